Source: an optimization exercise on an open RTL-to-GDS flow (aim: small area, a short achievable clock period and few clock cycles). Production flows keep margins and buffers that such runs may drop.
Where RTL was checked, it was by simulation tests only, not by an equivalence proof against the original.
The runs stand in the order in which they began. Some may have run side by side, so a run need not build on the results above it, and the first need not be the original design.
The series may have gaps, and a smaller design here may also do less where the tests do not look.
The RTL of runs 1, 4, 5, 8 to 13, 16, 19, 20, 24, 28 and 29 was laid out without a check of its function.
Power and IR drop assume default switching activity.

**design/flow/run.sh**
```bash
#!/bin/bash
# synth_recipe.tcl (not shown) runs the flow's synth.tcl, then flattens the netlist and writes it again
# the make line also repeats each setting of config.mk as NAME=value (left out here)
make -C /OpenROAD-flow-scripts/flow DESIGN_CONFIG=/design/flow/config.mk WORK_HOME=/design/flow/orfs CLKGATE_MAP_FILE= SYNTH_SCRIPT=/design/flow/synth_recipe.tcl finish
```
**design/flow/config.mk**
```make
export PLATFORM = sky130hd
export DESIGN_NAME = cpu
export DESIGN_NICKNAME = cpu
export VERILOG_FILES = /design/flow/design.v
export SDC_FILE = /design/flow/constraint.sdc
export NUM_CORES = 4
export LEC_CHECK = 0
export CAP_MARGIN = 20
export CORE_MARGIN = 2
export CORE_UTILIZATION = 40
export SLEW_MARGIN = 20
```
**design/flow/constraint.sdc**
```tcl
create_clock -name core_clock -period 10.0 [get_ports {clk}]
set_input_delay 2.0000 -clock core_clock [delete_from_list [all_inputs] [get_ports {clk}]]
set_output_delay 2.0000 -clock core_clock [all_outputs]
set_load 0.01 [all_outputs]
```
**design/flow/design.v**
```verilog
module shifter(in, shift, out);
  input [15:0] in;
  input [1:0] shift;
  output reg [15:0] out;
  always @(*) begin
    case(shift)
      2'b00: out = in;   
      2'b01: out = in << 1;   
      2'b10: out = in >> 1;   
      2'b11: out = {in[15], in[15:1]};   
      default: out = {16{1'bx}};    
    endcase
  end
endmodule
module ALU(ain, bin, alu_op, out, status);
  input [15:0] ain, bin;
  input [1:0] alu_op;
  output [15:0] out;
  output [2:0] status;
  ALU_result result(ain, bin, alu_op, out);  
  ALU_status result_status(ain, bin, out, status);  
endmodule
module ALU_result(ain, bin, alu_op, out);
  input [15:0] ain, bin;
  input [1:0] alu_op;
  output reg [15:0] out;
  always @(*) begin
    case(alu_op)
      2'b00: out = ain + bin;   
      2'b01: out = ain - bin;   
      2'b10: out = ain & bin;   
      2'b11: out = ~bin;        
      default: out = {16{1'bx}};   
    endcase
  end
endmodule
module ALU_status(ain, bin, alu_result, status);
  input [15:0] ain, bin, alu_result;
  output [2:0] status;
  assign status = {ain[15] & bin[15] & ~alu_result[15],   
                   alu_result[15],         
                   alu_result == 16'b0};   
endmodule
module Load_enabled_register(clk, load, in, out);
  parameter width = 16;  
  input clk, load;
  input [width-1:0] in;
  output [width-1:0] out; 
  reg [width-1:0] out;  
  wire[width-1:0] next_out = load ? in : out;
  always @(posedge clk) begin
    out <= next_out;   
  end
endmodule
module Decoder(in, out);
  parameter in_width = 3;
  parameter out_width = 8;
  input [in_width-1:0] in;
  output [out_width-1:0] out;
  wire [out_width-1:0] out = 1 << in; 
endmodule
module MUX_2in_binary(in1, in0, select, out);
  parameter width = 16;   
  input [width-1:0] in1, in0;
  input select;
  output reg [width-1:0] out;
  always @(*) begin
    case(select)
      1'b0: out = in0;
      1'b1: out = in1;
      default: out = {width{1'bx}};   
    endcase
  end
endmodule
module MUX_4in_binary(in3, in2, in1, in0, select, out);
  parameter width = 16;   
  input [width-1:0] in3, in2, in1, in0;
  input [1:0] select;
  output reg [width-1:0] out;
  always @(*) begin
    case(select)
      2'b00: out = in0;
      2'b01: out = in1;
      2'b10: out = in2;
      2'b11: out = in3;
      default: out = {width{1'bx}};   
    endcase
  end
endmodule
module MUX_8in(in7, in6, in5, in4, in3, in2, in1, in0, select, out);
  parameter width = 16;  
  input [width-1:0] in7, in6, in5, in4, in3, in2, in1, in0;
  input [7:0] select;
  output reg [width-1:0] out;
  always @(*) begin
    case(select)
      8'b00000001: out = in0;
      8'b00000010: out = in1;
      8'b00000100: out = in2;
      8'b00001000: out = in3;
      8'b00010000: out = in4;
      8'b00100000: out = in5;
      8'b01000000: out = in6;
      8'b10000000: out = in7;
      default: out = {width{1'bx}};  
    endcase
  end
endmodule
module Register_file(clk, data_in, write, writenum, readnum, data_out);
  input clk, write;   
  input [2:0] writenum, readnum;   
  input [15:0] data_in;  
  output [15:0] data_out;  
  wire [7:0] decoded_writenum;
  Decoder #(3, 8) decoder_write(writenum, decoded_writenum);
  wire [15:0] R0, R1, R2, R3, R4, R5, R6, R7; 
  Load_enabled_register #(16) R0_reg(clk, write & decoded_writenum[0], data_in, R0);
  Load_enabled_register #(16) R1_reg(clk, write & decoded_writenum[1], data_in, R1);
  Load_enabled_register #(16) R2_reg(clk, write & decoded_writenum[2], data_in, R2);
  Load_enabled_register #(16) R3_reg(clk, write & decoded_writenum[3], data_in, R3);
  Load_enabled_register #(16) R4_reg(clk, write & decoded_writenum[4], data_in, R4);
  Load_enabled_register #(16) R5_reg(clk, write & decoded_writenum[5], data_in, R5);
  Load_enabled_register #(16) R6_reg(clk, write & decoded_writenum[6], data_in, R6);
  Load_enabled_register #(16) R7_reg(clk, write & decoded_writenum[7], data_in, R7);
  wire [7:0] decoded_readnum;
  Decoder #(3, 8) decoder_read(readnum, decoded_readnum);
  MUX_8in #(16) output_multiplexer(R7, R6, R5, R4, R3, R2, R1, R0, decoded_readnum, data_out);
endmodule
module datapath(clk,  
                readnum, vsel, loada, loadb,   
                shift, asel, bsel, ALUop, loadc, loads, sximm5,  
                writenum, write, sximm8, mdata, PC,  
                status, datapath_out  
              );
   input clk, write, asel, bsel, loada, loadb, loadc, loads;
   input [2:0] readnum, writenum;
   input [1:0] ALUop, shift, vsel;
   input [15:0] mdata, sximm8, sximm5;
   input [7:0] PC;
   output [2:0] status;
   output [15:0] datapath_out;  
   wire [15:0] reg_data_in;   
   wire [15:0] reg_data_out;
   Register_file REGFILE(clk, reg_data_in, write, writenum, readnum, reg_data_out);
   wire [15:0] pipeline_reg_A_out, pipeline_reg_B_out;
   Load_enabled_register #(16) pipeline_reg_A(clk, loada, reg_data_out, pipeline_reg_A_out);
   Load_enabled_register #(16) pipeline_reg_B(clk, loadb, reg_data_out, pipeline_reg_B_out);
   wire [15:0] pipeline_reg_B_out_shifted;
   shifter shift_reg_B(pipeline_reg_B_out, shift, pipeline_reg_B_out_shifted);
   wire [15:0] source_operand_A_out, source_operand_B_out;
   MUX_2in_binary source_operand_A(16'b0, pipeline_reg_A_out, asel, source_operand_A_out);
   MUX_2in_binary source_operand_B(sximm5, pipeline_reg_B_out_shifted, bsel, source_operand_B_out);
   wire [15:0] alu_out;
   wire[2:0] alu_status;
   ALU alu_block(source_operand_A_out, source_operand_B_out, ALUop, alu_out, alu_status);
   Load_enabled_register #(3) status_register(clk, loads, alu_status, status);
   Load_enabled_register #(16) pipeline_reg_C(clk, loadc, alu_out, datapath_out);
   MUX_4in_binary writeback_mux(mdata, sximm8, {8'b0, PC}, datapath_out, vsel, reg_data_in);
endmodule
module vDFF(clk,D,Q);
  parameter n=1;
  input clk;
  input [n-1:0] D;
  output [n-1:0] Q;
  reg [n-1:0] Q;
  always @(posedge clk)
    Q <= D;
endmodule
module cpu(clk,reset,s,load,in,out,N,V,Z,w);
  input clk, reset, s, load;
  input [15:0] in;
  output [15:0] out;
  output N, V, Z, w;
  wire [15:0] inst_reg_out;
  Load_enabled_register #(16) instruction_register(clk, load, in, inst_reg_out);
  wire [2:0] nsel, opcode, readnum, writenum;
  wire [1:0] op, ALUop, shift;
  wire [15:0] sximm5, sximm8;
  Inst_dec instruction_decoder(inst_reg_out, nsel, opcode, op, ALUop, sximm5, sximm8, shift, readnum, writenum);
  wire [1:0] vsel;
  wire loada, loadb, asel, bsel, loadc, loads, write; 
  Controller datapath_controller(clk, s, reset, opcode, op, w, loada, loadb, loadc, loads, asel, bsel, vsel, nsel, write);
  datapath DP(.clk(clk),  
                .readnum(readnum), .vsel(vsel), .loada(loada), .loadb(loadb),   
                .shift(shift), .asel(asel), .bsel(bsel), .ALUop(ALUop), .loadc(loadc), .loads(loads), .sximm5(sximm5),  
                .writenum(writenum), .write(write), .sximm8(sximm8), .mdata(16'b0), .PC(8'b0),  
                .status({V, N, Z}), .datapath_out(out)  
              );
endmodule
module Inst_dec(inst_reg, nsel, opcode, op, ALUop, sximm5, sximm8, shift, readnum, writenum);
  input [15:0] inst_reg;
  input [2:0] nsel;
  output [2:0] opcode, readnum, writenum;
  output [1:0] op, ALUop, shift;
  output [15:0] sximm5, sximm8;
  assign opcode = inst_reg[15:13];
  assign op = inst_reg[12:11];
  assign ALUop = op;  
  assign sximm5 = { {11{inst_reg[4]}}, inst_reg[4:0] };   
  assign sximm8 = { {8{inst_reg[7]}}, inst_reg[7:0] };    
  assign shift = inst_reg[4:3];
  assign readnum = (nsel == 3'b001) ? inst_reg[10:8]   
                 : (nsel == 3'b010) ? inst_reg[7:5]    
                 : (nsel == 3'b100) ? inst_reg[2:0]    
                 : 3'bxxx;
  assign writenum = readnum;
endmodule
module Controller(clk, s, reset, opcode, op, w, loada, loadb, loadc, loads, asel, bsel, vsel, nsel, write);
  input clk, s, reset;
  input [2:0] opcode;
  input [1:0] op;
  output w, loada, loadb, loadc, loads, asel, bsel, write;
  output [2:0] nsel;
  output [1:0] vsel;
  wire [2:0] present_state, next_state;
  wire [2:0] next_state_reset = reset ? 3'b000 : next_state;
  reg [15:0] next;
  vDFF #(3) clk_state(clk, next_state_reset, present_state);
  always @(*) begin
    casex({s, opcode, op, present_state})
      {6'b0xxxxx, 3'b000}: next = {3'b000, 13'b1000000000000};   
      {6'b1xxxxx, 3'b000}: next = {3'b001, 13'b1000000000000};  
      {6'bx11010, 3'b001}: next = {3'b101, 13'b0};  
      {6'bx10101, 3'b001}, {6'bx101x0, 3'b001}: next = {3'b010, 13'b0};  
      {6'bx11000, 3'b001}, {6'bx10111, 3'b001}: next = {3'b011, 13'b0};  
      {6'bxxxxxx, 3'b010}: next = {3'b011, 13'b0100000000010};  
      {6'bxxxxxx, 3'b011}: next = {3'b100, 13'b0010000001000};  
      {6'bx11000, 3'b100}: next = {3'b101, 13'b0001010000000};  
      {6'bx10111, 3'b100}, {6'bx101x0, 3'b100}: next = {3'b101, 13'b0001000000000};  
      {6'bx10101, 3'b100}: next = {3'b000, 13'b0000100000000};  
      {6'bx11010, 3'b101}: next = {3'b000, 13'b0000000100011};  
      {6'bxxxxxx, 3'b101}: next = {3'b000, 13'b0000000000101};  
      default: next = {16{1'bx}};
   endcase
  end
  assign {next_state, w, loada, loadb, loadc, loads, asel, bsel, vsel, nsel, write} = next;
endmodule
```
==> impl_metrics.yaml, run 1 <==
layout:
  multiInputGateArea_um2: 3820
  area_growth_syn_to_layout_pct: 12.8
  ff_latch_area_um2: 5920
  nFillCells: 2206
  drive_gt1_share_pct: 11.6
  diodes: 0
  fin_cells: 1163
  final_nets: 862
floorplan:
  initial_core_util_pct: 40.9
  die-area_um2: 26200
  die_w_um: 162
  row_count: 57
  pin_count: 40
  core_um2: 24400
  die_h_um: 162
logic_synthesis:
  yosysWarnings: 9
  synth_area_um2: 9980
  synthTopCellsByArea: "edfxtp_1, nand2_1, mux4_2, mux2i_1, a21oi_1"
  synthArstFlopShare_pct: 0
  ys_seq_area_share_pct: 59.2
  yosys_register_bits: 198
  synth_area_leader_cell: "edfxtp_1"
  yosys_most_used_dff: "edfxtp_1"
  syn_inst: 794
  synth_enable_flop_cells: 195
  syn_area_per_cell_um2: 12.6
  yosysTopAreaCellShare_pct: 58.6
  netlist-cell-type-count: 89
hold_path:
  holdCritStartpoint: "DP.REGFILE.R0_reg.out[11]"
  hold_depth: 1
  hp-class: "reg2reg"
  holdPathEnd: "DP.pipeline_reg_B.out[11]"
placement:
  dp_cells: 1131
  gp_congestion: 0.784
  dp_hpwl_um: 15500
  portBuffers: 39
flow_run:
  cap_violations: 0
setup_path:
  cp_num_buf_inv: 2
  slowest_delay_ns: 0.83
  cp_max_fo: 29
  critPathTopFamily: "compound AO/OA/AOI/OAI gates"
  slowest_stage: "o21a_1"
  end_kind: "register"
  crit_type: "in2reg"
  critical_path_required_ns: 10.11
  path_cells: "clkdlybuf4s50_1 > o221a_2 > o2111ai_1 > nor4_2 > mux2i_1 > o21a_1 > o21ai_0 > nor3_2 > buf_4"
  rr_worst_depth: 15
  r2r-start: "instruction_register.out[3]"
  cp-startpoint: "s"
  reg2reg_slack_ns: 4.71
  arrival_ns: 5.73
  rr_endpoint: "DP.status_register.out[0]"
  critPathLaunchType: "input port"
detailed_routing:
  drc_errors: 0
  routedWlPerCell_um: 19.1
  ant_nets: 0
  vias: 6489
  first_iter_violations: 497
  drt_wl_total_um: 22200
  viasPerCell: 5.58
  dr.pass1.iters: 5
power_and_ir_drop:
  internal_power_mw: 1.40
  seq_power_share_pct: 49.4
  p_sw_mw: 0.530
  combPwrFrac_pct: 17.7
  p_leak_nw: 3.95
  swShare_pct: 27.4
  pwr-share-clk_pct: 33.0
  cellPowerDensity_nw_per_um2: 172
  max-vdd-ir-drop_v: 0.000124
grt:
  grt_pass1_vias: 6283
  met1_usage_pct: 24.7
  grt_usage_pct: 17.6
  grt.met3_usage_pct: 2.63
  antenna_found_initial: 0
  grt_overflow: 0
  use_met2_pct: 28.1
  grt.busiest_layer: "met2"
  grt_pass1_wl_um: 35400
  grt_max_degree: 46
cts:
  cts_tree: "built"
  hold_buffers: 0
  h-tree-depth: 4
  clk_pin_slew_worst_paths_ns: 0.07
  clk_latency_ns: 0.43
  cts_setup_buffers: 0
  cts_buffer_depth: 2
  cts_resized: 0
  clkSinkCount: 198
  cts_buffers: 17
  cts-root-buf: "clkbuf_16"
timing:
  setup_violations: 0
  drv_slew: 0
  relSlewSlack_pct: 28.5
  rsz0062_at_grt: "no"
  hold_viol: 0
  max_freq_mhz: 178
  tns_ns: 0
  tightest_slew_ns: 1.07
  fin_crit_sh_pct: 56.1
  fin_crit_ns: 5.61
  clock_skew_ns: 0.0127
status:
  outcome: "complete, no violations"
## layout by cell type, fill, tap and decap left out, drive strengths merged, types with 5 or more instances in the layout
cell / instances
nor2b: 6
xnor2: 9
nand2b: 11
and2: 18
nor2: 52
buf: 18
inv: 20
nand3: 17
a21o: 14
nor3b: 7
mux4: 16
nand2: 106
edfxtp: 195
or3: 5
clkbuf: 17
nor3: 17
a22oi: 7
a31oi: 9
o21a: 8
ha: 15
mux2i: 34
a21oi: 39
clkdlybuf4s50: 39
o31ai: 5
xor2: 11
clkinv: 8
o21ai: 36
and3: 6
## routing by layer
layer  share of wire (%)  vias up
li1                    -     3096
met4                 1.8        0
met5                   0        -
met1                  47     3213
met3                 3.9       28
met2                  47      152
## final cells by class
| type | count | share of cell area [%] |
|---|---|---|
| sequential | 198 | 52.5 |
| multi-input combinational | 539 | 33.9 |
| timing repair buffer | 57 | 4.67 |
| clock buffer | 17 | 3.78 |
| tap | 324 | 3.60 |
| clock inverter | 15 | 1.06 |
| inverter | 13 | 0.433 |
## synthesized netlist by cell type (5+ instances only)
cell,n
nor3b_1,7
mux4_2,16
o21a_1,8
nand2b_1,11
ha_1,15
a21o_1,14
o21ai_0,27
nand2_1,105
a21oi_1,39
a31oi_1,9
and3_1,6
o21ai_1,8
nor3_1,16
inv_1,12
a22oi_1,7
buf_2,13
nand3_1,17
clkbuf_1,20
nor2b_1,6
edfxtp_1,195
mux2i_1,34
xnor2_1,9
xor2_1,11
and2_1,17
buf_1,5
nor2_1,52
## cells by family (layout without fill, tap and decap cells)
logic type	count (synthesis)	in the layout	share of synthesized area (%)
buf+inv	57	102	2.64
fa+ha+maj	17	17	2.18
compound gates	173	173	12.2
flops	198	198	59.2
xor+xnor	25	25	2.89
mux	54	54	7.47
simple gates	270	270	13.4
## metrics by stage
| stage | power [mW] | hold slack (ns) | cell area [um2] | setup WS [ns] | util, % |
|---|---|---|---|---|---|
| after detailed placement | 1.31 | 0.618 | 10700 | 4.05 | 43.9 |
| after floorplan | 1.22 | 0.543 | 9980 | 4.60 | - |
| after global placement | 1.31 | 0.593 | 10700 | 4.14 | 43.9 |
| after global routing | 2.01 | 0.658 | 11300 | 4.05 | 46.2 |
| after CTS | 1.94 | 0.641 | 11300 | 4.50 | 46.2 |
| final | 1.93 | 0.649 | 11300 | 4.39 | 46.2 |
## worst max path at each step
| stage | to | cells past startpoint |
|---|---|---|
| 2_1_floorplan | DP.REGFILE.R1_reg.out[0] | 9 |
| 3_3_place_gp | DP.REGFILE.R2_reg.out[10] | 9 |
| 3_5_place_dp | DP.REGFILE.R2_reg.out[9] | 9 |
| 4_1_cts | DP.REGFILE.R2_reg.out[13] | 9 |
| 5_1_grt | DP.REGFILE.R2_reg.out[13] | 9 |
| 6_report | DP.REGFILE.R2_reg.out[13] | 9 |
## power by group through the flow
stage               clock network, mW  logic [mW]  registers, mW
global placement                    0       0.336          0.972
finish                          0.636       0.341          0.954
detailed placement                  0       0.338          0.972
CTS                             0.645       0.341          0.954
floorplan                           0       0.256          0.966
global route                    0.678       0.379          0.956
==> run 2, diff against run 1 <==
==> design/flow/design.v (replaced) <==
module cpu(clk,reset,s,load,in,out,N,V,Z,w);
  input clk, reset, s, load;
  input [15:0] in;
  output [15:0] out;
  output N, V, Z, w;
  reg [13:0] ir;
  always @(posedge clk)
    if (load) ir <= {in[14], in[12:0]};
  wire [13:0] e = load ? {in[14], in[12:0]} : ir;
  wire       movg = e[13];           
  wire [1:0] op   = e[12:11];
  wire       movi = movg &  op[1];   
  wire       movr = movg & ~op[1];   
  wire       cmp  = ~movg & (op == 2'b01);
  wire [2:0] rn = e[10:8];
  wire [2:0] rd = e[7:5];
  wire [1:0] sh = e[4:3];
  wire [2:0] rm = e[2:0];
  wire [7:0] im8 = e[7:0];
  wire go = s & ~reset;
  reg [15:0] r0, r1, r2, r3, r4, r5, r6, r7;
  reg [15:0] a, bm;
  always @(*) begin
    case (rn)
      3'd0: a = r0; 3'd1: a = r1; 3'd2: a = r2; 3'd3: a = r3;
      3'd4: a = r4; 3'd5: a = r5; 3'd6: a = r6; default: a = r7;
    endcase
    case (rm)
      3'd0: bm = r0; 3'd1: bm = r1; 3'd2: bm = r2; 3'd3: bm = r3;
      3'd4: bm = r4; 3'd5: bm = r5; 3'd6: bm = r6; default: bm = r7;
    endcase
  end
  reg [15:0] b;
  always @(*)
    case (sh)
      2'b00: b = bm;
      2'b01: b = {bm[14:0], 1'b0};
      2'b10: b = {1'b0, bm[15:1]};
      default: b = {bm[15], bm[15:1]};
    endcase
  wire [15:0] sum  = a + b;
  wire [15:0] diff = a - b;
  reg  [15:0] res;
  always @(*)
    if (movg) res = b;
    else case (op)
      2'b00:   res = sum;
      2'b10:   res = a & b;
      default: res = ~b;
    endcase
  wire [15:0] wdata = movi ? {{8{im8[7]}}, im8} : res;
  wire [2:0]  wnum  = movi ? rn : rd;
  wire        wen   = go & ~cmp;
  always @(posedge clk) begin
    if (wen && wnum == 3'd0) r0 <= wdata;
    if (wen && wnum == 3'd1) r1 <= wdata;
    if (wen && wnum == 3'd2) r2 <= wdata;
    if (wen && wnum == 3'd3) r3 <= wdata;
    if (wen && wnum == 3'd4) r4 <= wdata;
    if (wen && wnum == 3'd5) r5 <= wdata;
    if (wen && wnum == 3'd6) r6 <= wdata;
    if (wen && wnum == 3'd7) r7 <= wdata;
  end
  reg [15:0] c;
  reg [2:0]  nvz;
  always @(posedge clk) begin
    if (go && !cmp && !movi) c <= res;
    if (go && cmp) nvz <= {diff[15], a[15] & b[15] & ~diff[15], a == b};
  end
  assign out = c;
  assign {N, V, Z} = nvz;
  assign w = 1'b1;
endmodule
==> run 2 against run 1 <==
  * Worst hold slack worse by 0.14 ns
  * Worst setup slack worse by 2.3 ns
  * Clock power is 2% higher
  * Wire length up 30%
  * Cell area is 1.8% lower
  * Critical path depth increased by 8
  * Combinational power grew 130%
  * Core utilization is 0.30 points lower
  * Highest routed layer unchanged
  * Register-to-register slack got worse by 0.82 ns
  * Synthesized cell count grew 22%
  * First-iteration DRC count rose by 45%
==> impl_metrics.yaml, run 2 <==
timing:
  max_freq_mhz: 127
  fin_crit_ns: 7.88
  hold_viol: 0
  setup_violations: 0
  drv_slew: 0
  clock_skew_ns: 0.0182
  layout_setup_ws_ns: 2.12
  tns_ns: 0
  relSlewSlack_pct: 28.1
  tightest_slew_ns: 1.08
  fin_crit_sh_pct: 78.8
  rsz0062_at_grt: "no"
cts:
  h-tree-depth: 4
  cts-root-buf: "clkbuf_16"
  cts_tree: "built"
  cts_resized: 0
  cts_setup_buffers: 0
  cts_buffers: 17
  clk_latency_ns: 0.43
  clkSinkCount: 161
  cts_buffer_depth: 2
  clk_pin_slew_worst_paths_ns: 0.07
  hold_buffers: 0
floorplan:
  core_um2: 24100
  initial_core_util_pct: 40.4
  row_count: 57
  die-area_um2: 25600
  pin_count: 40
  die_w_um: 160
  die_h_um: 160
logic_synthesis:
  syn_inst: 970
  synthMostInstantiatedCell: "nand2_1"
  yosys_most_used_dff: "edfxtp_1"
  synthTopCellsByCount: "nand2_1, edfxtp_1, nor2_1"
  yosys_register_bits: 161
  synth_area_leader_cell: "edfxtp_1"
  synth_area_um2: 9730
  syn_area_per_cell_um2: 10.0
  synthArstFlopShare_pct: 0
  netlist-cell-type-count: 81
  yosysWarnings: 1
  synthTopCellsByArea: "edfxtp_1, nand2_1, ha_1, a21oi_1, mux2i_1"
  yosysTopAreaCellShare_pct: 45.4
  ys_seq_area_share_pct: 48.2
  synth_enable_flop_cells: 147
flow_run:
  cap_violations: 0
placement:
  portBuffers: 36
  dpl_worst_slack_ns: 1.76
  dpl_cell_area_um2: 10500
  gp_congestion: 0.896
  dp_hpwl_um: 18900
status:
  outcome: "complete, no violations"
layout:
  diodes: 0
  nFillCells: 2324
  drive_gt1_share_pct: 11.9
  fin_util_pct: 45.9
  area_growth_syn_to_layout_pct: 13.6
  final_common_cell: "nand2_1"
  design_area_um2: 11100
  final_nets: 1045
  layout_common_cells: "nand2_1, edfxtp_1, a21oi_1, nor2_1, nand3_1"
setup_path:
  crit_type: "in2reg"
  slowest_delay_ns: 0.70
  path_cells: "clkdlybuf4s50_1 > mux2i_4 > inv_2 > nand3_2 > o221ai_1 > o22ai_1 > nor2_2 > inv_1 > ha_1 > nor2b_1 > o31a_1 > o221a_2 > o31ai_1 > a21oi_1 > xnor2_1 > a211o_1 > o21ai_0"
  critPathLaunchType: "input port"
  arrival_ns: 7.98
  critical_path_required_ns: 10.10
  end_kind: "register"
  cp_max_fo: 36
  slowest_stage: "o21ai_0"
power_and_ir_drop:
  cellPowerDensity_nw_per_um2: 203
  max-vdd-ir-drop_v: 0.000108
  finalPower_mw: 2.25
  swShare_pct: 35.6
  internal_power_mw: 1.45
  pwr-share-clk_pct: 28.9
  p_sw_mw: 0.801
  p_leak_nw: 3.96
  combPwrFrac_pct: 34.1
  seq_power_share_pct: 36.9
detailed_routing:
  drt_wl_total_um: 29000
  routedWlPerCell_um: 21.8
  first_iter_violations: 719
  dr.pass1.iters: 5
  vias: 7877
  viasPerCell: 5.93
  ant_nets: 0
  drc_errors: 0
grt:
  antenna_found_initial: 0
  grt_usage_pct: 22.7
  grt_pass1_wl_um: 44000
  grt_overflow: 0
  grt_max_degree: 45
  grt_pass1_vias: 7348
hold_path:
  hp-class: "reg2reg"
## run 2: cell families after synthesis
group,count (synthesis),synth area share [%]
and+or+nand+nor,345,15.2
other,1,0.0385
AOI/OAI and AO/OA,274,20.0
adders and majority gates,32,4.19
xor gates and xnor gates,11,0.990
buffers and inverters,94,4.37
DFF,161,48.2
muxes,52,7.01
## run 2: worst max-delay path: cells and delay by family
family,cells,cell delay [ns]
muxes,1,0.10
buffers and inverters,3,1.16
and+or+nand+nor,3,1.05
AOI/OAI and AO/OA,8,3.11
adders and majority gates,1,0.35
xor gates and xnor gates,1,0.17
## run 2: cell type report
type | count | area (um2) | share of cell area (%)
multi-input combinational | 715 | 4690 | 42.4
inverter | 36 | 135 | 1.22
clock buffer | 18 | 439 | 3.97
timing repair buffer | 62 | 551 | 4.98
clock inverter | 13 | 139 | 1.26
sequential | 161 | 4690 | 42.5
tap | 324 | 405 | 3.67
## run 2: through the flow
stage          cells  hold WS [ns]
2_1_floorplan    970         0.455
3_3_place_gp    1298         0.495
3_5_place_dp    1298         0.504
4_1_cts         1329         0.523
5_1_grt         1329         0.542
6_report        1329         0.514
## run 2: worst paths after layout
path | startpoint | to | slack, ns | cells after the start
hold reg to reg | ir[5] | ir[5] | 0.51 | 2
setup reg to reg | ir[2] | r6[14] | 3.89 | 16
setup / recovery | in[2] | r6[14] | 2.12 | 17
hold / removal | ir[5] | ir[5] | 0.51 | 2
## run 2: per-layer routing
metal | share of wire, % | track usage (%) | up-vias
met1 | 43 | 31.6 | 3822
met2 | 47 | 36.5 | 346
met3 | 8.7 | 4.23 | 36
met5 | 0 | 0 | -
met4 | 1.9 | 5.98 | 0
li1 | - | - | 3673
## run 2: power groups by stage
stage               Sequential [mW]  Clock, mW  Combinational [mW]
detailed placement            0.845          0               0.751
finish                        0.830      0.650               0.768
global route                  0.833      0.687               0.836
floorplan                     0.844          0               0.540
global placement              0.844          0               0.746
CTS                           0.830      0.658               0.755
Testbench counts for the RTL of run 2, summed over its fixed seeds: cycles 16,000.
==> run 3, diff against run 2 <==
--- a/design/flow/config.mk
+++ b/design/flow/config.mk
@@ -8,4 +8,6 @@
 export CAP_MARGIN = 20
 export CORE_MARGIN = 2
 export CORE_UTILIZATION = 40
+export SETUP_SLACK_MARGIN = 5
 export SLEW_MARGIN = 20
+export TNS_END_PERCENT = 100
==> run 3 against run 2 <==
  * Clock-buffer cell count is 1 lower
  * Global-route usage is 3.4 points higher
  * First-iteration DRC count increased by 26%
  * Register-to-register slack gained 1.9 ns
  * Via count up 11%
  * Synthesized cell count did not move
  * Clock power is 0.9% higher
  * Flip-flop and latch count unchanged
  * Critical path depth up 3
  * Critical path type unchanged
  * Largest power group is now combinational cells
==> impl_metrics.yaml, run 3 <==
status:
  outcome: "complete, no violations"
logic_synthesis:
  syn_inst: 970
  synth_area_leader_cell: "edfxtp_1"
  synth_area_um2: 9730
  yosysTopAreaCellShare_pct: 45.4
  netlist-cell-type-count: 81
  ys_seq_area_share_pct: 48.2
  synthMostInstantiatedCell: "nand2_1"
  syn_area_per_cell_um2: 10.0
  synthArstFlopShare_pct: 0
  yosys_most_used_dff: "edfxtp_1"
  synth_enable_flop_cells: 147
  yosys_register_bits: 161
  yosysWarnings: 1
  synthTopCellsByCount: "nand2_1, edfxtp_1, nor2_1"
  synthTopCellsByArea: "edfxtp_1, nand2_1, ha_1, a21oi_1, mux2i_1"
timing:
  clock_skew_ns: 0.0125
  fin_crit_ns: 5.57
  relSlewSlack_pct: 47.8
  drv_slew: 0
  fin_crit_sh_pct: 55.7
  setup_violations: 0
  hold_viol: 0
  timing.hold.ws_ns: 0.514
  rsz0062_at_grt: "yes"
  tns_ns: 0
  max_freq_mhz: 180
  tightest_slew_ns: 0.784
cts:
  clk_pin_slew_worst_paths_ns: 0.07
  clk_latency_ns: 0.44
  cts_tree: "built"
  hold_buffers: 0
  h-tree-depth: 4
  clkSinkCount: 161
  cts_buffer_depth: 2
  cts-root-buf: "clkbuf_16"
  cts_buffers: 17
grt:
  grt_overflow: 0
  met1_usage_pct: 35.1
  grt_pass1_vias: 8319
  grt.met3_usage_pct: 3.77
  use_met2_pct: 42.7
  antenna_found_initial: 0
  grt.busiest_layer: "met2"
  grt_usage_pct: 26.1
  grt_max_degree: 38
  grt_pass1_wl_um: 50600
power_and_ir_drop:
  p_leak_nw: 4.87
  max-vdd-ir-drop_v: 0.000125
  cellPowerDensity_nw_per_um2: 199
placement:
  portBuffers: 36
  dp_hpwl_um: 19100
  dpl_cell_area_um2: 10700
  gp_congestion: 0.865
floorplan:
  core_um2: 24100
  initial_core_util_pct: 40.4
  pin_count: 40
  die-area_um2: 25600
  die_w_um: 160
  row_count: 57
  die_h_um: 160
detailed_routing:
  drt_wl_total_um: 33300
  vias: 8709
  routedWlPerCell_um: 23.2
  drc_errors: 0
  first_iter_violations: 908
  dr.pass1.iters: 7
  viasPerCell: 6.05
  ant_nets: 0
layout:
  area_growth_syn_to_layout_pct: 36.2
  diodes: 0
  nFillCells: 2055
  final_nets: 1154
  layout_common_cells: "nand2_1, edfxtp_1, buf_4, nor2_1, a21oi_1"
  drive_gt1_share_pct: 30.8
  design_area_um2: 13200
  fin_util_pct: 55.0
  final_common_cell: "nand2_1"
setup_path:
  arrival_ns: 5.80
  crit_type: "in2reg"
  cp_max_fo: 8
  critPathLaunchType: "input port"
  critical_path_required_ns: 10.23
  end_kind: "register"
flow_run:
  cap_violations: 0
hold_path:
  hp-class: "reg2reg"
[run 3: cells by family after synthesis]
family,synth area share (%)
AO/OA/AOI/OAI,20.0
XOR/XNOR,0.990
adder cells (fa/ha/maj),4.19
buffers and inverters,4.37
flip-flops,48.2
multiplexers,7.01
other,0.0385
AND/OR/NAND/NOR,15.2
[run 3: cell type report]
| class | count | area (um2) | area share, % |
|---|---|---|---|
| Timing Repair Buffer | 170 | 1860 | 14.0 |
| Sequential cell | 161 | 4690 | 35.4 |
| Inverter | 36 | 186 | 1.41 |
| Tap cell | 324 | 405 | 3.06 |
| Clock buffer | 17 | 425 | 3.21 |
| Timing Repair inverter | 1 | 8.76 | 0.0661 |
| Multi-Input combinational cell | 715 | 5510 | 41.6 |
| Clock inverter | 15 | 164 | 1.24 |
[run 3: per-layer routing]
layer / part of all wire [%] / vias up
met5: 0 / -
met3: 9.0 / 83
li1: - / 3902
met2: 47 / 485
met1: 41 / 4239
met4: 3.7 / 0
[run 3: metrics by stage]
step | std cells | setup WS [ns] | total power [mW]
detailed placement | 1300 | 2.42 | 1.66
global route | 1439 | 4.27 | 2.74
global placement | 1300 | 2.46 | 1.65
CTS | 1428 | 4.48 | 2.57
floorplan | 970 | 4.33 | 1.44
finish | 1439 | 4.43 | 2.64
[run 3: where the power goes]
part | leakage, nW | internal [mW] | switching (mW)
sequential | 1.46 | 0.817 | 0.0130
combinational | 3.13 | 0.503 | 0.647
clock | 0.285 | 0.337 | 0.319
total | 4.87 | 1.66 | 0.979
[run 3: worst paths after layout]
kind / start / end / slack, ns / cells after the start
setup / recovery: load / r7[10] / 4.43 / 20
hold / removal: ir[6] / ir[6] / 0.51 / 1
setup reg to reg: ir[1] / r7[10] / 5.76 / 18
hold reg to reg: ir[6] / ir[6] / 0.51 / 1
[run 3: repair_timing]
| item | in CTS | in global routing |
|---|---|---|
| setup buffers | 84 | 11 |
| gates resized for setup | 175 | 21 |
| pin swaps | 66 | 18 |
| cloned | 12 | 0 |
| endpoints found under the setup margin | 147 | 167 |
[run 3: worst max-delay path, cell delays in order]
cell	delay (ns)
buf_16	0.11
buf_12	0.11
mux2i_4	0.25
buf_12	0.17
mux4_2	0.50
nor2_1	0.12
a211o_1	0.25
nor2_2	0.08
nor2_4	0.15
inv_2	0.06
ha_4	0.21
nor2b_4	0.13
o31a_1	0.30
o221a_4	0.24
o31ai_4	0.25
buf_6	0.15
nand4b_1	0.15
o311ai_4	0.15
o21ai_2	0.12
o2bb2ai_4	0.29
==> run 4, diff against run 3 <==
==> design/flow/design.v (replaced) <==
module shifter(in, shift, out);
  input [15:0] in;
  input [1:0] shift;
  output reg [15:0] out;
  always @(*)
    case (shift)
      2'b00: out = in;
      2'b01: out = {in[14:0], 1'b0};
      2'b10: out = {1'b0, in[15:1]};
      default: out = {in[15], in[15:1]};
    endcase
endmodule
module cpu(clk,reset,s,load,in,out,N,V,Z,w);
  input clk, reset, s, load;
  input [15:0] in;
  output [15:0] out;
  output N, V, Z, w;
  reg [13:0] ir;
  always @(posedge clk)
    if (load) ir <= {in[14], in[12:0]};
  wire [13:0] e = load ? {in[14], in[12:0]} : ir;
  wire       movg = e[13];           
  wire [1:0] op   = e[12:11];        
  wire       movi = movg &  op[1];   
  wire       cmp  = ~movg & ~op[1] & op[0];
  wire [2:0] rn = e[10:8];
  wire [2:0] rd = e[7:5];
  wire [1:0] sh = e[4:3];
  wire [2:0] rm = e[2:0];
  wire [7:0] im8 = e[7:0];
  wire go = s & ~reset;
  reg [15:0] r0, r1, r2, r3, r4, r5, r6, r7;
  wire [127:0] rf = {r7, r6, r5, r4, r3, r2, r1, r0};
  wire [7:0] sa = movg ? 8'd0 : (8'd1 << rn);
  wire [7:0] sb = 8'd1 << rm;
  wire [15:0] a, bm;
  rdport pa(rf, sa, a);
  rdport pb(rf, sb, bm);
  wire [15:0] b;
  shifter u_sh(bm, sh, b);
  wire        sub = ~op[1] & op[0];
  wire [15:0] sum = a + (b ^ {16{sub}}) + {15'd0, sub};
  reg  [15:0] res;
  always @(*)
    case (op)
      2'b10:   res = a & b;
      2'b11:   res = ~b;
      default: res = sum;
    endcase
  wire [15:0] wdata = movi ? {{8{im8[7]}}, im8} : res;
  wire [2:0]  wnum  = movi ? rn : rd;
  wire [7:0]  wsel  = (go & ~cmp) ? (8'd1 << wnum) : 8'd0;
  always @(posedge clk) begin
    if (wsel[0]) r0 <= wdata;
    if (wsel[1]) r1 <= wdata;
    if (wsel[2]) r2 <= wdata;
    if (wsel[3]) r3 <= wdata;
    if (wsel[4]) r4 <= wdata;
    if (wsel[5]) r5 <= wdata;
    if (wsel[6]) r6 <= wdata;
    if (wsel[7]) r7 <= wdata;
  end
  reg [15:0] c;
  reg [2:0]  nvz;
  always @(posedge clk) begin
    if (go && !cmp && !movi) c <= res;
    if (go && cmp) nvz <= {sum[15], a[15] & b[15] & ~sum[15], sum == 16'd0};
  end
  assign out = c;
  assign {N, V, Z} = nvz;
  assign w = 1'b1;
endmodule
module rdport(rf, sel, q);
  input [127:0] rf;
  input [7:0] sel;
  output reg [15:0] q;
  integer k;
  always @(*) begin
    q = 16'd0;
    for (k = 0; k < 8; k = k + 1) q = q | ({16{sel[k]}} & rf[k*16 +: 16]);
  end
endmodule
==> run 4 against run 3 <==
  * Clock skew is 0.0018 ns higher
  * Worst hold slack better by 0.0068 ns
  * Largest cell class unchanged
  * Largest power group unchanged
  * Cell count decreased by 14%
  * Power rose by 0.84%
  * Non-clock buffer count shrank 17
  * Critical path depth fell by 3
  * Clock power about the same
  * Sequential share of layout area grew 2.7 points
  * Register-to-register slack worse by 0.13 ns
==> impl_metrics.yaml, run 4 <==
placement:
  dp_hpwl_um: 18300
  portBuffers: 36
  dp_cells: 1110
  gp_congestion: 0.880
logic_synthesis:
  synth_area_leader_cell: "edfxtp_1"
  synthTopCellsByCount: "edfxtp_1, mux2i_1, nand2_1"
  ys_seq_area_share_pct: 51.3
  yosysWarnings: 3
  synth_area_um2: 9160
  yosys_register_bits: 161
  synthTopCellsByArea: "edfxtp_1, mux2i_1, nand2_1, dfxtp_1, a22oi_1"
  synth_enable_flop_cells: 147
  yosysTopAreaCellShare_pct: 48.2
  synthArstFlopShare_pct: 0
  synthMostInstantiatedCell: "edfxtp_1"
  yosys_most_used_dff: "edfxtp_1"
  syn_area_per_cell_um2: 11.3
  syn_inst: 808
  netlist-cell-type-count: 73
grt:
  met1_usage_pct: 33.3
  use_met2_pct: 42.9
  grt_usage_pct: 25.9
  grt.busiest_layer: "met2"
  grt_pass1_vias: 7364
  grt_pass1_wl_um: 45900
  grt.met3_usage_pct: 4.29
  grt_overflow: 0
  antenna_found_initial: 0
  grt_max_degree: 27
power_and_ir_drop:
  cellPowerDensity_nw_per_um2: 216
  finalPower_mw: 2.66
  p_leak_nw: 4.59
  max-vdd-ir-drop_v: 0.000118
cts:
  clk_pin_slew_worst_paths_ns: 0.07
  cts_buffers: 17
  cts-root-buf: "clkbuf_16"
  clk_latency_ns: 0.44
  cts_buffer_depth: 2
  h-tree-depth: 4
  hold_buffers: 0
  clkSinkCount: 161
  cts_tree: "built"
floorplan:
  row_count: 55
  initial_core_util_pct: 40.6
  die_w_um: 155
  die-area_um2: 24100
  core_um2: 22600
  pin_count: 40
  die_h_um: 155
status:
  outcome: "complete, no violations"
setup_path:
  crit_type: "in2reg"
  cp_max_fo: 5
  critPathLaunchType: "input port"
  cp-startpoint: "in[10]"
  end_kind: "register"
  reg2reg_slack_ns: 5.63
  endpoint: "nvz[0]"
  slowest_stage: "or3b_4"
  slowest_delay_ns: 0.48
  path_depth: 17
  r2r-start: "ir[2]"
  rr_endpoint: "nvz[0]"
  arrival_ns: 6.06
  critical_path_required_ns: 10.25
  rr_worst_depth: 20
  critPathTopFamily: "compound AO/OA/AOI/OAI gates"
  cp_num_buf_inv: 2
  path_cells: "clkdlybuf4s50_1 > or3b_4 > and2_2 > o221ai_1 > a22oi_2 > mux2_4 > fa_2 > nor2b_2 > o31a_1 > o211ai_1 > buf_4 > a21oi_2 > nor2_2 > xor2_2 > o2111ai_2 > a211oi_2 > nor4bb_4"
timing:
  rsz0062_at_grt: "yes"
  clock_skew_ns: 0.0143
  tns_ns: 0
  drv_slew: 0
  fin_crit_sh_pct: 58.1
  tightest_slew_ns: 0.920
  relSlewSlack_pct: 38.0
  setup_violations: 0
  hold_viol: 0
  fin_crit_ns: 5.81
  max_freq_mhz: 172
  timing.hold.ws_ns: 0.521
detailed_routing:
  routedWlPerCell_um: 25.1
  drc_errors: 0
  dr.pass1.iters: 6
  viasPerCell: 6.11
  ant_nets: 0
  first_iter_violations: 775
  drt_wl_total_um: 31000
  vias: 7559
hold_path:
  hp-class: "reg2reg"
layout:
  diodes: 0
  fin_cells: 1237
  area_growth_syn_to_layout_pct: 34.4
  layout_common_cells: "edfxtp_1, buf_4, mux2i_1, nand2_1, nor2_1"
  final_common_cell: "edfxtp_1"
  drive_gt1_share_pct: 33.1
  nFillCells: 1841
  final_nets: 974
flow_run:
  cap_violations: 0
-- run 4: cell types whose count changed in the layout (fill, tap and decap cells not counted), sizes merged, moves of 17 or more --
cell,change
nand2,-74
nor2,-31
mux2i,+60
nand3,-20
ha,-17
inv,-18
a21oi,-44
a22oi,+22
-- run 4: routing by layer --
metal,up-vias,part of all wire (%)
met3,72,7.6
met4,0,4.0
met2,381,48
met5,-,0
li1,3383,-
met1,3723,40
-- run 4: final cells by class --
cell class                      count  area (um2)  share of cell area, %
Timing Repair Buffer              153        1600                   13.0
Multi-Input combinational cell    586        4910                   39.9
Sequential cell                   161        4690                   38.1
Clock buffer                       18         429                   3.49
Timing Repair inverter              5        53.8                  0.437
Tap cell                          285         357                   2.90
Inverter                           15         114                  0.925
Clock inverter                     14         153                   1.24
-- run 4: per-stage QoR --
step                      setup slack (ns)  util, %  cell area [um2]
after floorplan                       4.11        -             9300
after global placement                1.85     44.3            10000
after detailed placement              1.77     44.3            10000
after CTS                             4.24     53.1            12000
after global routing                  3.99     54.5            12300
final                                 4.19     54.5            12300
-- run 4: what timing repair did --
action                                  4_1_cts  5_1_grt
gates cloned                                 13        0
pin swaps                                    46       19
gates resized for setup                     147       50
endpoints found under the setup margin      294      136
setup buffers                                68       14
-- run 4: power by group --
part           switching [mW]  internal (mW)  total, mW
Sequential             0.0140          0.848      0.862
Clock                   0.288          0.371      0.659
Combinational           0.637          0.500       1.14
Total                   0.939           1.72       2.66
-- run 4: cells by family after synthesis --
logic type,count (synthesis),share of synthesized area (%)
AOI/OAI and AO/OA,204,15.8
xor gates and xnor gates,26,2.57
adders and majority gates,15,2.13
buffers and inverters,61,2.86
DFF,161,51.3
muxes,115,13.8
other,1,0.0410
and+or+nand+nor,225,11.5
-- run 4: how the worst min path moves through the flow --
stage,from,endpoint,slack (ns),depth (start not counted)
2_1_floorplan,ir[5],ir[5],0.47,1
3_3_place_gp,ir[7],ir[7],0.50,1
3_5_place_dp,ir[7],ir[7],0.51,1
4_1_cts,ir[7],ir[7],0.52,1
5_1_grt,ir[7],ir[7],0.54,1
6_report,ir[7],ir[7],0.52,1
==> run 5, diff against run 4 <==
==> design/flow/design.v (replaced) <==
module cpu(clk,reset,s,load,in,out,N,V,Z,w);
  input clk, reset, s, load;
  input [15:0] in;
  output [15:0] out;
  output N, V, Z, w;
  reg [13:0] ir;
  always @(posedge clk)
    if (load) ir <= {in[14], in[12:0]};
  wire [13:0] e = load ? {in[14], in[12:0]} : ir;
  wire       movg = e[13];           
  wire [1:0] op   = e[12:11];        
  wire       movi = movg &  op[1];   
  wire       cmp  = ~movg & ~op[1] &  op[0];
  wire       andi = ~movg &  op[1] & ~op[0];
  wire       inv  = ~movg &  op[0];            
  wire       usea = ~movg & ~(op[1] & op[0]);  
  wire [2:0] rn = e[10:8];
  wire [1:0] sh = e[4:3];
  wire [2:0] rm = e[2:0];
  wire go = s & ~reset;
  reg pend;
  reg [15:0] r0, r1, r2, r3, r4, r5, r6, r7;
  wire [15:0] sum;
  wire        wmovi = ir[13] & ir[12];
  wire [15:0] wdata = wmovi ? {{8{ir[7]}}, ir[7:0]} : sum;
  wire [2:0]  wnum  = wmovi ? ir[10:8] : ir[7:5];
  wire [7:0]  wsel  = pend ? (8'd1 << wnum) : 8'd0;
  always @(posedge clk) begin
    pend <= go & ~cmp;
    if (wsel[0]) r0 <= wdata;
    if (wsel[1]) r1 <= wdata;
    if (wsel[2]) r2 <= wdata;
    if (wsel[3]) r3 <= wdata;
    if (wsel[4]) r4 <= wdata;
    if (wsel[5]) r5 <= wdata;
    if (wsel[6]) r6 <= wdata;
    if (wsel[7]) r7 <= wdata;
  end
  wire [127:0] rf = {r7, r6, r5, r4, r3, r2, r1, r0};
  wire fwa = pend & (wnum == rn);
  wire fwb = pend & (wnum == rm);
  wire [7:0] sa = (usea & ~fwa) ? (8'd1 << rn) : 8'd0;
  wire [7:0] sb = fwb ? 8'd0 : (8'd1 << rm);
  wire [15:0] a, bm;
  rdport pa(rf, wdata, sa, usea & fwa, a);
  rdport pb(rf, wdata, sb, fwb, bm);
  reg [15:0] b;
  always @(*)
    case (sh)
      2'b00: b = bm;
      2'b01: b = {bm[14:0], 1'b0};
      2'b10: b = {1'b0, bm[15:1]};
      default: b = {bm[15], bm[15:1]};
    endcase
  wire [15:0] bi = inv ? ~b : b;
  reg [15:0] p, g;
  reg cin, vpre;
  reg cw, cf;    
  always @(posedge clk)
    if (go && !movi) begin
      p    <= andi ? (a & bi) : (a ^ bi);
      g    <= andi ? 16'd0 : (a & bi);
      cin  <= cmp;
      vpre <= a[15] & b[15];
      cw   <= ~cmp;
      cf   <= cmp;
    end
  wire [15:0] cy;    
  adder_carries ac(p, g, cin, cy);
  assign sum = p ^ cy;
  wire [2:0] nvz = {sum[15], vpre & ~sum[15], &p};
  reg [15:0] c;
  reg [2:0]  st;
  always @(posedge clk) begin
    if (cw) c <= sum;
    if (cf) st <= nvz;
  end
  assign out = cw ? sum : c;
  assign {N, V, Z} = cf ? nvz : st;
  assign w = 1'b1;
endmodule
module rdport(rf, fw, sel, fsel, q);
  input [127:0] rf;
  input [15:0] fw;
  input [7:0] sel;
  input fsel;
  output reg [15:0] q;
  integer k;
  always @(*) begin
    q = {16{fsel}} & fw;
    for (k = 0; k < 8; k = k + 1) q = q | ({16{sel[k]}} & rf[k*16 +: 16]);
  end
endmodule
module adder_carries(p, g, cin, cy);
  input [15:0] p, g;
  input cin;
  output [15:0] cy;
  wire [15:0] g0 = {g[15:1], g[0] | (p[0] & cin)};
  wire [15:0] g1, p1, g2, p2, g3, p3, g4;
  wire [15:0] p0 = p;
  genvar i;
  generate
    for (i = 0; i < 16; i = i + 1) begin : ks
      if (i >= 1) begin : l1
        assign g1[i] = g0[i] | (p0[i] & g0[i-1]);
        assign p1[i] = p0[i] & p0[i-1];
      end else begin : l1b
        assign g1[i] = g0[i];
        assign p1[i] = p0[i];
      end
      if (i >= 2) begin : l2
        assign g2[i] = g1[i] | (p1[i] & g1[i-2]);
        assign p2[i] = p1[i] & p1[i-2];
      end else begin : l2b
        assign g2[i] = g1[i];
        assign p2[i] = p1[i];
      end
      if (i >= 4) begin : l3
        assign g3[i] = g2[i] | (p2[i] & g2[i-4]);
        assign p3[i] = p2[i] & p2[i-4];
      end else begin : l3b
        assign g3[i] = g2[i];
        assign p3[i] = p2[i];
      end
      if (i >= 8) begin : l4
        assign g4[i] = g3[i] | (p3[i] & g3[i-8]);
      end else begin : l4b
        assign g4[i] = g3[i];
      end
    end
  endgenerate
  assign cy = {g4[14:0], cin};
endmodule
==> run 5 against run 4 <==
  * Non-clock buffer count grew 9
  * Power shrank 8.4%
  * Critical path type unchanged
  * Synthesized cell count grew 16%
  * Sequential power grew 19%
  * Clock-buffer cell count shrank 1
  * First-iteration DRC count grew 69%
  * Largest power group is now sequential cells
  * Critical path depth shrank 1
  * Register-to-register slack gained 0.02 ns
  * Maximum frequency grew 8.1%
==> impl_metrics.yaml, run 5 <==
status:
  outcome: "complete, no violations"
layout:
  area_growth_syn_to_layout_pct: 28.3
  final_common_cell: "edfxtp_1"
  nFillCells: 2155
  final_nets: 1114
  drive_gt1_share_pct: 28.0
  layout_common_cells: "edfxtp_1, nand2_1, buf_4, nand3_1, a21oi_1"
  diodes: 0
setup_path:
  crit_type: "in2reg"
  cp-startpoint: "load"
  critical_path_required_ns: 10.20
  reg2reg_slack_ns: 5.65
  end_kind: "register"
  arrival_ns: 5.59
  rr_endpoint: "p[10]"
  rr_worst_depth: 16
  critPathLaunchType: "input port"
  r2r-start: "cf"
  cp_max_fo: 8
cts:
  clk_latency_ns: 0.45
  cts_buffer_depth: 2
  cts-root-buf: "clkbuf_16"
  clkSinkCount: 196
  cts_buffers: 17
  cts_tree: "built"
  h-tree-depth: 4
  clk_pin_slew_worst_paths_ns: 0.08
timing:
  clock_skew_ns: 0.0130
  tns_ns: 0
  rsz0062_at_grt: "yes"
  drv_slew: 0
  fin_crit_sh_pct: 53.8
  tightest_slew_ns: 1.11
  relSlewSlack_pct: 25.5
  layout_setup_ws_ns: 4.62
  max_freq_mhz: 186
  fin_crit_ns: 5.38
  setup_violations: 0
  hold_viol: 0
placement:
  gp_congestion: 0.943
  dp_hpwl_um: 23100
  portBuffers: 36
  dpl_worst_slack_ns: 2.89
logic_synthesis:
  synth_enable_flop_cells: 165
  synthMostInstantiatedCell: "edfxtp_1"
  yosysTopAreaCellShare_pct: 47.7
  yosys_register_bits: 196
  synthTopCellsByArea: "edfxtp_1, dfxtp_1, nand2_1, mux2_2, a22oi_1"
  ys_seq_area_share_pct: 53.7
  yosysWarnings: 2
  synth_area_um2: 10400
  syn_area_per_cell_um2: 11.0
  yosys_most_used_dff: "edfxtp_1"
  synthTopCellsByCount: "edfxtp_1, nand2_1, nand3_1"
  synthArstFlopShare_pct: 0
  netlist-cell-type-count: 74
  synth_area_leader_cell: "edfxtp_1"
  syn_inst: 941
floorplan:
  initial_core_util_pct: 41.0
  pin_count: 40
  die_h_um: 165
  core_um2: 25300
  row_count: 58
  die_w_um: 165
  die-area_um2: 27300
detailed_routing:
  viasPerCell: 6.38
  dr.pass1.iters: 6
  vias: 9053
  drt_wl_total_um: 36100
  ant_nets: 0
  drc_errors: 0
  routedWlPerCell_um: 25.4
  first_iter_violations: 1313
grt:
  grt_max_degree: 35
  antenna_found_initial: 0
  grt_usage_pct: 26.5
  grt_pass1_vias: 8655
  grt_overflow: 0
  grt_pass1_wl_um: 52300
hold_path:
  hp-class: "reg2reg"
  holdPathEnd: "c[14]"
  hold_depth: 2
  holdCritStartpoint: "c[14]"
power_and_ir_drop:
  finalPower_mw: 2.43
  max-vdd-ir-drop_v: 0.000123
  p_leak_nw: 4.87
  cellPowerDensity_nw_per_um2: 183
flow_run:
  cap_violations: 0
==> run 5: cell count changes in the layout (fill, tap and decap cells not counted), sizes merged, moves of 16 or more <==
cell | previous run | this run
dfxtp | 14 | 31
a21oi | 35 | 53
edfxtp | 147 | 165
buf | 114 | 130
o21ai | 43 | 26
mux2 | 13 | 34
mux2i | 97 | 30
nand3 | 32 | 57
nand2 | 87 | 106
and2 | 8 | 25
==> run 5: kinds of logic after synthesis <==
family / count (synthesis) / share of synthesized area (%)
adder cells (fa/ha/maj): 18 / 2.17
flip-flops: 196 / 53.7
other: 1 / 0.0361
AO/OA/AOI/OAI: 242 / 16.8
buffers and inverters: 67 / 2.59
multiplexers: 65 / 7.03
AND/OR/NAND/NOR: 320 / 15.0
XOR/XNOR: 32 / 2.70
==> run 5: cell type report <==
class | instances | area [um2] | share of cell area [%]
multi-input combinational | 678 | 5150 | 38.6
clock buffer | 17 | 425 | 3.19
sequential | 196 | 5580 | 41.8
timing repair buffer | 162 | 1470 | 11.0
inverter | 21 | 108 | 0.808
tap | 330 | 413 | 3.10
clock inverter | 15 | 185 | 1.39
==> run 5: report_power, final <==
group	switching, mW	leakage, nW	total [mW]	internal (mW)
Sequential	0.0430	1.77	1.03	0.986
Clock	0.359	0.291	0.699	0.341
Combinational	0.404	2.81	0.706	0.302
==> run 5: per-stage QoR <==
stage          utilization (%)  instance area, um2  hold WS, ns  cells
4_1_cts                   50.1               12700        0.461   1380
6_report                  52.6               13300        0.459   1419
2_1_floorplan                -               10400        0.487    941
3_3_place_gp              44.6               11300        0.439   1293
3_5_place_dp              44.6               11300        0.447   1293
5_1_grt                   52.6               13300        0.476   1419
==> run 5: worst max-delay path by stage <==
stage,to,slack [ns],depth (start not counted)
after floorplan,p[13],4.60,12
after detailed placement,p[10],2.89,15
after global routing,p[13],4.54,16
after global placement,p[2],2.88,14
after CTS,p[13],4.61,15
final,p[13],4.62,16
==> run 5: timing repair <==
action | 4_1_cts | 5_1_grt
gates resized for setup | 115 | 68
setup endpoints to repair | 45 | 37
pin swaps | 52 | 49
setup buffers | 53 | 37
cloned | 2 | 1
hold buffers | 0 | 0
==> run 5: metal layers <==
layer	wire length [um]	track usage, %	vias up
met2	16100	41.3	668
met5	0	0	-
met3	4090	5.34	146
met1	13900	34.6	4310
met4	2020	14.4	0
li1	-	-	3929
==> run 5: worst max-delay path, cell delays in order <==
cell and delay (ns):
buf_6 0.07, buf_12 0.10, buf_4 0.13, mux2i_4 0.26, clkinv_4 0.12, and3_4 0.20, a211oi_4 0.25, buf_6 0.16
a21oi_1 0.07, or4_4 0.55, or4b_4 0.51, or2_1 0.26, a31oi_2 0.23, xnor2_1 0.09, ha_1 0.32, mux2_4 0.26
==> run 6, diff against run 5 <==
--- a/design/flow/design.v
+++ b/design/flow/design.v
@@ -1,3 +1,23 @@
+module pgcalc(a, bm, sh, andi, inv, cin, p, g, g0, b15);
+  input [15:0] a, bm;
+  input [1:0] sh;
+  input andi, inv, cin;
+  output [15:0] p, g;
+  output g0, b15;
+  reg [15:0] b;
+  always @(*)
+    case (sh)
+      2'b00: b = bm;
+      2'b01: b = {bm[14:0], 1'b0};
+      2'b10: b = {1'b0, bm[15:1]};
+      default: b = {bm[15], bm[15:1]};
+    endcase
+  wire [15:0] bi = b ^ {16{inv}};
+  assign p = andi ? (a & bi) : (a ^ bi);
+  assign g = andi ? 16'd0 : (a & bi);
+  assign g0 = g[0] | (p[0] & cin);
+  assign b15 = b[15];
+endmodule
 module cpu(clk,reset,s,load,in,out,N,V,Z,w);
   input clk, reset, s, load;
   input [15:0] in;
@@ -37,36 +57,33 @@
     if (wsel[7]) r7 <= wdata;
   end
   wire [127:0] rf = {r7, r6, r5, r4, r3, r2, r1, r0};
-  wire fwa = pend & (wnum == rn);
-  wire fwb = pend & (wnum == rm);
-  wire [7:0] sa = (usea & ~fwa) ? (8'd1 << rn) : 8'd0;
-  wire [7:0] sb = fwb ? 8'd0 : (8'd1 << rm);
+  wire [7:0] dn = 8'd1 << rn;
+  wire [7:0] dm = 8'd1 << rm;
+  wire [7:0] sa = {8{usea}} & dn & ~wsel;
+  wire [7:0] sb = dm & ~wsel;
+  wire fa = usea & |(dn & wsel);
+  wire fb = |(dm & wsel);
   wire [15:0] a, bm;
-  rdport pa(rf, wdata, sa, usea & fwa, a);
-  rdport pb(rf, wdata, sb, fwb, bm);
-  reg [15:0] b;
-  always @(*)
-    case (sh)
-      2'b00: b = bm;
-      2'b01: b = {bm[14:0], 1'b0};
-      2'b10: b = {1'b0, bm[15:1]};
-      default: b = {bm[15], bm[15:1]};
-    endcase
-  wire [15:0] bi = inv ? ~b : b;
+  rdport pa(rf, wdata, sa, fa, a);
+  rdport pb(rf, wdata, sb, fb, bm);
+  wire [15:0] pn, gn;
+  wire g0n, b15;
+  pgcalc pg(a, bm, sh, andi, inv, cmp, pn, gn, g0n, b15);
   reg [15:0] p, g;
   reg cin, vpre;
   reg cw, cf;    
   always @(posedge clk)
     if (go && !movi) begin
-      p    <= andi ? (a & bi) : (a ^ bi);
-      g    <= andi ? 16'd0 : (a & bi);
+      p    <= pn;
+      g    <= {gn[15:1], g0n};
       cin  <= cmp;
-      vpre <= a[15] & b[15];
+      vpre <= a[15] & b15;
       cw   <= ~cmp;
       cf   <= cmp;
     end
   wire [15:0] cy;    
-  adder_carries ac(p, g, cin, cy);
+  adder_carries ac(p, g, cy[15:1]);
+  assign cy[0] = cin;
   assign sum = p ^ cy;
   wire [2:0] nvz = {sum[15], vpre & ~sum[15], &p};
   reg [15:0] c;
@@ -91,22 +108,19 @@
     for (k = 0; k < 8; k = k + 1) q = q | ({16{sel[k]}} & rf[k*16 +: 16]);
   end
 endmodule
-module adder_carries(p, g, cin, cy);
+module adder_carries(p, g, cy);
   input [15:0] p, g;
-  input cin;
-  output [15:0] cy;
-  wire [15:0] g0 = {g[15:1], g[0] | (p[0] & cin)};
+  output [15:1] cy;
   wire [15:0] g1, p1, g2, p2, g3, p3, g4;
-  wire [15:0] p0 = p;
   genvar i;
   generate
     for (i = 0; i < 16; i = i + 1) begin : ks
       if (i >= 1) begin : l1
-        assign g1[i] = g0[i] | (p0[i] & g0[i-1]);
-        assign p1[i] = p0[i] & p0[i-1];
+        assign g1[i] = g[i] | (p[i] & g[i-1]);
+        assign p1[i] = p[i] & p[i-1];
       end else begin : l1b
-        assign g1[i] = g0[i];
-        assign p1[i] = p0[i];
+        assign g1[i] = g[i];
+        assign p1[i] = p[i];
       end
       if (i >= 2) begin : l2
         assign g2[i] = g1[i] | (p1[i] & g1[i-2]);
@@ -129,5 +143,5 @@
       end
     end
   endgenerate
-  assign cy = {g4[14:0], cin};
+  assign cy = g4[14:0];
 endmodule
--- a/design/flow/config.mk
+++ b/design/flow/config.mk
@@ -10,4 +10,5 @@
 export CORE_UTILIZATION = 40
 export SETUP_SLACK_MARGIN = 5
 export SLEW_MARGIN = 20
+export SYNTH_HIERARCHICAL = 1
 export TNS_END_PERCENT = 100
==> run 6 against run 5 <==
  * Critical path type is now reg2out
  * Still clean on timing, DRC and antenna
  * First-iteration DRC count is 46% lower
  * Combinational power is 32% lower
  * Clock power is 8.0% lower
  * Sequential share of layout area is 7.0 points higher
  * Largest cell class unchanged
  * Non-clock buffer count is 73 lower
==> impl_metrics.yaml, run 6 <==
status:
  outcome: "complete, no violations"
layout:
  layout_common_cells: "edfxtp_1, nor2_1, buf_4, a21oi_1"
  nFillCells: 2063
  final_common_cell: "edfxtp_1"
  ff_latch_area_um2: 5580
  multiInputGateArea_um2: 4010
  diodes: 0
  final_nets: 847
  area_growth_syn_to_layout_pct: 18.1
  drive_gt1_share_pct: 22.9
detailed_routing:
  vias: 6918
  routedWlPerCell_um: 23.6
  first_iter_violations: 713
  dr.pass1.iters: 7
  drt_wl_total_um: 27000
  viasPerCell: 6.05
  ant_nets: 0
  drc_errors: 0
power_and_ir_drop:
  p_leak_nw: 4.04
  combPwrFrac_pct: 22.3
  p_sw_mw: 0.635
  swShare_pct: 29.7
  max-vdd-ir-drop_v: 0.000121
  finalPower_mw: 2.14
  seq_power_share_pct: 47.6
  internal_power_mw: 1.51
  pwr-share-clk_pct: 30.0
  cellPowerDensity_nw_per_um2: 187
timing:
  relSlewSlack_pct: 34.0
  setup_violations: 0
  tightest_slew_ns: 0.987
  fin_crit_ns: 4.92
  tns_ns: 0
  fin_crit_sh_pct: 49.2
  clock_skew_ns: 0.0153
  timing.hold.ws_ns: 0.448
  max_freq_mhz: 203
  rsz0062_at_grt: "yes"
  drv_slew: 0
  hold_viol: 0
  layout_setup_ws_ns: 5.08
setup_path:
  critical_path_required_ns: 8.00
  cp_max_fo: 7
  critPathLaunchType: "register"
  crit_type: "reg2out"
  end_kind: "output pin"
  arrival_ns: 2.92
floorplan:
  die_w_um: 159
  core_um2: 23600
  row_count: 56
  initial_core_util_pct: 41.0
  die_h_um: 159
  die-area_um2: 25400
  pin_count: 40
cts:
  h-tree-depth: 4
  cts_tree: "built"
  clk_latency_ns: 0.43
  cts_buffer_depth: 2
  cts_buffers: 17
  clk_pin_slew_worst_paths_ns: 0.07
  clkSinkCount: 196
  cts-root-buf: "clkbuf_16"
grt:
  grt_max_degree: 35
  use_met2_pct: 34.5
  met1_usage_pct: 26.1
  grt_overflow: 0
  antenna_found_initial: 0
  grt.busiest_layer: "met2"
  grt_pass1_vias: 6707
  grt.met3_usage_pct: 4.74
  grt_pass1_wl_um: 39700
  grt_usage_pct: 20.8
logic_synthesis:
  syn_inst: 750
  synth_area_um2: 9670
  syn_area_per_cell_um2: 12.9
  yosysWarnings: 9
flow_run:
  cap_violations: 0
hold_path:
  hp-class: "reg2reg"
placement:
  dpl_worst_slack_ns: 3.61
  portBuffers: 36
  gp_congestion: 0.831
  dp_hpwl_um: 16600
run 6: layer usage:
metal  wire length, um  up-vias
met5                 0        -
li1                  -     3147
met2             13100      338
met1             10800     3378
met4               801        0
met3              2270       55
run 6: final timing paths:
path,startpoint,end,slack (ns),cells past startpoint
worst min-delay path,st[1],st[1],0.45,2
worst min register to register,st[1],st[1],0.45,2
worst max-delay path,p[8],out[15],5.08,8
worst max register to register,p[8],p[15],5.61,15
run 6: power groups by stage:
| stage | logic (mW) | registers, mW | clock network [mW] |
|---|---|---|---|
| after global routing | 0.519 | 1.02 | 0.689 |
| after CTS | 0.461 | 1.02 | 0.657 |
| after floorplan | 0.296 | 1.02 | 0 |
| after global placement | 0.424 | 1.03 | 0 |
| after detailed placement | 0.435 | 1.03 | 0 |
| final | 0.478 | 1.02 | 0.643 |
run 6: critical path: stages (launching register included):
cell,delay [ns]
edfxtp_1,0.50
a21oi_1,0.23
nand2_1,0.09
a221o_2,0.42
a221o_1,0.38
a21o_1,0.24
xnor2_4,0.19
a21oi_1,0.18
clkdlybuf4s15_1,0.26
run 6: area by class of cell:
| cell class | instances | share of cell area [%] |
|---|---|---|
| clock inverters | 14 | 1.05 |
| repair buffers | 89 | 7.45 |
| multi-input cells | 498 | 35.1 |
| well taps | 319 | 3.50 |
| inverters | 9 | 0.318 |
| flip-flops and latches | 196 | 48.8 |
| clock buffers | 18 | 3.76 |
run 6: what timing repair did:
item	in CTS	in global routing
gates cloned	2	0
setup endpoints to repair	37	26
hold buffers	0	0
gates resized for setup	35	22
pin swaps	11	17
setup buffers	12	17
hold endpoints to repair	0	0
run 6: stage by stage:
step	instances	utilization, %	cell area [um2]
5_1_grt	1143	48.4	11400
3_3_place_gp	1080	43.9	10400
2_1_floorplan	750	-	9670
6_report	1143	48.4	11400
3_5_place_dp	1080	43.9	10400
4_1_cts	1126	47.4	11200
Testbench counts for the RTL of run 6, summed over its fixed seeds: cycles 16,000.
==> run 7, diff against run 6 <==
==> design/flow/flow/run.sh (new file) <==
#!/bin/bash
set -euo pipefail
bash standard.sh SETUP_SLACK_MARGIN=6.5 finish > orfs_make.log 2>&1
==> design/flow/standard.sh (new file) <==
#!/bin/bash
# synth_recipe.tcl (not shown) runs the flow's synth.tcl, then flattens the netlist and writes it again
# the make line also repeats each setting of config.mk as NAME=value (left out here)
make -C /OpenROAD-flow-scripts/flow DESIGN_CONFIG=/design/flow/config.mk WORK_HOME=/design/flow/orfs CLKGATE_MAP_FILE= SYNTH_SCRIPT=/design/flow/synth_recipe.tcl "${@:-finish}"
--- a/design/flow/config.mk
+++ b/design/flow/config.mk
@@ -8,7 +8,6 @@
 export CAP_MARGIN = 20
 export CORE_MARGIN = 2
 export CORE_UTILIZATION = 40
-export SETUP_SLACK_MARGIN = 5
 export SLEW_MARGIN = 20
 export SYNTH_HIERARCHICAL = 1
 export TNS_END_PERCENT = 100
removed: design/flow/run.sh
==> run 7 against run 6 <==
  * First-iteration DRC count rose by 9.5%
  * Still clean on timing, DRC and antenna
  * Maximum frequency rose by 0.25%
  * Worst setup slack improved by 0.012 ns
  * Largest cell class unchanged
  * Via count rose by 4.9%
  * Sequential power barely moved
  * Cell count rose by 3.9%
  * Power rose by 6.8%
==> impl_metrics.yaml, run 7 <==
power_and_ir_drop:
  finalPower_mw: 2.28
  p_leak_nw: 4.44
  max-vdd-ir-drop_v: 0.000118
  cellPowerDensity_nw_per_um2: 185
grt:
  grt_usage_pct: 22.2
  grt_max_degree: 34
  grt_pass1_wl_um: 42500
  grt_pass1_vias: 7261
  antenna_found_initial: 0
  grt_overflow: 0
timing:
  relSlewSlack_pct: 31.9
  clock_skew_ns: 0.00733
  setup_violations: 0
  tightest_slew_ns: 1.02
  max_freq_mhz: 204
  rsz0062_at_grt: "yes"
  drv_slew: 0
  fin_crit_sh_pct: 49.1
  hold_viol: 0
  fin_crit_ns: 4.91
  tns_ns: 0
  layout_setup_ws_ns: 5.09
placement:
  gp_congestion: 0.817
  portBuffers: 36
  dpl_worst_slack_ns: 3.06
  dp_hpwl_um: 16400
layout:
  layout_common_cells: "edfxtp_1, buf_4, nor2_1, a22oi_1, a222oi_1"
  drive_gt1_share_pct: 37.4
  ff_latch_area_um2: 5580
  fin_util_pct: 52.3
  multiInputGateArea_um2: 4570
  nFillCells: 1978
  diodes: 0
  area_growth_syn_to_layout_pct: 27.8
  final_common_cell: "edfxtp_1"
  final_nets: 892
setup_path:
  critPathLaunchType: "register"
  path_cells: "o21ai_1 > o21ai_2 > a221o_2 > a221o_1 > a21o_1 > xnor2_4 > buf_6 > a21oi_4 > buf_6"
  end_kind: "output pin"
  cp-startpoint: "p[2]"
  cp_common_cell: "buf_6"
  r2r-start: "p[1]"
  slowest_delay_ns: 0.48
  crit_type: "reg2out"
  cp_max_fo: 5
  slowest_stage: "edfxtp_1"
  critical_path_required_ns: 8.00
  arrival_ns: 2.91
logic_synthesis:
  synth_area_um2: 9670
  syn_area_per_cell_um2: 12.9
  yosysWarnings: 9
  syn_inst: 750
detailed_routing:
  ant_nets: 0
  vias: 7260
  dr.pass1.iters: 10
  drc_errors: 0
  drt_wl_total_um: 28800
  routedWlPerCell_um: 24.2
  viasPerCell: 6.11
  first_iter_violations: 781
cts:
  cts_buffers: 17
  clk_latency_ns: 0.43
  cts-root-buf: "clkbuf_16"
  cts_tree: "built"
  clkSinkCount: 196
  h-tree-depth: 4
  clk_pin_slew_worst_paths_ns: 0.07
  hold_buffers: 0
  cts_buffer_depth: 2
flow_run:
  cap_violations: 0
status:
  outcome: "complete, no violations"
floorplan:
  initial_core_util_pct: 41.0
  die_w_um: 159
  pin_count: 40
  die_h_um: 159
  core_um2: 23600
  die-area_um2: 25400
  row_count: 56
hold_path:
  holdCritStartpoint: "st[1]"
  hp-class: "reg2reg"
-- run 7: final cells by class --
| type | instances | area share [%] |
|---|---|---|
| Multi-Input combinational cell | 500 | 37.0 |
| Timing Repair Buffer | 132 | 9.67 |
| Inverter | 9 | 0.294 |
| Clock inverter | 13 | 1.18 |
| Tap cell | 319 | 3.23 |
| Sequential cell | 196 | 45.1 |
| Clock buffer | 19 | 3.50 |
-- run 7: path summary, 6_finish.rpt --
kind | to | slack [ns] | cells past startpoint
worst max-delay path | N | 5.09 | 9
worst min-delay path | st[1] | 0.45 | 2
worst max register to register | p[14] | 5.60 | 21
worst min register to register | st[1] | 0.45 | 2
-- run 7: worst max-delay path, delay by kind of cell (launching register included) --
family,cells,cell delay (ns)
flops,1,0.48
xor+xnor,1,0.17
compound gates,6,1.57
buf+inv,2,0.27
-- run 7: per-layer routing --
metal / part of all wire [%] / vias up / GRT usage (%)
li1: - / 3239 / -
met1: 39 / 3620 / 26.7
met2: 51 / 338 / 38.5
met3: 8.2 / 63 / 5.73
met4: 2.3 / 0 / 7.77
met5: 0 / - / 0
-- run 7: power breakdown --
part | total (mW) | leakage [nW] | switching (mW) | internal (mW)
clock network | 0.687 | 0.282 | 0.313 | 0.374
registers | 1.02 | 1.76 | 0.0372 | 0.982
logic | 0.579 | 2.40 | 0.323 | 0.256
total | 2.28 | 4.44 | 0.673 | 1.61
-- run 7: per-stage QoR --
step | instances | hold slack, ns | instance area (um2)
6_report | 1188 | 0.451 | 12400
5_1_grt | 1188 | 0.483 | 12400
4_1_cts | 1172 | 0.455 | 12000
3_5_place_dp | 1079 | 0.445 | 10400
3_3_place_gp | 1079 | 0.439 | 10400
2_1_floorplan | 750 | 0.461 | 9780
-- run 7: what timing repair did --
item / 4_1_cts / 5_1_grt
setup buffers: 57 / 16
gates cloned: 4 / 0
gates resized for setup: 178 / 50
pin swaps: 63 / 51
setup endpoints to repair: 91 / 51
==> run 8, diff against run 7 <==
--- a/design/flow/design.v
+++ b/design/flow/design.v
@@ -24,9 +24,9 @@
   output [15:0] out;
   output N, V, Z, w;
   reg [13:0] ir;
+  wire [13:0] e = load ? {in[14], in[12:0]} : ir;
   always @(posedge clk)
-    if (load) ir <= {in[14], in[12:0]};
-  wire [13:0] e = load ? {in[14], in[12:0]} : ir;
+    ir <= e;
   wire       movg = e[13];           
   wire [1:0] op   = e[12:11];        
   wire       movi = movg &  op[1];   
@@ -70,20 +70,18 @@
   wire g0n, b15;
   pgcalc pg(a, bm, sh, andi, inv, cmp, pn, gn, g0n, b15);
   reg [15:0] p, g;
-  reg cin, vpre;
-  reg cw, cf;    
-  always @(posedge clk)
-    if (go && !movi) begin
-      p    <= pn;
-      g    <= {gn[15:1], g0n};
-      cin  <= cmp;
-      vpre <= a[15] & b15;
-      cw   <= ~cmp;
-      cf   <= cmp;
-    end
+  reg vpre;
+  reg cw, cf;
+  always @(posedge clk) begin
+    p    <= pn;
+    g    <= {gn[15:1], g0n};
+    vpre <= a[15] & b15;
+    cw   <= go & ~cmp & ~movi;
+    cf   <= go & cmp;
+  end
   wire [15:0] cy;    
   adder_carries ac(p, g, cy[15:1]);
-  assign cy[0] = cin;
+  assign cy[0] = cf;    
   assign sum = p ^ cy;
   wire [2:0] nvz = {sum[15], vpre & ~sum[15], &p};
   reg [15:0] c;
==> design/flow/run.sh (new file) <==
#!/bin/bash
# synth_recipe.tcl (not shown) runs the flow's synth.tcl, then flattens the netlist and writes it again
# the make line also repeats each setting of config.mk as NAME=value (left out here)
make -C /OpenROAD-flow-scripts/flow DESIGN_CONFIG=/design/flow/config.mk WORK_HOME=/design/flow/orfs CLKGATE_MAP_FILE= SYNTH_SCRIPT=/design/flow/synth_recipe.tcl finish
--- a/design/flow/config.mk
+++ b/design/flow/config.mk
@@ -8,6 +8,7 @@
 export CAP_MARGIN = 20
 export CORE_MARGIN = 2
 export CORE_UTILIZATION = 40
+export SETUP_SLACK_MARGIN = 5
 export SLEW_MARGIN = 20
 export SYNTH_HIERARCHICAL = 1
 export TNS_END_PERCENT = 100
removed: design/flow/flow/run.sh
removed: design/flow/standard.sh
==> run 8 against run 7 <==
  * Die area down 3.7%
  * Core utilization down 4.7 points
  * Still clean on timing, DRC and antenna
  * Sequential power up 13%
  * Register-to-register slack better by 0.17 ns
  * Global-route usage down 0.70 points
  * Non-clock buffer count down 61
  * Critical path depth unchanged
==> impl_metrics.yaml, run 8 <==
setup_path:
  slowest_delay_ns: 0.43
  end_kind: "output pin"
  slowest_stage: "a221o_1"
  path_cells: "a211oi_4 > o21ai_2 > a221o_2 > a221o_1 > a21o_1 > xnor2_4 > nand3_1 > o21ai_2 > clkdlybuf4s15_2"
  cp_max_fo: 4
  critical_path_required_ns: 8.00
  crit_type: "reg2out"
  arrival_ns: 2.91
  critPathLaunchType: "register"
  rr_worst_depth: 15
  cp_common_cell: "o21ai_2"
floorplan:
  initial_core_util_pct: 41.0
  row_count: 55
  core_um2: 22700
  pin_count: 40
  die-area_um2: 24500
  die_h_um: 157
  die_w_um: 157
cts:
  clk_latency_ns: 0.43
  cts_buffers: 17
  h-tree-depth: 4
  cts_tree: "built"
  clkSinkCount: 196
  clk_pin_slew_worst_paths_ns: 0.07
  cts_buffer_depth: 2
  cts-root-buf: "clkbuf_16"
grt:
  grt_pass1_vias: 6763
  grt_pass1_wl_um: 38900
  grt_overflow: 0
  grt_usage_pct: 21.5
  antenna_found_initial: 0
  grt_max_degree: 34
detailed_routing:
  routedWlPerCell_um: 23.9
  viasPerCell: 6.23
  drt_wl_total_um: 26100
  dr.pass1.iters: 6
  first_iter_violations: 1078
  vias: 6793
  drc_errors: 0
  ant_nets: 0
placement:
  dp_hpwl_um: 16400
  portBuffers: 36
  gp_congestion: 0.873
  dpl_cell_area_um2: 9930
  dpl_worst_slack_ns: 3.36
hold_path:
  hp-class: "reg2reg"
  hold_depth: 2
flow_run:
  cap_violations: 0
timing:
  max_freq_mhz: 204
  rsz0062_at_grt: "yes"
  tightest_slew_ns: 0.984
  relSlewSlack_pct: 34.1
  fin_crit_sh_pct: 49.1
  layout_setup_ws_ns: 5.09
  clock_skew_ns: 0.0137
  timing.hold.ws_ns: 0.461
  setup_violations: 0
  fin_crit_ns: 4.91
  drv_slew: 0
  hold_viol: 0
  tns_ns: 0
layout:
  diodes: 0
  fin_util_pct: 47.6
  design_area_um2: 10800
  nFillCells: 2036
  area_growth_syn_to_layout_pct: 16.1
  final_common_cell: "edfxtp_1"
  final_nets: 829
  layout_common_cells: "edfxtp_1, dfxtp_1, a21oi_1, nor2_1, nand3_1"
  drive_gt1_share_pct: 19.4
logic_synthesis:
  synth_area_um2: 9310
  syn_inst: 749
  syn_area_per_cell_um2: 12.4
  yosysWarnings: 9
power_and_ir_drop:
  p_leak_nw: 3.87
  max-vdd-ir-drop_v: 0.000115
  cellPowerDensity_nw_per_um2: 237
status:
  outcome: "complete, no violations"
run 8: changes by cell type in the layout (fill, tap and decap cells not counted), moves of 18 or more:
cell | before | now
edfxtp_1 | 165 | 131
dfxtp_1 | 31 | 64
a21oi_1 | 23 | 41
clkdlybuf4s50_1 | 12 | 31
buf_6 | 22 | 0
buf_4 | 69 | 30
run 8: power by group:
group	internal, mW	total (mW)	leakage [nW]	switching (mW)
clock network	0.379	0.694	0.286	0.316
registers	1.06	1.15	1.73	0.0899
logic	0.285	0.720	1.86	0.435
total	1.73	2.57	3.87	0.841
run 8: repair_timing:
item	in CTS	in global routing
gates resized for setup	21	16
buffers inserted	10	3
setup endpoints to repair	36	23
pin swaps	4	7
hold buffers	0	0
run 8: area by class of cell:
cell class / count / area (um2) / area share, %
well taps: 285 / 357 / 3.30
flip-flops and latches: 196 / 5240 / 48.4
multi-input cells: 498 / 3890 / 36.0
clock inverters: 13 / 166 / 1.54
repair buffers: 71 / 694 / 6.42
clock buffers: 19 / 433 / 4.00
inverters: 9 / 33.8 / 0.312
run 8: worst paths after layout:
path,endpoint,from,slack (ns)
max reg2reg,p[15],p[1],5.77
min,st[1],st[1],0.46
max,V,p[1],5.09
min reg2reg,st[1],st[1],0.46
run 8: metal layers:
metal	GRT usage (%)	part of all wire [%]	vias up
li1	-	-	3068
met1	28.1	41	3360
met4	6.55	1.5	0
met2	36.1	49	333
met5	0	0	-
met3	4.32	8.8	32
run 8: critical path, delay by kind of cell, from the launching register on:
family | cells | cell delay [ns]
simple gates | 1 | 0.12
buf+inv | 1 | 0.24
flops | 1 | 0.35
xor+xnor | 1 | 0.23
compound gates | 6 | 1.54
run 8: per-stage QoR:
step                power [mW]  cells
floorplan                 1.57    749
global placement          1.81   1046
detailed placement        1.84   1046
CTS                       2.56   1088
global route              2.69   1091
finish                    2.57   1091
==> run 9, diff against run 8 <==
==> design/flow/design.v (replaced) <==
module shifter(in, shift, out);
  input [15:0] in;
  input [1:0] shift;
  output reg [15:0] out;
  always @(*)
    case (shift)
      2'b00: out = in;
      2'b01: out = {in[14:0], 1'b0};
      2'b10: out = {1'b0, in[15:1]};
      default: out = {in[15], in[15:1]};
    endcase
endmodule
module mux16(s, d1, d0, q);
  input [15:0] s, d1, d0;
  output [15:0] q;
  assign q = (s & d1) | (~s & d0);
endmodule
module adder_carries(p, g, cy);
  input [15:0] p, g;
  output [15:1] cy;
  wire [15:0] g1n, p1n, g2, p2, g3n, p3n, g4, p4;
  ks_aoi #(1) l1(g,   p,   g1n, p1n);
  ks_oai #(2) l2(g1n, p1n, g2,  p2);
  ks_aoi #(4) l3(g2,  p2,  g3n, p3n);
  ks_oai #(8) l4(g3n, p3n, g4,  p4);
  assign cy = g4[14:0];
endmodule
module ks_aoi(g, p, gn, pn);
  parameter D = 1;
  input [15:0] g, p;
  output [15:0] gn, pn;
  genvar i;
  generate
    for (i = 0; i < 16; i = i + 1) begin : b
      if (i >= D) begin : m
        assign gn[i] = ~(g[i] | (p[i] & g[i-D]));
        assign pn[i] = ~(p[i] & p[i-D]);
      end else begin : t
        assign gn[i] = ~g[i];
        assign pn[i] = ~p[i];
      end
    end
  endgenerate
endmodule
module ks_oai(gn, pn, g, p);
  parameter D = 1;
  input [15:0] gn, pn;
  output [15:0] g, p;
  genvar i;
  generate
    for (i = 0; i < 16; i = i + 1) begin : b
      if (i >= D) begin : m
        assign g[i] = ~(gn[i] & (pn[i] | gn[i-D]));
        assign p[i] = ~(pn[i] | pn[i-D]);
      end else begin : t
        assign g[i] = ~gn[i];
        assign p[i] = ~pn[i];
      end
    end
  endgenerate
endmodule
module rdsel(ni, nr, ui, ur, load, wsel, sel, f);
  input [2:0] ni, nr;
  input ui, ur, load;
  input [7:0] wsel;
  output [7:0] sel;
  output f;
  wire [7:0] di = {8{ui}} & (8'd1 << ni);
  wire [7:0] dr = {8{ur}} & (8'd1 << nr);
  wire [7:0] d  = load ? di : dr;
  assign sel = d & ~wsel;
  assign f   = |(d & wsel);
endmodule
module rdport(rf, fw, sel, fsel, q);
  input [127:0] rf;
  input [15:0] fw;
  input [7:0] sel;
  input fsel;
  output reg [15:0] q;
  integer k;
  always @(*) begin
    q = {16{fsel}} & fw;
    for (k = 0; k < 8; k = k + 1) q = q | ({16{sel[k]}} & rf[k*16 +: 16]);
  end
endmodule
module cpu(clk,reset,s,load,in,out,N,V,Z,w);
  input clk, reset, s, load;
  input [15:0] in;
  output [15:0] out;
  output N, V, Z, w;
  reg  [13:0] ir;
  wire [13:0] ei = {in[14], in[12:0]};
  wire [13:0] e  = load ? ei : ir;
  always @(posedge clk)
    ir <= e;
  wire       movg = e[13];           
  wire [1:0] op   = e[12:11];        
  wire       movi = movg &  op[1];   
  wire       cmp  = ~movg & ~op[1] &  op[0];
  wire       andi = ~movg &  op[1] & ~op[0];
  wire       inv  = ~movg &  op[0];            
  wire [1:0] sh   = e[4:3];
  wire go = s & ~reset;
  reg pend;
  reg [15:0] r0, r1, r2, r3, r4, r5, r6, r7;
  wire [15:0] sum;
  wire        wmovi = ir[13] & ir[12];
  wire [15:0] wdata = wmovi ? {{8{ir[7]}}, ir[7:0]} : sum;
  wire [2:0]  wnum  = wmovi ? ir[10:8] : ir[7:5];
  wire [7:0]  wsel  = pend ? (8'd1 << wnum) : 8'd0;
  always @(posedge clk) begin
    pend <= go & ~cmp;
    if (wsel[0]) r0 <= wdata;
    if (wsel[1]) r1 <= wdata;
    if (wsel[2]) r2 <= wdata;
    if (wsel[3]) r3 <= wdata;
    if (wsel[4]) r4 <= wdata;
    if (wsel[5]) r5 <= wdata;
    if (wsel[6]) r6 <= wdata;
    if (wsel[7]) r7 <= wdata;
  end
  wire [127:0] rf = {r7, r6, r5, r4, r3, r2, r1, r0};
  wire usea_i = ~ei[13] & ~(ei[12] & ei[11]);   
  wire usea_r = ~ir[13] & ~(ir[12] & ir[11]);
  wire [7:0] sa, sb;
  wire fa, fb;
  rdsel sela(ei[10:8], ir[10:8], usea_i, usea_r, load, wsel, sa, fa);
  rdsel selb(ei[2:0],  ir[2:0],  1'b1,   1'b1,   load, wsel, sb, fb);
  wire [15:0] a, bm, b;
  rdport pa(rf, wdata, sa, fa, a);
  rdport pb(rf, wdata, sb, fb, bm);
  shifter shb(bm, sh, b);
  wire [15:0] x1 = ~(a ^ {16{inv | andi}});         
  wire [15:0] x0 = {16{~andi}} & (a ^ {16{inv}});    
  wire [15:0] y1 = {16{~andi & ~inv}} & a;           
  wire [15:0] y0 = {16{inv}} & a;                    
  wire [15:0] y1c = {y1[15:1], y1[0] | (x1[0] & cmp)};
  wire [15:0] y0c = {y0[15:1], y0[0] | (x0[0] & cmp)};
  wire [15:0] pn, gn;
  mux16 mp(b, x1, x0, pn);
  mux16 mg(b, y1c, y0c, gn);
  reg [15:0] p, g;
  reg vpre;
  reg cw, cf;
  always @(posedge clk) begin
    p    <= pn;
    g    <= gn;
    vpre <= a[15] & b[15];
    cw   <= go & ~cmp & ~movi;
    cf   <= go & cmp;
  end
  wire [15:0] cy;    
  adder_carries ac(p, g, cy[15:1]);
  assign cy[0] = cf;    
  assign sum = p ^ cy;
  wire [2:0] nvz = {sum[15], vpre & ~sum[15], &p};
  reg [15:0] c;
  reg [2:0]  st;
  always @(posedge clk) begin
    if (cw) c <= sum;
    if (cf) st <= nvz;
  end
  assign out = cw ? sum : c;
  assign {N, V, Z} = cf ? nvz : st;
  assign w = 1'b1;
endmodule
==> run 9 against run 8 <==
  * Still clean
  * Worst hold slack better by 0.017 ns
  * Wire length is 5.3% higher
  * Synthesized area is 8.7% higher
  * Sequential share of layout area is 2.1 points lower
  * Critical path type is now in2reg
  * Largest power group unchanged
==> impl_metrics.yaml, run 9 <==
status:
  outcome: "complete, no violations"
timing:
  max_freq_mhz: 206
  tns_ns: 0
  tightest_slew_ns: 0.960
  setup_violations: 0
  drv_slew: 0
  fin_crit_ns: 4.84
  fin_crit_sh_pct: 48.4
  relSlewSlack_pct: 35.9
  hold_viol: 0
  rsz0062_at_grt: "no"
  clock_skew_ns: 0.0104
grt:
  grt_overflow: 0
  grt_max_degree: 39
  grt_pass1_wl_um: 41600
  grt_pass1_vias: 7102
  antenna_found_initial: 0
  grt_usage_pct: 20.9
layout:
  multiInputGateArea_um2: 4530
  ff_latch_area_um2: 5300
  final_nets: 942
  diodes: 0
  layout_common_cells: "edfxtp_1, a21oi_1, dfxtp_1, nor2_1, nand2_1"
  final_common_cell: "edfxtp_1"
  area_growth_syn_to_layout_pct: 13.0
  design_area_um2: 11400
  fin_util_pct: 45.7
  drive_gt1_share_pct: 16.2
  fin_cells: 1233
  nFillCells: 2294
cts:
  clkSinkCount: 196
  clk_latency_ns: 0.45
  h-tree-depth: 4
  cts_tree: "built"
  cts_buffers: 17
  cts_buffer_depth: 2
  clk_pin_slew_worst_paths_ns: 0.07
  cts-root-buf: "clkbuf_16"
  hold_buffers: 0
power_and_ir_drop:
  finalPower_mw: 2.29
  p_leak_nw: 4.07
  cellPowerDensity_nw_per_um2: 200
  max-vdd-ir-drop_v: 0.000131
floorplan:
  die_h_um: 163
  core_um2: 25000
  die-area_um2: 26600
  die_w_um: 163
  row_count: 58
  initial_core_util_pct: 40.4
  pin_count: 40
hold_path:
  holdCritStartpoint: "c[13]"
  hp-class: "reg2reg"
setup_path:
  cp_max_fo: 38
  r2r-start: "ir[10]"
  crit_type: "in2reg"
  critPathLaunchType: "input port"
  critical_path_required_ns: 10.33
  cp-startpoint: "load"
  arrival_ns: 5.18
  end_kind: "register"
flow_run:
  cap_violations: 0
placement:
  dp_cells: 1197
  portBuffers: 36
  dpl_cell_area_um2: 10700
  dp_hpwl_um: 18100
  gp_congestion: 0.829
detailed_routing:
  first_iter_violations: 878
  drt_wl_total_um: 27500
  ant_nets: 0
  vias: 7388
  drc_errors: 0
  viasPerCell: 5.99
  routedWlPerCell_um: 22.3
  dr.pass1.iters: 7
logic_synthesis:
  syn_inst: 854
  synth_area_um2: 10100
  syn_area_per_cell_um2: 11.8
  yosysWarnings: 9
-- run 9: path summary, 6_finish.rpt --
path | endpoint | slack [ns] | cells past startpoint
setup / recovery | g[13] | 5.16 | 10
hold / removal | c[13] | 0.48 | 2
setup reg to reg | p[12] | 5.20 | 15
hold reg to reg | c[13] | 0.48 | 2
-- run 9: through the flow --
step	hold slack (ns)	setup slack (ns)
after CTS	0.478	5.01
after global placement	0.461	3.95
after global routing	0.495	5.00
after detailed placement	0.463	3.92
after floorplan	0.489	5.71
final	0.477	5.16
-- run 9: area by class of cell --
class / count / share of cell area [%]
tap: 330 / 3.61
sequential: 196 / 46.3
timing repair buffer: 55 / 4.57
clock buffer: 18 / 3.75
multi-input combinational: 593 / 39.6
inverter: 27 / 0.886
clock inverter: 14 / 1.25
-- run 9: critical path: stages --
cell and delay [ns]:
clkdlybuf4s50_1 0.49, buf_8 0.25, nor3b_1 0.41, a32oi_1 0.17, nor2_4 0.55, a222oi_1 0.19
nand3_1 0.25, mux2i_1 0.11, o21ai_0 0.39, mux2_4 0.33
-- run 9: per-layer routing --
metal / wire [um] / global-route usage, %
met5: 0 / 0
met2: 13200 / 35.5
met4: 539 / 6.44
met3: 1670 / 3.96
met1: 12000 / 27.2
-- run 9: power breakdown --
group / internal (mW) / leakage (nW) / switching, mW
clock: 0.352 / 0.277 / 0.324
combinational: 0.216 / 2.05 / 0.325
sequential: 1.01 / 1.74 / 0.0627
-- run 9: what timing repair did --
item / CTS / global route
setup endpoints to repair: 32 / 31
buffers inserted: 3 / 1
pin swaps: 2 / 1
resized for setup: 6 / 11
==> run 10, diff against run 9 <==
==> design/flow/flow/run.sh (new file) <==
#!/bin/bash
set -euo pipefail
bash standard.sh SETUP_SLACK_MARGIN=6.5 finish > orfs_make.log 2>&1
==> design/flow/standard.sh (new file) <==
#!/bin/bash
# synth_recipe.tcl (not shown) runs the flow's synth.tcl, then flattens the netlist and writes it again
# the make line also repeats each setting of config.mk as NAME=value (left out here)
make -C /OpenROAD-flow-scripts/flow DESIGN_CONFIG=/design/flow/config.mk WORK_HOME=/design/flow/orfs CLKGATE_MAP_FILE= SYNTH_SCRIPT=/design/flow/synth_recipe.tcl "${@:-finish}"
--- a/design/flow/config.mk
+++ b/design/flow/config.mk
@@ -8,7 +8,6 @@
 export CAP_MARGIN = 20
 export CORE_MARGIN = 2
 export CORE_UTILIZATION = 40
-export SETUP_SLACK_MARGIN = 5
 export SLEW_MARGIN = 20
 export SYNTH_HIERARCHICAL = 1
 export TNS_END_PERCENT = 100
removed: design/flow/run.sh
==> run 10 against run 9 <==
  * Still clean on timing, DRC and antenna
  * Sequential power hardly changed
  * Clock power is 3% higher
  * Wire length is 11% higher
  * Synthesized cell count stayed put
  * Core utilization is 7.5 points higher
  * Combinational power is about 40% higher
  * Flip-flop and latch count stayed put
  * Non-clock buffer count is 84 higher
==> impl_metrics.yaml, run 10 <==
power_and_ir_drop:
  pwr-share-clk_pct: 27.2
  max-vdd-ir-drop_v: 0.000117
  p_leak_nw: 4.93
  cellPowerDensity_nw_per_um2: 192
  swShare_pct: 32.0
  p_sw_mw: 0.819
  seq_power_share_pct: 43.2
  combPwrFrac_pct: 29.6
  internal_power_mw: 1.74
layout:
  nFillCells: 2089
  diodes: 0
  layout_common_cells: "edfxtp_1, buf_4, nor2_1, dfxtp_1, mux2_4"
  final_common_cell: "edfxtp_1"
  multiInputGateArea_um2: 5530
  ff_latch_area_um2: 5360
  final_nets: 1027
  area_growth_syn_to_layout_pct: 31.5
  drive_gt1_share_pct: 45.6
  design_area_um2: 13300
cts:
  h-tree-depth: 4
  hold_buffers: 0
  cts_buffer_depth: 2
  cts-root-buf: "clkbuf_16"
  clk_latency_ns: 0.44
  cts_buffers: 17
  clk_pin_slew_worst_paths_ns: 0.07
  clkSinkCount: 196
  cts_tree: "built"
flow_run:
  cap_violations: 0
logic_synthesis:
  syn_area_per_cell_um2: 11.8
  syn_inst: 854
  yosysWarnings: 9
  synth_area_um2: 10100
setup_path:
  critical_path_required_ns: 10.32
  end_kind: "register"
  cp_common_cell: "buf_12"
  slowest_delay_ns: 0.32
  critPathTopFamily: "compound AO/OA/AOI/OAI gates"
  path_cells: "buf_12 > buf_12 > nand3b_1 > o22ai_2 > a211oi_2 > nand4_1 > buf_6 > buf_12 > a22o_1 > a221oi_2 > nand3_2 > ha_1 > and2_1 > mux2_4"
  slowest_stage: "ha_1"
  critPathLaunchType: "input port"
  cp_num_buf_inv: 4
  arrival_ns: 4.50
  cp_max_fo: 6
  crit_type: "in2reg"
detailed_routing:
  routedWlPerCell_um: 23.2
  ant_nets: 0
  wl_met2_um: 15200
  first_iter_violations: 973
  dr.pass1.iters: 9
  drt_wl_total_um: 30500
  top_layer_used: "met4"
  viasPerCell: 6.03
  vias: 7949
  met1_length_um: 12600
  wl_met3_um: 2070
  drc_errors: 0
timing:
  fin_crit_ns: 4.18
  rsz0062_at_grt: "yes"
  relSlewSlack_pct: 36.3
  tightest_slew_ns: 0.955
  tns_ns: 0
  clock_skew_ns: 0.0167
  max_freq_mhz: 239
  drv_slew: 0
  setup_violations: 0
  fin_crit_sh_pct: 41.8
  hold_viol: 0
grt:
  antenna_found_initial: 0
  grt_pass1_wl_um: 45200
  grt_overflow: 0
  grt_usage_pct: 22.9
  grt_pass1_vias: 7555
  grt_max_degree: 34
floorplan:
  die_h_um: 163
  die-area_um2: 26600
  die_w_um: 163
  core_um2: 25000
  row_count: 58
  pin_count: 40
  initial_core_util_pct: 40.4
hold_path:
  hp-class: "reg2reg"
placement:
  gp_congestion: 0.848
  portBuffers: 36
  dpl_cell_area_um2: 10900
  dp_hpwl_um: 17900
status:
  outcome: "complete, no violations"
==> run 10: layer usage <==
metal / up-vias / track usage [%]
met5: - / 0
met2: 316 / 39.2
met3: 52 / 3.30
li1: 3624 / -
met4: 0 / 7.12
met1: 3957 / 30.1
==> run 10: final timing paths <==
| path | to | slack [ns] | cells after the start | startpoint |
|---|---|---|---|---|
| worst max-delay path | p[10] | 5.82 | 14 | load |
| worst min-delay path | st[1] | 0.49 | 2 | st[1] |
| worst max register to register | p[8] | 5.91 | 15 | ir[8] |
| worst min register to register | st[1] | 0.49 | 2 | st[1] |
==> run 10: cell type report <==
cell class | count | area share [%]
clock buffer | 19 | 3.40
clock inverter | 13 | 1.07
inverter | 27 | 0.799
multi-input combinational | 594 | 41.6
sequential | 196 | 40.3
tap | 330 | 3.10
timing repair buffer | 139 | 9.71
==> run 10: power groups by stage <==
stage / combinational, mW / clock, mW / sequential [mW]
6_report: 0.756 / 0.695 / 1.11
5_1_grt: 0.810 / 0.739 / 1.11
4_1_cts: 0.668 / 0.704 / 1.10
3_5_place_dp: 0.544 / 0 / 1.09
3_3_place_gp: 0.534 / 0 / 1.09
2_1_floorplan: 0.359 / 0 / 1.07
==> run 10: what timing repair did <==
action | in CTS | in global routing
setup buffers | 52 | 33
cloned | 4 | 0
pin swaps | 69 | 58
resized for setup | 293 | 67
endpoints found under the setup margin | 51 | 51
==> run 10: per-stage QoR <==
step	worst slack, ns	total power [mW]	utilization, %	instances	hold slack [ns]
detailed placement	3.85	1.64	43.6	1197	0.465
finish	5.82	2.56	53.1	1318	0.486
CTS	5.75	2.47	50.9	1285	0.469
floorplan	5.85	1.43	-	862	0.489
global route	5.70	2.66	53.1	1318	0.504
global placement	3.90	1.62	43.6	1197	0.464
==> run 10: worst register-to-register path, delay by kind of cell, from the launching register on <==
family	cells	cell delay [ns]
simple gates	6	1.62
compound gates	5	1.01
flops	1	0.54
buf+inv	2	0.31
mux	1	0.25
fa+ha+maj	1	0.24
==> run 11, diff against run 10 <==
==> design/flow/design.v: back to that of run 8 <==
==> design/flow/run.sh (new file) <==
#!/bin/bash
# synth_recipe.tcl (not shown) runs the flow's synth.tcl, then flattens the netlist and writes it again
# the make line also repeats each setting of config.mk as NAME=value (left out here)
make -C /OpenROAD-flow-scripts/flow DESIGN_CONFIG=/design/flow/config.mk WORK_HOME=/design/flow/orfs CLKGATE_MAP_FILE= SYNTH_SCRIPT=/design/flow/synth_recipe.tcl finish
--- a/design/flow/config.mk
+++ b/design/flow/config.mk
@@ -8,6 +8,8 @@
 export CAP_MARGIN = 20
 export CORE_MARGIN = 2
 export CORE_UTILIZATION = 40
+export PLACE_DENSITY = 0.8
+export SETUP_SLACK_MARGIN = 5
 export SLEW_MARGIN = 20
 export SYNTH_HIERARCHICAL = 1
 export TNS_END_PERCENT = 100
removed: design/flow/flow/run.sh
removed: design/flow/standard.sh
==> run 11 against run 10 <==
  * Combinational power decreased by 2.6%
  * Register-to-register slack worse by 0.19 ns
  * Synthesized cell count fell by 12%
  * Critical path depth decreased by 5
  * Largest power group unchanged
  * Worst setup slack got worse by 0.74 ns
  * Flip-flop and latch count did not move
  * Non-clock buffer count shrank 45
==> impl_metrics.yaml, run 11 <==
logic_synthesis:
  yosysWarnings: 9
  syn_area_per_cell_um2: 12.4
  synth_area_um2: 9310
  syn_inst: 749
detailed_routing:
  drc_errors: 0
  ant_nets: 0
  routedWlPerCell_um: 22.3
  drt_wl_total_um: 24800
  viasPerCell: 6.32
  dr.pass1.iters: 10
  vias: 7036
  first_iter_violations: 966
layout:
  final_nets: 852
  multiInputGateArea_um2: 4020
  fin_util_pct: 49.0
  area_growth_syn_to_layout_pct: 19.5
  ff_latch_area_um2: 5240
  layout_common_cells: "edfxtp_1, dfxtp_1, buf_4, a21oi_1, nor2_1"
  diodes: 0
  final_common_cell: "edfxtp_1"
  drive_gt1_share_pct: 24.4
  nFillCells: 1889
floorplan:
  initial_core_util_pct: 41.0
  die_h_um: 157
  row_count: 55
  core_um2: 22700
  die-area_um2: 24500
  pin_count: 40
  die_w_um: 157
grt:
  antenna_found_initial: 0
  grt_max_degree: 34
  grt_overflow: 0
  grt_pass1_vias: 6761
  grt_pass1_wl_um: 37200
  grt_usage_pct: 20.2
timing:
  drv_slew: 0
  hold_viol: 0
  fin_crit_sh_pct: 49.2
  tightest_slew_ns: 1.08
  clock_skew_ns: 0.0102
  setup_violations: 0
  max_freq_mhz: 203
  fin_crit_ns: 4.92
  rsz0062_at_grt: "no"
  relSlewSlack_pct: 28.3
  tns_ns: 0
cts:
  h-tree-depth: 4
  cts_tree: "built"
  clk_latency_ns: 0.43
  cts-root-buf: "clkbuf_16"
  cts_buffers: 17
  cts_buffer_depth: 2
  clkSinkCount: 196
  clk_pin_slew_worst_paths_ns: 0.06
  hold_buffers: 0
hold_path:
  hold_depth: 2
  hp-class: "reg2reg"
  holdPathEnd: "st[1]"
  holdCritStartpoint: "st[1]"
setup_path:
  reg2reg_slack_ns: 5.72
  arrival_ns: 2.92
  critPathTopFamily: "compound AO/OA/AOI/OAI gates"
  rr_worst_depth: 16
  r2r-start: "p[1]"
  end_kind: "output pin"
  crit_type: "reg2out"
  critPathLaunchType: "register"
  slowest_delay_ns: 0.41
  cp_num_buf_inv: 2
  cp_max_fo: 4
  rr_endpoint: "p[15]"
  critical_path_required_ns: 8.00
  path_cells: "a211oi_2 > o21ai_2 > a221o_2 > a221o_1 > a21o_1 > xnor2_2 > buf_4 > a21oi_1 > dlygate4sd2_1"
  slowest_stage: "a221o_1"
placement:
  gp_congestion: 0.865
  portBuffers: 36
  dp_hpwl_um: 15500
power_and_ir_drop:
  cellPowerDensity_nw_per_um2: 232
  p_leak_nw: 4.06
  finalPower_mw: 2.59
  max-vdd-ir-drop_v: 0.000134
flow_run:
  cap_violations: 0
status:
  outcome: "complete, no violations"
[run 11: cell type report]
| cell class | instances | share of cell area (%) |
|---|---|---|
| inverters | 9 | 0.304 |
| clock inverters | 14 | 1.59 |
| clock buffers | 18 | 3.86 |
| multi-input cells | 498 | 36.1 |
| well taps | 285 | 3.20 |
| flip-flops and latches | 196 | 47.1 |
| repair buffers | 94 | 7.85 |
[run 11: where the power goes]
part           internal [mW]  switching, mW
clock network          0.397          0.300
registers               1.06         0.0893
logic                  0.304          0.432
[run 11: layer usage]
metal  vias to the layer above  wire, um  GRT usage, %
li1                       3113         -             -
met1                      3397      9390          24.4
met2                       438     11900          33.4
met3                        88      2530          5.23
met4                         0       947          10.0
met5                         -         0             0
[run 11: worst reg2reg max path, cell delays in order (launching register included)]
cell	delay, ns
dfxtp_2	0.35
a211oi_2	0.27
o21ai_2	0.12
a221o_2	0.39
a221o_1	0.41
a21o_1	0.21
xnor2_2	0.21
buf_4	0.14
buf_4	0.10
a21oi_1	0.22
a22o_2	0.35
a221oi_1	0.28
nand3_1	0.15
a22o_1	0.25
xor2_1	0.15
ha_1	0.31
mux2_2	0.26
[run 11: how the worst max path moves through the flow]
stage,to,start,cells after the start,slack (ns)
2_1_floorplan,p[4],load,13,5.06
3_3_place_gp,p[2],load,13,3.93
3_5_place_dp,p[2],load,13,3.81
4_1_cts,p[2],load,15,4.95
5_1_grt,N,p[1],9,4.99
6_report,N,p[1],9,5.08
[run 11: metrics by stage]
| step | hold slack [ns] | cells | setup WS, ns | area, um2 |
|---|---|---|---|---|
| global route | 0.475 | 1114 | 4.99 | 11100 |
| finish | 0.450 | 1114 | 5.08 | 11100 |
| floorplan | 0.481 | 749 | 5.06 | 9310 |
| CTS | 0.478 | 1105 | 4.95 | 11000 |
| global placement | 0.461 | 1045 | 3.93 | 9980 |
| detailed placement | 0.463 | 1045 | 3.81 | 9980 |
[run 11: timing repair]
action	in CTS	in global routing
resized for setup	24	29
cloned	0	1
buffers inserted	28	8
endpoints found under the setup margin	36	27
pin swaps	10	15
==> run 12, diff against run 11 <==
--- a/design/flow/config.mk
+++ b/design/flow/config.mk
@@ -8,7 +8,8 @@
 export CAP_MARGIN = 20
 export CORE_MARGIN = 2
 export CORE_UTILIZATION = 40
-export PLACE_DENSITY = 0.8
+export CTS_BUF_LIST = sky130_fd_sc_hd__clkbuf_4 sky130_fd_sc_hd__clkbuf_8
+export CTS_CLUSTER_SIZE = 30
 export SETUP_SLACK_MARGIN = 5
 export SLEW_MARGIN = 20
 export SYNTH_HIERARCHICAL = 1
==> run 12 against run 11 <==
  * Largest power group unchanged
  * Synthesized area did not move
  * Critical path depth fell by 1
  * Cell count fell by 2.0%
  * Register-to-register slack improved by 0.03 ns
  * Wire length rose by 4.8%
  * Die area did not move
  * Still clean on timing, DRC and antenna
  * Core utilization fell by 2.1 points
==> impl_metrics.yaml, run 12 <==
cts:
  hold_buffers: 0
  cts_buffers: 17
  clk_pin_slew_worst_paths_ns: 0.10
  cts-root-buf: "clkbuf_8"
  cts_buffer_depth: 2
  h-tree-depth: 4
  clkSinkCount: 196
  cts_tree: "built"
  clk_latency_ns: 0.48
power_and_ir_drop:
  max-vdd-ir-drop_v: 0.0000823
  p_leak_nw: 3.80
  cellPowerDensity_nw_per_um2: 227
  finalPower_mw: 2.41
timing:
  rsz0062_at_grt: "yes"
  setup_violations: 0
  tightest_slew_ns: 0.997
  drv_slew: 0
  relSlewSlack_pct: 33.2
  fin_crit_ns: 4.91
  timing.hold.ws_ns: 0.461
  hold_viol: 0
  fin_crit_sh_pct: 49.1
  clock_skew_ns: 0.0176
  tns_ns: 0
  max_freq_mhz: 204
detailed_routing:
  viasPerCell: 6.16
  vias: 6724
  drt_wl_total_um: 26000
  dr.pass1.iters: 7
  routedWlPerCell_um: 23.8
  ant_nets: 0
  drc_errors: 0
  first_iter_violations: 924
layout:
  design_area_um2: 10600
  nFillCells: 2058
  drive_gt1_share_pct: 20.3
  area_growth_syn_to_layout_pct: 14.3
  final_common_cell: "edfxtp_1"
  diodes: 0
  layout_common_cells: "edfxtp_1, dfxtp_1, nor2_1, a21oi_1"
  final_nets: 830
  fin_cells: 1092
status:
  outcome: "complete, no violations"
setup_path:
  crit_type: "reg2out"
  rr_worst_depth: 15
  rr_endpoint: "p[15]"
  reg2reg_slack_ns: 5.75
  arrival_ns: 2.91
  critical_path_required_ns: 8.00
  r2r-start: "p[5]"
  critPathLaunchType: "register"
  end_kind: "output pin"
  cp_max_fo: 6
hold_path:
  holdPathEnd: "st[1]"
  holdCritStartpoint: "st[1]"
  hold_depth: 2
  hp-class: "reg2reg"
grt:
  grt_pass1_vias: 6742
  grt_usage_pct: 21.6
  grt_max_degree: 34
  antenna_found_initial: 0
  grt_pass1_wl_um: 38900
  grt_overflow: 0
floorplan:
  row_count: 55
  initial_core_util_pct: 41.0
  core_um2: 22700
  pin_count: 40
  die-area_um2: 24500
  die_w_um: 157
  die_h_um: 157
placement:
  dp_hpwl_um: 16400
  gp_congestion: 0.873
  dpl_cell_area_um2: 9930
  portBuffers: 36
  dp_cells: 1046
logic_synthesis:
  yosysWarnings: 9
  synth_area_um2: 9310
  syn_inst: 749
  syn_area_per_cell_um2: 12.4
flow_run:
  cap_violations: 0
[run 12: per-layer routing]
| metal | share of wire, % | up-vias | GRT usage (%) | wire, um |
|---|---|---|---|---|
| met5 | 0 | - | 0 | 0 |
| met4 | 2.2 | 0 | 7.99 | 579 |
| met3 | 8.4 | 55 | 4.18 | 2190 |
| met2 | 49 | 298 | 36.2 | 12700 |
| met1 | 41 | 3303 | 27.9 | 10500 |
| li1 | - | 3068 | - | - |
[run 12: cell type report]
| type | count | area [um2] | share of cell area (%) |
|---|---|---|---|
| flip-flops and latches | 196 | 5240 | 49.2 |
| well taps | 285 | 357 | 3.35 |
| clock inverters | 13 | 166 | 1.56 |
| clock buffers | 19 | 249 | 2.34 |
| inverters | 9 | 33.8 | 0.317 |
| multi-input cells | 498 | 3900 | 36.7 |
| repair buffers | 72 | 692 | 6.50 |
[run 12: worst max-delay path by stage]
stage | startpoint | end | slack, ns | depth (start not counted)
6_report | p[5] | out[15] | 5.09 | 8
5_1_grt | p[5] | out[15] | 4.99 | 8
4_1_cts | g[0] | out[15] | 4.99 | 8
3_5_place_dp | load | p[2] | 3.36 | 12
3_3_place_gp | load | p[2] | 3.44 | 12
2_1_floorplan | load | p[4] | 5.06 | 13
[run 12: report_power, final]
part           switching [mW]  internal (mW)
Clock                   0.300          0.237
Combinational           0.436          0.287
Sequential             0.0915           1.06
[run 12: stage by stage]
step | setup slack (ns) | utilization, %
finish | 5.09 | 46.9
global route | 4.99 | 46.9
floorplan | 5.06 | -
global placement | 3.44 | 43.7
CTS | 4.99 | 46.4
detailed placement | 3.36 | 43.7
[run 12: critical path, cell delays in order (launching register included)]
cell and delay [ns]:
dfxtp_1 0.41, a211oi_2 0.26, o21ai_2 0.11, a221o_2 0.37, a221o_1 0.42, a21o_1 0.24
xnor2_4 0.25, a21oi_2 0.09, clkdlybuf4s15_1 0.28
[run 12: what timing repair did]
action | in CTS | in global routing
buffers inserted | 10 | 4
pin swaps | 4 | 7
setup endpoints to repair | 36 | 19
resized for setup | 25 | 19
hold endpoints to repair | 0 | 0
==> run 13, diff against run 12 <==
==> design/flow/flow/run.sh (new file) <==
#!/bin/bash
# Layout: the standard ORFS flow (standard.sh: unchanged synthesis,
# floorplan, power grid, placement, CTS and routing), with two settings
# beyond config.mk's list:
#  - the port buffers that global placement inserts are buf_2 cells
#    (buffer_ports otherwise picks a slow delay buffer);
#  - repair_timing aims at MARGIN ns of setup slack.
# The clock, the constraints and the checks are unchanged.
set -euo pipefail
MARGIN=${MARGIN:-5}
bash standard.sh "BUFFER_PORTS_ARGS=-buffer_cell sky130_fd_sc_hd__buf_2" \
  "SETUP_SLACK_MARGIN=$MARGIN" finish > orfs_make.log 2>&1
==> design/flow/standard.sh (new file) <==
#!/bin/bash
# synth_recipe.tcl (not shown) runs the flow's synth.tcl, then flattens the netlist and writes it again
# the make line also repeats each setting of config.mk as NAME=value (left out here)
make -C /OpenROAD-flow-scripts/flow DESIGN_CONFIG=/design/flow/config.mk WORK_HOME=/design/flow/orfs CLKGATE_MAP_FILE= SYNTH_SCRIPT=/design/flow/synth_recipe.tcl "${@:-finish}"
--- a/design/flow/config.mk
+++ b/design/flow/config.mk
@@ -10,7 +10,6 @@
 export CORE_UTILIZATION = 40
 export CTS_BUF_LIST = sky130_fd_sc_hd__clkbuf_4 sky130_fd_sc_hd__clkbuf_8
 export CTS_CLUSTER_SIZE = 30
-export SETUP_SLACK_MARGIN = 5
 export SLEW_MARGIN = 20
 export SYNTH_HIERARCHICAL = 1
 export TNS_END_PERCENT = 100
removed: design/flow/run.sh
==> run 13 against run 12 <==
  * Still clean
  * Maximum frequency is 0.48% higher
  * Critical path depth is 1 higher
  * Non-clock buffer count decreased by 10
  * Register-to-register slack better by 0.04 ns
  * Sequential share of layout area up 1.6 points
  * Largest power group unchanged
==> impl_metrics.yaml, run 13 <==
status:
  outcome: "complete, no violations"
layout:
  drive_gt1_share_pct: 23.2
  final_nets: 820
  layout_common_cells: "edfxtp_1, dfxtp_1, a21oi_1, nor2_1, nand3_1"
  final_common_cell: "edfxtp_1"
  diodes: 0
  area_growth_syn_to_layout_pct: 10.6
  design_area_um2: 10300
  nFillCells: 2044
floorplan:
  die_w_um: 157
  initial_core_util_pct: 41.0
  pin_count: 40
  row_count: 55
  core_um2: 22700
  die_h_um: 157
  die-area_um2: 24500
grt:
  antenna_found_initial: 1
  grt_usage_pct: 21.1
  grt_overflow: 0
  grt_pass1_vias: 6653
  grt_max_degree: 34
  grt_pass1_wl_um: 38100
setup_path:
  rr_worst_depth: 15
  slowest_stage: "a221o_2"
  crit_type: "reg2out"
  arrival_ns: 2.89
  critPathLaunchType: "register"
  path_depth: 9
  critPathTopFamily: "compound AO/OA/AOI/OAI gates"
  slowest_delay_ns: 0.42
  critical_path_required_ns: 8.00
  end_kind: "output pin"
  cp_max_fo: 4
  path_cells: "a211oi_2 > o21ai_2 > a221o_2 > a221o_1 > a21o_1 > xnor2_4 > buf_4 > a21oi_2 > buf_2"
  cp_num_buf_inv: 2
detailed_routing:
  drc_errors: 0
  viasPerCell: 6.23
  vias: 6746
  ant_nets: 0
  dr.pass1.iters: 8
  drt_wl_total_um: 25400
  first_iter_violations: 1098
  routedWlPerCell_um: 23.4
timing:
  fin_crit_ns: 4.89
  drv_slew: 0
  clock_skew_ns: 0.0184
  rsz0062_at_grt: "no"
  tightest_slew_ns: 1.01
  tns_ns: 0
  max_freq_mhz: 205
  relSlewSlack_pct: 32.1
  fin_crit_sh_pct: 48.9
  setup_violations: 0
  hold_viol: 0
cts:
  cts-root-buf: "clkbuf_8"
  hold_buffers: 0
  cts_buffer_depth: 2
  cts_buffers: 17
  clk_latency_ns: 0.48
  clk_pin_slew_worst_paths_ns: 0.10
  cts_tree: "built"
  h-tree-depth: 4
  clkSinkCount: 196
power_and_ir_drop:
  max-vdd-ir-drop_v: 0.0000767
  p_leak_nw: 3.71
  cellPowerDensity_nw_per_um2: 228
hold_path:
  hold_depth: 2
  hp-class: "reg2reg"
logic_synthesis:
  syn_inst: 749
  syn_area_per_cell_um2: 12.4
  synth_area_um2: 9310
  yosysWarnings: 9
placement:
  dpl_cell_area_um2: 9770
  portBuffers: 36
  gp_congestion: 0.822
  dp_hpwl_um: 16100
flow_run:
  cap_violations: 0
## run 13: worst reg2reg max path, cell delays in order, from the launching register on
cell and delay (ns):
dfxtp_2 0.36, a211oi_2 0.29, o21ai_2 0.13, a221o_2 0.42, a221o_1 0.38, a21o_1 0.23, xnor2_4 0.20, buf_4 0.16
a21oi_1 0.22, a22o_2 0.35, a221oi_1 0.25, nand3_1 0.16, a22o_1 0.25, xor2_1 0.14, ha_1 0.31, mux2_2 0.25
## run 13: path summary, 6_finish.rpt
check	startpoint	to	slack (ns)
setup reg to reg	p[1]	p[15]	5.79
setup / recovery	p[1]	out[15]	5.11
hold reg to reg	st[1]	st[1]	0.46
hold / removal	st[1]	st[1]	0.46
## run 13: cell type report
type                    instances  area [um2]  share of cell area (%)
flip-flops and latches        196        5240                    50.9
multi-input cells             498        3870                    37.6
repair buffers                 62         390                    3.79
well taps                     285         357                    3.46
clock buffers                  18         241                    2.35
clock inverters                14         169                    1.64
inverters                       9        33.8                   0.328
## run 13: routing by layer
metal	GRT usage [%]	share of wire, %
met5	0	0
met4	8.52	2.5
met3	4.15	8.6
met2	34.8	48
met1	27.2	41
## run 13: stage by stage
step | setup slack (ns) | hold WS (ns) | utilization (%) | power (mW) | cells
global placement | 4.28 | 0.457 | 43.0 | 1.77 | 1046
finish | 5.11 | 0.458 | 45.3 | 2.35 | 1082
floorplan | 5.06 | 0.481 | - | 1.57 | 749
global route | 5.01 | 0.491 | 45.3 | 2.47 | 1082
CTS | 5.01 | 0.481 | 45.1 | 2.34 | 1080
detailed placement | 4.22 | 0.462 | 43.0 | 1.79 | 1046
## run 13: where the power goes
group / switching, mW / leakage (nW) / internal [mW]
registers: 0.0878 / 1.73 / 1.06
logic: 0.427 / 1.79 / 0.240
clock network: 0.298 / 0.199 / 0.233
total: 0.813 / 3.71 / 1.53
## run 13: repair_timing
| item | 4_1_cts | 5_1_grt |
|---|---|---|
| setup buffers | 2 | 2 |
| pin swaps | 3 | 5 |
| setup endpoints to repair | 22 | 14 |
| gates resized for setup | 8 | 11 |
==> run 14, diff against run 13 <==
--- a/design/flow/design.v
+++ b/design/flow/design.v
@@ -4,19 +4,24 @@
   input andi, inv, cin;
   output [15:0] p, g;
   output g0, b15;
-  reg [15:0] b;
-  always @(*)
-    case (sh)
-      2'b00: b = bm;
-      2'b01: b = {bm[14:0], 1'b0};
-      2'b10: b = {1'b0, bm[15:1]};
-      default: b = {bm[15], bm[15:1]};
-    endcase
+  wire s0 = ~sh[1] & ~sh[0];    
+  wire sl = ~sh[1] &  sh[0];    
+  wire sr =  sh[1];             
+  wire sa =  sh[1] &  sh[0];    
+  wire [15:0] nb;
+  aoi222 sft(bm, {bm[14:0], 1'b0}, {1'b0, bm[15:1]}, s0, sl, sr, nb[15:0]);
+  wire [15:0] b = ~nb | {sa & bm[15], 15'd0};
+  pgbits pgb(a, b, andi, inv, p, g);
+  assign g0 = g[0] | (p[0] & cin);
+  assign b15 = b[15];
+endmodule
+module pgbits(a, b, andi, inv, p, g);
+  input [15:0] a, b;
+  input andi, inv;
+  output [15:0] p, g;
   wire [15:0] bi = b ^ {16{inv}};
   assign p = andi ? (a & bi) : (a ^ bi);
   assign g = andi ? 16'd0 : (a & bi);
-  assign g0 = g[0] | (p[0] & cin);
-  assign b15 = b[15];
 endmodule
 module cpu(clk,reset,s,load,in,out,N,V,Z,w);
   input clk, reset, s, load;
@@ -99,12 +104,18 @@
   input [15:0] fw;
   input [7:0] sel;
   input fsel;
-  output reg [15:0] q;
-  integer k;
-  always @(*) begin
-    q = {16{fsel}} & fw;
-    for (k = 0; k < 8; k = k + 1) q = q | ({16{sel[k]}} & rf[k*16 +: 16]);
-  end
+  output [15:0] q;
+  wire [15:0] n0, n1, n2;
+  aoi222 g0(rf[15:0],    rf[31:16],   rf[47:32],   sel[0], sel[1], sel[2], n0);
+  aoi222 g1(rf[63:48],   rf[79:64],   rf[95:80],   sel[3], sel[4], sel[5], n1);
+  aoi222 g2(rf[111:96],  rf[127:112], fw,          sel[6], sel[7], fsel,   n2);
+  assign q = ~(n0 & n1 & n2);
+endmodule
+module aoi222(d0, d1, d2, s0, s1, s2, q);
+  input [15:0] d0, d1, d2;
+  input s0, s1, s2;
+  output [15:0] q;
+  assign q = ~(({16{s0}} & d0) | ({16{s1}} & d1) | ({16{s2}} & d2));
 endmodule
 module adder_carries(p, g, cy);
   input [15:0] p, g;
==> design/flow/run.sh (new file) <==
#!/bin/bash
# synth_recipe.tcl (not shown) runs the flow's synth.tcl, then flattens the netlist and writes it again
# the make line also repeats each setting of config.mk as NAME=value (left out here)
make -C /OpenROAD-flow-scripts/flow DESIGN_CONFIG=/design/flow/config.mk WORK_HOME=/design/flow/orfs CLKGATE_MAP_FILE= SYNTH_SCRIPT=/design/flow/synth_recipe.tcl finish
--- a/design/flow/config.mk
+++ b/design/flow/config.mk
@@ -10,6 +10,7 @@
 export CORE_UTILIZATION = 40
 export CTS_BUF_LIST = sky130_fd_sc_hd__clkbuf_4 sky130_fd_sc_hd__clkbuf_8
 export CTS_CLUSTER_SIZE = 30
+export SETUP_SLACK_MARGIN = 5
 export SLEW_MARGIN = 20
 export SYNTH_HIERARCHICAL = 1
 export TNS_END_PERCENT = 100
removed: design/flow/flow/run.sh
removed: design/flow/standard.sh
==> run 14 against run 13 <==
  * Combinational power grew 1%
  * Still clean on timing, DRC and antenna
  * Power shrank 0.99%
  * Via count shrank 1.9%
  * Global-route usage down 0.60 points
  * Flip-flop and latch count did not move
  * Synthesized area decreased by 4.1%
  * Highest routed layer unchanged
  * Critical endpoint is now g[0]
==> impl_metrics.yaml, run 14 <==
status:
  outcome: "complete, no violations"
floorplan:
  die-area_um2: 23500
  pin_count: 40
  row_count: 54
  die_w_um: 153
  initial_core_util_pct: 40.8
  die_h_um: 153
  core_um2: 21900
cts:
  clk_pin_slew_worst_paths_ns: 0.10
  cts-root-buf: "clkbuf_8"
  cts_buffer_depth: 2
  clk_latency_ns: 0.49
  h-tree-depth: 4
  cts_buffers: 17
  cts_tree: "built"
  clkSinkCount: 196
detailed_routing:
  drt_wl_total_um: 24200
  first_iter_violations: 1277
  vias: 6617
  dr.pass1.iters: 8
  ant_nets: 0
  drc_errors: 0
  routedWlPerCell_um: 23.4
  viasPerCell: 6.40
layout:
  drive_gt1_share_pct: 15.0
  ff_latch_area_um2: 5240
  final_common_cell: "edfxtp_1"
  diodes: 0
  multiInputGateArea_um2: 3420
  area_growth_syn_to_layout_pct: 12.4
  fin_cells: 1034
  nFillCells: 1946
  fin_util_pct: 45.8
  layout_common_cells: "edfxtp_1, a222oi_1, dfxtp_1, a21oi_1, nor2_1"
  final_nets: 777
grt:
  grt_pass1_wl_um: 36800
  antenna_found_initial: 0
  grt_usage_pct: 20.5
  grt_pass1_vias: 6509
  grt_overflow: 0
  grt_max_degree: 33
placement:
  portBuffers: 36
  dp_cells: 999
  dp_hpwl_um: 15600
  gp_congestion: 0.873
timing:
  hold_viol: 0
  relSlewSlack_pct: 24.8
  drv_slew: 0
  rsz0062_at_grt: "yes"
  timing.hold.ws_ns: 0.474
  fin_crit_ns: 4.97
  setup_violations: 0
  clock_skew_ns: 0.0131
  tightest_slew_ns: 1.13
  tns_ns: 0
  max_freq_mhz: 201
  fin_crit_sh_pct: 49.7
power_and_ir_drop:
  max-vdd-ir-drop_v: 0.0000798
  finalPower_mw: 2.32
  p_leak_nw: 3.63
  cellPowerDensity_nw_per_um2: 232
flow_run:
  cap_violations: 0
setup_path:
  critPathLaunchType: "input port"
  cp_max_fo: 16
  crit_type: "in2reg"
  arrival_ns: 5.35
  reg2reg_slack_ns: 5.47
  critical_path_required_ns: 10.39
  end_kind: "register"
logic_synthesis:
  yosysWarnings: 7
  syn_inst: 694
  synth_area_um2: 8920
  syn_area_per_cell_um2: 12.9
hold_path:
  hp-class: "reg2reg"
## run 14: path summary, 6_finish.rpt
kind | startpoint | to | cells past startpoint
min reg2reg | st[1] | st[1] | 2
min | st[1] | st[1] | 2
max reg2reg | ir[12] | p[7] | 12
max | in[8] | g[0] | 11
## run 14: cell type report
| class | count | share of cell area (%) |
|---|---|---|
| clock buffers | 18 | 2.41 |
| inverters | 24 | 0.898 |
| multi-input cells | 440 | 34.1 |
| repair buffers | 62 | 5.42 |
| well taps | 280 | 3.49 |
| clock inverters | 14 | 1.42 |
| flip-flops and latches | 196 | 52.2 |
## run 14: what timing repair did
item	CTS	global route
setup buffers	2	1
endpoints found under the setup margin	36	21
hold buffers	0	0
gates resized for setup	16	19
pin swaps	2	7
## run 14: through the flow
stage / cell area [um2] / setup WS [ns]
after floorplan: 8930 / 5.09
after global placement: 9560 / 3.68
after detailed placement: 9560 / 3.64
after CTS: 9980 / 5.01
after global routing: 10000 / 4.96
final: 10000 / 5.03
## run 14: power by group
| part | internal (mW) | switching, mW | total, mW |
|---|---|---|---|
| registers | 1.06 | 0.0858 | 1.15 |
| logic | 0.262 | 0.412 | 0.674 |
| clock network | 0.207 | 0.295 | 0.502 |
## run 14: layer usage
layer  global-route usage, %  wire (um)  vias to the layer above
met5                       0          0                        -
met4                    7.43        630                        0
met3                    5.02       2450                       65
met2                    33.8      11400                      401
met1                    26.2       9660                     3191
li1                        -          -                     2960
## run 14: critical path: stages
cell and delay [ns]:
clkdlybuf4s50_1 0.39, mux2i_1 0.42, mux4_2 0.39, nand4b_1 0.10, o21ai_1 0.08, o31a_1 0.59, a222oi_1 0.37, nand3_1 0.20
ha_1 0.34, mux2_2 0.27, a21o_1 0.17
Testbench counts for the RTL of run 14, summed over its fixed seeds: cycles 16,000.
==> run 15, diff against run 14 <==
==> design/flow/flow/run.sh (new file) <==
#!/bin/bash
# Layout: the standard ORFS flow (standard.sh: unchanged synthesis,
# floorplan, power grid, placement, CTS and routing), with two settings
# beyond config.mk's list:
#  - the port buffers that global placement inserts are buf_2 cells
#    (buffer_ports otherwise picks a slow delay buffer);
#  - repair_timing aims at MARGIN ns of setup slack.
# The clock, the constraints and the checks are unchanged.
set -euo pipefail
MARGIN=${MARGIN:-5}
bash standard.sh "BUFFER_PORTS_ARGS=-buffer_cell sky130_fd_sc_hd__buf_2" \
  "SETUP_SLACK_MARGIN=$MARGIN" finish > orfs_make.log 2>&1
==> design/flow/standard.sh (new file) <==
#!/bin/bash
# synth_recipe.tcl (not shown) runs the flow's synth.tcl, then flattens the netlist and writes it again
# the make line also repeats each setting of config.mk as NAME=value (left out here)
make -C /OpenROAD-flow-scripts/flow DESIGN_CONFIG=/design/flow/config.mk WORK_HOME=/design/flow/orfs CLKGATE_MAP_FILE= SYNTH_SCRIPT=/design/flow/synth_recipe.tcl "${@:-finish}"
--- a/design/flow/config.mk
+++ b/design/flow/config.mk
@@ -10,7 +10,6 @@
 export CORE_UTILIZATION = 40
 export CTS_BUF_LIST = sky130_fd_sc_hd__clkbuf_4 sky130_fd_sc_hd__clkbuf_8
 export CTS_CLUSTER_SIZE = 30
-export SETUP_SLACK_MARGIN = 5
 export SLEW_MARGIN = 20
 export SYNTH_HIERARCHICAL = 1
 export TNS_END_PERCENT = 100
removed: design/flow/run.sh
==> run 15 against run 14 <==
  * Flip-flop and latch count unchanged
  * Clock skew decreased by 0.0023 ns
  * Combinational power decreased by 4.6%
  * Clock-buffer cell count decreased by 1
  * Register-to-register slack improved by 0.05 ns
  * Synthesized cell count unchanged
  * Critical path type is now reg2out
==> impl_metrics.yaml, run 15 <==
grt:
  antenna_found_initial: 0
  grt_pass1_wl_um: 37300
  grt_overflow: 0
  grt_usage_pct: 20.9
  grt_pass1_vias: 6565
  grt_max_degree: 33
timing:
  max_freq_mhz: 204
  fin_crit_sh_pct: 49.1
  rsz0062_at_grt: "no"
  setup_violations: 0
  clock_skew_ns: 0.0108
  tns_ns: 0
  timing.hold.ws_ns: 0.480
  tightest_slew_ns: 1.08
  drv_slew: 0
  relSlewSlack_pct: 27.7
  fin_crit_ns: 4.91
  hold_viol: 0
status:
  outcome: "complete, no violations"
floorplan:
  die_w_um: 153
  core_um2: 21900
  row_count: 54
  die_h_um: 153
  pin_count: 40
  die-area_um2: 23500
  initial_core_util_pct: 40.8
cts:
  cts_tree: "built"
  clk_latency_ns: 0.47
  h-tree-depth: 4
  cts-root-buf: "clkbuf_8"
  cts_buffer_depth: 2
  clkSinkCount: 196
  clk_pin_slew_worst_paths_ns: 0.10
  cts_buffers: 17
power_and_ir_drop:
  p_sw_mw: 0.789
  p_leak_nw: 3.63
  max-vdd-ir-drop_v: 0.0000872
  seq_power_share_pct: 49.6
  combPwrFrac_pct: 27.9
  internal_power_mw: 1.52
  pwr-share-clk_pct: 22.5
  cellPowerDensity_nw_per_um2: 233
  swShare_pct: 34.2
hold_path:
  hp-class: "reg2reg"
logic_synthesis:
  synth_area_um2: 8920
  syn_area_per_cell_um2: 12.9
  syn_inst: 694
  yosysWarnings: 7
layout:
  area_growth_syn_to_layout_pct: 11.1
  drive_gt1_share_pct: 19.5
  final_common_cell: "edfxtp_1"
  diodes: 0
  nFillCells: 1988
  final_nets: 779
  design_area_um2: 9910
  fin_util_pct: 45.3
  layout_common_cells: "edfxtp_1, a222oi_1, dfxtp_1, a21oi_1, nor2_1"
detailed_routing:
  first_iter_violations: 1286
  viasPerCell: 6.41
  drc_errors: 0
  met1_length_um: 9700
  drt_wl_total_um: 24900
  wl_met2_um: 11800
  dr.pass1.iters: 7
  top_layer_used: "met4"
  wl_met3_um: 2470
  ant_nets: 0
  vias: 6632
  routedWlPerCell_um: 24.1
setup_path:
  reg2reg_slack_ns: 5.52
  crit_type: "reg2out"
  rr_endpoint: "g[0]"
  slowest_delay_ns: 0.41
  slowest_stage: "a221o_2"
  r2r-start: "ir[12]"
  arrival_ns: 2.91
  endpoint: "N"
  rr_worst_depth: 13
  path_cells: "a211oi_4 > o21ai_2 > a221o_2 > a221o_1 > a21o_1 > xnor2_2 > buf_4 > a21oi_1 > buf_2"
  critical_path_required_ns: 8.00
  cp_max_fo: 4
  critPathLaunchType: "register"
  cp-startpoint: "p[1]"
  end_kind: "output pin"
placement:
  portBuffers: 36
  dpl_cell_area_um2: 9410
  dp_hpwl_um: 15800
  gp_congestion: 0.856
flow_run:
  cap_violations: 0
-- run 15: layout make-up --
type	count	area, um2	share of cell area (%)
Tap cell	280	350	3.53
Sequential cell	196	5240	52.8
Clock inverter	14	166	1.68
Inverter	24	90.1	0.909
Multi-Input combinational cell	440	3440	34.7
Clock buffer	17	234	2.36
Timing Repair Buffer	64	397	4.00
-- run 15: worst max-delay path: cells and delay by family, from the launching register on --
family / cells / cell delay [ns]
xor gates and xnor gates: 1 / 0.16
AOI/OAI and AO/OA: 6 / 1.63
DFF: 1 / 0.36
buffers and inverters: 2 / 0.30
-- run 15: metal layers --
| layer | track usage [%] | up-vias |
|---|---|---|
| met3 | 4.56 | 72 |
| met4 | 9.92 | 0 |
| met2 | 34.4 | 412 |
| met5 | 0 | - |
| li1 | - | 2959 |
| met1 | 26.4 | 3189 |
-- run 15: how the worst min path moves through the flow --
stage,start,end,slack [ns],cells past startpoint
after floorplan,ir[11],ir[11],0.48,1
after global placement,st[0],st[0],0.46,1
after detailed placement,c[10],c[10],0.46,2
after CTS,c[5],c[5],0.48,2
after global routing,c[10],c[10],0.50,2
final,c[7],c[7],0.48,2
-- run 15: power by group through the flow --
stage / logic (mW) / clock network, mW / registers [mW]
detailed placement: 0.610 / 0 / 1.16
CTS: 0.625 / 0.531 / 1.14
finish: 0.643 / 0.520 / 1.15
floorplan: 0.416 / 0 / 1.13
global placement: 0.588 / 0 / 1.16
global route: 0.705 / 0.562 / 1.16
-- run 15: repair_timing --
item | in CTS | in global routing
hold buffers | 0 | 0
endpoints found under the setup margin | 17 | 3
setup buffers | 1 | 3
pin swaps | 2 | 3
gates resized for setup | 6 | 10
-- run 15: stage by stage --
step / worst slack [ns] / cells / total power [mW]
final: 5.09 / 1035 / 2.31
after global routing: 5.00 / 1035 / 2.43
after CTS: 5.02 / 1032 / 2.30
after detailed placement: 4.30 / 1000 / 1.77
after global placement: 4.36 / 1000 / 1.74
after floorplan: 5.09 / 695 / 1.55
==> run 16, diff against run 15 <==
--- a/design/flow/design.v
+++ b/design/flow/design.v
@@ -9,19 +9,20 @@
   wire sr =  sh[1];             
   wire sa =  sh[1] &  sh[0];    
   wire [15:0] nb;
-  aoi222 sft(bm, {bm[14:0], 1'b0}, {1'b0, bm[15:1]}, s0, sl, sr, nb[15:0]);
-  wire [15:0] b = ~nb | {sa & bm[15], 15'd0};
-  pgbits pgb(a, b, andi, inv, p, g);
-  assign g0 = g[0] | (p[0] & cin);
-  assign b15 = b[15];
+  aoi222 sft(bm, {bm[14:0], 1'b0}, {sa & bm[15], bm[15:1]}, s0, sl, sr, nb);
+  pgbits pgb(a, nb, andi, inv, cin, p, g);
+  assign g0 = g[0];
+  assign b15 = ~nb[15];
 endmodule
-module pgbits(a, b, andi, inv, p, g);
-  input [15:0] a, b;
-  input andi, inv;
+module pgbits(a, nb, andi, inv, cin, p, g);
+  input [15:0] a, nb;
+  input andi, inv, cin;
   output [15:0] p, g;
-  wire [15:0] bi = b ^ {16{inv}};
-  assign p = andi ? (a & bi) : (a ^ bi);
-  assign g = andi ? 16'd0 : (a & bi);
+  wire [15:0] bi = ~(nb ^ {16{inv}});
+  wire [15:0] x  = a ^ bi;
+  wire [15:0] y  = a & bi;
+  assign p = andi ? y : x;
+  assign g = andi ? 16'd0 : {y[15:1], y[0] | (x[0] & cin)};
 endmodule
 module cpu(clk,reset,s,load,in,out,N,V,Z,w);
   input clk, reset, s, load;
==> run 16 against run 15 <==
  * Worst hold slack worse by 0.0012 ns
  * Maximum frequency up 0.41%
  * Clock power down 1%
  * Synthesized cell count down 2.0%
==> impl_metrics.yaml, run 16 <==
grt:
  grt_max_degree: 33
  grt_overflow: 0
  grt_usage_pct: 21.1
  grt_pass1_vias: 6403
  antenna_found_initial: 0
  grt_pass1_wl_um: 37200
power_and_ir_drop:
  cellPowerDensity_nw_per_um2: 234
  max-vdd-ir-drop_v: 0.0000908
  p_leak_nw: 3.46
logic_synthesis:
  synth_area_um2: 8870
  syn_inst: 680
  syn_area_per_cell_um2: 13.0
  yosysWarnings: 7
setup_path:
  rr_worst_depth: 11
  path_depth: 10
  cp_num_buf_inv: 1
  cp-startpoint: "load"
  crit_type: "in2reg"
  path_cells: "clkbuf_4 > mux2i_1 > mux4_2 > nand4b_1 > o21ai_1 > o31a_1 > a222oi_1 > nand3_1 > ha_1 > mux2_2"
  reg2reg_slack_ns: 5.68
  critPathTopFamily: "multiplexers"
  rr_endpoint: "p[8]"
  end_kind: "register"
  endpoint: "p[7]"
  critical_path_required_ns: 10.37
  slowest_stage: "o31a_1"
  r2r-start: "ir[12]"
  critPathLaunchType: "input port"
  arrival_ns: 5.26
  slowest_delay_ns: 0.59
  cp_max_fo: 22
detailed_routing:
  dr.pass1.iters: 11
  drc_errors: 0
  routedWlPerCell_um: 24.8
  vias: 6617
  ant_nets: 0
  first_iter_violations: 1475
  viasPerCell: 6.50
  drt_wl_total_um: 25200
layout:
  final_nets: 761
  area_growth_syn_to_layout_pct: 10.7
  final_common_cell: "edfxtp_1"
  drive_gt1_share_pct: 19.8
  layout_common_cells: "edfxtp_1, a222oi_1, dfxtp_1, a21oi_1, nor2_1"
  diodes: 0
status:
  outcome: "complete, no violations"
cts:
  cts_tree: "built"
  hold_buffers: 0
  clk_pin_slew_worst_paths_ns: 0.11
  clkSinkCount: 196
  cts-root-buf: "clkbuf_8"
  cts_buffer_depth: 2
  cts_buffers: 17
  clk_latency_ns: 0.48
  h-tree-depth: 4
timing:
  relSlewSlack_pct: 25.0
  drv_slew: 0
  clock_skew_ns: 0.0140
  fin_crit_sh_pct: 48.9
  hold_viol: 0
  fin_crit_ns: 4.89
  layout_setup_ws_ns: 5.11
  tightest_slew_ns: 1.13
  tns_ns: 0
  max_freq_mhz: 205
  rsz0062_at_grt: "no"
  setup_violations: 0
floorplan:
  initial_core_util_pct: 40.7
  core_um2: 21800
  pin_count: 40
  die_w_um: 153
  die_h_um: 153
  die-area_um2: 23400
  row_count: 54
flow_run:
  cap_violations: 0
placement:
  portBuffers: 36
  gp_congestion: 0.837
  dp_hpwl_um: 15800
  dpl_worst_slack_ns: 4.46
hold_path:
  hp-class: "reg2reg"
-- run 16: what timing repair did --
action                                 4_1_cts  5_1_grt
setup buffers                                0        2
endpoints found under the hold margin        0        0
pin swaps                                    1        3
setup endpoints to repair                    6       21
gates resized for setup                      4        7
-- run 16: layer usage --
layer	track usage [%]	share of wire, %	vias up
met3	5.19	11	58
li1	-	-	2933
met1	27.3	40	3227
met5	0	0	-
met2	33.7	46	399
met4	9.13	2.8	0
-- run 16: layout make-up --
| class | instances | area (um2) |
|---|---|---|
| inverter | 10 | 37.5 |
| timing repair buffer | 62 | 378 |
| tap | 280 | 350 |
| sequential | 196 | 5240 |
| fill | 1972 | 12000 |
| multi-input combinational | 438 | 3410 |
| clock buffer | 17 | 234 |
| clock inverter | 15 | 178 |
-- run 16: per-stage QoR --
stage | hold slack [ns] | util (%) | cell area (um2) | cells | power [mW]
2_1_floorplan | 0.481 | - | 8870 | 680 | 1.55
3_3_place_gp | 0.457 | 42.8 | 9340 | 984 | 1.74
3_5_place_dp | 0.462 | 42.8 | 9340 | 984 | 1.77
4_1_cts | 0.480 | 44.8 | 9780 | 1016 | 2.29
5_1_grt | 0.494 | 45.0 | 9820 | 1018 | 2.41
6_report | 0.479 | 45.0 | 9820 | 1018 | 2.30
-- run 16: how the worst min path moves through the flow --
| stage | startpoint | cells past startpoint | end | slack (ns) |
|---|---|---|---|---|
| 2_1_floorplan | ir[11] | 1 | ir[11] | 0.48 |
| 3_3_place_gp | c[15] | 2 | c[15] | 0.46 |
| 3_5_place_dp | c[7] | 2 | c[7] | 0.46 |
| 4_1_cts | c[7] | 2 | c[7] | 0.48 |
| 5_1_grt | c[7] | 2 | c[7] | 0.49 |
| 6_report | c[7] | 2 | c[7] | 0.48 |
-- run 16: report_power, final --
group / total [mW] / internal (mW) / switching [mW]
logic: 0.640 / 0.232 / 0.408
clock network: 0.513 / 0.192 / 0.322
registers: 1.15 / 1.06 / 0.0860
-- run 16: worst reg2reg max path: cells and delay by family (launching register included) --
family                   cells  cell delay (ns)
flip-flops                   1             0.37
buffers and inverters        1             0.26
multiplexers                 1             0.26
XOR/XNOR                     1             0.13
adder cells (fa/ha/maj)      1             0.32
AND/OR/NAND/NOR              4             1.50
AO/OA/AOI/OAI                3             1.38
==> run 17, diff against run 16 <==
--- a/design/flow/design.v
+++ b/design/flow/design.v
@@ -9,20 +9,19 @@
   wire sr =  sh[1];             
   wire sa =  sh[1] &  sh[0];    
   wire [15:0] nb;
-  aoi222 sft(bm, {bm[14:0], 1'b0}, {sa & bm[15], bm[15:1]}, s0, sl, sr, nb);
-  pgbits pgb(a, nb, andi, inv, cin, p, g);
-  assign g0 = g[0];
-  assign b15 = ~nb[15];
+  aoi222 sft(bm, {bm[14:0], 1'b0}, {1'b0, bm[15:1]}, s0, sl, sr, nb[15:0]);
+  wire [15:0] b = ~nb | {sa & bm[15], 15'd0};
+  pgbits pgb(a, b, andi, inv, p, g);
+  assign g0 = g[0] | (p[0] & cin);
+  assign b15 = b[15];
 endmodule
-module pgbits(a, nb, andi, inv, cin, p, g);
-  input [15:0] a, nb;
-  input andi, inv, cin;
+module pgbits(a, b, andi, inv, p, g);
+  input [15:0] a, b;
+  input andi, inv;
   output [15:0] p, g;
-  wire [15:0] bi = ~(nb ^ {16{inv}});
-  wire [15:0] x  = a ^ bi;
-  wire [15:0] y  = a & bi;
-  assign p = andi ? y : x;
-  assign g = andi ? 16'd0 : {y[15:1], y[0] | (x[0] & cin)};
+  wire [15:0] bi = b ^ {16{inv}};
+  assign p = andi ? (a & bi) : (a ^ bi);
+  assign g = andi ? 16'd0 : (a & bi);
 endmodule
 module cpu(clk,reset,s,load,in,out,N,V,Z,w);
   input clk, reset, s, load;
--- a/design/flow/flow/run.sh
+++ b/design/flow/flow/run.sh
@@ -7,6 +7,6 @@
 #  - repair_timing aims at MARGIN ns of setup slack.
 # The clock, the constraints and the checks are unchanged.
 set -euo pipefail
-MARGIN=${MARGIN:-5}
+MARGIN=${MARGIN:-5.3}
 bash standard.sh "BUFFER_PORTS_ARGS=-buffer_cell sky130_fd_sc_hd__buf_2" \
   "SETUP_SLACK_MARGIN=$MARGIN" finish > orfs_make.log 2>&1
==> run 17 against run 16 <==
  * Still clean
  * Critical path depth shrank 1
  * Sequential share of layout area fell by 1.3 points
  * Register-to-register slack got worse by 0.11 ns
  * Cell area up 2.5%
  * Sequential power about the same
  * Maximum frequency increased by 2.8%
  * Clock power is 1% higher
  * First-iteration DRC count is 13% lower
  * Worst setup slack improved by 0.13 ns
  * Clock-buffer cell count is the same
  * Critical path type is now reg2out
  * Core utilization is 1.0 points higher
  * Flip-flop and latch count stayed put
==> impl_metrics.yaml, run 17 <==
status:
  outcome: "complete, no violations"
timing:
  tns_ns: 0
  rsz0062_at_grt: "yes"
  fin_crit_ns: 4.76
  hold_viol: 0
  setup_violations: 0
  fin_crit_sh_pct: 47.6
  clock_skew_ns: 0.0114
  tightest_slew_ns: 1.09
  max_freq_mhz: 210
  relSlewSlack_pct: 27.5
  drv_slew: 0
  timing.hold.ws_ns: 0.462
layout:
  design_area_um2: 10100
  final_common_cell: "edfxtp_1"
  fin_util_pct: 46.0
  final_nets: 791
  diodes: 0
  drive_gt1_share_pct: 22.5
  ff_latch_area_um2: 5240
  nFillCells: 1973
  area_growth_syn_to_layout_pct: 12.8
  multiInputGateArea_um2: 3480
  layout_common_cells: "edfxtp_1, a222oi_1, dfxtp_1, nor2_1"
setup_path:
  cp-startpoint: "g[0]"
  rr_worst_depth: 13
  cp_num_buf_inv: 2
  arrival_ns: 2.76
  critical_path_required_ns: 8.00
  reg2reg_slack_ns: 5.57
  cp_max_fo: 4
  critPathTopFamily: "compound AO/OA/AOI/OAI gates"
  critPathLaunchType: "register"
  slowest_stage: "dfxtp_4"
  path_cells: "a211oi_4 > o21ai_2 > a221o_2 > a221o_1 > a21o_1 > xnor2_2 > buf_4 > a21oi_2 > buf_2"
  end_kind: "output pin"
  path_depth: 9
  rr_endpoint: "p[15]"
  endpoint: "out[15]"
  r2r-start: "ir[12]"
  slowest_delay_ns: 0.37
  crit_type: "reg2out"
cts:
  clkSinkCount: 196
  clk_pin_slew_worst_paths_ns: 0.10
  hold_buffers: 0
  cts_buffer_depth: 2
  cts_tree: "built"
  cts-root-buf: "clkbuf_8"
  cts_buffers: 17
  h-tree-depth: 4
  clk_latency_ns: 0.47
placement:
  dp_hpwl_um: 15700
  portBuffers: 36
  gp_congestion: 0.857
  dpl_cell_area_um2: 9430
power_and_ir_drop:
  cellPowerDensity_nw_per_um2: 232
  max-vdd-ir-drop_v: 0.0000903
  p_leak_nw: 3.73
floorplan:
  core_um2: 21900
  initial_core_util_pct: 40.8
  die_h_um: 153
  die_w_um: 153
  die-area_um2: 23500
  pin_count: 40
  row_count: 54
grt:
  antenna_found_initial: 0
  grt_overflow: 0
  grt_pass1_wl_um: 37600
  grt_usage_pct: 20.8
  grt_pass1_vias: 6728
  grt_max_degree: 33
hold_path:
  hp-class: "reg2reg"
detailed_routing:
  routedWlPerCell_um: 23.7
  drt_wl_total_um: 24800
  vias: 6685
  dr.pass1.iters: 14
  drc_errors: 0
  first_iter_violations: 1280
  viasPerCell: 6.38
  ant_nets: 0
logic_synthesis:
  synth_area_um2: 8920
  yosysWarnings: 7
  syn_inst: 694
  syn_area_per_cell_um2: 12.9
flow_run:
  cap_violations: 0
-- run 17: changes by cell type in the layout (fill, tap and decap cells not counted), sizes merged, moves of 3 or more --
cell and delta:
xnor2 -16, clkinv -3, xor2 +16, inv +17
buf +15
-- run 17: final cells by class --
type / instances / area share (%)
timing repair buffer: 76 / 4.96
multi-input combinational: 440 / 34.5
clock buffer: 17 / 2.32
inverter: 24 / 0.895
sequential: 196 / 52.1
tap: 280 / 3.48
clock inverter: 15 / 1.74
-- run 17: how the worst min path moves through the flow --
stage | from | endpoint | depth (start not counted)
floorplan | ir[11] | ir[11] | 1
global placement | c[15] | c[15] | 2
detailed placement | c[3] | c[3] | 2
CTS | st[1] | st[1] | 2
global route | st[1] | st[1] | 2
finish | st[1] | st[1] | 2
-- run 17: tightest hold or removal path, delay by kind of cell (launching register included) --
| kind | cells | cell delay (ns) |
|---|---|---|
| compound gates | 1 | 0.06 |
| buf+inv | 1 | 0.04 |
| flops | 1 | 0.32 |
-- run 17: layer usage --
layer / share of wire, % / up-vias / routed length, um / global-route usage (%)
li1: - / 2995 / - / -
met1: 40 / 3225 / 9990 / 26.9
met2: 48 / 418 / 11900 / 34.4
met3: 9.8 / 47 / 2430 / 3.94
met4: 2.0 / 0 / 503 / 8.91
met5: 0 / - / 0 / 0
-- run 17: timing repair --
item | 4_1_cts | 5_1_grt
pin swaps | 9 | 14
gates resized for setup | 18 | 9
setup endpoints to repair | 21 | 19
buffers inserted | 7 | 9
gates cloned | 0 | 0
-- run 17: power by group --
group / leakage, nW / switching [mW] / internal (mW)
sequential: 1.73 / 0.0879 / 1.06
clock: 0.208 / 0.308 / 0.213
combinational: 1.79 / 0.418 / 0.252
-- run 17: through the flow --
step,instances,setup slack [ns],total power [mW]
6_report,1048,5.24,2.34
5_1_grt,1048,5.10,2.45
3_3_place_gp,1000,4.54,1.74
2_1_floorplan,695,5.32,1.55
4_1_cts,1039,5.20,2.32
3_5_place_dp,1000,4.52,1.77
Testbench counts for the RTL of run 17, summed over its fixed seeds: cycles 16,000.
==> run 18, diff against run 17 <==
--- a/design/flow/design.v
+++ b/design/flow/design.v
@@ -9,19 +9,64 @@
   wire sr =  sh[1];             
   wire sa =  sh[1] &  sh[0];    
   wire [15:0] nb;
-  aoi222 sft(bm, {bm[14:0], 1'b0}, {1'b0, bm[15:1]}, s0, sl, sr, nb[15:0]);
-  wire [15:0] b = ~nb | {sa & bm[15], 15'd0};
-  pgbits pgb(a, b, andi, inv, p, g);
-  assign g0 = g[0] | (p[0] & cin);
-  assign b15 = b[15];
+  aoi222 sft(bm, {bm[14:0], 1'b0}, {sa & bm[15], bm[15:1]}, s0, sl, sr, nb);
+  pgbits pgb(a, nb, andi, inv, cin, p, g);
+  assign g0 = g[0];
+  assign b15 = ~nb[15];
 endmodule
-module pgbits(a, b, andi, inv, p, g);
-  input [15:0] a, b;
-  input andi, inv;
+module pgbits(a, nb, andi, inv, cin, p, g);
+  input [15:0] a, nb;
+  input andi, inv, cin;
   output [15:0] p, g;
-  wire [15:0] bi = b ^ {16{inv}};
-  assign p = andi ? (a & bi) : (a ^ bi);
-  assign g = andi ? 16'd0 : (a & bi);
+  wire [15:0] bi = ~(nb ^ {16{inv}});
+  wire [15:0] x  = a ^ bi;
+  wire [15:0] y  = a & bi;
+  assign p = andi ? y : x;
+  assign g = andi ? 16'd0 : {y[15:1], y[0] | (x[0] & cin)};
+endmodule
+module adder_carries(p, g, cy);
+  input [15:0] p, g;
+  output [15:1] cy;
+  wire [15:0] g1n, p1n, g2, p2, g3n, p3n, g4, p4;
+  ks_aoi #(1) l1(g,   p,   g1n, p1n);
+  ks_oai #(2) l2(g1n, p1n, g2,  p2);
+  ks_aoi #(4) l3(g2,  p2,  g3n, p3n);
+  ks_oai #(8) l4(g3n, p3n, g4,  p4);
+  assign cy = g4[14:0];
+endmodule
+module ks_aoi(g, p, gn, pn);
+  parameter D = 1;
+  input [15:0] g, p;
+  output [15:0] gn, pn;
+  genvar i;
+  generate
+    for (i = 0; i < 16; i = i + 1) begin : b
+      if (i >= D) begin : m
+        assign gn[i] = ~(g[i] | (p[i] & g[i-D]));
+        assign pn[i] = ~(p[i] & p[i-D]);
+      end else begin : t
+        assign gn[i] = ~g[i];
+        assign pn[i] = ~p[i];
+      end
+    end
+  endgenerate
+endmodule
+module ks_oai(gn, pn, g, p);
+  parameter D = 1;
+  input [15:0] gn, pn;
+  output [15:0] g, p;
+  genvar i;
+  generate
+    for (i = 0; i < 16; i = i + 1) begin : b
+      if (i >= D) begin : m
+        assign g[i] = ~(gn[i] & (pn[i] | gn[i-D]));
+        assign p[i] = ~(pn[i] | pn[i-D]);
+      end else begin : t
+        assign g[i] = ~gn[i];
+        assign p[i] = ~pn[i];
+      end
+    end
+  endgenerate
 endmodule
 module cpu(clk,reset,s,load,in,out,N,V,Z,w);
   input clk, reset, s, load;
@@ -117,40 +162,3 @@
   output [15:0] q;
   assign q = ~(({16{s0}} & d0) | ({16{s1}} & d1) | ({16{s2}} & d2));
 endmodule
-module adder_carries(p, g, cy);
-  input [15:0] p, g;
-  output [15:1] cy;
-  wire [15:0] g1, p1, g2, p2, g3, p3, g4;
-  genvar i;
-  generate
-    for (i = 0; i < 16; i = i + 1) begin : ks
-      if (i >= 1) begin : l1
-        assign g1[i] = g[i] | (p[i] & g[i-1]);
-        assign p1[i] = p[i] & p[i-1];
-      end else begin : l1b
-        assign g1[i] = g[i];
-        assign p1[i] = p[i];
-      end
-      if (i >= 2) begin : l2
-        assign g2[i] = g1[i] | (p1[i] & g1[i-2]);
-        assign p2[i] = p1[i] & p1[i-2];
-      end else begin : l2b
-        assign g2[i] = g1[i];
-        assign p2[i] = p1[i];
-      end
-      if (i >= 4) begin : l3
-        assign g3[i] = g2[i] | (p2[i] & g2[i-4]);
-        assign p3[i] = p2[i] & p2[i-4];
-      end else begin : l3b
-        assign g3[i] = g2[i];
-        assign p3[i] = p2[i];
-      end
-      if (i >= 8) begin : l4
-        assign g4[i] = g3[i] | (p3[i] & g3[i-8]);
-      end else begin : l4b
-        assign g4[i] = g3[i];
-      end
-    end
-  endgenerate
-  assign cy = g4[14:0];
-endmodule
--- a/design/flow/flow/run.sh
+++ b/design/flow/flow/run.sh
@@ -7,6 +7,6 @@
 #  - repair_timing aims at MARGIN ns of setup slack.
 # The clock, the constraints and the checks are unchanged.
 set -euo pipefail
-MARGIN=${MARGIN:-5.3}
+MARGIN=${MARGIN:-5}
 bash standard.sh "BUFFER_PORTS_ARGS=-buffer_cell sky130_fd_sc_hd__buf_2" \
   "SETUP_SLACK_MARGIN=$MARGIN" finish > orfs_make.log 2>&1
==> run 18 against run 17 <==
  * Synthesized cell count up 3.5%
  * Still clean on timing, DRC and antenna
  * Clock-buffer cell count unchanged
  * Clock skew up 0.0010 ns
  * Power down 0.72%
  * Die area up 0.39%
  * Clock power about the same
  * Cell area down 2.1%
  * Critical path depth up 5
  * Maximum frequency down 1.7%
  * Core utilization down 0.97 points
  * Worst setup slack worse by 0.083 ns
==> impl_metrics.yaml, run 18 <==
power_and_ir_drop:
  p_leak_nw: 3.44
  p_sw_mw: 0.812
  internal_power_mw: 1.51
  max-vdd-ir-drop_v: 0.0000919
  seq_power_share_pct: 49.3
  swShare_pct: 35.0
  combPwrFrac_pct: 28.3
  cellPowerDensity_nw_per_um2: 236
  pwr-share-clk_pct: 22.4
cts:
  cts_buffer_depth: 2
  cts_tree: "built"
  clkSinkCount: 196
  h-tree-depth: 4
  clk_pin_slew_worst_paths_ns: 0.10
  cts_buffers: 17
  clk_latency_ns: 0.47
  hold_buffers: 0
  cts-root-buf: "clkbuf_8"
layout:
  design_area_um2: 9860
  layout_common_cells: "edfxtp_1, a222oi_1, dfxtp_1, a21oi_1, nor2_1"
  final_common_cell: "edfxtp_1"
  area_growth_syn_to_layout_pct: 10.0
  drive_gt1_share_pct: 17.4
  final_nets: 800
  diodes: 0
  fin_cells: 1056
setup_path:
  critical_path_required_ns: 10.37
  critPathLaunchType: "input port"
  crit_type: "in2reg"
  slowest_stage: "a21oi_4"
  end_kind: "register"
  slowest_delay_ns: 0.60
  arrival_ns: 5.21
  cp_max_fo: 22
  path_cells: "clkbuf_4 > mux2i_2 > inv_2 > nand2_1 > nand3_1 > a21oi_4 > a222oi_1 > nand3_1 > and3_2 > a222oi_1 > buf_4 > xnor2_1 > ha_1 > mux2_2"
timing:
  max_freq_mhz: 207
  fin_crit_sh_pct: 48.4
  setup_violations: 0
  timing.hold.ws_ns: 0.471
  drv_slew: 0
  relSlewSlack_pct: 30.6
  tightest_slew_ns: 1.04
  rsz0062_at_grt: "no"
  hold_viol: 0
  tns_ns: 0
  fin_crit_ns: 4.84
  clock_skew_ns: 0.0124
grt:
  antenna_found_initial: 0
  grt_max_degree: 33
  met1_usage_pct: 26.7
  grt_usage_pct: 21.6
  grt_pass1_wl_um: 38800
  grt.met3_usage_pct: 6.00
  grt_overflow: 0
  use_met2_pct: 35.4
  grt_pass1_vias: 6820
  grt.busiest_layer: "met2"
floorplan:
  pin_count: 40
  die-area_um2: 23600
  core_um2: 21900
  initial_core_util_pct: 40.9
  row_count: 54
  die_h_um: 154
  die_w_um: 154
placement:
  portBuffers: 36
  dp_hpwl_um: 16600
  dp_cells: 1024
  dpl_cell_area_um2: 9420
  gp_congestion: 0.857
flow_run:
  cap_violations: 0
detailed_routing:
  drc_errors: 0
  viasPerCell: 6.45
  ant_nets: 0
  drt_wl_total_um: 25500
  vias: 6813
  first_iter_violations: 1252
  dr.pass1.iters: 11
  routedWlPerCell_um: 24.2
logic_synthesis:
  yosysWarnings: 7
  syn_area_per_cell_um2: 12.5
  synth_area_um2: 8960
  syn_inst: 718
status:
  outcome: "complete, no violations"
hold_path:
  hp-class: "reg2reg"
## run 18: timing repair
item | 4_1_cts | 5_1_grt
pin swaps | 0 | 1
buffers inserted | 0 | 1
endpoints found under the hold margin | 0 | 0
gates resized for setup | 2 | 2
setup endpoints to repair | 1 | 7
## run 18: area by class of cell
| type | count | area [um2] |
|---|---|---|
| fill | 2001 | 12000 |
| tap | 280 | 350 |
| inverter | 25 | 93.8 |
| timing repair buffer | 62 | 378 |
| multi-input combinational | 462 | 3390 |
| sequential | 196 | 5240 |
| clock buffer | 17 | 234 |
| clock inverter | 14 | 170 |
## run 18: routing by layer
| layer | part of all wire (%) | wire length, um | up-vias |
|---|---|---|---|
| li1 | - | - | 3038 |
| met1 | 39 | 9930 | 3308 |
| met2 | 48 | 12300 | 407 |
| met3 | 11 | 2690 | 60 |
| met4 | 2.5 | 643 | 0 |
| met5 | 0 | 0 | - |
## run 18: stage by stage
| step | worst slack (ns) | power [mW] | utilization [%] |
|---|---|---|---|
| after floorplan | 5.23 | 1.57 | - |
| after global placement | 4.50 | 1.78 | 43.0 |
| after detailed placement | 4.38 | 1.80 | 43.0 |
| after CTS | 5.00 | 2.32 | 44.9 |
| after global routing | 5.01 | 2.44 | 45.0 |
| final | 5.16 | 2.32 | 45.0 |
## run 18: power groups by stage
stage / clock, mW / sequential (mW) / combinational, mW
6_report: 0.522 / 1.14 / 0.657
5_1_grt: 0.563 / 1.16 / 0.720
4_1_cts: 0.531 / 1.14 / 0.644
3_5_place_dp: 0 / 1.16 / 0.638
3_3_place_gp: 0 / 1.16 / 0.624
2_1_floorplan: 0 / 1.13 / 0.436
## run 18: worst max-delay path, delay by kind of cell
kind            cells  cell delay [ns]
compound gates      3             0.81
buf+inv             3             0.65
simple gates        4             0.65
mux                 2             0.68
fa+ha+maj           1             0.29
xor+xnor            1             0.12
## run 18: final timing paths
kind | start | to | slack [ns] | cells past startpoint
worst min-delay path | st[1] | st[1] | 0.47 | 2
worst max register to register | ir[12] | p[15] | 6.12 | 15
worst max-delay path | load | p[15] | 5.16 | 14
worst min register to register | st[1] | st[1] | 0.47 | 2
Testbench counts for the RTL of run 18, summed over its fixed seeds: cycles 16,000.
==> run 19, diff against run 18 <==
--- a/design/flow/design.v
+++ b/design/flow/design.v
@@ -1,18 +1,12 @@
-module pgcalc(a, bm, sh, andi, inv, cin, p, g, g0, b15);
-  input [15:0] a, bm;
+module shifter(bm, sh, nb);
+  input [15:0] bm;
   input [1:0] sh;
-  input andi, inv, cin;
-  output [15:0] p, g;
-  output g0, b15;
+  output [15:0] nb;
   wire s0 = ~sh[1] & ~sh[0];    
   wire sl = ~sh[1] &  sh[0];    
   wire sr =  sh[1];             
   wire sa =  sh[1] &  sh[0];    
-  wire [15:0] nb;
   aoi222 sft(bm, {bm[14:0], 1'b0}, {sa & bm[15], bm[15:1]}, s0, sl, sr, nb);
-  pgbits pgb(a, nb, andi, inv, cin, p, g);
-  assign g0 = g[0];
-  assign b15 = ~nb[15];
 endmodule
 module pgbits(a, nb, andi, inv, cin, p, g);
   input [15:0] a, nb;
@@ -116,24 +110,26 @@
   wire [15:0] a, bm;
   rdport pa(rf, wdata, sa, fa, a);
   rdport pb(rf, wdata, sb, fb, bm);
-  wire [15:0] pn, gn;
-  wire g0n, b15;
-  pgcalc pg(a, bm, sh, andi, inv, cmp, pn, gn, g0n, b15);
-  reg [15:0] p, g;
-  reg vpre;
+  wire [15:0] nb;    
+  shifter shb(bm, sh, nb);
+  reg [15:0] ar, nbr;
+  reg andr, invr;
   reg cw, cf;
   always @(posedge clk) begin
-    p    <= pn;
-    g    <= {gn[15:1], g0n};
-    vpre <= a[15] & b15;
+    ar   <= a;
+    nbr  <= nb;
+    andr <= andi;
+    invr <= inv;
     cw   <= go & ~cmp & ~movi;
     cf   <= go & cmp;
   end
+  wire [15:0] p, g;
+  pgbits pgb(ar, nbr, andr, invr, cf, p, g);    
   wire [15:0] cy;    
   adder_carries ac(p, g, cy[15:1]);
-  assign cy[0] = cf;    
+  assign cy[0] = cf;
   assign sum = p ^ cy;
-  wire [2:0] nvz = {sum[15], vpre & ~sum[15], &p};
+  wire [2:0] nvz = {sum[15], ar[15] & ~nbr[15] & ~sum[15], &p};
   reg [15:0] c;
   reg [2:0]  st;
   always @(posedge clk) begin
==> run 19 against run 18 <==
  * First-iteration DRC count shrank 8.7%
  * Global-route usage shrank 0.46 points
  * Cell count grew 3.2%
  * Clock skew grew 0.0037 ns
  * Flip-flop and latch count grew 2
  * Sequential power is essentially flat
  * Via count grew 0.68%
  * Synthesized cell count grew 1.1%
  * Cell area grew 6.1%
  * Sequential share of layout area shrank 2.6 points
  * Critical endpoint is now out[9]
  * Largest power group unchanged
==> impl_metrics.yaml, run 19 <==
grt:
  grt_pass1_wl_um: 37900
  grt_overflow: 0
  grt_pass1_vias: 6583
  grt_usage_pct: 21.1
  grt_max_degree: 33
  antenna_found_initial: 0
setup_path:
  rr_worst_depth: 17
  cp_num_buf_inv: 3
  path_cells: "buf_6 > buf_4 > xnor2_2 > ha_1 > mux2_4 > nand2_1 > nor2_1 > a21oi_1 > o21ai_2 > xnor2_2 > a21oi_1 > buf_2"
  rr_endpoint: "nbr[15]"
  reg2reg_slack_ns: 6.31
  cp_max_fo: 6
  cp-startpoint: "invr"
  r2r-start: "invr"
  critical_path_required_ns: 8.00
  slowest_delay_ns: 0.40
  arrival_ns: 2.91
  critPathLaunchType: "register"
  critPathTopFamily: "buffers and inverters"
  crit_type: "reg2out"
  endpoint: "out[9]"
  slowest_stage: "dfxtp_4"
  path_depth: 12
  end_kind: "output pin"
logic_synthesis:
  syn_inst: 726
  synth_area_um2: 9070
  yosysWarnings: 7
  syn_area_per_cell_um2: 12.5
layout:
  ff_latch_area_um2: 5280
  design_area_um2: 10500
  diodes: 0
  layout_common_cells: "edfxtp_1, a222oi_1, dfxtp_1, buf_4, a21oi_1"
  nFillCells: 2054
  drive_gt1_share_pct: 27.5
  area_growth_syn_to_layout_pct: 15.2
  final_common_cell: "edfxtp_1"
  final_nets: 828
  multiInputGateArea_um2: 3800
hold_path:
  hp-class: "reg2reg"
detailed_routing:
  vias: 6859
  first_iter_violations: 1143
  drt_wl_total_um: 25400
  dr.pass1.iters: 13
  viasPerCell: 6.29
  ant_nets: 0
  routedWlPerCell_um: 23.3
  drc_errors: 0
cts:
  clk_pin_slew_worst_paths_ns: 0.10
  h-tree-depth: 4
  cts_buffer_depth: 2
  clkSinkCount: 198
  cts-root-buf: "clkbuf_8"
  cts_tree: "built"
  clk_latency_ns: 0.47
  cts_buffers: 17
floorplan:
  core_um2: 22400
  row_count: 55
  initial_core_util_pct: 40.4
  die_w_um: 155
  pin_count: 40
  die-area_um2: 23900
  die_h_um: 155
timing:
  fin_crit_ns: 4.91
  rsz0062_at_grt: "yes"
  relSlewSlack_pct: 30.0
  setup_violations: 0
  max_freq_mhz: 204
  tns_ns: 0
  drv_slew: 0
  clock_skew_ns: 0.0161
  fin_crit_sh_pct: 49.1
  hold_viol: 0
  tightest_slew_ns: 1.05
power_and_ir_drop:
  cellPowerDensity_nw_per_um2: 242
  p_leak_nw: 3.73
  finalPower_mw: 2.53
  max-vdd-ir-drop_v: 0.0000818
placement:
  gp_congestion: 0.904
  dpl_cell_area_um2: 9610
  portBuffers: 36
  dp_hpwl_um: 16300
status:
  outcome: "complete, no violations"
flow_run:
  cap_violations: 0
==> run 19: cell types whose count changed in the layout (fill, tap and decap cells not counted), moves of 10 or more <==
cell | previous run | this run
a21oi_1 | 61 | 41
mux2_2 | 24 | 12
xnor2_1 | 33 | 19
xnor2_2 | 0 | 14
mux2_4 | 0 | 10
buf_4 | 26 | 44
a21oi_2 | 0 | 15
nor3_2 | 4 | 16
nor2_2 | 0 | 10
nor3_1 | 14 | 4
==> run 19: area by class of cell <==
| class | count | area share (%) |
|---|---|---|
| inverter | 27 | 0.982 |
| sequential | 198 | 50.5 |
| clock inverter | 14 | 1.27 |
| multi-input combinational | 466 | 36.3 |
| tap | 285 | 3.41 |
| timing repair buffer | 82 | 5.18 |
| clock buffer | 18 | 2.31 |
==> run 19: worst min path at each step <==
stage	from	endpoint	slack [ns]	depth (start not counted)
2_1_floorplan	r5[0]	ar[0]	0.47	2
3_3_place_gp	c[15]	c[15]	0.46	2
3_5_place_dp	c[13]	c[13]	0.46	2
4_1_cts	c[14]	c[14]	0.48	2
5_1_grt	st[1]	st[1]	0.49	2
6_report	st[1]	st[1]	0.46	2
==> run 19: power breakdown <==
part | leakage, nW | total, mW | switching [mW] | internal, mW
combinational | 1.80 | 0.925 | 0.576 | 0.349
clock | 0.188 | 0.492 | 0.305 | 0.187
sequential | 1.75 | 1.11 | 0.0421 | 1.07
==> run 19: worst min-delay path, delay by kind of cell (launching register included) <==
family | cells | cell delay (ns)
flip-flops | 1 | 0.32
buffers and inverters | 1 | 0.06
AO/OA/AOI/OAI | 1 | 0.05
==> run 19: what timing repair did <==
item | in CTS | in global routing
pin swaps | 7 | 15
endpoints found under the setup margin | 18 | 15
setup buffers | 11 | 8
hold buffers | 0 | 0
gates resized for setup | 23 | 49
gates cloned | 0 | 0
==> run 19: layer usage <==
layer | GRT usage (%) | wire length [um]
met3 | 3.59 | 1890
met5 | 0 | 0
met4 | 8.20 | 597
met1 | 28.1 | 10700
met2 | 34.7 | 12200
==> run 19: metrics by stage <==
step	setup WS, ns	hold slack (ns)	instances	util [%]
after detailed placement	4.80	0.462	1039	42.8
after CTS	4.97	0.476	1082	45.4
after floorplan	5.69	0.468	726	-
after global routing	4.95	0.494	1090	46.6
final	5.09	0.462	1090	46.6
after global placement	4.78	0.459	1039	42.8
==> run 20, diff against run 19 <==
--- a/design/flow/design.v
+++ b/design/flow/design.v
@@ -8,15 +8,14 @@
   wire sa =  sh[1] &  sh[0];    
   aoi222 sft(bm, {bm[14:0], 1'b0}, {sa & bm[15], bm[15:1]}, s0, sl, sr, nb);
 endmodule
-module pgbits(a, nb, andi, inv, cin, p, g);
+module halfadd(a, nb, inv, cin, x, y);
   input [15:0] a, nb;
-  input andi, inv, cin;
-  output [15:0] p, g;
+  input inv, cin;
+  output [15:0] x, y;
   wire [15:0] bi = ~(nb ^ {16{inv}});
-  wire [15:0] x  = a ^ bi;
-  wire [15:0] y  = a & bi;
-  assign p = andi ? y : x;
-  assign g = andi ? 16'd0 : {y[15:1], y[0] | (x[0] & cin)};
+  wire [15:0] y0 = a & bi;
+  assign x = a ^ bi;
+  assign y = {y0[15:1], y0[0] | (x[0] & cin)};
 endmodule
 module adder_carries(p, g, cy);
   input [15:0] p, g;
@@ -112,24 +111,26 @@
   rdport pb(rf, wdata, sb, fb, bm);
   wire [15:0] nb;    
   shifter shb(bm, sh, nb);
-  reg [15:0] ar, nbr;
-  reg andr, invr;
+  wire [15:0] xn, yn;
+  halfadd ha(a, nb, inv, cmp, xn, yn);
+  reg [15:0] xr, yr;
+  reg andr, vpre;
   reg cw, cf;
   always @(posedge clk) begin
-    ar   <= a;
-    nbr  <= nb;
+    xr   <= xn;
+    yr   <= yn;
     andr <= andi;
-    invr <= inv;
+    vpre <= a[15] & ~nb[15];
     cw   <= go & ~cmp & ~movi;
     cf   <= go & cmp;
   end
-  wire [15:0] p, g;
-  pgbits pgb(ar, nbr, andr, invr, cf, p, g);    
+  wire [15:0] p = andr ? yr : xr;
+  wire [15:0] g = andr ? 16'd0 : yr;
   wire [15:0] cy;    
   adder_carries ac(p, g, cy[15:1]);
   assign cy[0] = cf;
   assign sum = p ^ cy;
-  wire [2:0] nvz = {sum[15], ar[15] & ~nbr[15] & ~sum[15], &p};
+  wire [2:0] nvz = {sum[15], vpre & ~sum[15], &p};
   reg [15:0] c;
   reg [2:0]  st;
   always @(posedge clk) begin
==> run 20 against run 19 <==
  * Worst hold slack gained 0.0036 ns
  * Wire length is 1.8% higher
  * Power decreased by 5.0%
  * Sequential power about the same
==> impl_metrics.yaml, run 20 <==
setup_path:
  crit_type: "in2reg"
  path_cells: "buf_2 > mux2i_4 > mux4_2 > nand2_1 > a211oi_2 > buf_4 > a222oi_1 > nand3_1 > a222oi_1 > xnor2_1 > ha_1"
  cp_common_cell: "a222oi_1"
  slowest_delay_ns: 0.50
  slowest_stage: "a222oi_1"
  cp_max_fo: 18
  critical_path_required_ns: 10.35
  critPathLaunchType: "input port"
  arrival_ns: 5.26
  end_kind: "register"
power_and_ir_drop:
  cellPowerDensity_nw_per_um2: 232
  finalPower_mw: 2.41
  p_leak_nw: 3.73
  max-vdd-ir-drop_v: 0.0000900
timing:
  hold_viol: 0
  relSlewSlack_pct: 33.9
  tns_ns: 0
  fin_crit_sh_pct: 49.1
  drv_slew: 0
  setup_violations: 0
  fin_crit_ns: 4.91
  rsz0062_at_grt: "no"
  max_freq_mhz: 204
  clock_skew_ns: 0.0267
  tightest_slew_ns: 0.988
grt:
  antenna_found_initial: 0
  grt_pass1_wl_um: 38300
  grt_pass1_vias: 6647
  grt_max_degree: 38
  grt_overflow: 0
  grt_usage_pct: 20.8
detailed_routing:
  dr.pass1.iters: 10
  wl_met3_um: 2380
  met1_length_um: 10300
  drc_errors: 0
  wl_met2_um: 12500
  first_iter_violations: 1291
  drt_wl_total_um: 25800
  viasPerCell: 6.14
  routedWlPerCell_um: 23.1
  vias: 6867
  ant_nets: 0
  top_layer_used: "met4"
floorplan:
  die_h_um: 157
  initial_core_util_pct: 40.3
  row_count: 56
  pin_count: 40
  die_w_um: 157
  core_um2: 23300
  die-area_um2: 24700
layout:
  design_area_um2: 10400
  area_growth_syn_to_layout_pct: 10.5
  drive_gt1_share_pct: 21.8
  fin_util_pct: 44.6
  layout_common_cells: "edfxtp_1, a222oi_1, dfxtp_1, nand2_1, nand3_1"
  final_nets: 823
  diodes: 0
  fin_cells: 1119
  final_common_cell: "edfxtp_1"
cts:
  clk_pin_slew_worst_paths_ns: 0.10
  clk_latency_ns: 0.48
  cts_buffers: 17
  cts_buffer_depth: 2
  cts-root-buf: "clkbuf_8"
  clkSinkCount: 198
  cts_tree: "built"
  h-tree-depth: 4
placement:
  dp_hpwl_um: 17000
  dp_cells: 1087
  gp_congestion: 0.919
  dpl_cell_area_um2: 9900
  portBuffers: 36
logic_synthesis:
  syn_area_per_cell_um2: 12.6
  synth_area_um2: 9380
  yosysWarnings: 7
  syn_inst: 745
hold_path:
  hp-class: "reg2reg"
flow_run:
  cap_violations: 0
status:
  outcome: "complete, no violations"
run 20: path summary, 6_finish.rpt:
check / startpoint / end / slack, ns / cells after the start
setup reg to reg: andr / xr[15] / 6.04 / 14
hold reg to reg: st[0] / st[0] / 0.47 / 2
setup / recovery: load / xr[15] / 5.09 / 11
hold / removal: st[0] / st[0] / 0.47 / 2
run 20: per-stage QoR:
stage	hold WS [ns]	setup slack [ns]
finish	0.466	5.09
global route	0.495	5.00
CTS	0.469	5.01
detailed placement	0.435	4.70
global placement	0.444	4.70
floorplan	0.487	5.55
run 20: critical path: cells and delay by family:
family | cells | cell delay, ns
AO/OA/AOI/OAI | 3 | 0.90
XOR/XNOR | 1 | 0.18
adder cells (fa/ha/maj) | 1 | 0.26
buffers and inverters | 2 | 0.63
multiplexers | 2 | 0.85
AND/OR/NAND/NOR | 2 | 0.42
run 20: routing by layer:
layer  up-vias  GRT usage [%]
li1       3100              -
met1      3345           26.5
met2       373           34.9
met3        49           3.85
met4         0           8.05
met5         -              0
run 20: cell type report:
type                    instances  area, um2
fillers                      2165      12900
clock inverters                14        200
clock buffers                  18        241
inverters                      34        128
well taps                     319        399
multi-input cells             476       3750
repair buffers                 60        373
flip-flops and latches        198       5280
run 20: what timing repair did:
action	in CTS	in global routing
buffers inserted	0	0
hold buffers	0	0
gates resized for setup	1	6
setup endpoints to repair	3	4
run 20: power breakdown:
group	switching, mW	internal, mW
Sequential	0.0472	1.07
Combinational	0.484	0.247
Clock	0.315	0.242
==> run 21, diff against run 20 <==
--- a/design/flow/design.v
+++ b/design/flow/design.v
@@ -1,21 +1,28 @@
-module shifter(bm, sh, nb);
-  input [15:0] bm;
+module pgcalc(a, bm, sh, andi, inv, cin, p, g, g0, b15);
+  input [15:0] a, bm;
   input [1:0] sh;
-  output [15:0] nb;
+  input andi, inv, cin;
+  output [15:0] p, g;
+  output g0, b15;
   wire s0 = ~sh[1] & ~sh[0];    
   wire sl = ~sh[1] &  sh[0];    
   wire sr =  sh[1];             
   wire sa =  sh[1] &  sh[0];    
+  wire [15:0] nb;
   aoi222 sft(bm, {bm[14:0], 1'b0}, {sa & bm[15], bm[15:1]}, s0, sl, sr, nb);
+  pgbits pgb(a, nb, andi, inv, cin, p, g);
+  assign g0 = g[0];
+  assign b15 = ~nb[15];
 endmodule
-module halfadd(a, nb, inv, cin, x, y);
+module pgbits(a, nb, andi, inv, cin, p, g);
   input [15:0] a, nb;
-  input inv, cin;
-  output [15:0] x, y;
+  input andi, inv, cin;
+  output [15:0] p, g;
   wire [15:0] bi = ~(nb ^ {16{inv}});
-  wire [15:0] y0 = a & bi;
-  assign x = a ^ bi;
-  assign y = {y0[15:1], y0[0] | (x[0] & cin)};
+  wire [15:0] x  = a ^ bi;
+  wire [15:0] y  = a & bi;
+  assign p = andi ? y : x;
+  assign g = andi ? 16'd0 : {y[15:1], y[0] | (x[0] & cin)};
 endmodule
 module adder_carries(p, g, cy);
   input [15:0] p, g;
@@ -109,26 +116,22 @@
   wire [15:0] a, bm;
   rdport pa(rf, wdata, sa, fa, a);
   rdport pb(rf, wdata, sb, fb, bm);
-  wire [15:0] nb;    
-  shifter shb(bm, sh, nb);
-  wire [15:0] xn, yn;
-  halfadd ha(a, nb, inv, cmp, xn, yn);
-  reg [15:0] xr, yr;
-  reg andr, vpre;
+  wire [15:0] pn, gn;
+  wire g0n, b15;
+  pgcalc pg(a, bm, sh, andi, inv, cmp, pn, gn, g0n, b15);
+  reg [15:0] p, g;
+  reg vpre;
   reg cw, cf;
   always @(posedge clk) begin
-    xr   <= xn;
-    yr   <= yn;
-    andr <= andi;
-    vpre <= a[15] & ~nb[15];
+    p    <= pn;
+    g    <= {gn[15:1], g0n};
+    vpre <= a[15] & b15;
     cw   <= go & ~cmp & ~movi;
     cf   <= go & cmp;
   end
-  wire [15:0] p = andr ? yr : xr;
-  wire [15:0] g = andr ? 16'd0 : yr;
   wire [15:0] cy;    
   adder_carries ac(p, g, cy[15:1]);
-  assign cy[0] = cf;
+  assign cy[0] = cf;    
   assign sum = p ^ cy;
   wire [2:0] nvz = {sum[15], vpre & ~sum[15], &p};
   reg [15:0] c;
--- a/design/flow/flow/run.sh
+++ b/design/flow/flow/run.sh
@@ -9,4 +9,4 @@
 set -euo pipefail
 MARGIN=${MARGIN:-5}
 bash standard.sh "BUFFER_PORTS_ARGS=-buffer_cell sky130_fd_sc_hd__buf_2" \
-  "SETUP_SLACK_MARGIN=$MARGIN" finish > orfs_make.log 2>&1
+  "SETUP_SLACK_MARGIN=$MARGIN" "RECOVER_POWER=${RECOVER:-100}" finish > orfs_make.log 2>&1
==> run 21 against run 20 <==
  * The layout now fails its checks (max-capacitance violations, max-slew violations)
  * Die area is 4.4% lower
  * Critical path depth increased by 3
  * Wire length is 1.0% lower
  * Synthesized cell count decreased by 3.6%
  * Maximum frequency fell by 18%
  * Critical path type unchanged
  * Critical endpoint is now p[15]
==> impl_metrics.yaml, run 21 <==
layout:
  layout_common_cells: "edfxtp_1, a222oi_1, dfxtp_1, a21oi_1, nor2_1"
  multiInputGateArea_um2: 3330
  nFillCells: 2031
  drive_gt1_share_pct: 11.6
  final_common_cell: "edfxtp_1"
  area_growth_syn_to_layout_pct: 8.52
  fin_util_pct: 44.4
  diodes: 0
  ff_latch_area_um2: 5240
  final_nets: 800
  fin_cells: 1056
setup_path:
  crit_type: "in2reg"
  end_kind: "register"
  cp_common_cell: "clkbuf_1"
  critPathLaunchType: "input port"
  critical_path_required_ns: 10.37
  path_cells: "clkbuf_1 > mux2i_1 > inv_1 > nand2_1 > nor3_1 > clkbuf_1 > a222oi_1 > nand3_1 > and3_2 > a222oi_1 > clkbuf_1 > xnor2_1 > ha_1 > mux2_2"
  slowest_stage: "clkbuf_1"
  cp_num_buf_inv: 4
  cp_max_fo: 22
  critPathTopFamily: "buffers and inverters"
  arrival_ns: 6.36
  slowest_delay_ns: 0.79
placement:
  portBuffers: 36
  dp_hpwl_um: 16600
  dp_cells: 1024
  gp_congestion: 0.857
  dpl_worst_slack_ns: 4.38
power_and_ir_drop:
  cellPowerDensity_nw_per_um2: 237
  p_sw_mw: 0.810
  pwr-share-clk_pct: 22.6
  seq_power_share_pct: 49.6
  p_leak_nw: 3.34
  combPwrFrac_pct: 27.7
  max-vdd-ir-drop_v: 0.0000933
  swShare_pct: 35.1
  internal_power_mw: 1.50
detailed_routing:
  dr.pass1.iters: 9
  routedWlPerCell_um: 24.2
  drt_wl_total_um: 25600
  first_iter_violations: 1316
  viasPerCell: 6.40
  vias: 6754
  drc_errors: 0
  ant_nets: 0
cts:
  clkSinkCount: 196
  cts_buffer_depth: 2
  cts_tree: "built"
  cts-root-buf: "clkbuf_8"
  clk_pin_slew_worst_paths_ns: 0.10
  h-tree-depth: 4
  clk_latency_ns: 0.47
  cts_buffers: 17
timing:
  tightest_slew_ns: 1.84
  relSlewSlack_pct: -22.9
  rsz0062_at_grt: "no"
  max_freq_mhz: 167
  timing.hold.ws_ns: 0.477
  drv_slew: 18
  setup_violations: 0
  clock_skew_ns: 0.0128
  layout_setup_ws_ns: 4.02
  fin_crit_sh_pct: 59.8
  tns_ns: 0
  hold_viol: 0
  fin_crit_ns: 5.98
grt:
  grt_pass1_wl_um: 38800
  grt_overflow: 0
  antenna_found_initial: 0
  grt_max_degree: 33
  grt_usage_pct: 21.6
  grt_pass1_vias: 6820
logic_synthesis:
  syn_inst: 718
  synth_area_um2: 8960
  yosysWarnings: 7
  syn_area_per_cell_um2: 12.5
floorplan:
  pin_count: 40
  core_um2: 21900
  initial_core_util_pct: 40.9
  die_w_um: 154
  row_count: 54
  die_h_um: 154
  die-area_um2: 23600
status:
  so_faults: "max-capacitance violations, max-slew violations"
  outcome: "complete, but fails checks"
flow_run:
  cap_violations: 1
hold_path:
  hp-class: "reg2reg"
[run 21: area by class of cell]
| cell class | instances | share of cell area, % |
|---|---|---|
| clock buffer | 17 | 2.41 |
| timing repair buffer | 62 | 3.22 |
| multi-input combinational | 462 | 34.2 |
| tap | 280 | 3.60 |
| sequential | 196 | 53.8 |
| inverter | 25 | 0.965 |
| clock inverter | 14 | 1.75 |
[run 21: power by group through the flow]
stage               combinational, mW  clock, mW  sequential, mW
finish                          0.640      0.522            1.15
global route                    0.704      0.563            1.16
CTS                             0.644      0.531            1.14
detailed placement              0.638          0            1.16
global placement                0.624          0            1.16
floorplan                       0.436          0            1.13
[run 21: metal layers]
| layer | up-vias | global-route usage (%) | share of wire, % | wire length [um] |
|---|---|---|---|---|
| met5 | - | 0 | 0 | 0 |
| met4 | 0 | 9.39 | 2.4 | 612 |
| met3 | 52 | 6.00 | 11 | 2770 |
| met2 | 394 | 35.4 | 48 | 12300 |
| met1 | 3268 | 26.7 | 39 | 9900 |
| li1 | 3040 | - | - | - |
[run 21: worst reg2reg max path, cell delays in order (launching register included)]
cell      delay (ns)
dfxtp_1         0.39
nand2_1         0.71
a31oi_1         0.40
nor2_1          0.17
clkbuf_1        1.06
nor3_1          0.21
clkbuf_1        0.53
a222oi_1        0.47
nand3_1         0.22
and3_2          0.26
a222oi_1        0.23
clkbuf_1        0.21
xnor2_1         0.09
ha_1            0.33
mux2_2          0.26
[run 21: through the flow]
stage | power (mW) | instance area (um2)
floorplan | 1.57 | 8960
global placement | 1.78 | 9420
detailed placement | 1.80 | 9420
CTS | 2.32 | 9830
global route | 2.43 | 9720
finish | 2.31 | 9720
[run 21: repair_timing]
| item | CTS | global route |
|---|---|---|
| setup endpoints to repair | 1 | 7 |
| pin swaps | 0 | 1 |
| hold buffers | 0 | 0 |
| setup buffers | 0 | 1 |
| resized for setup | 2 | 2 |
[run 21: worst paths after layout]
path | start | endpoint | cells past startpoint | slack (ns)
setup / recovery | load | p[15] | 14 | 4.02
hold / removal | st[1] | st[1] | 2 | 0.48
setup reg to reg | ir[12] | p[15] | 14 | 4.37
hold reg to reg | st[1] | st[1] | 2 | 0.48
Testbench counts for the RTL of run 21, summed over its fixed seeds: cycles 16,000.
==> run 22, diff against run 21 <==
--- a/design/flow/flow/run.sh
+++ b/design/flow/flow/run.sh
@@ -7,6 +7,6 @@
 #  - repair_timing aims at MARGIN ns of setup slack.
 # The clock, the constraints and the checks are unchanged.
 set -euo pipefail
-MARGIN=${MARGIN:-5}
+MARGIN=${MARGIN:-6}
 bash standard.sh "BUFFER_PORTS_ARGS=-buffer_cell sky130_fd_sc_hd__buf_2" \
-  "SETUP_SLACK_MARGIN=$MARGIN" "RECOVER_POWER=${RECOVER:-100}" finish > orfs_make.log 2>&1
+  "SETUP_SLACK_MARGIN=$MARGIN" finish > orfs_make.log 2>&1
==> run 22 against run 21 <==
  * The run now finishes clean
  * Cell count rose by 4.0%
  * Synthesized area did not move
  * Clock skew fell by 0.0013 ns
  * Power rose by 3.6%
  * Clock-buffer cell count rose by 1
  * Global-route usage rose by 1.1 points
  * Clock power fell by 8.0%
  * Worst setup slack improved by 1.7 ns
==> impl_metrics.yaml, run 22 <==
setup_path:
  cp_max_fo: 8
  reg2reg_slack_ns: 6.17
  cp-startpoint: "load"
  crit_type: "in2reg"
  rr_worst_depth: 14
  critical_path_required_ns: 10.36
  rr_endpoint: "p[4]"
  r2r-start: "ir[12]"
  end_kind: "register"
  arrival_ns: 4.66
  critPathLaunchType: "input port"
cts:
  cts-root-buf: "clkbuf_8"
  hold_buffers: 0
  h-tree-depth: 4
  cts_buffers: 17
  cts_tree: "built"
  clkSinkCount: 196
  clk_latency_ns: 0.47
  clk_pin_slew_worst_paths_ns: 0.10
  cts_buffer_depth: 2
detailed_routing:
  viasPerCell: 6.43
  drc_errors: 0
  vias: 7060
  ant_nets: 0
  first_iter_violations: 1621
  dr.pass1.iters: 12
  routedWlPerCell_um: 25.2
  drt_wl_total_um: 27600
layout:
  fin_cells: 1098
  nFillCells: 1937
  final_common_cell: "edfxtp_1"
  layout_common_cells: "edfxtp_1, a222oi_1, dfxtp_1, nor2_1, a21oi_1"
  ff_latch_area_um2: 5250
  area_growth_syn_to_layout_pct: 18.9
  diodes: 0
  fin_util_pct: 48.7
  multiInputGateArea_um2: 3770
  design_area_um2: 10700
  drive_gt1_share_pct: 29.8
  final_nets: 841
timing:
  tightest_slew_ns: 0.976
  fin_crit_sh_pct: 43.0
  rsz0062_at_grt: "yes"
  tns_ns: 0
  relSlewSlack_pct: 35.0
  max_freq_mhz: 232
  fin_crit_ns: 4.30
  hold_viol: 0
  setup_violations: 0
  clock_skew_ns: 0.0115
  drv_slew: 0
floorplan:
  row_count: 54
  pin_count: 40
  core_um2: 21900
  initial_core_util_pct: 40.9
  die_h_um: 154
  die-area_um2: 23600
  die_w_um: 154
flow_run:
  cap_violations: 0
placement:
  dp_hpwl_um: 16700
  dpl_cell_area_um2: 9500
  gp_congestion: 0.934
  portBuffers: 36
  dp_cells: 1023
grt:
  grt_pass1_vias: 6958
  grt_usage_pct: 22.7
  grt_pass1_wl_um: 40500
  antenna_found_initial: 0
  grt_overflow: 0
  grt_max_degree: 33
hold_path:
  holdPathEnd: "c[15]"
  holdCritStartpoint: "c[15]"
  hold_depth: 2
  hp-class: "reg2reg"
power_and_ir_drop:
  max-vdd-ir-drop_v: 0.0000791
  finalPower_mw: 2.39
  cellPowerDensity_nw_per_um2: 224
  p_leak_nw: 3.77
status:
  outcome: "complete, no violations"
logic_synthesis:
  syn_area_per_cell_um2: 12.5
  syn_inst: 718
  synth_area_um2: 8960
  yosysWarnings: 7
==> run 22: changes by cell type in the layout (fill, tap and decap cells not counted), sizes merged <==
cell	before	now
bufbuf	0	1
clkinvlp	2	3
clkbuf	47	18
buf	32	102
bufinv	2	0
clkinv	4	5
==> run 22: through the flow <==
| step | hold WS, ns | setup slack (ns) |
|---|---|---|
| after floorplan | 0.481 | 5.45 |
| after global placement | 0.456 | 4.41 |
| after detailed placement | 0.465 | 4.41 |
| after CTS | 0.482 | 5.78 |
| after global routing | 0.504 | 5.67 |
| final | 0.476 | 5.70 |
==> run 22: worst max-delay path by stage <==
stage | end | depth (start not counted)
after floorplan | p[15] | 13
after global routing | p[13] | 13
after CTS | p[6] | 13
after detailed placement | p[15] | 13
final | p[8] | 12
after global placement | p[15] | 13
==> run 22: final cells by class <==
| cell class | instances | area share [%] |
|---|---|---|
| clock inverters | 14 | 1.13 |
| clock buffers | 18 | 2.27 |
| inverters | 25 | 0.904 |
| flip-flops and latches | 196 | 49.2 |
| multi-input cells | 462 | 35.4 |
| well taps | 280 | 3.29 |
| repair buffers | 103 | 7.81 |
==> run 22: routing by layer <==
| layer | up-vias | share of wire (%) | track usage [%] |
|---|---|---|---|
| li1 | 3116 | - | - |
| met1 | 3391 | 38 | 28.8 |
| met2 | 456 | 47 | 37.7 |
| met3 | 97 | 9.9 | 4.37 |
| met4 | 0 | 4.7 | 10.4 |
| met5 | - | 0 | 0 |
==> run 22: power breakdown <==
part | switching (mW) | internal [mW] | total, mW
combinational | 0.468 | 0.283 | 0.751
sequential | 0.0936 | 1.07 | 1.16
clock | 0.298 | 0.182 | 0.480
total | 0.860 | 1.53 | 2.39
==> run 22: repair_timing <==
| item | 4_1_cts | 5_1_grt |
|---|---|---|
| gates cloned | 8 | 2 |
| resized for setup | 97 | 24 |
| setup endpoints to repair | 47 | 45 |
| setup buffers | 27 | 6 |
| pin swaps | 64 | 42 |
==> run 22: worst max-delay path, stage by stage <==
cell,delay [ns]
buf_16,0.10
mux2i_4,0.31
inv_4,0.09
nand2_4,0.09
nor3_2,0.08
buf_4,0.22
a222oi_1,0.32
nand3_1,0.22
a222oi_1,0.47
xnor2_1,0.18
ha_2,0.30
mux2_2,0.26
==> run 23, diff against run 22 <==
--- a/design/flow/flow/run.sh
+++ b/design/flow/flow/run.sh
@@ -7,6 +7,6 @@
 #  - repair_timing aims at MARGIN ns of setup slack.
 # The clock, the constraints and the checks are unchanged.
 set -euo pipefail
-MARGIN=${MARGIN:-6}
+MARGIN=${MARGIN:-5.5}
 bash standard.sh "BUFFER_PORTS_ARGS=-buffer_cell sky130_fd_sc_hd__buf_2" \
   "SETUP_SLACK_MARGIN=$MARGIN" finish > orfs_make.log 2>&1
==> run 23 against run 22 <==
  * Still clean
  * Register-to-register slack better by 0.03 ns
  * Worst hold slack better by 0.0016 ns
  * Clock power is 7.9% higher
  * Core utilization down 2.8 points
  * First-iteration DRC count fell by 14%
  * Sequential power hardly changed
  * Critical path depth rose by 2
  * Clock-buffer cell count decreased by 1
  * Synthesized area stayed put
  * Critical path type unchanged
  * Critical endpoint is now p[15]
==> impl_metrics.yaml, run 23 <==
hold_path:
  hp-class: "reg2reg"
timing:
  setup_violations: 0
  max_freq_mhz: 226
  clock_skew_ns: 0.0145
  fin_crit_ns: 4.43
  layout_setup_ws_ns: 5.57
  rsz0062_at_grt: "yes"
  tns_ns: 0
  tightest_slew_ns: 1.07
  drv_slew: 0
  hold_viol: 0
  fin_crit_sh_pct: 44.3
  relSlewSlack_pct: 28.4
floorplan:
  die-area_um2: 23600
  initial_core_util_pct: 40.9
  die_w_um: 154
  die_h_um: 154
  row_count: 54
  core_um2: 21900
  pin_count: 40
setup_path:
  crit_type: "in2reg"
  critical_path_required_ns: 10.36
  critPathLaunchType: "input port"
  cp_num_buf_inv: 4
  path_cells: "buf_12 > mux2i_4 > inv_2 > nand2_2 > nor3_2 > buf_4 > a222oi_1 > nand3_1 > and3_4 > a222oi_1 > buf_4 > xnor2_1 > ha_1 > mux2_2"
  slowest_stage: "a222oi_1"
  arrival_ns: 4.79
  critPathTopFamily: "buffers and inverters"
  cp_max_fo: 22
  slowest_delay_ns: 0.36
  end_kind: "register"
cts:
  clk_pin_slew_worst_paths_ns: 0.10
  clk_latency_ns: 0.48
  h-tree-depth: 4
  cts-root-buf: "clkbuf_8"
  cts_buffers: 17
  hold_buffers: 0
  clkSinkCount: 196
  cts_buffer_depth: 2
  cts_tree: "built"
placement:
  dpl_worst_slack_ns: 4.40
  portBuffers: 36
  gp_congestion: 0.856
  dpl_cell_area_um2: 9500
  dp_hpwl_um: 16700
status:
  outcome: "complete, no violations"
layout:
  final_common_cell: "edfxtp_1"
  final_nets: 810
  fin_util_pct: 45.9
  design_area_um2: 10000
  drive_gt1_share_pct: 20.5
  area_growth_syn_to_layout_pct: 12.1
  layout_common_cells: "edfxtp_1, a222oi_1, dfxtp_1, a21oi_1, nor2_1"
  diodes: 0
detailed_routing:
  drt_wl_total_um: 25700
  dr.pass1.iters: 8
  routedWlPerCell_um: 24.1
  drc_errors: 0
  vias: 6818
  first_iter_violations: 1389
  viasPerCell: 6.39
  ant_nets: 0
logic_synthesis:
  syn_area_per_cell_um2: 12.5
  yosysWarnings: 7
  synth_area_um2: 8960
  syn_inst: 718
power_and_ir_drop:
  p_leak_nw: 3.51
  max-vdd-ir-drop_v: 0.0000732
  finalPower_mw: 2.34
  cellPowerDensity_nw_per_um2: 233
flow_run:
  cap_violations: 0
grt:
  grt_usage_pct: 21.6
  grt_overflow: 0
  grt_max_degree: 33
  antenna_found_initial: 0
  grt_pass1_wl_um: 38900
  grt_pass1_vias: 6814
## run 23: changes by cell type in the layout (fill, tap and decap cells not counted), sizes merged
cell	before	now
bufbuf	1	0
bufinv	0	1
clkbuf	18	17
buf	102	72
## run 23: metrics by stage
step,cells,hold WS [ns]
final,1067,0.478
after global placement,1022,0.458
after detailed placement,1022,0.463
after floorplan,718,0.481
after global routing,1067,0.495
after CTS,1056,0.481
## run 23: timing repair
| item | 4_1_cts | 5_1_grt |
|---|---|---|
| resized for setup | 4 | 5 |
| pin swaps | 1 | 10 |
| endpoints found under the setup margin | 32 | 18 |
| buffers inserted | 2 | 11 |
## run 23: report_power, final
group          total [mW]  switching (mW)  internal, mW  leakage (nW)
combinational       0.674           0.445         0.229          1.59
clock               0.518           0.308         0.210         0.196
sequential           1.15          0.0842          1.06          1.73
total                2.34           0.838          1.50          3.51
## run 23: final timing paths
check	start	end	slack (ns)	depth (start not counted)
worst max-delay path	load	p[15]	5.57	14
worst min-delay path	c[14]	c[14]	0.48	2
worst max register to register	ir[12]	p[4]	6.20	13
worst min register to register	c[14]	c[14]	0.48	2
## run 23: cell type report
type | instances | area (um2)
fillers | 1953 | 11900
flip-flops and latches | 196 | 5240
multi-input cells | 462 | 3490
repair buffers | 72 | 469
well taps | 280 | 350
clock inverters | 15 | 170
clock buffers | 17 | 234
inverters | 25 | 93.8
## run 23: worst reg2reg max path, cell delays in order (launching register included)
cell and delay, ns:
dfxtp_1 0.50, a21boi_1 0.14, nor2_1 0.23, nand2_1 0.19, nor2_1 0.13, buf_4 0.33, nor3_1 0.11, buf_4 0.23
a222oi_1 0.45, nand3_1 0.27, a222oi_1 0.44, xnor2_1 0.13, ha_1 0.31, mux2_2 0.26
## run 23: per-layer routing
layer,track usage (%),routed length (um),up-vias
met3,5.07,2590,53
li1,-,-,3054
met1,27.8,10200,3321
met2,35.3,12200,390
met4,8.78,641,0
met5,0,0,-
==> run 24, diff against run 23 <==
--- a/design/flow/design.v
+++ b/design/flow/design.v
@@ -74,7 +74,8 @@
   output [15:0] out;
   output N, V, Z, w;
   reg [13:0] ir;
-  wire [13:0] e = load ? {in[14], in[12:0]} : ir;
+  wire [13:0] ei = {in[14], in[12:0]};
+  wire [13:0] e = load ? ei : ir;
   always @(posedge clk)
     ir <= e;
   wire       movg = e[13];           
@@ -107,12 +108,12 @@
     if (wsel[7]) r7 <= wdata;
   end
   wire [127:0] rf = {r7, r6, r5, r4, r3, r2, r1, r0};
-  wire [7:0] dn = 8'd1 << rn;
-  wire [7:0] dm = 8'd1 << rm;
-  wire [7:0] sa = {8{usea}} & dn & ~wsel;
-  wire [7:0] sb = dm & ~wsel;
-  wire fa = usea & |(dn & wsel);
-  wire fb = |(dm & wsel);
+  wire usea_i = ~ei[13] & ~(ei[12] & ei[11]);   
+  wire usea_r = ~ir[13] & ~(ir[12] & ir[11]);
+  wire [7:0] sa, sb;
+  wire fa, fb;
+  rdsel sela(ei[10:8], ir[10:8], usea_i, usea_r, load, wsel, sa, fa);
+  rdsel selb(ei[2:0],  ir[2:0],  1'b1,   1'b1,   load, wsel, sb, fb);
   wire [15:0] a, bm;
   rdport pa(rf, wdata, sa, fa, a);
   rdport pb(rf, wdata, sb, fb, bm);
@@ -144,6 +145,21 @@
   assign {N, V, Z} = cf ? nvz : st;
   assign w = 1'b1;
 endmodule
+module rdsel(ni, nr, ui, ur, load, wsel, sel, f);
+  input [2:0] ni, nr;
+  input ui, ur, load;
+  input [7:0] wsel;
+  output [7:0] sel;
+  output f;
+  wire [7:0] di = {8{ui}} & (8'd1 << ni);
+  wire [7:0] dr = {8{ur}} & (8'd1 << nr);
+  wire [7:0] si = di & ~wsel;
+  wire [7:0] sr = dr & ~wsel;
+  wire fi = |(di & wsel);
+  wire fr = |(dr & wsel);
+  assign sel = load ? si : sr;
+  assign f   = load ? fi : fr;
+endmodule
 module rdport(rf, fw, sel, fsel, q);
   input [127:0] rf;
   input [15:0] fw;
==> run 24 against run 23 <==
  * Die area grew 5.2%
  * Synthesized area increased by 5.3%
  * Wire length grew 3.3%
  * Highest routed layer unchanged
  * Critical path type unchanged
  * Synthesized cell count grew 10%
  * Sequential share of layout area is 1.5 points lower
  * Clock skew about the same
  * Sequential power is essentially flat
  * Core utilization is 0.99 points lower
==> impl_metrics.yaml, run 24 <==
status:
  outcome: "complete, no violations"
detailed_routing:
  dr.pass1.iters: 9
  ant_nets: 0
  vias: 7222
  first_iter_violations: 1358
  routedWlPerCell_um: 22.8
  drt_wl_total_um: 26500
  viasPerCell: 6.19
  drc_errors: 0
layout:
  ff_latch_area_um2: 5300
  multiInputGateArea_um2: 3820
  final_common_cell: "edfxtp_1"
  design_area_um2: 10500
  diodes: 0
  layout_common_cells: "edfxtp_1, a222oi_1, a21oi_1, dfxtp_1, nor2_1"
  area_growth_syn_to_layout_pct: 10.9
  fin_util_pct: 44.9
  nFillCells: 2193
  final_nets: 870
  drive_gt1_share_pct: 18.7
setup_path:
  end_kind: "register"
  rr_worst_depth: 15
  arrival_ns: 4.81
  rr_endpoint: "p[5]"
  critical_path_required_ns: 10.36
  cp-startpoint: "load"
  r2r-start: "ir[9]"
  reg2reg_slack_ns: 5.65
  cp_max_fo: 27
  endpoint: "p[1]"
  critPathLaunchType: "input port"
  crit_type: "in2reg"
floorplan:
  pin_count: 40
  core_um2: 23300
  die-area_um2: 24800
  row_count: 56
  initial_core_util_pct: 40.4
  die_h_um: 158
  die_w_um: 158
timing:
  fin_crit_ns: 4.44
  fin_crit_sh_pct: 44.4
  setup_violations: 0
  relSlewSlack_pct: 27.8
  max_freq_mhz: 225
  tightest_slew_ns: 1.08
  drv_slew: 0
  clock_skew_ns: 0.0147
  hold_viol: 0
  tns_ns: 0
  rsz0062_at_grt: "yes"
power_and_ir_drop:
  p_leak_nw: 3.61
  cellPowerDensity_nw_per_um2: 230
  max-vdd-ir-drop_v: 0.0000919
  finalPower_mw: 2.41
placement:
  dp_hpwl_um: 16400
  portBuffers: 36
  gp_congestion: 0.888
  dpl_cell_area_um2: 9850
cts:
  h-tree-depth: 4
  clkSinkCount: 196
  clk_latency_ns: 0.48
  cts_tree: "built"
  cts-root-buf: "clkbuf_8"
  cts_buffer_depth: 2
  clk_pin_slew_worst_paths_ns: 0.11
  cts_buffers: 17
  hold_buffers: 0
grt:
  grt_pass1_wl_um: 38600
  grt_max_degree: 55
  grt_overflow: 0
  antenna_found_initial: 0
  grt_pass1_vias: 6679
  grt_usage_pct: 21.2
logic_synthesis:
  synth_area_um2: 9440
  syn_area_per_cell_um2: 11.9
  yosysWarnings: 7
  syn_inst: 790
hold_path:
  hp-class: "reg2reg"
flow_run:
  cap_violations: 0
run 24: report_power, final:
part	total (mW)	leakage, nW	switching (mW)	internal (mW)
Clock	0.521	0.196	0.309	0.212
Combinational	0.716	1.68	0.463	0.253
Sequential	1.17	1.74	0.0849	1.08
run 24: worst min path at each step:
stage | startpoint | to | slack (ns) | cells past startpoint
3_5_place_dp | c[12] | c[12] | 0.46 | 2
4_1_cts | c[12] | c[12] | 0.47 | 2
3_3_place_gp | c[11] | c[11] | 0.46 | 2
2_1_floorplan | ir[11] | ir[11] | 0.49 | 1
6_report | c[12] | c[12] | 0.47 | 2
5_1_grt | c[12] | c[12] | 0.49 | 2
run 24: routing by layer:
| layer | vias to the layer above | global-route usage, % | wire length, um |
|---|---|---|---|
| met5 | - | 0 | 0 |
| met3 | 48 | 5.15 | 2760 |
| met1 | 3447 | 28.3 | 10900 |
| met4 | 0 | 8.40 | 597 |
| li1 | 3309 | - | - |
| met2 | 418 | 33.1 | 12200 |
run 24: layout make-up:
cell class                 count  area share (%)
sequential                   196            50.6
multi-input combinational    530            36.5
timing repair buffer          66            4.40
tap                          319            3.81
clock buffer                  18            2.31
clock inverter                14            1.53
inverter                      23           0.825
run 24: worst max-delay path: stages:
cell      delay (ns)
buf_2           0.13
buf_12          0.18
nor3_1          0.07
a41oi_1         0.28
nor2_4          0.20
a222oi_1        0.47
nand3_1         0.29
a222oi_1        0.50
xnor2_1         0.17
ha_1            0.26
mux2_2          0.26
run 24: repair_timing:
item	in CTS	in global routing
pin swaps	2	15
resized for setup	8	19
hold endpoints to repair	0	0
buffers inserted	1	10
endpoints found under the setup margin	14	29
gates cloned	1	2
run 24: stage by stage:
step | worst slack, ns | hold slack, ns | instances
2_1_floorplan | 5.48 | 0.491 | 795
4_1_cts | 5.52 | 0.475 | 1154
6_report | 5.56 | 0.472 | 1166
3_3_place_gp | 4.84 | 0.460 | 1120
5_1_grt | 5.44 | 0.486 | 1166
3_5_place_dp | 4.77 | 0.460 | 1120
==> run 25, diff against run 24 <==
--- a/design/flow/design.v
+++ b/design/flow/design.v
@@ -74,8 +74,7 @@
   output [15:0] out;
   output N, V, Z, w;
   reg [13:0] ir;
-  wire [13:0] ei = {in[14], in[12:0]};
-  wire [13:0] e = load ? ei : ir;
+  wire [13:0] e = load ? {in[14], in[12:0]} : ir;
   always @(posedge clk)
     ir <= e;
   wire       movg = e[13];           
@@ -108,12 +107,12 @@
     if (wsel[7]) r7 <= wdata;
   end
   wire [127:0] rf = {r7, r6, r5, r4, r3, r2, r1, r0};
-  wire usea_i = ~ei[13] & ~(ei[12] & ei[11]);   
-  wire usea_r = ~ir[13] & ~(ir[12] & ir[11]);
-  wire [7:0] sa, sb;
-  wire fa, fb;
-  rdsel sela(ei[10:8], ir[10:8], usea_i, usea_r, load, wsel, sa, fa);
-  rdsel selb(ei[2:0],  ir[2:0],  1'b1,   1'b1,   load, wsel, sb, fb);
+  wire [7:0] dn = 8'd1 << rn;
+  wire [7:0] dm = 8'd1 << rm;
+  wire [7:0] sa = {8{usea}} & dn & ~wsel;
+  wire [7:0] sb = dm & ~wsel;
+  wire fa = usea & |(dn & wsel);
+  wire fb = |(dm & wsel);
   wire [15:0] a, bm;
   rdport pa(rf, wdata, sa, fa, a);
   rdport pb(rf, wdata, sb, fb, bm);
@@ -145,21 +144,6 @@
   assign {N, V, Z} = cf ? nvz : st;
   assign w = 1'b1;
 endmodule
-module rdsel(ni, nr, ui, ur, load, wsel, sel, f);
-  input [2:0] ni, nr;
-  input ui, ur, load;
-  input [7:0] wsel;
-  output [7:0] sel;
-  output f;
-  wire [7:0] di = {8{ui}} & (8'd1 << ni);
-  wire [7:0] dr = {8{ur}} & (8'd1 << nr);
-  wire [7:0] si = di & ~wsel;
-  wire [7:0] sr = dr & ~wsel;
-  wire fi = |(di & wsel);
-  wire fr = |(dr & wsel);
-  assign sel = load ? si : sr;
-  assign f   = load ? fi : fr;
-endmodule
 module rdport(rf, fw, sel, fsel, q);
   input [127:0] rf;
   input [15:0] fw;
--- a/design/flow/flow/run.sh
+++ b/design/flow/flow/run.sh
@@ -7,6 +7,6 @@
 #  - repair_timing aims at MARGIN ns of setup slack.
 # The clock, the constraints and the checks are unchanged.
 set -euo pipefail
-MARGIN=${MARGIN:-5.5}
+MARGIN=${MARGIN:-5.7}
 bash standard.sh "BUFFER_PORTS_ARGS=-buffer_cell sky130_fd_sc_hd__buf_2" \
   "SETUP_SLACK_MARGIN=$MARGIN" finish > orfs_make.log 2>&1
==> run 25 against run 24 <==
  * Still clean on timing, DRC and antenna
  * Combinational power is 1% lower
  * Worst setup slack better by 0.093 ns
  * Flip-flop and latch count unchanged
  * Wire length rose by 0.75%
  * Sequential power about the same
  * Global-route usage up 0.49 points
  * Maximum frequency increased by 2.1%
  * Cell count fell by 7.2%
  * Critical path depth increased by 1
  * Clock-buffer cell count unchanged
  * Critical path type unchanged
  * Largest cell class unchanged
==> impl_metrics.yaml, run 25 <==
layout:
  layout_common_cells: "edfxtp_1, a222oi_1, dfxtp_1, a21oi_1, nor2_1"
  nFillCells: 1962
  diodes: 0
  final_nets: 825
  design_area_um2: 10300
  drive_gt1_share_pct: 24.8
  area_growth_syn_to_layout_pct: 15.3
  final_common_cell: "edfxtp_1"
grt:
  grt.busiest_layer: "met2"
  met1_usage_pct: 27.6
  grt.met3_usage_pct: 5.16
  grt_pass1_wl_um: 39200
  antenna_found_initial: 0
  grt_max_degree: 33
  use_met2_pct: 35.5
  grt_usage_pct: 21.6
  grt_overflow: 0
  grt_pass1_vias: 6856
floorplan:
  pin_count: 40
  row_count: 54
  die_h_um: 154
  initial_core_util_pct: 40.9
  core_um2: 21900
  die-area_um2: 23600
  die_w_um: 154
placement:
  dpl_cell_area_um2: 9500
  gp_congestion: 0.847
  portBuffers: 36
  dp_hpwl_um: 16600
status:
  outcome: "complete, no violations"
timing:
  tightest_slew_ns: 1.06
  relSlewSlack_pct: 29.0
  clock_skew_ns: 0.0194
  rsz0062_at_grt: "yes"
  drv_slew: 0
  hold_viol: 0
  max_freq_mhz: 230
  fin_crit_sh_pct: 43.5
  tns_ns: 0
  fin_crit_ns: 4.35
  setup_violations: 0
setup_path:
  slowest_delay_ns: 0.41
  slowest_stage: "a222oi_1"
  cp_common_cell: "a222oi_1"
  arrival_ns: 4.72
  crit_type: "in2reg"
  critPathLaunchType: "input port"
  cp_max_fo: 6
  path_cells: "buf_16 > mux2i_4 > inv_4 > nand2_4 > nor3_4 > buf_6 > a222oi_1 > nand3_1 > a222oi_1 > xnor2_1 > ha_1 > mux2_4"
  critical_path_required_ns: 10.37
  end_kind: "register"
power_and_ir_drop:
  combPwrFrac_pct: 29.4
  pwr-share-clk_pct: 22.8
  seq_power_share_pct: 47.8
  max-vdd-ir-drop_v: 0.0000857
  swShare_pct: 35.3
  p_sw_mw: 0.849
  p_leak_nw: 3.65
  finalPower_mw: 2.40
  cellPowerDensity_nw_per_um2: 233
  internal_power_mw: 1.56
logic_synthesis:
  yosysWarnings: 7
  syn_area_per_cell_um2: 12.5
  synth_area_um2: 8960
  syn_inst: 718
cts:
  cts_buffers: 17
  h-tree-depth: 4
  hold_buffers: 0
  clk_latency_ns: 0.47
  clkSinkCount: 196
  cts_tree: "built"
  cts-root-buf: "clkbuf_8"
  cts_buffer_depth: 2
  clk_pin_slew_worst_paths_ns: 0.11
detailed_routing:
  ant_nets: 0
  routedWlPerCell_um: 24.7
  drc_errors: 0
  drt_wl_total_um: 26700
  vias: 6944
  dr.pass1.iters: 17
  first_iter_violations: 1415
  viasPerCell: 6.42
flow_run:
  cap_violations: 0
hold_path:
  hp-class: "reg2reg"
## run 25: repair_timing
item	4_1_cts	5_1_grt
setup buffers	14	8
endpoints found under the setup margin	35	27
pin swaps	15	32
gates resized for setup	12	37
gates cloned	0	5
## run 25: metal layers
| layer | routed length [um] | vias up |
|---|---|---|
| met1 | 10500 | 3333 |
| met4 | 893 | 0 |
| met2 | 12700 | 463 |
| met5 | 0 | - |
| met3 | 2620 | 59 |
| li1 | - | 3089 |
## run 25: cell type report
type	count	area [um2]	area share [%]
clock buffer	18	241	2.34
clock inverter	14	189	1.83
inverter	25	96.3	0.933
multi-input combinational	462	3570	34.5
sequential	196	5240	50.8
tap	280	350	3.39
timing repair buffer	87	641	6.20
## run 25: power by group through the flow
stage	sequential [mW]	combinational, mW	clock (mW)
5_1_grt	1.16	0.762	0.592
2_1_floorplan	1.13	0.442	0
4_1_cts	1.14	0.667	0.556
6_report	1.15	0.707	0.547
3_3_place_gp	1.16	0.626	0
3_5_place_dp	1.16	0.646	0
## run 25: path summary, 6_finish.rpt
| check | slack [ns] | to | from | cells after the start |
|---|---|---|---|---|
| max | 5.65 | p[0] | load | 12 |
| min | 0.48 | c[6] | c[6] | 2 |
| max reg2reg | 6.17 | p[0] | ir[12] | 13 |
| min reg2reg | 0.48 | c[6] | c[6] | 2 |
## run 25: worst max-delay path: cells and delay by family
family | cells | cell delay [ns]
AOI/OAI and AO/OA | 2 | 0.79
xor gates and xnor gates | 1 | 0.15
adders and majority gates | 1 | 0.36
buffers and inverters | 3 | 0.36
muxes | 2 | 0.59
and+or+nand+nor | 3 | 0.45
## run 25: through the flow
step	worst slack, ns	cells	utilization, %	hold WS (ns)
global route	5.60	1082	47.2	0.499
floorplan	5.45	718	-	0.481
finish	5.65	1082	47.2	0.478
CTS	5.71	1069	46.1	0.481
global placement	4.45	1023	43.4	0.456
detailed placement	4.41	1023	43.4	0.461
Testbench counts for the RTL of run 25, summed over its fixed seeds: cycles 16,000.
==> run 26, diff against run 25 <==
==> design/flow/flow/run.sh (replaced) <==
#!/bin/bash
# Layout: the standard ORFS flow (standard.sh: unchanged synthesis,
# floorplan, power grid, placement, CTS and routing), with two settings
# beyond config.mk's list:
#  - the port buffers that global placement inserts are buf_1 cells
#    (buffer_ports otherwise picks a slow delay buffer);
#  - repair_timing aims at MARGIN ns of setup slack.
# The clock, the constraints and the checks are unchanged.
set -euo pipefail
MARGIN=${MARGIN:-5.5}
bash standard.sh "BUFFER_PORTS_ARGS=-buffer_cell sky130_fd_sc_hd__buf_1" \
  "SETUP_SLACK_MARGIN=$MARGIN" finish > orfs_make.log 2>&1
--- a/design/flow/config.mk
+++ b/design/flow/config.mk
@@ -9,7 +9,7 @@
 export CORE_MARGIN = 2
 export CORE_UTILIZATION = 40
 export CTS_BUF_LIST = sky130_fd_sc_hd__clkbuf_4 sky130_fd_sc_hd__clkbuf_8
-export CTS_CLUSTER_SIZE = 30
+export CTS_CLUSTER_SIZE = 40
 export SLEW_MARGIN = 20
 export SYNTH_HIERARCHICAL = 1
 export TNS_END_PERCENT = 100
==> run 26 against run 25 <==
  * Die area is the same
  * Worst setup slack lost 0.14 ns
  * Cell area shrank 1.6%
  * Synthesized area is the same
  * Wire length shrank 2.1%
  * Clock power shrank 8.0%
  * Largest cell class unchanged
  * Worst hold slack lost 0.00088 ns
  * Clock skew is essentially flat
  * Flip-flop and latch count is the same
  * Non-clock buffer count shrank 2
  * Still clean on timing, DRC and antenna
==> impl_metrics.yaml, run 26 <==
timing:
  max_freq_mhz: 223
  layout_setup_ws_ns: 5.51
  tns_ns: 0
  drv_slew: 0
  setup_violations: 0
  rsz0062_at_grt: "yes"
  relSlewSlack_pct: 29.8
  clock_skew_ns: 0.0197
  tightest_slew_ns: 1.05
  fin_crit_sh_pct: 44.9
  hold_viol: 0
  fin_crit_ns: 4.49
cts:
  cts_buffer_depth: 2
  clkSinkCount: 196
  hold_buffers: 0
  h-tree-depth: 4
  cts-root-buf: "clkbuf_8"
  cts_buffers: 17
  clk_pin_slew_worst_paths_ns: 0.10
  clk_latency_ns: 0.47
  cts_tree: "built"
placement:
  gp_congestion: 0.874
  dp_hpwl_um: 16600
  dpl_worst_slack_ns: 4.46
  portBuffers: 36
  dp_cells: 1024
detailed_routing:
  drc_errors: 0
  vias: 6910
  first_iter_violations: 1426
  ant_nets: 0
  drt_wl_total_um: 26200
  viasPerCell: 6.40
  dr.pass1.iters: 11
  routedWlPerCell_um: 24.2
setup_path:
  end_kind: "register"
  critical_path_required_ns: 10.36
  arrival_ns: 4.86
  rr_worst_depth: 13
  critPathLaunchType: "input port"
  cp_max_fo: 8
  reg2reg_slack_ns: 6.14
  crit_type: "in2reg"
logic_synthesis:
  syn_area_per_cell_um2: 12.5
  synth_area_um2: 8960
  syn_inst: 718
  yosysWarnings: 7
floorplan:
  die_h_um: 154
  die_w_um: 154
  core_um2: 21900
  initial_core_util_pct: 40.9
  die-area_um2: 23600
  pin_count: 40
  row_count: 54
layout:
  fin_util_pct: 46.4
  diodes: 0
  layout_common_cells: "edfxtp_1, a222oi_1, dfxtp_1, a21oi_1, nor2_1"
  final_nets: 823
  area_growth_syn_to_layout_pct: 13.4
  final_common_cell: "edfxtp_1"
  drive_gt1_share_pct: 17.9
  fin_cells: 1080
  nFillCells: 1941
power_and_ir_drop:
  max-vdd-ir-drop_v: 0.0000700
  cellPowerDensity_nw_per_um2: 229
  p_leak_nw: 3.51
  finalPower_mw: 2.33
flow_run:
  cap_violations: 0
grt:
  grt_max_degree: 33
  grt_usage_pct: 21.2
  grt_pass1_wl_um: 38200
  grt_overflow: 0
  antenna_found_initial: 0
  grt_pass1_vias: 6728
hold_path:
  hp-class: "reg2reg"
  hold_depth: 2
status:
  outcome: "complete, no violations"
[run 26: cell types whose count changed in the layout (fill, tap and decap cells not counted), sizes merged]
cell / delta
buf: -1
bufinv: -1
clkbuf: -1
clkinv: -2
clkinvlp: +1
inv: +2
[run 26: final timing paths]
path               start  endpoint
setup / recovery    load      p[2]
hold / removal     c[14]     c[14]
hold reg to reg    c[14]     c[14]
setup reg to reg  ir[12]      p[4]
[run 26: power by group]
group | internal (mW) | total, mW | switching, mW
Combinational | 0.233 | 0.684 | 0.450
Sequential | 1.06 | 1.14 | 0.0817
Clock | 0.208 | 0.503 | 0.295
Total | 1.50 | 2.33 | 0.827
[run 26: what timing repair did]
item | CTS | global route
endpoints found under the setup margin | 31 | 23
resized for setup | 5 | 26
buffers inserted | 8 | 12
pin swaps | 9 | 30
cloned | 0 | 4
[run 26: metrics by stage]
stage,area (um2),hold WS (ns)
after floorplan,9060,0.481
after global placement,9460,0.461
after global routing,10200,0.496
final,10200,0.477
after CTS,9940,0.481
after detailed placement,9460,0.465
[run 26: layout make-up]
class	instances	area [um2]	share of cell area, %
Inverter	25	96.3	0.948
Sequential cell	196	5240	51.5
Timing Repair Buffer	85	599	5.90
Clock buffer	18	241	2.38
Tap cell	280	350	3.45
Multi-Input combinational cell	462	3500	34.4
Clock inverter	14	140	1.38
[run 26: per-layer routing]
metal,share of wire [%],vias to the layer above,track usage [%]
met4,3.3,0,8.96
li1,-,3083,-
met3,10,72,5.92
met1,39,3326,26.2
met2,48,429,35.0
met5,0,-,0
[run 26: worst max-delay path, stage by stage]
cell	delay [ns]
buf_8	0.08
buf_12	0.13
mux2i_4	0.30
inv_4	0.09
nand2_4	0.10
nor3_4	0.06
buf_6	0.15
a222oi_1	0.41
nand3_1	0.27
a222oi_1	0.51
xnor2_1	0.14
ha_1	0.34
mux2_4	0.26
==> run 27, diff against run 26 <==
==> design/flow/flow/run.sh (replaced) <==
#!/bin/bash
# Layout: the standard ORFS flow (standard.sh: unchanged synthesis,
# floorplan, power grid, placement, CTS and routing), with two settings
# beyond config.mk's list:
#  - the port buffers that global placement inserts are buf_2 cells
#    (buffer_ports otherwise picks a slow delay buffer);
#  - repair_timing aims at MARGIN ns of setup slack.
# The clock, the constraints and the checks are unchanged.
set -euo pipefail
MARGIN=${MARGIN:-5.5}
bash standard.sh "BUFFER_PORTS_ARGS=-buffer_cell sky130_fd_sc_hd__buf_2" \
  "SETUP_SLACK_MARGIN=$MARGIN" finish > orfs_make.log 2>&1
--- a/design/flow/config.mk
+++ b/design/flow/config.mk
@@ -9,7 +9,9 @@
 export CORE_MARGIN = 2
 export CORE_UTILIZATION = 40
 export CTS_BUF_LIST = sky130_fd_sc_hd__clkbuf_4 sky130_fd_sc_hd__clkbuf_8
-export CTS_CLUSTER_SIZE = 40
+export CTS_CLUSTER_SIZE = 30
+export GPL_ROUTABILITY_DRIVEN = 0
+export PLACE_DENSITY = 0.7
 export SLEW_MARGIN = 20
 export SYNTH_HIERARCHICAL = 1
 export TNS_END_PERCENT = 100
==> run 27 against run 26 <==
  * Register-to-register slack got worse by 0.19 ns
  * Power fell by 0.21%
  * Worst setup slack gained 0.013 ns
  * First-iteration DRC count decreased by 4.9%
  * Clock-buffer cell count increased by 1
  * Clock skew down 0.0016 ns
  * Combinational power fell by 1%
  * Core utilization shrank 0.074 points
  * Clock power about the same
  * Wire length is 7.5% lower
  * Critical path depth rose by 1
  * Via count down 2.5%
==> impl_metrics.yaml, run 27 <==
power_and_ir_drop:
  seq_power_share_pct: 49.2
  p_sw_mw: 0.814
  cellPowerDensity_nw_per_um2: 229
  swShare_pct: 35.0
  p_leak_nw: 3.52
  pwr-share-clk_pct: 21.8
  combPwrFrac_pct: 29.1
  internal_power_mw: 1.51
  max-vdd-ir-drop_v: 0.0000946
detailed_routing:
  ant_nets: 0
  viasPerCell: 6.31
  drc_errors: 0
  drt_wl_total_um: 24200
  dr.pass1.iters: 11
  vias: 6738
  routedWlPerCell_um: 22.7
  first_iter_violations: 1356
cts:
  cts_buffers: 17
  cts-root-buf: "clkbuf_8"
  h-tree-depth: 4
  clk_pin_slew_worst_paths_ns: 0.10
  clkSinkCount: 196
  cts_tree: "built"
  cts_buffer_depth: 2
  clk_latency_ns: 0.48
status:
  outcome: "complete, no violations"
timing:
  setup_violations: 0
  timing.hold.ws_ns: 0.474
  max_freq_mhz: 223
  fin_crit_sh_pct: 44.8
  tns_ns: 0
  layout_setup_ws_ns: 5.52
  fin_crit_ns: 4.48
  clock_skew_ns: 0.0181
  relSlewSlack_pct: 32.8
  tightest_slew_ns: 1.00
  hold_viol: 0
  drv_slew: 0
  rsz0062_at_grt: "yes"
logic_synthesis:
  yosysWarnings: 7
  synth_area_um2: 8960
  syn_inst: 718
  syn_area_per_cell_um2: 12.5
layout:
  final_common_cell: "edfxtp_1"
  fin_cells: 1067
  area_growth_syn_to_layout_pct: 13.3
  final_nets: 810
  diodes: 0
  nFillCells: 1962
  drive_gt1_share_pct: 22.5
  layout_common_cells: "edfxtp_1, a222oi_1, dfxtp_1, a21oi_1, nor2_1"
setup_path:
  crit_type: "in2reg"
  cp-startpoint: "load"
  r2r-start: "ir[13]"
  arrival_ns: 4.85
  reg2reg_slack_ns: 5.95
  end_kind: "register"
  path_cells: "buf_12 > mux2i_4 > inv_2 > nand2_2 > nor3_2 > buf_4 > a222oi_1 > nand3_1 > and3_4 > a222oi_1 > buf_4 > xnor2_1 > ha_1 > mux2_2"
  slowest_delay_ns: 0.42
  critical_path_required_ns: 10.37
  rr_worst_depth: 13
  endpoint: "p[15]"
  cp_max_fo: 22
  slowest_stage: "a222oi_1"
  critPathLaunchType: "input port"
  rr_endpoint: "p[6]"
grt:
  grt_pass1_wl_um: 36500
  grt_max_degree: 33
  grt.busiest_layer: "met2"
  grt_usage_pct: 20.1
  met1_usage_pct: 26.5
  antenna_found_initial: 0
  use_met2_pct: 32.6
  grt.met3_usage_pct: 4.59
  grt_overflow: 0
  grt_pass1_vias: 6506
placement:
  portBuffers: 36
  dp_cells: 1021
  dp_hpwl_um: 16000
  dpl_worst_slack_ns: 4.47
floorplan:
  die_h_um: 154
  core_um2: 21900
  initial_core_util_pct: 40.9
  pin_count: 40
  row_count: 54
  die_w_um: 154
  die-area_um2: 23600
flow_run:
  cap_violations: 0
hold_path:
  hp-class: "reg2reg"
  holdCritStartpoint: "c[3]"
==> run 27: area by class of cell <==
| type | count | area [um2] | share of cell area (%) |
|---|---|---|---|
| Multi-Input combinational cell | 463 | 3590 | 35.4 |
| Clock inverter | 13 | 141 | 1.39 |
| Timing Repair Buffer | 71 | 489 | 4.82 |
| Tap cell | 280 | 350 | 3.45 |
| Clock buffer | 19 | 249 | 2.45 |
| Inverter | 25 | 93.8 | 0.925 |
| Sequential cell | 196 | 5240 | 51.6 |
==> run 27: how the worst min path moves through the flow <==
stage,to,cells after the start
global route,c[10],2
global placement,c[11],2
CTS,c[13],2
finish,c[3],2
floorplan,ir[11],1
detailed placement,st[2],2
==> run 27: metrics by stage <==
| stage | util (%) | total power, mW | area, um2 |
|---|---|---|---|
| 2_1_floorplan | - | 1.57 | 9060 |
| 3_3_place_gp | 43.5 | 1.78 | 9520 |
| 3_5_place_dp | 43.6 | 1.79 | 9540 |
| 4_1_cts | 45.5 | 2.30 | 9950 |
| 5_1_grt | 46.4 | 2.44 | 10100 |
| 6_report | 46.4 | 2.32 | 10100 |
==> run 27: metal layers <==
layer  share of wire, %  up-vias  routed length (um)
li1                   -     3064                   -
met1                 41     3237                9900
met2                 47      386               11400
met3                9.9       51                2390
met4                2.2        0                 530
met5                  0        -                   0
==> run 27: power by group through the flow <==
stage                     clock network, mW  logic, mW  registers, mW
after global routing                  0.549      0.742           1.15
final                                 0.506      0.676           1.14
after floorplan                           0      0.442           1.13
after CTS                             0.516      0.641           1.14
after global placement                    0      0.622           1.16
after detailed placement                  0      0.633           1.16
==> run 27: critical path, delay by kind of cell <==
kind | cells | cell delay (ns)
buf+inv | 4 | 0.68
compound gates | 2 | 0.67
simple gates | 4 | 0.58
mux | 2 | 0.52
fa+ha+maj | 1 | 0.32
xor+xnor | 1 | 0.07
==> run 27: timing repair <==
| item | 4_1_cts | 5_1_grt |
|---|---|---|
| gates resized for setup | 3 | 15 |
| cloned | 0 | 1 |
| buffers inserted | 2 | 11 |
| pin swaps | 3 | 16 |
| hold buffers | 0 | 0 |
| endpoints found under the setup margin | 31 | 21 |
==> run 28, diff against run 27 <==
==> design/flow/design.v: back to that of run 16 <==
--- a/design/flow/config.mk
+++ b/design/flow/config.mk
@@ -10,8 +10,6 @@
 export CORE_UTILIZATION = 40
 export CTS_BUF_LIST = sky130_fd_sc_hd__clkbuf_4 sky130_fd_sc_hd__clkbuf_8
 export CTS_CLUSTER_SIZE = 30
-export GPL_ROUTABILITY_DRIVEN = 0
-export PLACE_DENSITY = 0.7
 export SLEW_MARGIN = 20
 export SYNTH_HIERARCHICAL = 1
 export TNS_END_PERCENT = 100
==> run 28 against run 27 <==
  * Still clean on timing, DRC and antenna
  * Non-clock buffer count is 24 higher
  * Worst setup slack worse by 0.26 ns
  * Power is 1.1% higher
  * Core utilization is 0.85 points higher
  * Global-route usage is 0.86 points higher
  * Cell count is 1.5% lower
  * Sequential power hardly changed
  * Critical endpoint is now V
  * Largest cell class unchanged
  * Highest routed layer unchanged
==> impl_metrics.yaml, run 28 <==
status:
  outcome: "complete, no violations"
placement:
  portBuffers: 36
  gp_congestion: 0.879
  dpl_worst_slack_ns: 4.52
  dp_hpwl_um: 15600
setup_path:
  critical_path_required_ns: 8.00
  crit_type: "reg2out"
  end_kind: "output pin"
  critPathLaunchType: "register"
  cp_max_fo: 4
  reg2reg_slack_ns: 5.80
  arrival_ns: 2.75
detailed_routing:
  wl_met2_um: 12000
  viasPerCell: 6.37
  met1_length_um: 10000
  wl_met3_um: 2460
  vias: 6692
  drt_wl_total_um: 25200
  first_iter_violations: 1353
  drc_errors: 0
  routedWlPerCell_um: 24.0
  dr.pass1.iters: 17
  top_layer_used: "met4"
  ant_nets: 0
floorplan:
  die_w_um: 153
  core_um2: 21800
  initial_core_util_pct: 40.7
  row_count: 54
  die-area_um2: 23400
  pin_count: 40
  die_h_um: 153
cts:
  h-tree-depth: 4
  cts_buffers: 17
  clk_latency_ns: 0.47
  cts_tree: "built"
  cts_buffer_depth: 2
  hold_buffers: 0
  cts-root-buf: "clkbuf_8"
  clk_pin_slew_worst_paths_ns: 0.10
  clkSinkCount: 196
layout:
  nFillCells: 1890
  diodes: 0
  area_growth_syn_to_layout_pct: 16.1
  drive_gt1_share_pct: 26.5
  layout_common_cells: "edfxtp_1, a222oi_1, dfxtp_1, buf_4, nor2_1"
  final_nets: 794
  final_common_cell: "edfxtp_1"
  fin_util_pct: 47.2
power_and_ir_drop:
  p_sw_mw: 0.803
  max-vdd-ir-drop_v: 0.0000947
  cellPowerDensity_nw_per_um2: 228
  seq_power_share_pct: 49.0
  combPwrFrac_pct: 29.7
  internal_power_mw: 1.55
  pwr-share-clk_pct: 21.3
  swShare_pct: 34.2
  p_leak_nw: 3.68
timing:
  rsz0062_at_grt: "yes"
  fin_crit_ns: 4.75
  layout_setup_ws_ns: 5.25
  fin_crit_sh_pct: 47.5
  max_freq_mhz: 211
  drv_slew: 0
  setup_violations: 0
  tns_ns: 0
  clock_skew_ns: 0.0140
  relSlewSlack_pct: 29.7
  tightest_slew_ns: 1.05
  hold_viol: 0
  timing.hold.ws_ns: 0.461
logic_synthesis:
  yosysWarnings: 7
  synth_area_um2: 8870
  syn_area_per_cell_um2: 13.0
  syn_inst: 680
grt:
  antenna_found_initial: 0
  grt_pass1_vias: 6557
  grt_pass1_wl_um: 37700
  grt_usage_pct: 21.0
  grt_overflow: 0
  grt_max_degree: 33
flow_run:
  cap_violations: 0
hold_path:
  hp-class: "reg2reg"
run 28: final timing paths:
path	start	endpoint	cells after the start
worst min-delay path	st[1]	st[1]	2
worst max-delay path	p[1]	V	9
worst max register to register	p[1]	p[15]	16
worst min register to register	st[1]	st[1]	2
run 28: layer usage:
metal,vias up,GRT usage (%)
li1,2997,-
met1,3224,27.3
met2,406,34.6
met3,65,3.83
met4,0,8.69
met5,-,0
run 28: critical path, cell delays in order (launching register included):
cell,delay [ns]
dfxtp_4,0.37
a211oi_4,0.27
o21ai_2,0.10
a221o_2,0.36
a221o_1,0.36
a21o_1,0.21
xnor2_2,0.24
nand3_1,0.10
o21ai_1,0.11
buf_2,0.15
run 28: area by class of cell:
class	count	area (um2)	share of cell area [%]
clock buffers	18	241	2.34
clock inverters	14	144	1.40
inverters	10	37.5	0.364
multi-input cells	438	3530	34.3
flip-flops and latches	196	5250	50.9
well taps	280	350	3.40
repair buffers	95	751	7.29
run 28: metrics by stage:
stage,area [um2],power [mW],instances
after floorplan,8990,1.56,680
after global placement,9410,1.74,983
after detailed placement,9410,1.77,983
after CTS,9980,2.30,1030
after global routing,10300,2.46,1051
final,10300,2.35,1051
run 28: timing repair:
item                                    CTS  global route
gates cloned                              0             1
setup buffers                            15            19
endpoints found under the hold margin     0             0
endpoints found under the setup margin   35            26
resized for setup                        18            23
pin swaps                                14            39
run 28: power groups by stage:
stage,clock network [mW],logic [mW],registers (mW)
floorplan,0,0.425,1.13
global placement,0,0.587,1.16
detailed placement,0,0.606,1.16
CTS,0.509,0.647,1.15
global route,0.540,0.754,1.16
finish,0.501,0.697,1.15
==> run 29, diff against run 28 <==
--- a/design/flow/design.v
+++ b/design/flow/design.v
@@ -23,6 +23,92 @@
   wire [15:0] y  = a & bi;
   assign p = andi ? y : x;
   assign g = andi ? 16'd0 : {y[15:1], y[0] | (x[0] & cin)};
+endmodule
+module adder_carries(p, g, cy);
+  input [15:0] p, g;
+  output [15:1] cy;
+  wire [7:1] g1n, p1n;
+  hc_pair l1(g[15:1], p[15:1], g1n, p1n);
+  wire [7:0] g1nx = {g1n, ~g[0]};           
+  wire [7:1] g2;
+  wire [7:2] p2;
+  hc_oai1 l2(g1nx, p1n, g2, p2);
+  wire [7:0] g2x = {g2, g[0]};              
+  wire [7:2] g3n;
+  wire [7:4] p3n;
+  hc_aoi2 l3(g2x, p2, g3n, p3n);
+  wire [7:0] g3nx = {g3n, ~g2[1], g1nx[0]};  
+  wire [7:4] g4;
+  hc_oai4 l4(g3nx, p3n, g4);
+  wire [7:0] ge = {g4, ~g3n[3:2], g2x[1:0]};  
+  wire [7:0] go;
+  hc_odd l5(g, p, ge, go);
+  assign cy = {ge[7], go[6], ge[6], go[5], ge[5], go[4], ge[4], go[3],
+               ge[3], go[2], ge[2], go[1], ge[1], go[0], ge[0]};
+endmodule
+module hc_pair(g, p, gn, pn);
+  input [15:1] g, p;
+  output [7:1] gn, pn;
+  genvar j;
+  generate
+    for (j = 1; j < 8; j = j + 1) begin : b
+      assign gn[j] = ~(g[2*j] | (p[2*j] & g[2*j-1]));
+      assign pn[j] = ~(p[2*j] & p[2*j-1]);
+    end
+  endgenerate
+endmodule
+module hc_oai1(gn, pn, g, p);
+  input [7:0] gn;
+  input [7:1] pn;
+  output [7:1] g;
+  output [7:2] p;
+  genvar j;
+  generate
+    for (j = 1; j < 8; j = j + 1) begin : b
+      assign g[j] = ~(gn[j] & (pn[j] | gn[j-1]));
+      if (j >= 2) begin : q
+        assign p[j] = ~(pn[j] | pn[j-1]);
+      end
+    end
+  endgenerate
+endmodule
+module hc_aoi2(g, p, gn, pn);
+  input [7:0] g;
+  input [7:2] p;
+  output [7:2] gn;
+  output [7:4] pn;
+  genvar j;
+  generate
+    for (j = 2; j < 8; j = j + 1) begin : b
+      assign gn[j] = ~(g[j] | (p[j] & g[j-2]));
+      if (j >= 4) begin : q
+        assign pn[j] = ~(p[j] & p[j-2]);
+      end
+    end
+  endgenerate
+endmodule
+module hc_oai4(gn, pn, g);
+  input [7:0] gn;
+  input [7:4] pn;
+  output [7:4] g;
+  genvar j;
+  generate
+    for (j = 4; j < 8; j = j + 1) begin : b
+      assign g[j] = ~(gn[j] & (pn[j] | gn[j-4]));
+    end
+  endgenerate
+endmodule
+module hc_odd(g, p, ge, go);
+  input [15:0] g, p;
+  input [7:0] ge;
+  output [7:0] go;
+  genvar j;
+  generate
+    for (j = 0; j < 7; j = j + 1) begin : b
+      assign go[j] = g[2*j+1] | (p[2*j+1] & ge[j]);
+    end
+  endgenerate
+  assign go[7] = 1'b0;    
 endmodule
 module cpu(clk,reset,s,load,in,out,N,V,Z,w);
   input clk, reset, s, load;
@@ -118,40 +204,3 @@
   output [15:0] q;
   assign q = ~(({16{s0}} & d0) | ({16{s1}} & d1) | ({16{s2}} & d2));
 endmodule
-module adder_carries(p, g, cy);
-  input [15:0] p, g;
-  output [15:1] cy;
-  wire [15:0] g1, p1, g2, p2, g3, p3, g4;
-  genvar i;
-  generate
-    for (i = 0; i < 16; i = i + 1) begin : ks
-      if (i >= 1) begin : l1
-        assign g1[i] = g[i] | (p[i] & g[i-1]);
-        assign p1[i] = p[i] & p[i-1];
-      end else begin : l1b
-        assign g1[i] = g[i];
-        assign p1[i] = p[i];
-      end
-      if (i >= 2) begin : l2
-        assign g2[i] = g1[i] | (p1[i] & g1[i-2]);
-        assign p2[i] = p1[i] & p1[i-2];
-      end else begin : l2b
-        assign g2[i] = g1[i];
-        assign p2[i] = p1[i];
-      end
-      if (i >= 4) begin : l3
-        assign g3[i] = g2[i] | (p2[i] & g2[i-4]);
-        assign p3[i] = p2[i] & p2[i-4];
-      end else begin : l3b
-        assign g3[i] = g2[i];
-        assign p3[i] = p2[i];
-      end
-      if (i >= 8) begin : l4
-        assign g4[i] = g3[i] | (p3[i] & g3[i-8]);
-      end else begin : l4b
-        assign g4[i] = g3[i];
-      end
-    end
-  endgenerate
-  assign cy = g4[14:0];
-endmodule
==> run 29 against run 28 <==
  * Still clean
  * Die area about the same
  * Flip-flop and latch count unchanged
  * Clock power down 3%
  * Register-to-register slack worse by 0.09 ns
  * Non-clock buffer count down 17
  * Power down 2.8%
  * Combinational power down 5.0%
  * Via count down 2.1%
  * Maximum frequency up 6.7%
  * Critical path depth up 2
  * Worst hold slack better by 0.018 ns
  * Synthesized cell count up 0.74%
  * Critical path type is now in2reg
  * Largest cell class unchanged
  * Largest power group unchanged
  * Highest routed layer unchanged
==> impl_metrics.yaml, run 29 <==
detailed_routing:
  dr.pass1.iters: 11
  first_iter_violations: 1381
  viasPerCell: 6.31
  drc_errors: 0
  vias: 6554
  ant_nets: 0
  drt_wl_total_um: 24900
  routedWlPerCell_um: 23.9
setup_path:
  crit_type: "in2reg"
  critical_path_required_ns: 10.36
  cp_max_fo: 16
  critPathLaunchType: "input port"
  reg2reg_slack_ns: 5.71
  arrival_ns: 4.81
  end_kind: "register"
floorplan:
  pin_count: 40
  die_h_um: 153
  die_w_um: 153
  row_count: 54
  die-area_um2: 23400
  initial_core_util_pct: 40.6
  core_um2: 21800
power_and_ir_drop:
  p_sw_mw: 0.800
  cellPowerDensity_nw_per_um2: 226
  p_leak_nw: 3.56
  swShare_pct: 35.0
  pwr-share-clk_pct: 21.3
  internal_power_mw: 1.48
  seq_power_share_pct: 49.8
  max-vdd-ir-drop_v: 0.0000796
  combPwrFrac_pct: 29.0
grt:
  grt_max_degree: 33
  grt_pass1_vias: 6433
  antenna_found_initial: 0
  grt_pass1_wl_um: 37300
  grt_usage_pct: 21.0
  grt_overflow: 0
timing:
  fin_crit_sh_pct: 44.5
  relSlewSlack_pct: 23.7
  max_freq_mhz: 225
  drv_slew: 0
  clock_skew_ns: 0.0145
  layout_setup_ws_ns: 5.55
  tns_ns: 0
  rsz0062_at_grt: "yes"
  setup_violations: 0
  tightest_slew_ns: 1.14
  fin_crit_ns: 4.45
  hold_viol: 0
cts:
  cts_buffer_depth: 2
  cts-root-buf: "clkbuf_8"
  clkSinkCount: 196
  clk_latency_ns: 0.48
  h-tree-depth: 4
  cts_buffers: 17
  clk_pin_slew_worst_paths_ns: 0.10
  cts_tree: "built"
logic_synthesis:
  synth_area_um2: 8870
  syn_area_per_cell_um2: 12.9
  yosysWarnings: 7
  syn_inst: 685
placement:
  dp_hpwl_um: 15700
  gp_congestion: 0.880
  dpl_worst_slack_ns: 4.54
  portBuffers: 36
layout:
  final_common_cell: "edfxtp_1"
  diodes: 0
  layout_common_cells: "edfxtp_1, a222oi_1, dfxtp_1, nor2_1, a21oi_1"
  area_growth_syn_to_layout_pct: 13.7
  final_nets: 782
  fin_util_pct: 46.2
  drive_gt1_share_pct: 23.6
hold_path:
  hp-class: "reg2reg"
status:
  outcome: "complete, no violations"
flow_run:
  cap_violations: 0
## run 29: power groups by stage
stage | Combinational (mW) | Sequential [mW] | Clock [mW]
5_1_grt | 0.719 | 1.15 | 0.534
4_1_cts | 0.638 | 1.14 | 0.501
3_5_place_dp | 0.617 | 1.15 | 0
6_report | 0.662 | 1.14 | 0.486
3_3_place_gp | 0.603 | 1.15 | 0
2_1_floorplan | 0.429 | 1.13 | 0
## run 29: per-layer routing
metal,part of all wire (%),vias up,track usage [%]
met4,1.9,0,8.25
met3,10,41,4.20
met2,47,364,33.4
li1,-,2957,-
met5,0,-,0
met1,41,3192,28.3
## run 29: timing repair
| action | 4_1_cts | 5_1_grt |
|---|---|---|
| resized for setup | 8 | 7 |
| gates cloned | 0 | 1 |
| hold buffers | 0 | 0 |
| buffers inserted | 11 | 7 |
| pin swaps | 5 | 14 |
| endpoints found under the setup margin | 32 | 20 |
## run 29: final timing paths
| kind | from | cells after the start | end |
|---|---|---|---|
| hold reg to reg | c[9] | 2 | c[9] |
| setup reg to reg | ir[12] | 13 | p[15] |
| setup / recovery | load | 11 | p[3] |
| hold / removal | c[9] | 2 | c[9] |
## run 29: worst max-delay path, stage by stage
cell	delay, ns
buf_16	0.11
buf_4	0.15
mux2i_4	0.31
mux4_2	0.35
nand4b_1	0.10
o21ai_1	0.07
o31a_2	0.51
a222oi_1	0.37
nand3_1	0.22
ha_1	0.34
mux2_2	0.26
## run 29: layout make-up
cell class                      count  area, um2
Clock buffer                       17        234
Clock inverter                     15        144
Fill cell                        1942      11700
Inverter                           12       45.0
Multi-Input combinational cell    441       3480
Sequential cell                   196       5240
Tap cell                          280        350
Timing Repair Buffer               78        598
## run 29: metrics by stage
step | cells | total power [mW] | instance area [um2] | hold WS, ns
6_report | 1039 | 2.28 | 10100 | 0.479
5_1_grt | 1039 | 2.40 | 10100 | 0.502
4_1_cts | 1031 | 2.28 | 9960 | 0.482
3_5_place_dp | 988 | 1.77 | 9410 | 0.463
3_3_place_gp | 988 | 1.75 | 9410 | 0.459
2_1_floorplan | 685 | 1.56 | 8990 | 0.481

[static timing again, ports no longer ideal]
The flow's constraints put no driver on any port. The routed layouts listed below were extracted and timed again, unchanged, in two steps.
Step 1 assumes that a clkbuf_16 drives the clock port and a buf_2 every other input.
Step 2 moves the port delays by t, midway between the first and last clock arrival at a register: inputs arrive t later, outputs are due t later. That takes back most of the time a late clock gives input paths.
Slacks: ideal ports / drivers / drivers and shift; pairs: ideal ports / drivers.
| run | t (ns) | slack for setup (ns) | worst hold slack (ns) | latest minus earliest clock arrival (ns) | pins driven straight from the clock port |
|---|---|---|---|---|---|
| run 1 | 0.471 | 4.385 / 4.405 / 3.935 | 0.649 / 0.649 / 0.649 | 0.013 / 0.013 | 1 |
| run 2 | 0.471 | 2.118 / 2.143 / 1.672 | 0.514 / 0.514 / 0.514 | 0.018 / 0.018 | 1 |
| run 3 | 0.481 | 4.430 / 4.395 / 3.914 | 0.514 / 0.514 / 0.514 | 0.012 / 0.012 | 1 |
| run 4 | 0.476 | 4.185 / 4.157 / 3.681 | 0.521 / 0.521 / 0.521 | 0.014 / 0.015 | 1 |
| run 5 | 0.491 | 4.619 / 4.631 / 4.139 | 0.459 / 0.459 / 0.459 | 0.012 / 0.013 | 1 |
| run 6 | 0.476 | 5.075 / 5.026 / 4.700 | 0.448 / 0.448 / 0.448 | 0.015 / 0.015 | 1 |
| run 7 | 0.471 | 5.088 / 5.042 / 4.790 | 0.451 / 0.451 / 0.451 | 0.008 / 0.008 | 1 |
| run 8 | 0.463 | 5.093 / 5.051 / 4.702 | 0.461 / 0.461 / 0.461 | 0.015 / 0.014 | 1 |
| run 9 | 0.488 | 5.156 / 5.182 / 4.693 | 0.477 / 0.477 / 0.477 | 0.011 / 0.011 | 1 |
| run 10 | 0.483 | 5.822 / 5.824 / 5.341 | 0.486 / 0.486 / 0.486 | 0.016 / 0.017 | 1 |
| run 11 | 0.477 | 5.084 / 5.036 / 4.684 | 0.450 / 0.450 / 0.450 | 0.011 / 0.010 | 1 |
| run 12 | 0.510 | 5.087 / 5.046 / 4.699 | 0.461 / 0.461 / 0.461 | 0.018 / 0.018 | 1 |
| run 13 | 0.514 | 5.110 / 5.068 / 4.680 | 0.458 / 0.458 / 0.458 | 0.018 / 0.019 | 1 |
| run 14 | 0.518 | 5.032 / 5.033 / 4.515 | 0.474 / 0.474 / 0.474 | 0.014 / 0.014 | 1 |
| run 15 | 0.505 | 5.092 / 5.050 / 4.673 | 0.480 / 0.480 / 0.480 | 0.011 / 0.012 | 1 |
| run 16 | 0.516 | 5.113 / 5.072 / 4.608 | 0.479 / 0.479 / 0.479 | 0.014 / 0.014 | 1 |
| run 17 | 0.507 | 5.244 / 5.203 / 4.831 | 0.462 / 0.462 / 0.462 | 0.016 / 0.016 | 1 |
| run 18 | 0.506 | 5.161 / 5.180 / 4.675 | 0.471 / 0.471 / 0.471 | 0.013 / 0.013 | 1 |
| run 19 | 0.502 | 5.090 / 5.050 / 4.977 | 0.462 / 0.462 / 0.462 | 0.016 / 0.017 | 1 |
| run 20 | 0.504 | 5.092 / 5.113 / 4.609 | 0.466 / 0.466 / 0.466 | 0.027 / 0.026 | 1 |
| run 21 | 0.512 | 4.015 / 4.030 / 3.519 | 0.477 / 0.477 / 0.477 | 0.013 / 0.013 | 1 |
| run 22 | 0.504 | 5.695 / 5.637 / 5.133 | 0.476 / 0.476 / 0.476 | 0.011 / 0.012 | 1 |
| run 23 | 0.514 | 5.572 / 5.552 / 5.039 | 0.478 / 0.478 / 0.478 | 0.015 / 0.015 | 1 |
| run 24 | 0.510 | 5.556 / 5.567 / 5.057 | 0.472 / 0.472 / 0.472 | 0.015 / 0.015 | 1 |
| run 25 | 0.504 | 5.649 / 5.515 / 5.011 | 0.478 / 0.478 / 0.478 | 0.019 / 0.020 | 1 |
| run 26 | 0.504 | 5.506 / 5.496 / 4.992 | 0.477 / 0.477 / 0.477 | 0.020 / 0.020 | 1 |
| run 27 | 0.510 | 5.519 / 5.497 / 4.987 | 0.474 / 0.474 / 0.474 | 0.018 / 0.019 | 1 |
| run 28 | 0.506 | 5.255 / 5.214 / 4.996 | 0.461 / 0.461 / 0.461 | 0.014 / 0.014 | 1 |
| run 29 | 0.510 | 5.552 / 5.454 / 4.944 | 0.479 / 0.479 / 0.479 | 0.015 / 0.015 | 1 |
For run 25, which loses most, drivers alone change the setup slack by -0.134 ns; drivers and shift together by -0.638 ns.
